From an optimization exercise on the open Yosys and OpenROAD flow, aimed at small area; shortcuts taken in it are not production practice.
RTL that was checked went through simulation tests only; none was proved equivalent to the original.
Order is by start time. A run may have started before the one above it ended, and the first run may already hold edits.
Not every run is shown, and edits may drop behaviour that the tests do not exercise.
For runs 1, 3 to 8 and 12 to 16, only the layout was checked, not whether the RTL still works.
Power and IR drop assume default switching activity.

===== design.v =====
`timescale 1ns / 1ps
module wave(
	input clk,
	input rst,
	input [3:0]node,
	output reg wav
	);
	reg [31:0]cnt;
	reg [31:0]max;
	always@(*)
	begin
		case(node)
			0:max=-1;
			1:max=48;
			2:max=43;
			3:max=38;
			4:max=36;
			5:max=32;
			6:max=28;
			7:max=25;
			8:max=24;
			9:max=21;
			10:max=19;
			11:max=18;
			12:max=16;
			13:max=14;
			14:max=13;
			15:max=12;
		endcase
	end
	always@(posedge clk)
	begin
		if(rst)
		begin
			cnt<=0;
			wav<=0;
		end
		else if(cnt>=max)
		begin
			cnt<=0;
			wav<=~wav;
		end
		else
			cnt<=cnt+1;
	end
endmodule
module music(
	input clk,
	input rst,
	input rst_n,
	output beep
   );
	reg [207:0]music;
	reg [207:0]delay;
	reg [31:0]max;
	reg [31:0]cnt;
	reg t;
	reg t_q;
	reg [3:0]left;
	reg wt;
	reg [3:0]node;
	wire t_rise=t&~t_q;
	wave w(clk,rst,node,beep);
	always@(posedge clk)
	begin
		if(rst)begin
			cnt<=0;
			t<=0;
			t_q<=0;
		end else begin
			t_q<=t;
			if(~rst_n)
				cnt<=0;
			else if(cnt>=max)
			begin
				cnt<=0;
				t<=~t;
			end
			else
				cnt<=cnt+1;
		end
	end
	always@(posedge clk)
	begin
		if(rst)begin
			left<=0;
			wt<=0;
			node<=0;
			music<=0;
			delay<=0;
			max<=0;
		end else if(~rst_n)begin
			left<=1;
			wt<=0;
			node<=0;
			music<=208'h58898766699a98755aaba986556978_58887787659a98c5556978;
			delay<=208'h221111222211112222111122112224_2222422224222222112226;
		end else if(t_rise) begin
			left<=left-1;
			if(left==1)
			begin
				if(wt)
				begin
					music<={music[203:0],music[207:204]};
					delay<={delay[203:0],delay[207:204]};
					node<=music[207:204];
					left<=delay[207:204];
					max<=5172;
					wt<=0;
				end
				else
				begin
					node<=0;
					left<=1;
					max<=250;
					wt<=1;
				end
			end
		end
	end
endmodule
`timescale 1ns / 1ps
module button( 
	input in,
	input clk,
	input rst,
	output reg op
	);
	reg out;
	reg [31:0] cnt;
	always@(posedge clk)
	begin
		if(rst)
		begin
			out<=0;
			cnt<=0;
			op<=0;
		end
		else
		begin
			if(in!=out)
				cnt<=cnt+1;
			else
				cnt<=0;
			if(cnt>=500)
			begin
				out<=in;
				cnt<=0;
			end
			if(cnt>=500&&in)
			begin
				op<=1;
			end
			if(op)
				op<=0;
		end
	end
endmodule
module switch( 
	input in,
	input clk,
	input rst,
	output reg out
	);
	reg [31:0] cnt;
	always@(posedge clk)
	begin
		if(rst)
		begin
			out<=0;
			cnt<=0;
		end
		else
		begin
			if(in!=out)
				cnt<=cnt+1;
			else
				cnt<=0;
			if(cnt>=500)
			begin
				out<=in;
				cnt<=0;
			end
		end
	end
endmodule
module clock( 
	input clk,
	input rst,
	input [31:0]max,
	output reg c,
	output rise
	);
	reg [31:0]count1;
	reg c_q;
	assign rise=c&~c_q;
	always@(posedge clk)
	begin
		if(rst)
		begin
			count1<=0;
			c<=0;
			c_q<=0;
		end
		else
		begin
			c_q<=c;
			if(count1>=max)
			begin
				count1<=0;
				c<=~c;
			end
			else count1<=count1+1;
		end
	end
endmodule
module display( 
	input clk,
	input rst,
	input [19:0]num,
	output reg [3:0]an,
	output reg [6:0]seg
	);
	wire t0,t1;
	reg [1:0]c;
	reg [4:0]n;
	clock cl(clk,rst,25,t0,t1);
	always@(posedge clk)
	begin
		if(rst)
		begin
			an<=4'b1110;
			c<=0;
		end
		else if(t1)
		begin
			an<={an[2:0],an[3]};
			c<=c+1;
		end
	end
	always@(*)
	begin
		case(n)
			0:seg=7'b1000000; 
			1:seg=7'b1111001; 
			2:seg=7'b0100100; 
			3:seg=7'b0110000; 
			4:seg=7'b0011001; 
			5:seg=7'b0010010; 
			6:seg=7'b0000010; 
			7:seg=7'b1111000; 
			8:seg=7'b0000000; 
			9:seg=7'b0010000; 
			10:seg=7'b0001000; 
			11:seg=7'b0000011; 
			12:seg=7'b1000110; 
			13:seg=7'b0100001; 
			14:seg=7'b0000110; 
			15:seg=7'b0001110; 
			16:seg=7'b0001001; 
			17:seg=7'b1110001; 
			18:seg=7'b1000111; 
			19:seg=7'b0101011; 
			20:seg=7'b0001100; 
			21:seg=7'b0011000; 
			22:seg=7'b0101111; 
			23:seg=7'b0000111; 
			24:seg=7'b1000001; 
			25:seg=7'b0010001; 
			26:seg=7'b0111111; 
			27:seg=7'b1110111; 
			28:seg=7'b1111011; 
			29:seg=7'b0100011; 
			30:seg=7'b1100011; 
			31:seg=7'b1111111;
		endcase
	end
	always@(*)
	begin
		case(c)
			0:n=num[4:0];
			1:n=num[9:5];
			2:n=num[14:10];
			3:n=num[19:15];
		endcase
	end
endmodule
module edit( 
	input clk,
	input rst,
	input left,
	input right,
	input inc,
	input dec,
	output reg [1:0]curr,
	output reg [15:0]num
	);
	always@(posedge clk)
	begin
		if(rst)
			curr<=3;
		else if(left)
			curr<=curr+1;
		else if(right)
			curr<=curr-1;
	end
	always@(posedge clk)
	begin
		if(rst)begin
			num<=0;
		end
		else if(inc)
			case(curr)
				0:num[3:0]<=num[3:0]<9?num[3:0]+1:0;
				1:num[7:4]<=num[7:4]<9?num[7:4]+1:0;
				2:num[11:8]<=num[11:8]<9?num[11:8]+1:0;
				3:num[15:12]<=num[15:12]<9?num[15:12]+1:0;
			endcase
		else if(dec)
			case(curr)
				0:num[3:0]<=num[3:0]>0?num[3:0]-1:9;
				1:num[7:4]<=num[7:4]>0?num[7:4]-1:9;
				2:num[11:8]<=num[11:8]>0?num[11:8]-1:9;
				3:num[15:12]<=num[15:12]>0?num[15:12]-1:9;
			endcase
	end
endmodule
module showedit( 
	input clk,
	input rst,
	input [15:0]num,
	input [1:0]curr,
	output reg [19:0]data
	);
	wire t0,t;
	reg s;
	clock cl(clk,rst,5000,t0,t);
	always@(posedge clk)
	begin
		if(rst)
			s<=0;
		else if(t)
			s<=~s;
	end
	always@(*)
	begin
		if(s)
			data={1'b0,num[15:12],1'b0,num[11:8],1'b0,num[7:4],1'b0,num[3:0]};
		else
			case(curr)
				0:data={1'b0,num[15:12],1'b0,num[11:8],1'b0,num[7:4],5'd27};
				1:data={1'b0,num[15:12],1'b0,num[11:8],5'd27,1'b0,num[3:0]};
				2:data={1'b0,num[15:12],5'd27,1'b0,num[7:4],1'b0,num[3:0]};
				3:data={5'd27,1'b0,num[11:8],1'b0,num[7:4],1'b0,num[3:0]};
			endcase
	end
endmodule
module mem( 
	input clk,
	input rst,
	input [2:0]addr,
	input [15:0]idata,
	input we,
	output reg [15:0]odata
	);
	reg [15:0]data0;
	reg [15:0]data1;
	reg [15:0]data2;
	reg [15:0]data3;
	reg [15:0]data4;
	reg [15:0]data5;
	reg [15:0]data6;
	reg [15:0]data7;
	reg we_q;
	always@(*)
	begin
		case(addr)
			0:odata=data0;
			1:odata=data1;
			2:odata=data2;
			3:odata=data3;
			4:odata=data4;
			5:odata=data5;
			6:odata=data6;
			7:odata=data7;
		endcase
	end
	always@(posedge clk)
	begin
		if(rst)
		begin
			we_q<=0;
			data0<=0;
			data1<=0;
			data2<=0;
			data3<=0;
			data4<=0;
			data5<=0;
			data6<=0;
			data7<=0;
		end
		else
		begin
			we_q<=we;
			if(we&~we_q)
				case(addr)
					0:data0<=idata;
					1:data1<=idata;
					2:data2<=idata;
					3:data3<=idata;
					4:data4<=idata;
					5:data5<=idata;
					6:data6<=idata;
					7:data7<=idata;
				endcase
		end
	end
endmodule
module nosame( 
	input [15:0]num,
	output ok
	);
	wire [3:0]n0;
	wire [3:0]n1;
	wire [3:0]n2;
	wire [3:0]n3;
	assign n0=num[3:0];
	assign n1=num[7:4];
	assign n2=num[11:8];
	assign n3=num[15:12];
	assign ok=n0!=n1&&n0!=n2&&n0!=n3&&n1!=n2&&n1!=n3&&n2!=n3;
endmodule
module judge( 
	input [15:0]ans,
	input [15:0]num,
	output [2:0]a,
	output [2:0]b
	);
	wire [3:0]n0;
	wire [3:0]n1;
	wire [3:0]n2;
	wire [3:0]n3;
	wire [3:0]a0;
	wire [3:0]a1;
	wire [3:0]a2;
	wire [3:0]a3;
	assign n0=num[3:0];
	assign n1=num[7:4];
	assign n2=num[11:8];
	assign n3=num[15:12];
	assign a0=ans[3:0];
	assign a1=ans[7:4];
	assign a2=ans[11:8];
	assign a3=ans[15:12];
	assign a=(n0==a0)+(n1==a1)+(n2==a2)+(n3==a3);
	assign b=(n0==a1)+(n0==a2)+(n0==a3)
			  +(n1==a0)+(n1==a2)+(n1==a3)
			  +(n2==a0)+(n2==a1)+(n2==a3)
			  +(n3==a0)+(n3==a1)+(n3==a2);
endmodule
module showjudge( 
	input [15:0]ans,
	input [15:0]num,
	output [19:0]data
	);
	wire [2:0]a;
	wire [2:0]b;
	judge j(ans,num,a,b);
	assign data={2'd0,a,5'd10,2'd0,b,5'd11}; 
endmodule
module showrec( 
	input clk,
	input grst,
	input rst,
	input [2:0]currrec,
	input inc,
	input dec,
	input [15:0]memdata,
	input [15:0]ans,
	output reg [19:0]data,
	output [2:0]addr
	);
	wire c0,c;
	clock cl(clk,grst,12500,c0,c);
	reg [1:0]state;
	reg [2:0]showrec;
	wire [19:0]judgedata;
	showjudge sj(ans,memdata,judgedata);
	wire [3:0]showrecplus1;
	assign showrecplus1=showrec+1;
	assign addr=showrec;
	wire operate;
	assign operate=inc|dec|rst;
	always@(posedge clk)
	begin
		if(grst|operate)
			state<=0;
		else if(c)
		begin
			if(state==2)
				state<=0;
			else
				state<=state+1;
		end
	end
	always@(*)
	begin
		if(currrec==0)
			data={5'd19,5'd29,5'd19,5'd14};
		else
			case(state)
				0:data={1'd0,showrecplus1,5'd29,5'd15,2'd0,currrec};
				1:data={1'b0,memdata[15:12],1'b0,memdata[11:8],1'b0,memdata[7:4],1'b0,memdata[3:0]};
				2:data=judgedata;
				3:data=0;
			endcase
	end
	always@(posedge clk)
	begin
		if(grst)
			showrec<=0;
		else if(showrec>=currrec)
			showrec<=0;
		else if(inc)
		begin
			if(showrec<currrec-1)
				showrec<=showrec+1;
			else
				showrec<=0;
		end
		else if(dec)
		begin
			if(showrec>0)
				showrec<=showrec-1;
			else
				showrec<=currrec-1;
		end
	end
endmodule
module hello( 
	input clk,
	input rst,
	output [19:0]data
	);
	reg [44:0]txt;
	wire c0,c;
	clock cl(clk,rst,5000,c0,c);
	always@(posedge clk)
	begin
		if(rst)
			txt<={5'd31,5'd31,5'd31,5'd31,5'd16,5'd14,5'd18,5'd18,5'd0};
		else if(c)
			txt<={txt[39:0],txt[44:40]};
	end
	assign data=txt[44:25];
endmodule
module cong( 
	input clk,
	input grst,
	input rst,
	output [19:0]data
	);
	reg [94:0]txt;
	wire c0,c;
	clock cl(clk,grst,5000,c0,c);
	always@(posedge clk)
	begin
		if(grst)
			txt<=0;
		else if(rst)
			txt<={5'd31,5'd31,5'd31,5'd31,5'd12,5'd29,5'd19,5'd9,5'd22,5'd10,5'd23,5'd24,5'd18,5'd10,5'd23,5'd28,5'd29,5'd19,5'd5};
		else if(c)
			txt<={txt[89:0],txt[94:90]};
	end
	assign data=txt[94:75];
endmodule
module lose( 
	input clk,
	input grst,
	input rst,
	input [15:0]num,
	output [19:0]data
	);
	wire c0,c;
	clock cl(clk,grst,20000,c0,c);
	reg s;
	always@(posedge clk)
	begin
		if(grst|rst)
			s<=0;
		else if(c)
			s<=~s;
	end
	assign data=s?{1'b0,num[15:12],1'b0,num[11:8],1'b0,num[7:4],1'b0,num[3:0]}:{5'd18,5'd0,5'd5,5'd14};
endmodule
module gameover(
	input clk,
	input grst,
	input rst,
	input win,
	input [15:0]num,
	output [19:0]data
	);
	wire [19:0]data1,data2;
	cong cong1(clk,grst,rst,data1);
	lose lose1(clk,grst,rst,num,data2);
	assign data=win?data1:data2;
endmodule
module rndgen( 
	input clk,
	input rst,
	output reg [15:0]random
	);
	reg [15:0]rnd;
	wire ok;
	nosame n(rnd,ok);
	always@(posedge clk)
	begin
		if(rst)
			random<=16'd123;
		else if(ok)
			random<=rnd;
	end
	always@(posedge clk)
	begin
		if(rst)
			rnd<=0;
		else
		begin
			if(rnd[3:0]<9)
				rnd[3:0]<=rnd[3:0]+1;
			else
				rnd[3:0]<=0;
			if(rnd[3:0]==9)
				if(rnd[7:4]<9)
					rnd[7:4]<=rnd[7:4]+1;
				else
					rnd[7:4]<=0;
			if(rnd[7:4]==9&&rnd[3:0]==9)
				if(rnd[11:8]<9)
					rnd[11:8]<=rnd[11:8]+1;
				else
					rnd[11:8]<=0;
			if(rnd[11:8]==9&&rnd[7:4]==9&&rnd[3:0]==9)
				if(rnd[15:12]<9)
					rnd[15:12]<=rnd[15:12]+1;
				else
					rnd[15:12]<=0;
		end
	end
endmodule
module submit(
	input [15:0]ans,
	input [15:0]num,
	output [19:0]data
	);
	wire [19:0]sjdata;
	wire ok;
	showjudge sj(ans,num,sjdata);
	nosame n(num,ok);
	assign data=ok?sjdata:{5'd14,5'd22,5'd22,5'd31};
endmodule
module twinkle(
	input clk,
	input rst,
	input [2:0]n,
	output o
	);
	reg [7:0]br0;
	reg [6:0]cnt;
	wire c0,c;
	wire [7:0]br;
	wire [7:0]brc=(br0+(n<<5))%256;
	clock c1(clk,rst,250,c0,c);
	assign br=brc<128?brc:255-brc;
	always@(posedge clk)
	begin
		if(rst)
			br0<=0;
		else if(c)
			br0<=br0+1;
	end
	always@(posedge clk)
	begin
		if(rst)
			cnt<=0;
		else
			cnt<=cnt+1;
	end
	assign o=br>=cnt;
endmodule
module twinkle8(
	input clk,
	input rst,
	output [7:0]o
	);
	twinkle t0(clk,rst,0,o[0]);
	twinkle t1(clk,rst,1,o[1]);
	twinkle t2(clk,rst,2,o[2]);
	twinkle t3(clk,rst,3,o[3]);
	twinkle t4(clk,rst,4,o[4]);
	twinkle t5(clk,rst,5,o[5]);
	twinkle t6(clk,rst,6,o[6]);
	twinkle t7(clk,rst,7,o[7]);
endmodule
module sound(
	input clk,
	input rst,
	input press,
	input guesswrong,
	input win,
	output reg beep
	);
	wire music_out;
	reg press_en;
	reg [31:0]press_cnt;
	reg guesswrong_en;
	wire press_sound;
	wire press_rise;
	wire guesswrong_sound;
	reg [3:0]guesswrong_node;
	music music1(clk,rst,win,music_out);
	always@(posedge clk)
	begin
		if(rst)begin
			press_en<=0;
			press_cnt<=0;
		end else if(press)begin
			press_en<=1;
			press_cnt<=5000;
		end else if(press_cnt>0) begin
			press_cnt<=press_cnt-1;
		end else if(press_cnt==0) begin
			press_en<=0;
		end
	end
	clock c1(clk,rst,20,press_sound,press_rise);
	wave wv(clk,rst,guesswrong_node,guesswrong_sound);
	reg [31:0]guesswrong_cnt;
	always@(posedge clk)
	begin
		if(rst)begin
			guesswrong_en<=0;
			guesswrong_node<=0;
			guesswrong_cnt<=0;
		end else if(guesswrong)begin
			guesswrong_en<=1;
			guesswrong_node<=15;
			guesswrong_cnt<=2500;
		end else if(guesswrong_cnt>0)
			guesswrong_cnt<=guesswrong_cnt-1;
		else if(guesswrong_cnt==0)begin
			guesswrong_cnt<=2500;
			if(guesswrong_node>1)
				guesswrong_node<=guesswrong_node-1;
			else
				guesswrong_en<=0;
		end
	end
	always@(*)
	begin
		if(press_en)
			beep=press_sound;
		else if(guesswrong_en)
			beep=guesswrong_sound;
		else if(win)
			beep=music_out;
		else
			beep=1;
	end
endmodule
module top(
	input clk, 
	input rst, 
	input [7:0]sw, 
	input [3:0]btn, 
	output [3:0]an, 
	output [6:0]seg, 
	output dp, 
	output [7:0]led, 
	output beep 
	);
	wire [19:0]edit_disp;
	wire [19:0]hello_disp;
	wire [19:0]rec_disp;
	wire [19:0]submit_disp;
	wire [19:0]gameover_disp;
	reg [19:0]disp;
	wire key_l,key_r,key_i,key_d;
	reg edit_l,edit_r,edit_i,edit_d;
	reg rec_i,rec_d;
	wire [15:0]mem_odata;
	reg [2:0]mem_addr;
	wire [2:0]rec_addr;
	wire [15:0]mem_idata;
	reg mem_we;
	reg [3:0]curr_rec; 
	reg [15:0]ans; 
	wire [15:0]edit_num; 
	reg [1:0]gamestate; 
	wire [15:0]random;
	wire nosame_ok;
	wire sw0,sw1,sw2,sw3,sw4,sw5,sw6,sw7;
	wire sound_out;
	wire [2:0]judge_a,judge_b;
	reg win;
	reg gameover_rst;
	wire showrec_rst;
	reg edit_rst;
	wire [7:0]tw;
	reg guess_wrong;
	always@(posedge clk)
	begin
		if(rst)begin
			gamestate<=0;
			curr_rec<=0;
			win<=0;
			ans<=16'h1234;
			edit_rst<=0;
			mem_we<=0;
			gameover_rst<=0;
			guess_wrong<=0;
		end
		else if(sw7)begin
			gamestate<=0;
			curr_rec<=0;
			win<=0;
		end
		else begin
			guess_wrong<=0;
			case(gamestate)
				0:begin
					if(key_l|key_r|key_i|key_d)begin
						gamestate<=1;
						curr_rec<=0;
						ans<=random;
						edit_rst<=1;
					end
				end
				1:begin
					edit_rst<=0;
					if(sw1&&~sw0)begin 
						gamestate<=2;
						if(nosame_ok)begin
							curr_rec<=curr_rec+1;
							mem_we<=1;
							if(judge_a!=4)
								guess_wrong<=1;
						end
					end
				end
				2:begin
					if(nosame_ok)begin
						mem_we<=0;
						if(judge_a==4)begin
							win<=1;
							curr_rec<=curr_rec-1;
							gamestate<=3;
							gameover_rst<=1;
						end else if(curr_rec==8)begin
							win<=0;
							gamestate<=3;
							gameover_rst<=1;
						end
					end
					if(~sw1)
						gamestate<=1;
				end
				3:begin
					gameover_rst<=0;
					if(~sw1)begin
						gamestate<=0;
						curr_rec<=0;
						win<=0;
					end
				end
			endcase
		end
	end
	always@(*)
	begin
		if(sw6)begin 
			disp={1'b0,ans[15:12],1'b0,ans[11:8],1'b0,ans[7:4],1'b0,ans[3:0]};
			mem_addr=0;
			edit_i=0;
			edit_d=0;
			edit_l=0;
			edit_r=0;
			rec_i=0;
			rec_d=0;
		end else
		if(gamestate==0)begin 
			disp=hello_disp;
			mem_addr=0;
			edit_l=0;
			edit_r=0;
			edit_i=0;
			edit_d=0;
			rec_i=0;
			rec_d=0;
		end else if(gamestate==3)begin 
			disp=gameover_disp;
			mem_addr=0;
			edit_i=0;
			edit_d=0;
			edit_l=0;
			edit_r=0;
			rec_i=0;
			rec_d=0;
		end else if(sw0)begin 
			disp=rec_disp;
			mem_addr=rec_addr;
			edit_l=0;
			edit_r=0;
			edit_i=0;
			edit_d=0;
			rec_i=key_i;
			rec_d=key_d;
		end else begin
			if(gamestate==1)begin 
				disp=edit_disp;
				mem_addr=curr_rec[2:0];
				edit_i=key_i;
				edit_d=key_d;
				edit_l=key_l;
				edit_r=key_r;
				rec_i=0;
				rec_d=0;
			end else begin 
				disp=submit_disp;
				mem_addr=curr_rec[2:0];
				edit_i=0;
				edit_d=0;
				edit_l=0;
				edit_r=0;
				rec_i=0;
				rec_d=0;
			end
		end
	end
	button b1(btn[3],clk,rst,key_l);
	button b2(btn[2],clk,rst,key_r);
	button b3(btn[1],clk,rst,key_i);
	button b4(btn[0],clk,rst,key_d);
	switch s0(sw[0],clk,rst,sw0);
	switch s1(sw[1],clk,rst,sw1);
	switch s2(sw[2],clk,rst,sw2);
	switch s3(sw[3],clk,rst,sw3);
	switch s4(sw[4],clk,rst,sw4);
	switch s5(sw[5],clk,rst,sw5);
	switch s6(sw[6],clk,rst,sw6);
	switch s7(sw[7],clk,rst,sw7);
	rndgen rndgen1(clk,rst,random);
	mem mem1(clk,rst,mem_addr,mem_idata,mem_we,mem_odata);
	assign mem_idata=edit_num;
	display display1(clk,rst,disp,an,seg);
	hello hello1(clk,rst,hello_disp);
	sound sound1(clk,rst,key_l|key_r|key_i|key_d,guess_wrong,win,sound_out);
	assign beep=sw5?sound_out:1;
	wire [1:0]edit_currdigit;
	edit edit1(clk,rst|edit_rst,edit_l,edit_r,edit_i,edit_d,edit_currdigit,edit_num);
	showedit showedit1(clk,rst,edit_num,edit_currdigit,edit_disp);
	showrec showrec1(clk,rst,showrec_rst,curr_rec[2:0],rec_i,rec_d,mem_odata,ans,rec_disp,rec_addr);
	assign showrec_rst=~sw0;
	nosame nosame1(edit_num,nosame_ok);
	judge judge1(ans,edit_num,judge_a,judge_b);
	submit submit1(ans,edit_num,submit_disp);
	gameover gameover1(clk,rst,gameover_rst,win,ans,gameover_disp);
	twinkle8 twinkle81(clk,rst,tw);
	assign dp=1;
	assign led=(8'b11111111<<curr_rec)&tw;
endmodule

===== constraint.sdc =====
create_clock -name core_clock -period 12.0 [get_ports {clk}]
set_input_delay 2.4000 -clock core_clock [delete_from_list [all_inputs] [get_ports {clk}]]
set_output_delay 2.4000 -clock core_clock [all_outputs]
set_load 0.01 [all_outputs]

===== config.mk =====
export PLATFORM = sky130hd
export DESIGN_NAME = top
export DESIGN_NICKNAME = top
export VERILOG_FILES = /design/flow/design.v
export SDC_FILE = /design/flow/constraint.sdc
export NUM_CORES = 4
export LEC_CHECK = 0
export CAP_MARGIN = 20
export CORE_MARGIN = 2
export CORE_UTILIZATION = 40
export SLEW_MARGIN = 20

===== run.sh =====
#!/bin/bash
# synth_recipe.tcl (not shown) runs the flow's synth.tcl, then flattens the netlist and writes it again
# the make line also repeats each setting of config.mk as NAME=value (left out here)
make -C /OpenROAD-flow-scripts/flow DESIGN_CONFIG=/design/flow/config.mk WORK_HOME=/design/flow/orfs CLKGATE_MAP_FILE= SYNTH_SCRIPT=/design/flow/synth_recipe.tcl finish

==> impl_results.md, run 1 <==
- Clk slew on worst S/H paths: 0.06 ns
- Final Hold Vio Count: 0
- EDFF count, synth: 0
- Main combinational cell family by area after synthesis: simple AND/OR/NAND/NOR gates
- Core area: 0.181 mm^2
- First-pass GRT wire length: 253,000 um
- Max Clock Skew: 0.0204 ns
- CP Class: register to primary output
- CP peak stage delay: 0.57 ns
- Register area share after synthesis: 52.0%
- FMAX: 0.0860 GHz
- Nature of the critical path endpoint: primary output
- Fin crit period: 11.63 ns
- CP Data Required Time: 9.60 ns
- DR WL/cell: 13.7 um
- Crit path launch type: register
- Post-Place Cells: 10.7k
- Setup_tns: 0 ns
- IO Count: 35
- Max-slew violation count: 0
- Internal power: 10.8 mW
- Tightest Pin Transition: 1.06 ns
- P&R area growth vs syn: 15.6%
- Synth area leaders: dfxtp_1, nand2_1, ha_1
- RD Place Congestion: 0.928
- # DRC: 0
- Clock Tree Root: clkbuf_16
- Largest net degree at the start of global routing: 170
- Tcrit/Tclk final: 96.9%
- Unrepaired setup endpoints after global routing: no
- Post-synthesis xor/xnor area fraction: 7.98%
- Worst VDD drop: 0.000143 V
- Final Non-Filler Cells: 11.0k
- Placed instance area: 0.0775 mm^2
- Final setup vio count: 0
- Router iterations before antenna repair: 6
- Clock Path Buffers: 3
- Leakage: 32.1 nW
- Min-Delay Path Class: register to register
- Syn avg cell area: 9.06 um^2
- Hold-fix buffers at CTS: 0
- Design area: 0.0846 mm^2
- Max_cap viols: 0
- Synth Area in Simple Gates: 19.3%
- Crit path arrival time: 9.23 ns
- Yosys top cell by area: dfxtp_1
- # clock sinks: 1,901
- Yosys top cell area share: 52.0%
- Chip Height: 432 um
- Max H-tree Level: 4
- Row count: 156
- IO buf count: 30
- Via/cell ratio: 4.88
- Logic pwr share: 8.0%
- Synth Area in Compound Gates: 10.6%
- Critical path peak fanout: 28
- Register bit total from synthesis: 1,901
- Gate Count Post-Synth: 8,077
- Fin util: 46.6%
- Worst skew pair latency: 0.83 ns
- Critical path's slowest cell: a2111oi_0
- Rel. slew slack: 29.5%
- GR Overflow Total: 0
- Yosys warning count: 25
- Post-synthesis mux area share: 1.11%
- Post-DRT Antenna Nets: 0
- Unique masters post-synth: 102
- Pwr dens: 167 mW/mm^2
- Ratio of cells with drive above 1 in the final layout: 5.83%
- Reg power frac: 47.5%
- Status: timing/DRC/antenna clean
- Routed WL: 151,000 um
- Switching power: 3.32 mW
- Die ar.: 0.186 mm^2
- DP HPWL: 97,100 um
- Total GRT Usage: 16.1%
- Top FF cell, synth: dfxtp_1
- Vias: 53.9k
- Total Nets Final: 8,826
- TritonCTS buffer count: 193
- Minimum hold slack: 0.442 ns
- DIE WIDTH: 432 um
- Syn Std Cell Area: 0.0732 mm^2
- Most used cell, CP: inv_1
- Post-Synth Adder-Cell Area: 5.30%
- Clock power frac: 44.5%
- Sw Share: 23.5%
- Initial antenna violation count: 3
- Vias in the first global route: 51.0k
- Detailed router's first-iteration violation count: 3,532
- CTS tree: built
- Post-synthesis async set-or-reset flop share: 0%
- Starting Density: 40.4%
[final timing paths]
kind,start,endpoint,slack [ns],depth (start not counted)
hold reg to reg,hello1.txt[5]$_SDFFE_PP0P_,hello1.txt[10]$_SDFFE_PP0P_,0.44,2
setup / recovery,s0.out$_SDFFE_PP0P_,seg[3],0.37,30
setup reg to reg,ans[0]$_SDFFE_PP0P_,curr_rec[0]$_SDFFE_PP0P_,7.79,13
hold / removal,hello1.txt[5]$_SDFFE_PP0P_,hello1.txt[10]$_SDFFE_PP0P_,0.44,2
[power by group through the flow]
stage / logic [mW] / clock network [mW] / registers, mW
final: 1.13 / 6.28 / 6.71
after global routing: 1.28 / 6.74 / 6.73
after CTS: 1.13 / 6.47 / 6.71
after detailed placement: 1.12 / 0 / 6.84
after global placement: 1.10 / 0 / 6.83
after floorplan: 0.837 / 0 / 6.78
[synthesized netlist by cell type (61+ instances only)]
| library cell | count |
|---|---|
| o22ai_1 | 162 |
| nor4_1 | 179 |
| clkbuf_1 | 369 |
| o21ai_0 | 110 |
| nor3_1 | 77 |
| nor2_1 | 901 |
| xor2_1 | 301 |
| dfxtp_1 | 1901 |
| nand3_1 | 180 |
| nor2b_1 | 75 |
| ha_1 | 283 |
| nand2b_1 | 61 |
| a31oi_1 | 87 |
| and3_1 | 78 |
| a21oi_1 | 605 |
| nand2_1 | 1372 |
| nand4_1 | 107 |
| xnor2_1 | 363 |
| inv_1 | 235 |
[metal layers]
layer / global-route usage [%] / vias to the layer above / part of all wire, %
li1: - / 27500 / -
met1: 21.4 / 25200 / 46
met2: 26.7 / 1003 / 46
met3: 2.94 / 250 / 5.1
met4: 4.92 / 0 / 2.2
met5: 0 / - / 0
[kinds of logic (layout without fill, tap and decap cells)]
group / count (synthesis) / in the layout
other cells: 2 / 565
compound gates: 1269 / 1269
xor+xnor: 665 / 665
buf+inv: 681 / 715
fa+ha+maj: 300 / 300
flops: 1901 / 1901
simple gates: 3187 / 3187
mux: 72 / 72
[cell type report]
| cell class | count | area [um^2] |
|---|---|---|
| well taps | 2370 | 2970 |
| inverters | 238 | 895 |
| repair buffers | 121 | 1040 |
| diodes | 1 | 2.50 |
| clock buffers | 282 | 5680 |
| multi-input cells | 6057 | 34800 |
| clock inverters | 74 | 1160 |
| flip-flops and latches | 1901 | 38100 |
| fillers | 17100 | 96800 |
[registers in the layout, summed over array words and instances, names as in the netlist, 45 cells and up]
name                 cells
sound1.music1.delay    208
sound1.music1.music    208
gameover1.cong1.txt     95
hello1.txt              45
[per-stage QoR]
stage / setup WS, ns / power [mW]
2_1_floorplan: 2.79 / 7.62
3_3_place_gp: 0.960 / 7.93
3_5_place_dp: 1.04 / 7.97
4_1_cts: 0.0480 / 14.3
5_1_grt: 0.0187 / 14.7
6_report: 0.375 / 14.1
[cell usage in the layout, fill, tap and decap left out, drive strengths merged, types with 13 or more instances in the layout]
cell,n
nand2,1372
clkdlybuf4s50,28
nand3b,32
a211o,17
mux2i,61
nand3,180
inv,249
and3,78
nand4,108
nor2b,75
or3,25
nor3,81
o31ai,21
xor2,301
a211oi,21
o221ai,15
nor4,182
o22ai,162
fa,17
a221oi,16
buf,93
or4,24
o211ai,22
or2,13
clkinv,32
a21o,48
clkbuf,282
nor2,902
a21oi,608
ha,283
conb,564
dfxtp,1901
bufinv,23
and2,16
a31oi,88
o21ai,117
xnor2,363
nand2b,61
[critical path: cells and delay by family, from the launching register on]
kind            cells  cell delay [ns]
flops               1             0.51
xor+xnor            1             0.17
compound gates      9             2.27
fa+ha+maj           6             2.51
mux                 2             0.73
buf+inv             9             1.61
simple gates        3             0.54
[what timing repair did]
action | in CTS | in global routing
setup buffers | 0 | 9
gates resized for setup | 0 | 24
endpoints found under the hold margin | 0 | 0
endpoints found under the setup margin | 0 | 7
==> inputs of run 2 (changes only) <==
==> design.v (replaced) <==
`timescale 1ns / 1ps
module wave( 
	input clk,
	input rst,
	input [3:0]node,
	output reg wav
	);
	reg [25:0]hi;
	reg [5:0]lo;
	reg [5:0]max;
	always@(*)
	begin
		case(node)
			1:max=48;
			2:max=43;
			3:max=38;
			4:max=36;
			5:max=32;
			6:max=28;
			7:max=25;
			8:max=24;
			9:max=21;
			10:max=19;
			11:max=18;
			12:max=16;
			13:max=14;
			14:max=13;
			15:max=12;
			default:max=6'bxxxxxx;
		endcase
	end
	wire hit=(node==0)?((&hi)&&(&lo)):((|hi)||lo>=max);
	always@(posedge clk)
	begin
		if(rst)
		begin
			hi<=0;
			lo<=0;
			wav<=0;
		end
		else if(hit)
		begin
			hi<=0;
			lo<=0;
			wav<=~wav;
		end
		else
			{hi,lo}<={hi,lo}+1;
	end
endmodule
module music(
	input clk,
	input rst,
	input rst_n,
	output beep
	);
	reg [12:0]cnt;
	reg [1:0]msel; 
	reg t;
	reg t_q;
	reg [2:0]left;
	reg wt;
	reg [3:0]node;
	reg [5:0]idx;
	reg [3:0]mnote;
	reg [2:0]mdelay;
	wire t_rise=t&~t_q;
	wave w(clk,rst,node,beep);
	wire hit=(msel==0)||(msel==1&&cnt==250)||(msel==2&&cnt==5172);
	always@(posedge clk)
	begin
		if(rst)begin
			cnt<=0;
			t<=0;
			t_q<=0;
		end else begin
			t_q<=t;
			if(~rst_n)
				cnt<=0;
			else if(hit)
			begin
				cnt<=0;
				t<=~t;
			end
			else
				cnt<=cnt+1;
		end
	end
	always@(*)
	begin
		case(idx)
			0:mnote=4'h5; 1:mnote=4'h8; 2:mnote=4'h8; 3:mnote=4'h9;
			4:mnote=4'h8; 5:mnote=4'h7; 6:mnote=4'h6; 7:mnote=4'h6;
			8:mnote=4'h6; 9:mnote=4'h9; 10:mnote=4'h9; 11:mnote=4'ha;
			12:mnote=4'h9; 13:mnote=4'h8; 14:mnote=4'h7; 15:mnote=4'h5;
			16:mnote=4'h5; 17:mnote=4'ha; 18:mnote=4'ha; 19:mnote=4'hb;
			20:mnote=4'ha; 21:mnote=4'h9; 22:mnote=4'h8; 23:mnote=4'h6;
			24:mnote=4'h5; 25:mnote=4'h5; 26:mnote=4'h6; 27:mnote=4'h9;
			28:mnote=4'h7; 29:mnote=4'h8; 30:mnote=4'h5; 31:mnote=4'h8;
			32:mnote=4'h8; 33:mnote=4'h8; 34:mnote=4'h7; 35:mnote=4'h7;
			36:mnote=4'h8; 37:mnote=4'h7; 38:mnote=4'h6; 39:mnote=4'h5;
			40:mnote=4'h9; 41:mnote=4'ha; 42:mnote=4'h9; 43:mnote=4'h8;
			44:mnote=4'hc; 45:mnote=4'h5; 46:mnote=4'h5; 47:mnote=4'h5;
			48:mnote=4'h6; 49:mnote=4'h9; 50:mnote=4'h7; 51:mnote=4'h8;
			default:mnote=4'bxxxx;
		endcase
	end
	always@(*)
	begin
		case(idx)
			0:mdelay=2; 1:mdelay=2; 2:mdelay=1; 3:mdelay=1;
			4:mdelay=1; 5:mdelay=1; 6:mdelay=2; 7:mdelay=2;
			8:mdelay=2; 9:mdelay=2; 10:mdelay=1; 11:mdelay=1;
			12:mdelay=1; 13:mdelay=1; 14:mdelay=2; 15:mdelay=2;
			16:mdelay=2; 17:mdelay=2; 18:mdelay=1; 19:mdelay=1;
			20:mdelay=1; 21:mdelay=1; 22:mdelay=2; 23:mdelay=2;
			24:mdelay=1; 25:mdelay=1; 26:mdelay=2; 27:mdelay=2;
			28:mdelay=2; 29:mdelay=4; 30:mdelay=2; 31:mdelay=2;
			32:mdelay=2; 33:mdelay=2; 34:mdelay=4; 35:mdelay=2;
			36:mdelay=2; 37:mdelay=2; 38:mdelay=2; 39:mdelay=4;
			40:mdelay=2; 41:mdelay=2; 42:mdelay=2; 43:mdelay=2;
			44:mdelay=2; 45:mdelay=2; 46:mdelay=1; 47:mdelay=1;
			48:mdelay=2; 49:mdelay=2; 50:mdelay=2; 51:mdelay=6;
			default:mdelay=3'bxxx;
		endcase
	end
	always@(posedge clk)
	begin
		if(rst)
			msel<=0;
		else if(rst_n&&t_rise&&left==1)
			msel<=wt?2:1;
	end
	always@(posedge clk)
	begin
		if(rst|~rst_n)begin
			left<=1;
			wt<=0;
			node<=0;
			idx<=0;
		end else if(t_rise) begin
			left<=left-1;
			if(left==1)
			begin
				if(wt)
				begin
					idx<=(idx==51)?0:idx+1;
					node<=mnote;
					left<=mdelay;
					wt<=0;
				end
				else
				begin
					node<=0;
					left<=1;
					wt<=1;
				end
			end
		end
	end
endmodule
`timescale 1ns / 1ps
module button( 
	input in,
	input clk,
	input rst,
	output reg op
	);
	reg out;
	reg [8:0]cnt;
	wire hit=(&cnt[8:4])&cnt[2]; 
	always@(posedge clk)
	begin
		if(rst)
		begin
			out<=0;
			cnt<=0;
			op<=0;
		end
		else
		begin
			op<=hit&in;
			if(hit)
			begin
				out<=in;
				cnt<=0;
			end
			else if(in!=out)
				cnt<=cnt+1;
			else
				cnt<=0;
		end
	end
endmodule
module switch( 
	input in,
	input clk,
	input rst,
	output reg out
	);
	reg [8:0]cnt;
	wire hit=(&cnt[8:4])&cnt[2]; 
	always@(posedge clk)
	begin
		if(rst)
		begin
			out<=0;
			cnt<=0;
		end
		else
		begin
			if(hit)
			begin
				out<=in;
				cnt<=0;
			end
			else if(in!=out)
				cnt<=cnt+1;
			else
				cnt<=0;
		end
	end
endmodule
module timebase(
	input clk,
	input rst,
	output reg [6:0]t7, 
	output rise_a, 
	output rise_b, 
	output rise_c, 
	output rise_d, 
	output rise_e, 
	output sq_f 
	);
	reg [1:0]m3; 
	reg [3:0]qa; 
	reg [10:0]qb; 
	reg [12:0]qc; 
	reg [12:0]qd; 
	reg [2:0]qf; 
	reg [7:0]qe; 
	wire tick6=t7[0]&(m3==2); 
	wire p3=t7[0]&(m3==0); 
	wire pge3=p3|(~t7[0]&(m3==1))|(t7[0]&(m3==2)); 
	assign rise_a=(qa==6)&&(t7[1:0]==2); 
	assign rise_b=(qb==833)&&p3; 
	assign rise_c=(qc==2083)&&p3; 
	assign rise_d=(qd==3333)&&p3; 
	assign rise_e=(qe==125)&&t7[0]; 
	assign sq_f=(qf>=4)||(qf==3&&pge3); 
	always@(posedge clk)
	begin
		if(rst)
		begin
			t7<=0;
			m3<=0;
			qa<=0;
			qb<=0;
			qc<=0;
			qd<=0;
			qf<=0;
			qe<=0;
		end
		else
		begin
			t7<=t7+1;
			m3<=(m3==2)?0:m3+1;
			if(t7[1:0]==3)
				qa<=(qa==12)?0:qa+1;
			if(t7[0])
				qe<=(qe==250)?0:qe+1;
			if(tick6)
			begin
				qb<=(qb==1666)?0:qb+1;
				qc<=(qc==4166)?0:qc+1;
				qd<=(qd==6666)?0:qd+1;
				qf<=(qf==6)?0:qf+1;
			end
		end
	end
endmodule
module twinkle8( 
	input clk,
	input rst,
	input rise,
	input [6:0]cnt,
	output [7:0]o
	);
	reg [7:0]br0;
	always@(posedge clk)
	begin
		if(rst)
			br0<=0;
		else if(rise)
			br0<=br0+1;
	end
	genvar i;
	generate
		for(i=0;i<8;i=i+1)
		begin:tw
			wire [2:0]hb=br0[7:5]+i;
			wire [6:0]br=hb[2]?~{hb[1:0],br0[4:0]}:{hb[1:0],br0[4:0]};
			assign o[i]=br>=cnt;
		end
	endgenerate
endmodule
module sound(
	input clk,
	input rst,
	input press,
	input guesswrong,
	input win,
	input press_sound,
	output beep
	);
	wire music_out;
	reg press_en;
	reg [12:0]press_cnt;
	reg guesswrong_en;
	reg [3:0]guesswrong_node;
	reg [11:0]guesswrong_cnt;
	wire guesswrong_sound;
	music music1(clk,rst,win,music_out);
	wave wv(clk,rst,guesswrong_node,guesswrong_sound);
	always@(posedge clk)
	begin
		if(rst)begin
			press_en<=0;
			press_cnt<=0;
		end else if(press)begin
			press_en<=1;
			press_cnt<=5000;
		end else if(press_cnt!=0) begin
			press_cnt<=press_cnt-1;
		end else begin
			press_en<=0;
		end
	end
	always@(posedge clk)
	begin
		if(rst)begin
			guesswrong_en<=0;
			guesswrong_node<=0;
			guesswrong_cnt<=0;
		end else if(guesswrong)begin
			guesswrong_en<=1;
			guesswrong_node<=15;
			guesswrong_cnt<=2500;
		end else if(guesswrong_cnt!=0)
			guesswrong_cnt<=guesswrong_cnt-1;
		else begin
			guesswrong_cnt<=2500;
			if(guesswrong_node>1)
				guesswrong_node<=guesswrong_node-1;
			else
				guesswrong_en<=0;
		end
	end
	assign beep=press_en?press_sound:
		guesswrong_en?guesswrong_sound:
		win?music_out:1'b1;
endmodule
module top(
	input clk, 
	input rst, 
	input [7:0]sw, 
	input [3:0]btn, 
	output [3:0]an, 
	output reg [6:0]seg, 
	output dp, 
	output [7:0]led, 
	output beep 
	);
	wire key_l,key_r,key_i,key_d;
	wire sw0,sw1,sw5,sw6,sw7;
	button b1(btn[3],clk,rst,key_l);
	button b2(btn[2],clk,rst,key_r);
	button b3(btn[1],clk,rst,key_i);
	button b4(btn[0],clk,rst,key_d);
	switch s0(sw[0],clk,rst,sw0);
	switch s1(sw[1],clk,rst,sw1);
	switch s5(sw[5],clk,rst,sw5);
	switch s6(sw[6],clk,rst,sw6);
	switch s7(sw[7],clk,rst,sw7);
	wire [6:0]t7;
	wire rise_a,rise_b,rise_c,rise_d,rise_e,sq_f;
	timebase tb1(clk,rst,t7,rise_a,rise_b,rise_c,rise_d,rise_e,sq_f);
	reg [1:0]gamestate; 
	reg [3:0]curr_rec; 
	reg win;
	reg [15:0]ans;
	reg edit_rst;
	reg mem_we;
	reg gameover_rst;
	reg guess_wrong;
	reg [1:0]curr; 
	reg [15:0]num; 
	reg [15:0]rnd;
	reg [15:0]random;
	wire nosame_ok=num[3:0]!=num[7:4]&&num[3:0]!=num[11:8]&&num[3:0]!=num[15:12]&&
		num[7:4]!=num[11:8]&&num[7:4]!=num[15:12]&&num[11:8]!=num[15:12];
	wire rnd_ok=rnd[3:0]!=rnd[7:4]&&rnd[3:0]!=rnd[11:8]&&rnd[3:0]!=rnd[15:12]&&
		rnd[7:4]!=rnd[11:8]&&rnd[7:4]!=rnd[15:12]&&rnd[11:8]!=rnd[15:12];
	wire hit4=num==ans; 
	always@(posedge clk)
	begin
		if(rst)begin
			gamestate<=0;
			curr_rec<=0;
			win<=0;
			ans<=16'h1234;
			edit_rst<=0;
			mem_we<=0;
			gameover_rst<=0;
			guess_wrong<=0;
		end
		else if(sw7)begin
			gamestate<=0;
			curr_rec<=0;
			win<=0;
		end
		else begin
			guess_wrong<=0;
			case(gamestate)
				0:begin
					if(key_l|key_r|key_i|key_d)begin
						gamestate<=1;
						curr_rec<=0;
						ans<=random;
						edit_rst<=1;
					end
				end
				1:begin
					edit_rst<=0;
					if(sw1&&~sw0)begin 
						gamestate<=2;
						if(nosame_ok)begin
							curr_rec<=curr_rec+1;
							mem_we<=1;
							if(~hit4)
								guess_wrong<=1;
						end
					end
				end
				2:begin
					if(nosame_ok)begin
						mem_we<=0;
						if(hit4)begin
							win<=1;
							curr_rec<=curr_rec-1;
							gamestate<=3;
							gameover_rst<=1;
						end else if(curr_rec==8)begin
							win<=0;
							gamestate<=3;
							gameover_rst<=1;
						end
					end
					if(~sw1)
						gamestate<=1;
				end
				3:begin
					gameover_rst<=0;
					if(~sw1)begin
						gamestate<=0;
						curr_rec<=0;
						win<=0;
					end
				end
			endcase
		end
	end
	wire play=~sw6&&(gamestate==1||gamestate==2);
	wire edit_on=play&&~sw0&&gamestate==1;
	wire rec_on=play&&sw0;
	wire edit_l=edit_on&key_l;
	wire edit_r=edit_on&key_r;
	wire edit_i=edit_on&key_i;
	wire edit_d=edit_on&key_d;
	wire rec_i=rec_on&key_i;
	wire rec_d=rec_on&key_d;
	wire [3:0]cd=num[curr*4+:4];
	wire [3:0]cd_new=edit_i?(cd==9?4'd0:cd+4'd1):(cd==0?4'd9:cd-4'd1);
	always@(posedge clk)
	begin
		if(rst|edit_rst)
			curr<=3;
		else if(edit_l)
			curr<=curr+1;
		else if(edit_r)
			curr<=curr-1;
	end
	always@(posedge clk)
	begin
		if(rst|edit_rst)
			num<=0;
		else if(edit_i|edit_d)
			num[curr*4+:4]<=cd_new;
	end
	always@(posedge clk)
	begin
		if(rst)
			rnd<=0;
		else
		begin
			rnd[3:0]<=(rnd[3:0]==9)?4'd0:rnd[3:0]+4'd1;
			if(rnd[3:0]==9)
				rnd[7:4]<=(rnd[7:4]==9)?4'd0:rnd[7:4]+4'd1;
			if(rnd[7:0]==8'h99)
				rnd[11:8]<=(rnd[11:8]==9)?4'd0:rnd[11:8]+4'd1;
			if(rnd[11:0]==12'h999)
				rnd[15:12]<=(rnd[15:12]==9)?4'd0:rnd[15:12]+4'd1;
		end
	end
	always@(posedge clk)
	begin
		if(rst)
			random<=16'd123;
		else if(rnd_ok)
			random<=rnd;
	end
	reg we_q;
	reg [15:0]mem0,mem1,mem2,mem3,mem4,mem5,mem6,mem7;
	reg [2:0]showrec;
	wire [2:0]currrec=curr_rec[2:0];
	wire [2:0]mem_addr=(sw6||gamestate==0||gamestate==3)?3'd0:sw0?showrec:currrec;
	wire mem_wr=mem_we&~we_q;
	wire [15:0]wdata=num&{16{~rst}};
	always@(posedge clk)
	begin
		if(rst)
			we_q<=0;
		else
			we_q<=mem_we;
	end
	always@(posedge clk) if(rst||(mem_wr&&mem_addr==0)) mem0<=wdata;
	always@(posedge clk) if(rst||(mem_wr&&mem_addr==1)) mem1<=wdata;
	always@(posedge clk) if(rst||(mem_wr&&mem_addr==2)) mem2<=wdata;
	always@(posedge clk) if(rst||(mem_wr&&mem_addr==3)) mem3<=wdata;
	always@(posedge clk) if(rst||(mem_wr&&mem_addr==4)) mem4<=wdata;
	always@(posedge clk) if(rst||(mem_wr&&mem_addr==5)) mem5<=wdata;
	always@(posedge clk) if(rst||(mem_wr&&mem_addr==6)) mem6<=wdata;
	always@(posedge clk) if(rst||(mem_wr&&mem_addr==7)) mem7<=wdata;
	reg [15:0]memdata; 
	always@(*)
	begin
		case(showrec)
			0:memdata=mem0;
			1:memdata=mem1;
			2:memdata=mem2;
			3:memdata=mem3;
			4:memdata=mem4;
			5:memdata=mem5;
			6:memdata=mem6;
			7:memdata=mem7;
		endcase
	end
	reg [1:0]rstate;
	always@(posedge clk)
	begin
		if(rst|~sw0|rec_i|rec_d)
			rstate<=0;
		else if(rise_c)
			rstate<=(rstate==2)?2'd0:rstate+2'd1;
	end
	always@(posedge clk)
	begin
		if(rst)
			showrec<=0;
		else if(showrec>=currrec)
			showrec<=0;
		else if(rec_i)
			showrec<=(showrec+3'd1==currrec)?3'd0:showrec+3'd1;
		else if(rec_d)
			showrec<=(showrec!=0)?showrec-3'd1:currrec-3'd1;
	end
	reg blink;
	reg [3:0]hk; 
	reg [4:0]ck; 
	reg cl; 
	reg ls; 
	always@(posedge clk)
	begin
		if(rst)
		begin
			blink<=0;
			hk<=0;
		end
		else if(rise_b)
		begin
			blink<=~blink;
			hk<=(hk==8)?4'd0:hk+4'd1;
		end
	end
	always@(posedge clk)
	begin
		if(rst)
		begin
			cl<=0;
			ck<=0;
		end
		else if(gameover_rst)
		begin
			cl<=1;
			ck<=0;
		end
		else if(rise_b)
			ck<=(ck==18)?5'd0:ck+5'd1;
	end
	always@(posedge clk)
	begin
		if(rst|gameover_rst)
			ls<=0;
		else if(rise_d)
			ls<=~ls;
	end
	reg [1:0]c;
	always@(posedge clk)
	begin
		if(rst)
			c<=0;
		else if(rise_a)
			c<=c+2'd1;
	end
	assign an=~(4'b0001<<c);
	wire [15:0]jn=sw0?memdata:num;
	wire [3:0]xd=jn[c*4+:4];
	wire [3:0]ad=ans[c*4+:4];
	wire [2:0]ja=(jn[3:0]==ans[3:0])+(jn[7:4]==ans[7:4])+(jn[11:8]==ans[11:8])+(jn[15:12]==ans[15:12]);
	wire [2:0]jb=(jn[3:0]==ans[7:4])+(jn[3:0]==ans[11:8])+(jn[3:0]==ans[15:12])
			  +(jn[7:4]==ans[3:0])+(jn[7:4]==ans[11:8])+(jn[7:4]==ans[15:12])
			  +(jn[11:8]==ans[3:0])+(jn[11:8]==ans[7:4])+(jn[11:8]==ans[15:12])
			  +(jn[15:12]==ans[3:0])+(jn[15:12]==ans[7:4])+(jn[15:12]==ans[11:8]);
	reg [4:0]jch;
	always@(*)
	begin
		case(c)
			3:jch={2'd0,ja};
			2:jch=5'd10;
			1:jch={2'd0,jb};
			0:jch=5'd11;
		endcase
	end
	reg [4:0]hch;
	always@(*)
	begin
		case((hk+4'd3-c)%9)
			0,1,2,3:hch=5'd31;
			4:hch=5'd16;
			5:hch=5'd14;
			6,7:hch=5'd18;
			default:hch=5'd0;
		endcase
	end
	reg [4:0]cch;
	always@(*)
	begin
		case((ck+5'd3-c)%19)
			0,1,2,3:cch=5'd31;
			4:cch=5'd12;
			5:cch=5'd29;
			6:cch=5'd19;
			7:cch=5'd9;
			8:cch=5'd22;
			9:cch=5'd10;
			10:cch=5'd23;
			11:cch=5'd24;
			12:cch=5'd18;
			13:cch=5'd10;
			14:cch=5'd23;
			15:cch=5'd28;
			16:cch=5'd29;
			17:cch=5'd19;
			default:cch=5'd5;
		endcase
	end
	reg [4:0]n; 
	always@(*)
	begin
		if(sw6)
			n={1'b0,ad};
		else if(gamestate==0)
			n=hch;
		else if(gamestate==3)
		begin
			if(win)
				n=cl?cch:5'd0;
			else if(ls)
				n={1'b0,ad};
			else
				case(c)
					3:n=5'd18;
					2:n=5'd0;
					1:n=5'd5;
					0:n=5'd14;
				endcase
		end
		else if(sw0)
		begin
			if(currrec==0)
				case(c)
					3:n=5'd19;
					2:n=5'd29;
					1:n=5'd19;
					0:n=5'd14;
				endcase
			else
				case(rstate)
					0:case(c)
						3:n={1'b0,{1'b0,showrec}+4'd1};
						2:n=5'd29;
						1:n=5'd15;
						0:n={2'd0,currrec};
					endcase
					1:n={1'b0,xd};
					2:n=jch;
					3:n=5'd0;
				endcase
		end
		else if(gamestate==1)
			n=(~blink&&curr==c)?5'd27:{1'b0,xd};
		else if(nosame_ok)
			n=jch;
		else
			case(c)
				3:n=5'd14;
				2:n=5'd22;
				1:n=5'd22;
				0:n=5'd31;
			endcase
	end
	always@(*)
	begin
		case(n)
			0:seg=7'b1000000; 
			1:seg=7'b1111001; 
			2:seg=7'b0100100; 
			3:seg=7'b0110000; 
			4:seg=7'b0011001; 
			5:seg=7'b0010010; 
			6:seg=7'b0000010; 
			7:seg=7'b1111000; 
			8:seg=7'b0000000; 
			9:seg=7'b0010000; 
			10:seg=7'b0001000; 
			11:seg=7'b0000011; 
			12:seg=7'b1000110; 
			13:seg=7'b0100001; 
			14:seg=7'b0000110; 
			15:seg=7'b0001110; 
			16:seg=7'b0001001; 
			17:seg=7'b1110001; 
			18:seg=7'b1000111; 
			19:seg=7'b0101011; 
			20:seg=7'b0001100; 
			21:seg=7'b0011000; 
			22:seg=7'b0101111; 
			23:seg=7'b0000111; 
			24:seg=7'b1000001; 
			25:seg=7'b0010001; 
			26:seg=7'b0111111; 
			27:seg=7'b1110111; 
			28:seg=7'b1111011; 
			29:seg=7'b0100011; 
			30:seg=7'b1100011; 
			31:seg=7'b1111111;
		endcase
	end
	wire [7:0]tw;
	twinkle8 twinkle81(clk,rst,rise_e,t7,tw);
	wire sound_out;
	sound sound1(clk,rst,key_l|key_r|key_i|key_d,guess_wrong,win,sq_f,sound_out);
	assign beep=sw5?sound_out:1'b1;
	assign dp=1;
	assign led=(8'b11111111<<curr_rec)&tw;
endmodule
==> run 2 against run 1 <==
Area after synthesis down 57%. Cell count down 57%. Maximum frequency up 0.43%. Via count down 53%. Setup slack better by 0.050 ns. Largest power group unchanged.
==> impl_results.md, run 2 <==
- Status: timing/DRC/antenna clean
- Total Nets Final: 3,888
- Die ar.: 0.0818 mm^2
- Yosys top cell by area: dfxtp_1
- DIE WIDTH: 286 um
- Vias: 25.3k
- Via/cell ratio: 5.33
- Yosys top cell area share: 25.6%
- EDFF count, synth: 128
- Synth area leaders: dfxtp_1, edfxtp_1, ha_1
- Syn Std Cell Area: 0.0318 mm^2
- Total GRT Usage: 17.8%
- Clock power frac: 42.4%
- Biggest regs: sound1.music1.w.hi: 26 flops, sound1.wv.hi: 26 flops
- R2r startpoint: sound1.guesswrong_cnt[0]$_SDFF_PP0_
- Max Clock Skew: 0.0248 ns
- Flop2flop setup slack: 7.65 ns
- Max H-tree Level: 2
- Min-Delay Path Class: register to register
- Sw Share: 25.0%
- Hold path cells: 1
- Row count: 103
- Top FF cell, synth: dfxtp_1
- Internal power: 3.14 mW
- Switching power: 1.04 mW
- Critical path's slowest cell: clkdlybuf4s50_1
- Router iterations before antenna repair: 6
- Most frequent cells in the layout: nor2_1, dfxtp_1, nand2_1
- P&R area growth vs syn: 12.1%
- Clock Path Buffers: 3
- Core area: 0.0789 mm^2
- Post-Synth Adder-Cell Area: 9.03%
- CTS tree: built
- Clk slew on worst S/H paths: 0.06 ns
- Yosys warning count: 8
- FMAX: 0.0864 GHz
- Vias in the first global route: 24.2k
- Gate Count Post-Synth: 3,648
- Register area share after synthesis: 37.7%
- # clock sinks: 535
- Post-synthesis xor/xnor area fraction: 11.2%
- Logic pwr share: 10.9%
- Max_cap viols: 0
- Synth Area in Compound Gates: 14.1%
- Register bit total from synthesis: 535
- CP Data Required Time: 9.60 ns
- Post-DRT Antenna Nets: 0
- Final Hold Vio Count: 0
- IO buf count: 30
- IO Count: 35
- Largest net degree at the start of global routing: 123
- Clock Tree Root: clkbuf_16
- Commonest non-fill, non-tap cell in the layout: nor2_1
- RR Endpoint: sound1.wv.max[3]$_DFF_P_
- Worst skew pair latency: 0.63 ns
- Power Total: 4.18 mW
- Most used cell, CP: a2111oi_4
- Top cells by count, synth: nor2_1, dfxtp_1, nand2_1
- Pwr dens: 117 mW/mm^2
- GR Overflow Total: 0
- Unique masters post-synth: 110
- Nature of the critical path endpoint: primary output
- DR WL/cell: 15.5 um
- Rel. slew slack: 29.5%
- Final setup vio count: 0
- First-pass GRT wire length: 123,000 um
- Count leader, synth: nor2_1
- Initial antenna violation count: 0
- # DRC: 0
- Chip Height: 286 um
- CP Class: register to primary output
- Post-synthesis mux area share: 2.98%
- Routed WL: 73,600 um
- CP peak stage delay: 0.52 ns
- Tightest Pin Transition: 1.06 ns
- Worst-case reg-to-reg path depth: 15
- Crit path arrival time: 9.18 ns
- TritonCTS buffer count: 58
- Worst Hold Endpoint: sound1.guesswrong_cnt[0]$_SDFF_PP0_
- Ratio of cells with drive above 1 in the final layout: 8.11%
- DP HPWL: 51,400 um
- Crit path launch type: register
- Post-synthesis async set-or-reset flop share: 0%
- Syn avg cell area: 8.72 um^2
- Min-delay src: sound1.guesswrong_cnt[0]$_SDFF_PP0_
- RD Place Congestion: 0.900
- Minimum hold slack: 0.443 ns
- Max-slew violation count: 0
- Reg power frac: 46.7%
- Unrepaired setup endpoints after global routing: yes
- Worst VDD drop: 0.000124 V
- Synth Area in Simple Gates: 20.6%
- Tcrit/Tclk final: 96.5%
- Starting Density: 40.3%
- Detailed router's first-iteration violation count: 1,675
- Critical path peak fanout: 8
- Diode count: 0
- Leakage: 13.6 nW
- Main combinational cell family by area after synthesis: simple AND/OR/NAND/NOR gates
- Fin crit period: 11.58 ns
run 2: cell types whose count changed in the layout (fill, tap and decap cells not counted), sizes merged, moves of 85 or more:
cell	before	now
edfxtp	0	128
clkbuf	282	86
o22ai	162	8
nor4	182	49
nand2	1372	310
inv	249	164
dfxtp	1901	407
xnor2	363	207
a21oi	608	204
conb	564	3
xor2	301	200
nor2	902	496
run 2: per-stage QoR:
stage	std cells	setup WS [ns]	cell area (um^2)	setup TNS, ns	util [%]
after floorplan	3649	0.0178	31800	0	-
after global placement	4623	0.155	33300	0	42.3
after detailed placement	4623	0.152	33300	0	42.3
after CTS	4736	0.0189	35400	0	44.9
after global routing	4751	-0.183	35700	-0.216	45.2
final	4751	0.425	35700	0	45.2
run 2: cell families after synthesis:
group / count (synthesis)
other: 2
DFF: 535
and+or+nand+nor: 1385
muxes: 78
xor gates and xnor gates: 407
adders and majority gates: 223
buffers and inverters: 353
AOI/OAI and AO/OA: 665
run 2: critical path, delay by kind of cell (launching register included):
kind | cells | cell delay, ns
AOI/OAI and AO/OA | 15 | 3.42
adders and majority gates | 5 | 1.43
buffers and inverters | 7 | 1.22
muxes | 4 | 1.11
and+or+nand+nor | 3 | 0.78
DFF | 1 | 0.34
xor gates and xnor gates | 1 | 0.23
run 2: power by group through the flow:
stage                     clock, mW  combinational (mW)  sequential (mW)
after global routing           1.90               0.518             1.96
after CTS                      1.83               0.455             1.95
after detailed placement          0               0.452             1.99
after floorplan                   0               0.329             1.98
final                          1.77               0.456             1.95
after global placement            0               0.448             1.99
run 2: layout make-up:
cell class                      instances  area, um^2
Tap cell                             1050        1310
Sequential cell                       535       12000
Clock inverter                         23         224
Clock buffer                           86        1710
Multi-Input combinational cell       2761       18700
Timing Repair Buffer                  129        1090
Inverter                              167         629
Fill cell                            7627       43200
run 2: repair_timing:
item                       in CTS  in global routing
hold endpoints to repair        0                  0
hold buffers                    0                  0
setup endpoints to repair       7                  7
pin swaps                       3                  6
gates resized for setup        11                 36
cloned                          0                  0
setup buffers                   4                 13
run 2: worst max-delay path by stage:
| stage | from | slack (ns) | endpoint |
|---|---|---|---|
| CTS | showrec[0]$_SDFFE_PP0P_ | 0.02 | seg[3] |
| detailed placement | c[1]$_SDFFE_PP0P_ | 0.15 | seg[5] |
| global route | c[1]$_SDFFE_PP0P_ | -0.18 | seg[5] |
| finish | c[1]$_SDFFE_PP0P_ | 0.42 | seg[5] |
| floorplan | c[1]$_SDFFE_PP0P_ | 0.02 | seg[5] |
| global placement | c[1]$_SDFFE_PP0P_ | 0.15 | seg[5] |
run 2: per-layer routing:
metal / vias up / routed length (um) / global-route usage, % / part of all wire (%)
li1: 12800 / - / - / -
met1: 11900 / 35000 / 24.4 / 47
met2: 556 / 33400 / 29.1 / 45
met3: 118 / 3780 / 2.88 / 5.1
met4: 0 / 1430 / 4.69 / 1.9
met5: - / 0 / 0 / 0
==> inputs of run 3 (changes only) <==
--- a/design.v
+++ b/design.v
@@ -4,3 +4,4 @@
 	input rst,
-	input [3:0]node,
+	input z,
+	input [5:0]max,
 	output reg wav
@@ -9,28 +10,16 @@
 	reg [5:0]lo;
-	reg [5:0]max;
-	always@(*)
-	begin
-		case(node)
-			1:max=48;
-			2:max=43;
-			3:max=38;
-			4:max=36;
-			5:max=32;
-			6:max=28;
-			7:max=25;
-			8:max=24;
-			9:max=21;
-			10:max=19;
-			11:max=18;
-			12:max=16;
-			13:max=14;
-			14:max=13;
-			15:max=12;
-			default:max=6'bxxxxxx;
-		endcase
-	end
-	wire hit=(node==0)?((&hi)&&(&lo)):((|hi)||lo>=max);
+	function ge6(input [5:0]a,input [5:0]b);
+		integer k;
+		reg r;
+		begin
+			r=1;
+			for(k=0;k<6;k=k+1)
+				r=(a[k]&~b[k])|(~(a[k]^b[k])&r);
+			ge6=r;
+		end
+	endfunction
+	wire hit=z?((&hi)&(&lo)):((|hi)|ge6(lo,max));
 	always@(posedge clk)
 	begin
-		if(rst)
+		if(rst|hit)
 		begin
@@ -38,12 +27,9 @@
 			lo<=0;
-			wav<=0;
 		end
+		else
+			{hi,lo}<={hi,lo}+32'd1;
+		if(rst)
+			wav<=0;
 		else if(hit)
-		begin
-			hi<=0;
-			lo<=0;
 			wav<=~wav;
-		end
-		else
-			{hi,lo}<={hi,lo}+1;
 	end
@@ -56,3 +42,3 @@
 	);
-	reg [12:0]cnt;
+	reg [12:0]cnt; 
 	reg [1:0]msel; 
@@ -60,29 +46,39 @@
 	reg t_q;
-	reg [2:0]left;
+	reg [2:0]left; 
 	reg wt;
 	reg [3:0]node;
-	reg [5:0]idx;
+	reg [5:0]idx; 
 	reg [3:0]mnote;
 	reg [2:0]mdelay;
+	reg [5:0]mmax;
 	wire t_rise=t&~t_q;
-	wave w(clk,rst,node,beep);
-	wire hit=(msel==0)||(msel==1&&cnt==250)||(msel==2&&cnt==5172);
+	always@(*)
+	begin
+		case(node)
+			5:mmax=32;
+			6:mmax=28;
+			7:mmax=25;
+			8:mmax=24;
+			9:mmax=21;
+			10:mmax=19;
+			11:mmax=18;
+			default:mmax=16;
+		endcase
+	end
+	wave w(clk,rst,node==0,mmax,beep);
+	wire hit=(msel==0)|(msel==1&(~cnt[1]&cnt[2]&~cnt[3]&~cnt[7]&cnt[8]))|(msel==2&(cnt[0]&~cnt[1]&~cnt[2]&~cnt[3]&cnt[5]&~cnt[6]&~cnt[9]&cnt[10]&cnt[11]&cnt[12]));
 	always@(posedge clk)
 	begin
-		if(rst)begin
+		if(rst|~rst_n|hit)
 			cnt<=0;
+		else
+			cnt<={cnt[11:0],~(cnt[7]^cnt[12])};
+		if(rst)
 			t<=0;
+		else if(rst_n&hit)
+			t<=~t;
+		if(rst)
 			t_q<=0;
-		end else begin
+		else
 			t_q<=t;
-			if(~rst_n)
-				cnt<=0;
-			else if(hit)
-			begin
-				cnt<=0;
-				t<=~t;
-			end
-			else
-				cnt<=cnt+1;
-		end
 	end
@@ -91,37 +87,58 @@
 		case(idx)
-			0:mnote=4'h5; 1:mnote=4'h8; 2:mnote=4'h8; 3:mnote=4'h9;
-			4:mnote=4'h8; 5:mnote=4'h7; 6:mnote=4'h6; 7:mnote=4'h6;
-			8:mnote=4'h6; 9:mnote=4'h9; 10:mnote=4'h9; 11:mnote=4'ha;
-			12:mnote=4'h9; 13:mnote=4'h8; 14:mnote=4'h7; 15:mnote=4'h5;
-			16:mnote=4'h5; 17:mnote=4'ha; 18:mnote=4'ha; 19:mnote=4'hb;
-			20:mnote=4'ha; 21:mnote=4'h9; 22:mnote=4'h8; 23:mnote=4'h6;
-			24:mnote=4'h5; 25:mnote=4'h5; 26:mnote=4'h6; 27:mnote=4'h9;
-			28:mnote=4'h7; 29:mnote=4'h8; 30:mnote=4'h5; 31:mnote=4'h8;
-			32:mnote=4'h8; 33:mnote=4'h8; 34:mnote=4'h7; 35:mnote=4'h7;
-			36:mnote=4'h8; 37:mnote=4'h7; 38:mnote=4'h6; 39:mnote=4'h5;
-			40:mnote=4'h9; 41:mnote=4'ha; 42:mnote=4'h9; 43:mnote=4'h8;
-			44:mnote=4'hc; 45:mnote=4'h5; 46:mnote=4'h5; 47:mnote=4'h5;
-			48:mnote=4'h6; 49:mnote=4'h9; 50:mnote=4'h7; 51:mnote=4'h8;
-			default:mnote=4'bxxxx;
-		endcase
-	end
-	always@(*)
-	begin
-		case(idx)
-			0:mdelay=2; 1:mdelay=2; 2:mdelay=1; 3:mdelay=1;
-			4:mdelay=1; 5:mdelay=1; 6:mdelay=2; 7:mdelay=2;
-			8:mdelay=2; 9:mdelay=2; 10:mdelay=1; 11:mdelay=1;
-			12:mdelay=1; 13:mdelay=1; 14:mdelay=2; 15:mdelay=2;
-			16:mdelay=2; 17:mdelay=2; 18:mdelay=1; 19:mdelay=1;
-			20:mdelay=1; 21:mdelay=1; 22:mdelay=2; 23:mdelay=2;
-			24:mdelay=1; 25:mdelay=1; 26:mdelay=2; 27:mdelay=2;
-			28:mdelay=2; 29:mdelay=4; 30:mdelay=2; 31:mdelay=2;
-			32:mdelay=2; 33:mdelay=2; 34:mdelay=4; 35:mdelay=2;
-			36:mdelay=2; 37:mdelay=2; 38:mdelay=2; 39:mdelay=4;
-			40:mdelay=2; 41:mdelay=2; 42:mdelay=2; 43:mdelay=2;
-			44:mdelay=2; 45:mdelay=2; 46:mdelay=1; 47:mdelay=1;
-			48:mdelay=2; 49:mdelay=2; 50:mdelay=2; 51:mdelay=6;
-			default:mdelay=3'bxxx;
+			6'd0:begin mnote=4'h5; mdelay=3'd4; end
+			6'd1:begin mnote=4'h8; mdelay=3'd4; end
+			6'd2:begin mnote=4'h8; mdelay=3'd0; end
+			6'd5:begin mnote=4'h9; mdelay=3'd0; end
+			6'd10:begin mnote=4'h8; mdelay=3'd0; end
+			6'd21:begin mnote=4'h7; mdelay=3'd0; end
+			6'd42:begin mnote=4'h6; mdelay=3'd4; end
+			6'd20:begin mnote=4'h6; mdelay=3'd4; end
+			6'd41:begin mnote=4'h6; mdelay=3'd4; end
+			6'd19:begin mnote=4'h9; mdelay=3'd4; end
+			6'd38:begin mnote=4'h9; mdelay=3'd0; end
+			6'd12:begin mnote=4'ha; mdelay=3'd0; end
+			6'd25:begin mnote=4'h9; mdelay=3'd0; end
+			6'd50:begin mnote=4'h8; mdelay=3'd0; end
+			6'd36:begin mnote=4'h7; mdelay=3'd4; end
+			6'd8:begin mnote=4'h5; mdelay=3'd4; end
+			6'd17:begin mnote=4'h5; mdelay=3'd4; end
+			6'd34:begin mnote=4'ha; mdelay=3'd4; end
+			6'd4:begin mnote=4'ha; mdelay=3'd0; end
+			6'd9:begin mnote=4'hb; mdelay=3'd0; end
+			6'd18:begin mnote=4'ha; mdelay=3'd0; end
+			6'd37:begin mnote=4'h9; mdelay=3'd0; end
+			6'd11:begin mnote=4'h8; mdelay=3'd4; end
+			6'd22:begin mnote=4'h6; mdelay=3'd4; end
+			6'd45:begin mnote=4'h5; mdelay=3'd0; end
+			6'd27:begin mnote=4'h5; mdelay=3'd0; end
+			6'd54:begin mnote=4'h6; mdelay=3'd4; end
+			6'd44:begin mnote=4'h9; mdelay=3'd4; end
+			6'd24:begin mnote=4'h7; mdelay=3'd4; end
+			6'd49:begin mnote=4'h8; mdelay=3'd3; end
+			6'd35:begin mnote=4'h5; mdelay=3'd4; end
+			6'd7:begin mnote=4'h8; mdelay=3'd4; end
+			6'd14:begin mnote=4'h8; mdelay=3'd4; end
+			6'd29:begin mnote=4'h8; mdelay=3'd4; end
+			6'd58:begin mnote=4'h7; mdelay=3'd3; end
+			6'd52:begin mnote=4'h7; mdelay=3'd4; end
+			6'd40:begin mnote=4'h8; mdelay=3'd4; end
+			6'd16:begin mnote=4'h7; mdelay=3'd4; end
+			6'd33:begin mnote=4'h6; mdelay=3'd4; end
+			6'd3:begin mnote=4'h5; mdelay=3'd3; end
+			6'd6:begin mnote=4'h9; mdelay=3'd4; end
+			6'd13:begin mnote=4'ha; mdelay=3'd4; end
+			6'd26:begin mnote=4'h9; mdelay=3'd4; end
+			6'd53:begin mnote=4'h8; mdelay=3'd4; end
+			6'd43:begin mnote=4'hc; mdelay=3'd4; end
+			6'd23:begin mnote=4'h5; mdelay=3'd4; end
+			6'd46:begin mnote=4'h5; mdelay=3'd0; end
+			6'd28:begin mnote=4'h5; mdelay=3'd0; end
+			6'd57:begin mnote=4'h6; mdelay=3'd4; end
+			6'd51:begin mnote=4'h9; mdelay=3'd4; end
+			6'd39:begin mnote=4'h7; mdelay=3'd4; end
+			6'd15:begin mnote=4'h8; mdelay=3'd2; end
+			default:begin mnote=4'bxxxx; mdelay=3'bxxx; end
 		endcase
 	end
+	wire left1=left==3'd0;
 	always@(posedge clk)
@@ -130,4 +147,4 @@
 			msel<=0;
-		else if(rst_n&&t_rise&&left==1)
-			msel<=wt?2:1;
+		else if(rst_n&t_rise&left1)
+			msel<=wt?2'd2:2'd1;
 	end
@@ -136,3 +153,3 @@
 		if(rst|~rst_n)begin
-			left<=1;
+			left<=3'd0;
 			wt<=0;
@@ -141,4 +158,3 @@
 		end else if(t_rise) begin
-			left<=left-1;
-			if(left==1)
+			if(left1)
 			begin
@@ -146,3 +162,3 @@
 				begin
-					idx<=(idx==51)?0:idx+1;
+					idx<=(idx[0]&idx[1]&idx[2]&idx[3])?6'd0:{idx[4:0],~(idx[0]^idx[5])};
 					node<=mnote;
@@ -154,3 +170,3 @@
 					node<=0;
-					left<=1;
+					left<=3'd0;
 					wt<=1;
@@ -158,2 +174,4 @@
 			end
+			else
+				left<={left[1:0],~(left[0]^left[2])};
 		end
@@ -169,4 +187,4 @@
 	reg out;
-	reg [8:0]cnt;
-	wire hit=(&cnt[8:4])&cnt[2]; 
+	reg [8:0]cnt; 
+	wire hit=(cnt[0]&cnt[1]&cnt[2]&~cnt[3]&~cnt[4]&~cnt[5]&~cnt[6]&cnt[7]&~cnt[8]);
 	always@(posedge clk)
@@ -176,3 +194,2 @@
 			out<=0;
-			cnt<=0;
 			op<=0;
@@ -183,11 +200,8 @@
 			if(hit)
-			begin
 				out<=in;
-				cnt<=0;
-			end
-			else if(in!=out)
-				cnt<=cnt+1;
-			else
-				cnt<=0;
 		end
+		if(rst|hit|(in==out))
+			cnt<=0;
+		else
+			cnt<={cnt[7:0],~(cnt[3]^cnt[8])};
 	end
@@ -201,3 +215,3 @@
 	reg [8:0]cnt;
-	wire hit=(&cnt[8:4])&cnt[2]; 
+	wire hit=(cnt[0]&cnt[1]&cnt[2]&~cnt[3]&~cnt[4]&~cnt[5]&~cnt[6]&cnt[7]&~cnt[8]);
 	always@(posedge clk)
@@ -205,18 +219,9 @@
 		if(rst)
-		begin
 			out<=0;
+		else if(hit)
+			out<=in;
+		if(rst|hit|(in==out))
 			cnt<=0;
-		end
 		else
-		begin
-			if(hit)
-			begin
-				out<=in;
-				cnt<=0;
-			end
-			else if(in!=out)
-				cnt<=cnt+1;
-			else
-				cnt<=0;
-		end
+			cnt<={cnt[7:0],~(cnt[3]^cnt[8])};
 	end
@@ -232,20 +237,16 @@
 	output rise_e, 
-	output sq_f 
+	output reg sq_f 
 	);
-	reg [1:0]m3; 
-	reg [3:0]qa; 
-	reg [10:0]qb; 
-	reg [12:0]qc; 
-	reg [12:0]qd; 
-	reg [2:0]qf; 
-	reg [7:0]qe; 
-	wire tick6=t7[0]&(m3==2); 
-	wire p3=t7[0]&(m3==0); 
-	wire pge3=p3|(~t7[0]&(m3==1))|(t7[0]&(m3==2)); 
-	assign rise_a=(qa==6)&&(t7[1:0]==2); 
-	assign rise_b=(qb==833)&&p3; 
-	assign rise_c=(qc==2083)&&p3; 
-	assign rise_d=(qd==3333)&&p3; 
-	assign rise_e=(qe==125)&&t7[0]; 
-	assign sq_f=(qf>=4)||(qf==3&&pge3); 
+	reg [5:0]qa;
+	reg [13:0]qb;
+	reg [14:0]qc;
+	reg [15:0]qd;
+	reg [8:0]qe;
+	reg [4:0]qf;
+	assign rise_a=(qa[0]&qa[1]&qa[2]&qa[3]);
+	assign rise_b=(qb[1]&qb[2]&qb[4]&~qb[6]&qb[7]&~qb[8]&~qb[9]&~qb[10]&~qb[11]&qb[12]&qb[13]);
+	assign rise_c=(qc[0]&~qc[1]&qc[2]&~qc[3]&qc[4]&~qc[5]&~qc[6]&qc[8]&~qc[9]&~qc[10]&~qc[11]&~qc[12]&~qc[13]);
+	assign rise_d=(qd[0]&~qd[1]&~qd[2]&~qd[3]&qd[4]&~qd[5]&~qd[6]&~qd[7]&~qd[8]&qd[11]&qd[12]&qd[13]&~qd[14]&~qd[15]);
+	assign rise_e=(qe[0]&qe[1]&qe[2]&qe[3]&~qe[4]&~qe[5]&~qe[6]&~qe[7]&qe[8]);
+	wire end_f=(~qf[0]&~qf[1]&~qf[3]&qf[4]);
 	always@(posedge clk)
@@ -255,9 +256,9 @@
 			t7<=0;
-			m3<=0;
-			qa<=0;
-			qb<=0;
-			qc<=0;
-			qd<=0;
+			qa<=6'd27;
+			qb<=14'd4899;
+			qc<=15'd1034;
+			qd<=16'd62712;
+			qe<=9'd319;
 			qf<=0;
-			qe<=0;
+			sq_f<=0;
 		end
@@ -265,15 +266,11 @@
 		begin
-			t7<=t7+1;
-			m3<=(m3==2)?0:m3+1;
-			if(t7[1:0]==3)
-				qa<=(qa==12)?0:qa+1;
-			if(t7[0])
-				qe<=(qe==250)?0:qe+1;
-			if(tick6)
-			begin
-				qb<=(qb==1666)?0:qb+1;
-				qc<=(qc==4166)?0:qc+1;
-				qd<=(qd==6666)?0:qd+1;
-				qf<=(qf==6)?0:qf+1;
-			end
+			t7<=t7+7'd1;
+			qa<=rise_a?6'd0:{qa[4:0],~(qa[0]^qa[5])};
+			qb<=rise_b?14'd0:{qb[12:0],~(qb[12]^qb[13])};
+			qc<=rise_c?15'd0:{qc[13:0],~(qc[0]^qc[14])};
+			qd<=rise_d?16'd0:{qd[14:0],~(qd[2]^qd[15])};
+			qe<=rise_e?9'd0:{qe[7:0],~(qe[3]^qe[8])};
+			qf<=end_f?5'd0:{qf[3:0],~(qf[0]^qf[4])};
+			if(end_f)
+				sq_f<=~sq_f;
 		end
@@ -294,4 +291,16 @@
 		else if(rise)
-			br0<=br0+1;
+			br0<=br0+8'd1;
 	end
+	function ge5(input [4:0]a,input [4:0]b);
+		integer k;
+		reg r;
+		begin
+			r=1;
+			for(k=0;k<5;k=k+1)
+				r=(a[k]&~b[k])|(~(a[k]^b[k])&r);
+			ge5=r;
+		end
+	endfunction
+	wire p=ge5(br0[4:0],cnt[4:0]);
+	wire q=ge5(~cnt[4:0],br0[4:0]);
 	genvar i;
@@ -301,4 +310,5 @@
 			wire [2:0]hb=br0[7:5]+i;
-			wire [6:0]br=hb[2]?~{hb[1:0],br0[4:0]}:{hb[1:0],br0[4:0]};
-			assign o[i]=br>=cnt;
+			wire [1:0]h=hb[2]?~hb[1:0]:hb[1:0];
+			wire e=hb[2]?q:p;
+			assign o[i]=(h>cnt[6:5])|((h==cnt[6:5])&e);
 		end
@@ -317,39 +327,64 @@
 	reg press_en;
-	reg [12:0]press_cnt;
+	reg [12:0]press_cnt; 
 	reg guesswrong_en;
-	reg [3:0]guesswrong_node;
-	reg [11:0]guesswrong_cnt;
+	reg [3:0]guesswrong_node; 
+	reg [11:0]guesswrong_cnt; 
+	reg [5:0]guesswrong_max;
 	wire guesswrong_sound;
 	music music1(clk,rst,win,music_out);
-	wave wv(clk,rst,guesswrong_node,guesswrong_sound);
+	always@(*)
+	begin
+		case(guesswrong_node)
+			4'd8:guesswrong_max=6'd48;
+			4'd12:guesswrong_max=6'd43;
+			4'd14:guesswrong_max=6'd38;
+			4'd7:guesswrong_max=6'd36;
+			4'd11:guesswrong_max=6'd32;
+			4'd13:guesswrong_max=6'd28;
+			4'd6:guesswrong_max=6'd25;
+			4'd3:guesswrong_max=6'd24;
+			4'd9:guesswrong_max=6'd21;
+			4'd4:guesswrong_max=6'd19;
+			4'd10:guesswrong_max=6'd18;
+			4'd5:guesswrong_max=6'd16;
+			4'd2:guesswrong_max=6'd14;
+			4'd1:guesswrong_max=6'd13;
+			4'd0:guesswrong_max=6'd12;
+			default:guesswrong_max=6'bxxxxxx;
+		endcase
+	end
+	wave wv(clk,rst,guesswrong_node==4'b1111,guesswrong_max,guesswrong_sound);
+	wire press_end=(~press_cnt[0]&~press_cnt[1]&~press_cnt[2]&~press_cnt[3]&press_cnt[4]&~press_cnt[7]&~press_cnt[9]&press_cnt[10]&press_cnt[11]&~press_cnt[12]);
 	always@(posedge clk)
 	begin
-		if(rst)begin
-			press_en<=0;
+		if(rst|press)
 			press_cnt<=0;
-		end else if(press)begin
+		else
+			press_cnt<={press_cnt[11:0],~(press_cnt[5]^press_cnt[12])};
+		if(rst)
+			press_en<=0;
+		else if(press)
 			press_en<=1;
-			press_cnt<=5000;
-		end else if(press_cnt!=0) begin
-			press_cnt<=press_cnt-1;
-		end else begin
+		else if(press_end)
 			press_en<=0;
-		end
 	end
+	wire gw_end=(~guesswrong_cnt[1]&guesswrong_cnt[2]&~guesswrong_cnt[3]&guesswrong_cnt[4]&guesswrong_cnt[5]&~guesswrong_cnt[6]&guesswrong_cnt[7]&~guesswrong_cnt[8]&~guesswrong_cnt[9]&~guesswrong_cnt[11]);
+	wire gw_last=guesswrong_node==4'd8||guesswrong_node==4'b1111;
 	always@(posedge clk)
 	begin
+		if(rst)
+			guesswrong_cnt<=12'd1204;
+		else if(guesswrong|gw_end)
+			guesswrong_cnt<=0;
+		else
+			guesswrong_cnt<={guesswrong_cnt[10:0],~(guesswrong_cnt[0]^guesswrong_cnt[11])};
 		if(rst)begin
 			guesswrong_en<=0;
-			guesswrong_node<=0;
-			guesswrong_cnt<=0;
+			guesswrong_node<=4'b1111;
 		end else if(guesswrong)begin
 			guesswrong_en<=1;
-			guesswrong_node<=15;
-			guesswrong_cnt<=2500;
-		end else if(guesswrong_cnt!=0)
-			guesswrong_cnt<=guesswrong_cnt-1;
-		else begin
-			guesswrong_cnt<=2500;
-			if(guesswrong_node>1)
-				guesswrong_node<=guesswrong_node-1;
+			guesswrong_node<=4'd0;
+		end else if(gw_end)begin
+			if(~gw_last)
+				guesswrong_node<={guesswrong_node[2:0],~(guesswrong_node[0]^guesswrong_node[3])};
 			else
@@ -437,3 +472,3 @@
 						if(nosame_ok)begin
-							curr_rec<=curr_rec+1;
+							curr_rec<=curr_rec+4'd1;
 							mem_we<=1;
@@ -449,3 +484,3 @@
 							win<=1;
-							curr_rec<=curr_rec-1;
+							curr_rec<=curr_rec-4'd1;
 							gamestate<=3;
@@ -481,4 +516,25 @@
 	wire rec_d=rec_on&key_d;
-	wire [3:0]cd=num[curr*4+:4];
-	wire [3:0]cd_new=edit_i?(cd==9?4'd0:cd+4'd1):(cd==0?4'd9:cd-4'd1);
+	function [3:0]inc10(input [3:0]d);
+		case(d)
+			0:inc10=1; 1:inc10=2; 2:inc10=3; 3:inc10=4; 4:inc10=5;
+			5:inc10=6; 6:inc10=7; 7:inc10=8; 8:inc10=9; default:inc10=0;
+		endcase
+	endfunction
+	function [3:0]dec10(input [3:0]d);
+		case(d)
+			1:dec10=0; 2:dec10=1; 3:dec10=2; 4:dec10=3; 5:dec10=4;
+			6:dec10=5; 7:dec10=6; 8:dec10=7; 9:dec10=8; default:dec10=9;
+		endcase
+	endfunction
+	reg [3:0]cd;
+	always@(*)
+	begin
+		case(curr)
+			0:cd=num[3:0];
+			1:cd=num[7:4];
+			2:cd=num[11:8];
+			3:cd=num[15:12];
+		endcase
+	end
+	wire [3:0]cd_new=edit_i?inc10(cd):dec10(cd);
 	always@(posedge clk)
@@ -488,5 +544,5 @@
 		else if(edit_l)
-			curr<=curr+1;
+			curr<={curr[1]^curr[0],~curr[0]};
 		else if(edit_r)
-			curr<=curr-1;
+			curr<={curr[1]^~curr[0],~curr[0]};
 	end
@@ -497,3 +553,8 @@
 		else if(edit_i|edit_d)
-			num[curr*4+:4]<=cd_new;
+			case(curr)
+				0:num[3:0]<=cd_new;
+				1:num[7:4]<=cd_new;
+				2:num[11:8]<=cd_new;
+				3:num[15:12]<=cd_new;
+			endcase
 	end
@@ -505,9 +566,9 @@
 		begin
-			rnd[3:0]<=(rnd[3:0]==9)?4'd0:rnd[3:0]+4'd1;
+			rnd[3:0]<=inc10(rnd[3:0]);
 			if(rnd[3:0]==9)
-				rnd[7:4]<=(rnd[7:4]==9)?4'd0:rnd[7:4]+4'd1;
+				rnd[7:4]<=inc10(rnd[7:4]);
 			if(rnd[7:0]==8'h99)
-				rnd[11:8]<=(rnd[11:8]==9)?4'd0:rnd[11:8]+4'd1;
+				rnd[11:8]<=inc10(rnd[11:8]);
 			if(rnd[11:0]==12'h999)
-				rnd[15:12]<=(rnd[15:12]==9)?4'd0:rnd[15:12]+4'd1;
+				rnd[15:12]<=inc10(rnd[15:12]);
 		end
@@ -563,3 +624,3 @@
 		else if(rise_c)
-			rstate<=(rstate==2)?2'd0:rstate+2'd1;
+			rstate<={rstate[0],~rstate[1]&~rstate[0]};
 	end
@@ -591,3 +652,3 @@
 			blink<=~blink;
-			hk<=(hk==8)?4'd0:hk+4'd1;
+			hk<=(hk[1]&hk[2])?4'd0:{hk[2:0],~(hk[0]^hk[3])};
 		end
@@ -607,3 +668,3 @@
 		else if(rise_b)
-			ck<=(ck==18)?5'd0:ck+5'd1;
+			ck<=(~ck[0]&~ck[1]&ck[4])?5'd0:{ck[3:0],~(ck[0]^ck[4])};
 	end
@@ -622,14 +683,7 @@
 		else if(rise_a)
-			c<=c+2'd1;
+			c<={c[1]^c[0],~c[0]};
 	end
-	assign an=~(4'b0001<<c);
+	assign an={~(c[1]&c[0]),~(c[1]&~c[0]),~(~c[1]&c[0]),~(~c[1]&~c[0])};
 	wire [15:0]jn=sw0?memdata:num;
-	wire [3:0]xd=jn[c*4+:4];
-	wire [3:0]ad=ans[c*4+:4];
-	wire [2:0]ja=(jn[3:0]==ans[3:0])+(jn[7:4]==ans[7:4])+(jn[11:8]==ans[11:8])+(jn[15:12]==ans[15:12]);
-	wire [2:0]jb=(jn[3:0]==ans[7:4])+(jn[3:0]==ans[11:8])+(jn[3:0]==ans[15:12])
-			  +(jn[7:4]==ans[3:0])+(jn[7:4]==ans[11:8])+(jn[7:4]==ans[15:12])
-			  +(jn[11:8]==ans[3:0])+(jn[11:8]==ans[7:4])+(jn[11:8]==ans[15:12])
-			  +(jn[15:12]==ans[3:0])+(jn[15:12]==ans[7:4])+(jn[15:12]==ans[11:8]);
-	reg [4:0]jch;
+	reg [3:0]xd,ad;
 	always@(*)
@@ -637,8 +691,26 @@
 		case(c)
-			3:jch={2'd0,ja};
-			2:jch=5'd10;
-			1:jch={2'd0,jb};
-			0:jch=5'd11;
+			0:begin xd=jn[3:0]; ad=ans[3:0]; end
+			1:begin xd=jn[7:4]; ad=ans[7:4]; end
+			2:begin xd=jn[11:8]; ad=ans[11:8]; end
+			3:begin xd=jn[15:12]; ad=ans[15:12]; end
+		endcase
+	end
+	wire [3:0]e0={jn[3:0]==ans[15:12],jn[3:0]==ans[11:8],jn[3:0]==ans[7:4],jn[3:0]==ans[3:0]};
+	wire [3:0]e1={jn[7:4]==ans[15:12],jn[7:4]==ans[11:8],jn[7:4]==ans[7:4],jn[7:4]==ans[3:0]};
+	wire [3:0]e2={jn[11:8]==ans[15:12],jn[11:8]==ans[11:8],jn[11:8]==ans[7:4],jn[11:8]==ans[3:0]};
+	wire [3:0]e3={jn[15:12]==ans[15:12],jn[15:12]==ans[11:8],jn[15:12]==ans[7:4],jn[15:12]==ans[3:0]};
+	wire [3:0]m=c[1]?{e3[3],e2[2],e1[1],e0[0]}:
+		{e3[2]|e3[1]|e3[0],e2[3]|e2[1]|e2[0],e1[3]|e1[2]|e1[0],e0[3]|e0[2]|e0[1]};
+	reg [2:0]jcnt;
+	always@(*)
+	begin
+		case(m)
+			4'b0000:jcnt=0;
+			4'b0001,4'b0010,4'b0100,4'b1000:jcnt=1;
+			4'b0011,4'b0101,4'b0110,4'b1001,4'b1010,4'b1100:jcnt=2;
+			4'b1111:jcnt=4;
+			default:jcnt=3;
 		endcase
 	end
+	wire [4:0]jch=c[0]?{2'd0,jcnt}:{4'b0101,~c[1]};
 	reg [4:0]hch;
@@ -646,8 +718,40 @@
 	begin
-		case((hk+4'd3-c)%9)
-			0,1,2,3:hch=5'd31;
-			4:hch=5'd16;
-			5:hch=5'd14;
-			6,7:hch=5'd18;
-			default:hch=5'd0;
+		case({hk,c})
+			{4'd0,2'd0}:hch=5'd31;
+			{4'd0,2'd1}:hch=5'd31;
+			{4'd0,2'd2}:hch=5'd31;
+			{4'd0,2'd3}:hch=5'd31;
+			{4'd1,2'd0}:hch=5'd16;
+			{4'd1,2'd1}:hch=5'd31;
+			{4'd1,2'd2}:hch=5'd31;
+			{4'd1,2'd3}:hch=5'd31;
+			{4'd2,2'd0}:hch=5'd14;
+			{4'd2,2'd1}:hch=5'd16;
+			{4'd2,2'd2}:hch=5'd31;
+			{4'd2,2'd3}:hch=5'd31;
+			{4'd5,2'd0}:hch=5'd18;
+			{4'd5,2'd1}:hch=5'd14;
+			{4'd5,2'd2}:hch=5'd16;
+			{4'd5,2'd3}:hch=5'd31;
+			{4'd10,2'd0}:hch=5'd18;
+			{4'd10,2'd1}:hch=5'd18;
+			{4'd10,2'd2}:hch=5'd14;
+			{4'd10,2'd3}:hch=5'd16;
+			{4'd4,2'd0}:hch=5'd0;
+			{4'd4,2'd1}:hch=5'd18;
+			{4'd4,2'd2}:hch=5'd18;
+			{4'd4,2'd3}:hch=5'd14;
+			{4'd9,2'd0}:hch=5'd31;
+			{4'd9,2'd1}:hch=5'd0;
+			{4'd9,2'd2}:hch=5'd18;
+			{4'd9,2'd3}:hch=5'd18;
+			{4'd3,2'd0}:hch=5'd31;
+			{4'd3,2'd1}:hch=5'd31;
+			{4'd3,2'd2}:hch=5'd0;
+			{4'd3,2'd3}:hch=5'd18;
+			{4'd6,2'd0}:hch=5'd31;
+			{4'd6,2'd1}:hch=5'd31;
+			{4'd6,2'd2}:hch=5'd31;
+			{4'd6,2'd3}:hch=5'd0;
+			default:hch=5'bxxxxx;
 		endcase
@@ -657,19 +761,80 @@
 	begin
-		case((ck+5'd3-c)%19)
-			0,1,2,3:cch=5'd31;
-			4:cch=5'd12;
-			5:cch=5'd29;
-			6:cch=5'd19;
-			7:cch=5'd9;
-			8:cch=5'd22;
-			9:cch=5'd10;
-			10:cch=5'd23;
-			11:cch=5'd24;
-			12:cch=5'd18;
-			13:cch=5'd10;
-			14:cch=5'd23;
-			15:cch=5'd28;
-			16:cch=5'd29;
-			17:cch=5'd19;
-			default:cch=5'd5;
+		case({ck,c})
+			{5'd0,2'd0}:cch=5'd31;
+			{5'd0,2'd1}:cch=5'd31;
+			{5'd0,2'd2}:cch=5'd31;
+			{5'd0,2'd3}:cch=5'd31;
+			{5'd1,2'd0}:cch=5'd12;
+			{5'd1,2'd1}:cch=5'd31;
+			{5'd1,2'd2}:cch=5'd31;
+			{5'd1,2'd3}:cch=5'd31;
+			{5'd2,2'd0}:cch=5'd29;
+			{5'd2,2'd1}:cch=5'd12;
+			{5'd2,2'd2}:cch=5'd31;
+			{5'd2,2'd3}:cch=5'd31;
+			{5'd5,2'd0}:cch=5'd19;
+			{5'd5,2'd1}:cch=5'd29;
+			{5'd5,2'd2}:cch=5'd12;
+			{5'd5,2'd3}:cch=5'd31;
+			{5'd10,2'd0}:cch=5'd9;
+			{5'd10,2'd1}:cch=5'd19;
+			{5'd10,2'd2}:cch=5'd29;
+			{5'd10,2'd3}:cch=5'd12;
+			{5'd21,2'd0}:cch=5'd22;
+			{5'd21,2'd1}:cch=5'd9;
+			{5'd21,2'd2}:cch=5'd19;
+			{5'd21,2'd3}:cch=5'd29;
+			{5'd11,2'd0}:cch=5'd10;
+			{5'd11,2'd1}:cch=5'd22;
+			{5'd11,2'd2}:cch=5'd9;
+			{5'd11,2'd3}:cch=5'd19;
+			{5'd22,2'd0}:cch=5'd23;
+			{5'd22,2'd1}:cch=5'd10;
+			{5'd22,2'd2}:cch=5'd22;
+			{5'd22,2'd3}:cch=5'd9;
+			{5'd12,2'd0}:cch=5'd24;
+			{5'd12,2'd1}:cch=5'd23;
+			{5'd12,2'd2}:cch=5'd10;
+			{5'd12,2'd3}:cch=5'd22;
+			{5'd25,2'd0}:cch=5'd18;
+			{5'd25,2'd1}:cch=5'd24;
+			{5'd25,2'd2}:cch=5'd23;
+			{5'd25,2'd3}:cch=5'd10;
+			{5'd19,2'd0}:cch=5'd10;
+			{5'd19,2'd1}:cch=5'd18;
+			{5'd19,2'd2}:cch=5'd24;
+			{5'd19,2'd3}:cch=5'd23;
+			{5'd7,2'd0}:cch=5'd23;
+			{5'd7,2'd1}:cch=5'd10;
+			{5'd7,2'd2}:cch=5'd18;
+			{5'd7,2'd3}:cch=5'd24;
+			{5'd14,2'd0}:cch=5'd28;
+			{5'd14,2'd1}:cch=5'd23;
+			{5'd14,2'd2}:cch=5'd10;
+			{5'd14,2'd3}:cch=5'd18;
+			{5'd29,2'd0}:cch=5'd29;
+			{5'd29,2'd1}:cch=5'd28;
+			{5'd29,2'd2}:cch=5'd23;
+			{5'd29,2'd3}:cch=5'd10;
+			{5'd27,2'd0}:cch=5'd19;
+			{5'd27,2'd1}:cch=5'd29;
+			{5'd27,2'd2}:cch=5'd28;
+			{5'd27,2'd3}:cch=5'd23;
+			{5'd23,2'd0}:cch=5'd5;
+			{5'd23,2'd1}:cch=5'd19;
+			{5'd23,2'd2}:cch=5'd29;
+			{5'd23,2'd3}:cch=5'd28;
+			{5'd15,2'd0}:cch=5'd31;
+			{5'd15,2'd1}:cch=5'd5;
+			{5'd15,2'd2}:cch=5'd19;
+			{5'd15,2'd3}:cch=5'd29;
+			{5'd30,2'd0}:cch=5'd31;
+			{5'd30,2'd1}:cch=5'd31;
+			{5'd30,2'd2}:cch=5'd5;
+			{5'd30,2'd3}:cch=5'd19;
+			{5'd28,2'd0}:cch=5'd31;
+			{5'd28,2'd1}:cch=5'd31;
+			{5'd28,2'd2}:cch=5'd31;
+			{5'd28,2'd3}:cch=5'd5;
+			default:cch=5'bxxxxx;
 		endcase
@@ -715,4 +880,3 @@
 					1:n={1'b0,xd};
-					2:n=jch;
-					3:n=5'd0;
+					default:n=jch;
 				endcase
@@ -774,3 +938,3 @@
 	assign dp=1;
-	assign led=(8'b11111111<<curr_rec)&tw;
+	assign led={curr_rec<=7,curr_rec<=6,curr_rec<=5,curr_rec<=4,curr_rec<=3,curr_rec<=2,curr_rec<=1,curr_rec==0}&tw;
 endmodule
==> flow/run.sh (new file) <==
#!/bin/bash
# standard layout, output kept in standard.log
bash standard.sh > standard.log 2>&1
==> standard.sh (new file) <==
#!/bin/bash
# synth_recipe.tcl (not shown) runs the flow's synth.tcl, then flattens the netlist and writes it again
# the make line also repeats each setting of config.mk as NAME=value (left out here)
make -C /OpenROAD-flow-scripts/flow DESIGN_CONFIG=/design/flow/config.mk WORK_HOME=/design/flow/orfs CLKGATE_MAP_FILE= SYNTH_SCRIPT=/design/flow/synth_recipe.tcl "${@:-finish}"
removed: run.sh
==> run 3 against run 2 <==
Maximum frequency is 19% higher. Sequential share of layout area rose by 7.0 points. Non-clock buffer count is 67 lower. Synthesized cell count is 21% lower. Design area decreased by 16%. Register-to-register slack better by 0.59 ns. Cell count shrank 22%. Worst hold slack worse by 0.022 ns.
==> impl_results.md, run 3 <==
- Post-synthesis async set-or-reset flop share: 0%
- Synth area leaders: dfxtp_1, edfxtp_1, ha_1
- Rel. slew slack: 31.8%
- Core area: 0.0670 mm^2
- DIE WIDTH: 264 um
- Vias: 20.8k
- CP Data Required Time: 9.60 ns
- Routed WL: 65,300 um
- Final setup vio count: 0
- Clock Tree Root: clkbuf_16
- Max H-tree Level: 2
- Most frequent cells in the layout: dfxtp_1, nor2_1, nand2_1
- Syn avg cell area: 9.38 um^2
- Crit path max-delay family: compound AO/OA/AOI/OAI gates
- Initial antenna violation count: 1
- Total GRT Usage: 18.3%
- Design area: 0.0298 mm^2
- Crit path launch type: register
- IO Count: 35
- Crit path cell chain: inv_1, ha_1, buf_4, nor4_4, and3_1, o32a_1, xor2_1, o41ai_1, o21a_1, inv_1, ha_1, nand2_1, o22ai_1, a31o_2, o21ai_0, a31oi_4, o21ai_2, inv_1, ha_1, xnor2_1, a211oi_1, a21oi_1, clkdlybuf4s50_1
- Chip Height: 264 um
- Fin crit period: 9.69 ns
- Critical path's slowest cell: nor4_4
- Switching power: 992 uW
- IO buf count: 30
- Crit path arrival time: 7.29 ns
- Detailed router's first-iteration violation count: 1,464
- Max Clock Skew: 0.0377 ns
- RD Place Congestion: 0.919
- Worst VDD drop: 0.000112 V
- Unrepaired setup endpoints after global routing: no
- Router iterations before antenna repair: 7
- EDFF count, synth: 128
- Max_cap viols: 0
- CP peak stage delay: 0.86 ns
- Tightest Pin Transition: 1.02 ns
- Syn Std Cell Area: 0.0271 mm^2
- Sw Share: 24.4%
- Unique masters post-synth: 91
- Placed instance area: 0.0279 mm^2
- Minimum hold slack: 0.421 ns
- Via/cell ratio: 5.58
- GR Overflow Total: 0
- Register area share after synthesis: 44.8%
- Buf+Inv Stages, Crit Path: 5
- DP HPWL: 43,700 um
- Status: timing/DRC/antenna clean
- Final worst slack: 2.31 ns
- First-pass GRT wire length: 105,000 um
- Clk slew on worst S/H paths: 0.07 ns
- Reg power frac: 47.8%
- Power Total: 4.07 mW
- Yosys warning count: 8
- Setup_tns: 0 ns
- Fin util: 44.5%
- Vias in the first global route: 20.0k
- Clock Path Buffers: 3
- Post-DRT Antenna Nets: 0
- DR WL/cell: 17.5 um
- Top cells by count, synth: dfxtp_1, nor2_1, nand2_1
- Flop2flop setup slack: 8.24 ns
- Die ar.: 0.0698 mm^2
- Logic pwr share: 9.0%
- Row count: 95
- Nature of the critical path endpoint: primary output
- Yosys top cell area share: 30.6%
- Tcrit/Tclk final: 80.8%
- Final Hold Vio Count: 0
- Setup WS pre-CTS: 3.02 ns
- Internal power: 3.08 mW
- Ratio of cells with drive above 1 in the final layout: 6.79%
- Count leader, synth: dfxtp_1
- Register bit total from synthesis: 541
- CP Class: register to primary output
- Post-CTS Setup Bufs: 0
- Gate Count Post-Synth: 2,886
- Starting Density: 40.4%
- Top FF cell, synth: dfxtp_1
- FMAX: 0.103 GHz
- Max-slew violation count: 0
- Diode count: 0
- Resize count post-CTS: 0
- Total Nets Final: 2,942
- Biggest regs: sound1.music1.w.hi: 26 flops, sound1.wv.hi: 26 flops
- Hold-fix buffers at CTS: 0
- P&R area growth vs syn: 10.2%
- Clock power frac: 43.2%
- Commonest non-fill, non-tap cell in the layout: dfxtp_1
- Worst skew pair latency: 0.63 ns
- Final Non-Filler Cells: 3,729
- # DRC: 0
- Leakage: 11.2 nW
- Critical path peak fanout: 33
- Largest net degree at the start of global routing: 80
- TritonCTS buffer count: 56
- Pwr dens: 136 mW/mm^2
- Min-Delay Path Class: register to register
- # clock sinks: 541
- Yosys top cell by area: dfxtp_1
- Post-Place Cells: 3,626
- CTS tree: built
## run 3: layer usage
| metal | up-vias | GRT usage (%) | wire length (um) | part of all wire [%] |
|---|---|---|---|---|
| met2 | 618 | 29.4 | 29500 | 45 |
| met3 | 98 | 3.02 | 4020 | 6.2 |
| met1 | 10000 | 25.1 | 30300 | 46 |
| li1 | 10100 | - | - | - |
| met4 | 0 | 5.44 | 1450 | 2.2 |
| met5 | - | 0 | 0 | 0 |
## run 3: kinds of logic after synthesis
| group | count (synthesis) | share of synthesized area [%] |
|---|---|---|
| buffers and inverters | 291 | 4.38 |
| AND/OR/NAND/NOR | 1070 | 20.2 |
| AO/OA/AOI/OAI | 535 | 14.2 |
| XOR/XNOR | 256 | 8.28 |
| other | 1 | 0.0139 |
| adder cells (fa/ha/maj) | 116 | 5.36 |
| flip-flops | 541 | 44.8 |
| multiplexers | 76 | 2.85 |
## run 3: cell type report
class | instances | area [um^2]
clock inverter | 25 | 323
inverter | 97 | 364
tap | 873 | 1090
timing repair buffer | 62 | 542
clock buffer | 77 | 1570
sequential | 541 | 12100
multi-input combinational | 2054 | 13800
fill | 6419 | 37200
## run 3: worst min-delay path, delay by kind of cell (launching register included)
| kind | cells | cell delay (ns) |
|---|---|---|
| flops | 1 | 0.31 |
| simple gates | 2 | 0.09 |
## run 3: final timing paths
kind,start,end,cells after the start
min reg2reg,tb1.qd[9]$_SDFF_PP0_,tb1.qd[10]$_SDFF_PP1_,2
max,showrec[0]$_SDFFE_PP0P_,seg[6],23
min,tb1.qd[9]$_SDFF_PP0_,tb1.qd[10]$_SDFF_PP1_,2
max reg2reg,win$_SDFFE_PP0P_,sound1.music1.mnote[3]$_DFF_P_,10
## run 3: power groups by stage
stage          logic [mW]  clock network, mW  registers [mW]
5_1_grt             0.398               1.88            1.95
3_3_place_gp        0.350                  0            1.98
2_1_floorplan       0.252                  0            1.97
6_report            0.365               1.76            1.95
3_5_place_dp        0.357                  0            1.99
4_1_cts             0.359               1.81            1.95
==> inputs of run 4 (changes only) <==
==> flow/run.sh (replaced) <==
#!/bin/bash
# Own flow: the standard synthesis, then its combinational logic re-mapped
# for area by ABC (flip-flop instances untouched), then the standard layout.
# Each tool writes its full output to a log file in this folder.
set -euo pipefail
R=$PWD/orfs/results/$FLOW_PLATFORM/top/base
LIB=$FLOW_HOME/platforms/$FLOW_PLATFORM/lib/sky130_fd_sc_hd__tt_025C_1v80.lib
YOSYS=$FLOW_HOME/../tools/install/yosys/bin/yosys
command -v "$YOSYS" >/dev/null 2>&1 || YOSYS=yosys

bash standard.sh synth > synth_std.log 2>&1
cp $R/1_2_yosys.v netlist_std.v

FFS=$(grep -o "sky130_fd_sc_hd__[a-z]*df[a-z0-9_]*" netlist_std.v | sort -u | tr '\n' ' ')
sed -e "s#@LIB@#$LIB#g" -e "s#@FFS@#$FFS#g" -e "s#@ABC@#$PWD/flow/area.abc#g" \
    -e "s#@IN@#$PWD/netlist_std.v#g" -e "s#@OUT@#$PWD/netlist_resyn.v#g" flow/resyn.ys > resyn.ys
"$YOSYS" -l resyn.log -s resyn.ys > /dev/null 2>&1

cp netlist_resyn.v $R/1_2_yosys.v
rm -f $R/1_synth.odb $R/1_synth.sdc
bash standard.sh synth > synth_odb.log 2>&1
bash standard.sh > layout.log 2>&1
==> flow/area.abc (new file) <==
strash
balance -l
resub -K 6 -l
rewrite -l
resub -K 6 -N 2 -l
refactor -l
resub -K 8 -l
balance -l
resub -K 8 -N 2 -l
rewrite -l
resub -K 10 -l
rewrite -z -l
resub -K 10 -N 2 -l
balance -l
resub -K 12 -l
refactor -z -l
resub -K 12 -N 2 -l
rewrite -z -l
balance -l
&get -n
&deepsyn -T 60
&put
dch -f
amap
==> flow/resyn.ys (new file) <==
# re-map the combinational logic of the standard synthesis netlist
read_liberty -ignore_miss_func @LIB@
read_verilog @IN@
hierarchy -top top
setattr -mod -set keep_hierarchy 1 @FFS@
flatten top
select -module top
opt_clean
abc -liberty @LIB@ -script @ABC@ -dont_use sky130_fd_sc_hd__probe_p_8 -dont_use sky130_fd_sc_hd__probec_p_8 -dont_use *lpflow*
opt_clean -purge
hilomap -singleton -hicell sky130_fd_sc_hd__conb_1 HI -locell sky130_fd_sc_hd__conb_1 LO
splitnets
opt_clean -purge
select -clear
tee -o resyn_stat.txt stat -liberty @LIB@ top
select top
write_verilog -noattr -nohex -nodec -selected @OUT@
==> run 4 against run 3 <==
Total power shrank 3.4%. Non-clock buffer count grew 5. Sequential cell count is the same. Setup slack lost 0.72 ns. Core utilization grew 2.1 points. Global-route usage grew 3.0 points.
==> impl_results.md, run 4 <==
- Status: timing/DRC/antenna clean
- Resize count post-CTS: 0
- Crit path arrival time: 8.02 ns
- Chip Height: 240 um
- IO buf count: 30
- P&R area growth vs syn: 15.1%
- Largest net degree at the start of global routing: 68
- Hold path cells: 2
- Die ar.: 0.0578 mm^2
- Crit path max-delay family: compound AO/OA/AOI/OAI gates
- Buf+Inv Stages, Crit Path: 5
- Vias: 19.7k
- Detailed router's first-iteration violation count: 1,748
- DR WL/cell: 18.3 um
- Ratio of cells with drive above 1 in the final layout: 4.86%
- Gate Count Post-Synth: 2,486
- Unrepaired setup endpoints after global routing: no
- DP HPWL: 42,000 um
- CP Data Required Time: 9.60 ns
- Leakage: 8.94 nW
- Post-DRT Antenna Nets: 0
- RD Place Congestion: 0.919
- Footprint of the multi-input gates: 0.00905 mm^2
- Max-slew violation count: 0
- Row count: 86
- CP peak stage delay: 1.06 ns
- CTS tree: built
- Clk slew on worst S/H paths: 0.06 ns
- Routed WL: 62,300 um
- Fin crit period: 10.42 ns
- # clock sinks: 541
- Yosys warning count: 8
- Critical path's slowest cell: a222oi_1
- Nature of the critical path endpoint: primary output
- Max H-tree Level: 2
- Most used cell, CP: clkinv_1
- IO Count: 35
- DIE WIDTH: 240 um
- Clock Path Buffers: 3
- Total Nets Final: 2,625
- Final setup vio count: 0
- Worst-case reg-to-reg path depth: 26
- FMAX: 0.0960 GHz
- Syn Std Cell Area: 0.0224 mm^2
- Setup_tns: 0 ns
- GR Overflow Total: 0
- Router iterations before antenna repair: 6
- Crit path cell chain: clkinv_1, nor2_4, a222oi_1, a222oi_1, clkinv_1, o22ai_1, or4_1, nand3_1, a22o_1, nand2_1, o21ai_0, o21ai_0, nor2_1, nor2_1, nor4_1, o32ai_1, clkinv_1, nor4_1, or2_0, nor2_1, o21ai_0, clkinv_1, o22ai_1, clkdlybuf4s50_1
- CP Class: register to primary output
- Worst skew pair latency: 0.60 ns
- Register Area: 0.0121 mm^2
- Syn avg cell area: 8.99 um^2
- Commonest non-fill, non-tap cell in the layout: dfxtp_1
- # DRC: 0
- Fillers: 5,224
- CP Depth: 24
- Min-Delay Path Class: register to register
- Worst VDD drop: 0.000141 V
- Tightest Pin Transition: 1.19 ns
- Biggest regs: sound1.music1.w.hi: 26 flops, sound1.wv.hi: 26 flops
- First-pass GRT wire length: 98,600 um
- Rel. slew slack: 20.5%
- Via/cell ratio: 5.78
- Critical path peak fanout: 23
- Minimum hold slack: 0.417 ns
- Max Clock Skew: 0.00865 ns
- Diode count: 0
- Tcrit/Tclk final: 86.8%
- Core area: 0.0552 mm^2
- Most frequent cells in the layout: dfxtp_1, nor2_1, clkinv_1
- Max_cap viols: 0
- Post-CTS Setup Bufs: 0
- Pwr dens: 153 mW/mm^2
- Crit path launch type: register
- Starting Density: 40.5%
- Total GRT Usage: 21.2%
- Vias in the first global route: 18.4k
- TritonCTS buffer count: 56
- Initial antenna violation count: 0
- Hold-fix buffers at CTS: 0
- Final Hold Vio Count: 0
- Clock Tree Root: clkbuf_16
-- run 4: changes by cell type in the layout (fill, tap and decap cells not counted), sizes merged, moves of 56 or more --
cell	previous run	this run
nand2	246	135
o21ai	79	135
nor3	37	114
mux2i	68	0
nor2	251	406
clkinv	21	332
xnor2	113	0
inv	96	5
ha	116	0
o22ai	6	163
xor2	143	0
and2	105	4
-- run 4: cell type report --
type | count | share of cell area, %
flip-flops and latches | 541 | 47.1
multi-input cells | 1624 | 35.2
clock buffers | 81 | 6.41
inverters | 321 | 4.69
well taps | 748 | 3.64
repair buffers | 67 | 2.22
clock inverters | 20 | 0.764
-- run 4: metrics by stage --
stage | setup slack [ns] | instances | cell area [um^2] | util [%] | power (mW)
2_1_floorplan | 3.75 | 2486 | 22400 | - | 2.14
3_3_place_gp | 2.19 | 3299 | 23900 | 43.2 | 2.24
3_5_place_dp | 2.18 | 3299 | 23900 | 43.2 | 2.24
4_1_cts | 1.49 | 3400 | 25700 | 46.6 | 3.97
5_1_grt | 1.07 | 3402 | 25700 | 46.6 | 4.08
6_report | 1.58 | 3402 | 25700 | 46.6 | 3.93
-- run 4: metal layers --
metal	GRT usage [%]	vias up	share of wire [%]	wire length [um]
met5	0	-	0	0
met4	7.17	0	2.6	1590
met3	3.04	128	7.0	4340
met2	35.0	769	46	28400
met1	28.5	9284	45	28000
li1	-	9488	-	-
-- run 4: path summary, 6_finish.rpt --
check	startpoint	endpoint	slack, ns
setup / recovery	showrec[0]$_SDFFE_PP0P_	seg[4]	1.58
hold / removal	sound1.music1.cnt[6]$_SDFF_PP0_	sound1.music1.cnt[7]$_SDFF_PP0_	0.42
setup reg to reg	sound1.wv.lo[1]$_SDFF_PP0_	sound1.wv.hi[22]$_SDFF_PP0_	6.68
hold reg to reg	sound1.music1.cnt[6]$_SDFF_PP0_	sound1.music1.cnt[7]$_SDFF_PP0_	0.42
-- run 4: worst register-to-register path: stages, from the launching register on --
cell      delay, ns
dfxtp_1        0.31
clkinv_1       0.10
nor2_1         0.16
clkinv_1       0.09
nor2_1         0.16
nand2_1        0.11
nor2_1         0.16
nand2_1        0.12
nor2_1         0.21
and2_0         0.22
and3_1         0.22
and3_1         0.21
and3_1         0.21
and3_1         0.20
and3_1         0.21
and3_1         0.22
and3_1         0.21
and3_1         0.20
and3_1         0.20
and3_1         0.22
and3_1         0.20
nand2_1        0.10
o211ai_1       0.19
o21a_1         0.21
nor2_1         0.06
clkinv_1       0.51
nor3_1         0.14
-- run 4: power by group --
part           switching (mW)  internal [mW]  total [mW]
registers              0.0362           1.93        1.96
logic                   0.163         0.0818       0.245
clock network           0.706           1.02        1.72
total                   0.905           3.02        3.93
==> inputs of run 5 (changes only) <==
--- a/config.mk
+++ b/config.mk
@@ -9,3 +9,4 @@
 export CORE_MARGIN = 2
-export CORE_UTILIZATION = 40
+export CORE_UTILIZATION = 60
+export CTS_BUF_LIST = sky130_fd_sc_hd__clkbuf_4
 export SLEW_MARGIN = 20
==> run 5 against run 4 <==
Sequential cell count stayed put. Via count is 4.3% higher. Area after synthesis is 0.72% higher. Global-route usage is 9.8 points higher. Design area is 1.5% lower. Wire length is 3.8% lower. Clock skew is 0.049 ns higher.
==> impl_results.md, run 5 <==
- FMAX: 0.0985 GHz
- Syn avg cell area: 8.86 um^2
- CTS tree: built
- Final setup vio count: 0
- Sw Share: 25.7%
- Ratio of cells with drive above 1 in the final layout: 8.96%
- Fillers: 2,926
- Design area: 0.0253 mm^2
- Largest net degree at the start of global routing: 54
- Logic pwr share: 8.7%
- Reg power frac: 52.3%
- Most frequent cells in the layout: nor2_1, dfxtp_1, clkinv_1
- Commonest non-fill, non-tap cell in the layout: nor2_1
- Fin crit period: 10.15 ns
- Die ar.: 0.0391 mm^2
- Clk slew on worst S/H paths: 0.06 ns
- Chip Height: 198 um
- Register Area: 0.0121 mm^2
- Yosys warning count: 8
- P&R area growth vs syn: 12.5%
- DIE WIDTH: 198 um
- Critical path peak fanout: 19
- First-pass GRT wire length: 97,800 um
- Final worst slack: 1.85 ns
- Worst VDD drop: 0.000124 V
- Router iterations before antenna repair: 9
- Routed WL: 60,000 um
- Final Hold Vio Count: 0
- Row count: 70
- Total GRT Usage: 31.0%
- Setup_tns: 0 ns
- Core area: 0.0368 mm^2
- DR WL/cell: 18.2 um
- CP Data Required Time: 9.60 ns
- Max-slew violation count: 0
- Fin util: 68.8%
- Nature of the critical path endpoint: primary output
- Tightest Pin Transition: 1.22 ns
- # clock sinks: 541
- Minimum hold slack: 0.389 ns
- Clock Path Buffers: 3
- Crit path arrival time: 7.75 ns
- Placed instance area: 0.0237 mm^2
- Via/cell ratio: 6.21
- Max_cap viols: 0
- TritonCTS buffer count: 138
- Vias in the first global route: 19.9k
- Crit path launch type: register
- Starting Density: 61.2%
- DP HPWL: 40,400 um
- Post-DRT Antenna Nets: 0
- Syn Std Cell Area: 0.0225 mm^2
- IO buf count: 30
- Post-CTS Setup Bufs: 0
- Detailed router's first-iteration violation count: 1,907
- Vias: 20.5k
- Max H-tree Level: 4
- Post-Place Cells: 3,072
- Final Non-Filler Cells: 3,305
- CP Class: register to primary output
- Tcrit/Tclk final: 84.6%
- Gate Count Post-Synth: 2,540
- Unrepaired setup endpoints after global routing: no
- Buf+Inv Stages, Crit Path: 5
- Biggest regs: sound1.music1.w.hi: 26 flops, sound1.wv.hi: 26 flops
- Crit path max-delay family: compound AO/OA/AOI/OAI gates
- Internal power: 2.81 mW
- GR Overflow Total: 0
- Min-Delay Path Class: register to register
- Critical path's slowest cell: a221oi_1
- CP peak stage delay: 0.91 ns
- Initial antenna violation count: 1
- IO Count: 35
- Pwr dens: 150 mW/mm^2
- Leakage: 8.98 nW
- Setup WS pre-CTS: 2.95 ns
- Worst skew pair latency: 0.83 ns
- RD Place Congestion: 1.02
- Hold-fix buffers at CTS: 0
- Status: timing/DRC/antenna clean
- # DRC: 0
- Total Nets Final: 2,759
- Clock Tree Root: clkbuf_4
- Footprint of the multi-input gates: 0.00916 mm^2
- Max Clock Skew: 0.0573 ns
- Switching power: 972 uW
- Clock power frac: 39.0%
- Rel. slew slack: 18.4%
- Resize count post-CTS: 0
- Power Total: 3.79 mW
==> run 5: worst register-to-register path: cells and delay by family (launching register included) <==
kind	cells	cell delay (ns)
and+or+nand+nor	20	4.15
buffers and inverters	2	0.46
AOI/OAI and AO/OA	2	0.34
DFF	1	0.31
==> run 5: worst paths after layout <==
check                                        to  slack, ns  depth (start not counted)                             from
max                                      seg[6]       1.85                         26          showrec[0]$_SDFFE_PP0P_
min          sound1.music1.left[1]$_SDFFE_PP0P_       0.39                          2  sound1.music1.mdelay[1]$_DFF_P_
max reg2reg         sound1.wv.hi[10]$_SDFF_PP0_       6.63                         24       sound1.wv.lo[1]$_SDFF_PP0_
min reg2reg  sound1.music1.left[1]$_SDFFE_PP0P_       0.39                          2  sound1.music1.mdelay[1]$_DFF_P_
==> run 5: cell type report <==
cell class,count,share of cell area [%]
flip-flops and latches,541,47.8
multi-input cells,1662,36.2
clock buffers,202,5.99
inverters,337,4.99
well taps,468,2.31
repair buffers,65,2.24
clock inverters,29,0.474
diodes,1,0.00988
==> run 5: layer usage <==
layer | track usage (%) | routed length [um]
met5 | 0 | 0
met4 | 14.5 | 2040
met3 | 7.24 | 5430
met2 | 49.4 | 27400
met1 | 40.1 | 25200
==> run 5: power groups by stage <==
stage,clock [mW],sequential (mW),combinational [mW]
floorplan,0,2.01,0.209
global placement,0,2.02,0.314
detailed placement,0,2.02,0.318
CTS,1.51,1.98,0.319
global route,1.62,1.98,0.359
finish,1.48,1.98,0.329
==> inputs of run 6 (changes only) <==
--- a/config.mk
+++ b/config.mk
@@ -9,4 +9,6 @@
 export CORE_MARGIN = 2
-export CORE_UTILIZATION = 60
-export CTS_BUF_LIST = sky130_fd_sc_hd__clkbuf_4
+export CORE_UTILIZATION = 50
+export CTS_BUF_LIST = sky130_fd_sc_hd__clkbuf_8
+export CTS_CLUSTER_DIAMETER = 40
+export CTS_CLUSTER_SIZE = 20
 export SLEW_MARGIN = 20
==> run 6 against run 5 <==
Still clean on timing, DRC and antenna. Clock power up 7%. Design area up 0.71%. Clock skew shrank 0.031 ns. Synthesized cell count did not move. Worst hold slack gained 0.026 ns. Sequential share of layout area decreased by 0.34 points. Total power rose by 3.1%. Largest cell class unchanged. Largest power group unchanged. Highest routed layer is now met5.
==> impl_results.md, run 6 <==
- CP peak stage delay: 0.91 ns
- Fillers: 4,051
- Fin crit period: 9.79 ns
- Syn avg cell area: 8.86 um^2
- Clock Path Buffers: 3
- Hold path cells: 2
- CP Class: register to primary output
- Worst-case reg-to-reg path depth: 28
- Critical path peak fanout: 17
- Final Hold Vio Count: 0
- Die ar.: 0.0467 mm^2
- Tcrit/Tclk final: 81.5%
- Min-delay src: sound1.press_cnt[10]$_SDFF_PP0_
- Routed WL: 61,200 um
- Tightest Pin Transition: 1.19 ns
- Final worst slack: 2.21 ns
- Total Nets Final: 2,691
- CP Data Required Time: 9.60 ns
- Placed instance area: 0.0238 mm^2
- Min-Delay Path Class: register to register
- Max_cap viols: 0
- Clk slew on worst S/H paths: 0.08 ns
- Ratio of cells with drive above 1 in the final layout: 6.11%
- Initial antenna violation count: 2
- Biggest regs: sound1.music1.w.hi: 26 flops, sound1.wv.hi: 26 flops
- Nature of the critical path endpoint: primary output
- DIE WIDTH: 216 um
- Fin util: 57.6%
- First-pass GRT wire length: 98,900 um
- Core area: 0.0443 mm^2
- Largest net degree at the start of global routing: 60
- P&R area growth vs syn: 13.3%
- Total GRT Usage: 26.1%
- Internal power: 2.86 mW
- Gate Count Post-Synth: 2,540
- Chip Height: 216 um
- DR WL/cell: 18.4 um
- Detailed router's first-iteration violation count: 1,835
- Max-slew violation count: 0
- Clock Tree Root: clkbuf_8
- Post-DRT Antenna Nets: 0
- FMAX: 0.102 GHz
- DP HPWL: 41,100 um
- Syn Std Cell Area: 0.0225 mm^2
- Worst skew pair latency: 0.68 ns
- Design area: 0.0255 mm^2
- Unrepaired setup endpoints after global routing: no
- Hold-fix buffers at CTS: 0
- Worst Hold Endpoint: sound1.press_cnt[11]$_SDFF_PP0_
- Crit path launch type: register
- Footprint of the multi-input gates: 0.00915 mm^2
- Commonest non-fill, non-tap cell in the layout: nor2_1
- Post-CTS Setup Bufs: 0
- Resize count post-CTS: 0
- # clock sinks: 541
- Setup WS pre-CTS: 3.15 ns
- IO buf count: 30
- Crit path cell chain: clkinv_1, nor2_2, buf_4, a222oi_1, and3_1, a221oi_1, clkinv_1, o22ai_1, or4_1, nand3_1, a32o_1, nand2_1, o21ai_0, o21ai_0, a21oi_1, nor2_1, o41ai_1, o21ai_0, nor2_1, nor2_1, nor2_1, or3_1, o31ai_1, clkdlybuf4s50_1
- Crit path arrival time: 7.39 ns
- Max H-tree Level: 3
- CTS tree: built
- Most used cell, CP: nor2_1
- Most frequent cells in the layout: nor2_1, dfxtp_1, clkinv_1
- Flop2flop setup slack: 6.50 ns
- Leakage: 8.81 nW
- TritonCTS buffer count: 72
- Yosys warning count: 8
- R2r startpoint: sound1.music1.w.lo[1]$_SDFF_PP0_
- RD Place Congestion: 0.994
- Rel. slew slack: 20.9%
- RR Endpoint: sound1.music1.w.hi[7]$_SDFF_PP0_
- Register Area: 0.0121 mm^2
- Router iterations before antenna repair: 6
- Setup_tns: 0 ns
- Row count: 77
- Worst VDD drop: 0.000107 V
- Max Clock Skew: 0.0267 ns
- Sw Share: 26.7%
- Pwr dens: 153 mW/mm^2
- Via/cell ratio: 5.96
- Clock power frac: 40.9%
- Switching power: 1.04 mW
- Status: timing/DRC/antenna clean
- Reg power frac: 50.7%
- Logic pwr share: 8.5%
- Critical path's slowest cell: a221oi_1
- # DRC: 0
- Vias: 19.8k
- Power Total: 3.90 mW
- Starting Density: 50.8%
- Final setup vio count: 0
- Vias in the first global route: 18.8k
- IO Count: 35
- GR Overflow Total: 0
## run 6: cell count changes in the layout (fill, tap and decap cells not counted), moves of 4 or more
cell and change:
clkinv_4 +5, bufinv_16 +9, clkinvlp_4 +10, inv_1 +4, inv_2 -5, clkbuf_4 -202
inv_6 +8, inv_8 +6, clkinv_8 +4, clkinv_1 -19, clkbuf_8 +74
## run 6: through the flow
step | instances | hold WS (ns)
4_1_cts | 3326 | 0.417
5_1_grt | 3327 | 0.431
3_5_place_dp | 3195 | 0.410
6_report | 3327 | 0.414
3_3_place_gp | 3195 | 0.406
2_1_floorplan | 2540 | 0.397
## run 6: area by class of cell
cell class                 instances  area share (%)
timing repair buffer              63            2.14
clock buffer                      74            3.99
multi-input combinational       1662            35.9
tap                              592            2.90
sequential                       541            47.5
antenna                            1         0.00981
inverter                         337            4.96
clock inverter                    57            2.63
## run 6: worst max path at each step
stage                     slack (ns)                     from  cells past startpoint      to
after floorplan                 4.12  showrec[1]$_SDFFE_PP0P_                     24  seg[6]
after global routing            1.76  showrec[0]$_SDFFE_PP0P_                     25  seg[6]
final                           2.21  showrec[0]$_SDFFE_PP0P_                     24  seg[6]
after global placement          3.11  showrec[0]$_SDFFE_PP0P_                     25  seg[6]
after CTS                       2.37  showrec[2]$_SDFFE_PP0P_                     26  seg[1]
after detailed placement        3.15  showrec[0]$_SDFFE_PP0P_                     25  seg[6]
## run 6: layer usage
layer / routed length [um] / part of all wire, % / track usage, %
met5: 13 / 0.021 / 0
met4: 1910 / 3.1 / 10.3
met3: 3880 / 6.3 / 4.88
met2: 26900 / 44 / 40.6
met1: 28400 / 47 / 36.1
## run 6: critical path: cells and delay by family, from the launching register on
family | cells | cell delay, ns
flops | 1 | 0.45
buf+inv | 4 | 1.63
simple gates | 10 | 1.97
compound gates | 10 | 2.64
## run 6: power by group through the flow
stage          clock network [mW]  registers (mW)  logic (mW)
2_1_floorplan                   0            2.01       0.209
3_3_place_gp                    0            2.02       0.319
3_5_place_dp                    0            2.02       0.323
4_1_cts                      1.64            1.98       0.325
5_1_grt                      1.71            1.98       0.362
6_report                     1.59            1.98       0.331
==> inputs of run 7 (changes only) <==
--- a/design.v
+++ b/design.v
@@ -582,4 +582,20 @@
 	end
+	function [6:0]enc2(input [3:0]a,input [3:0]b);
+		case({a[3],b[3]})
+			2'b00:enc2={1'b0,a[2:0],b[2:0]};
+			2'b10:enc2={3'b100,a[0],b[2:0]};
+			2'b01:enc2={3'b101,b[0],a[2:0]};
+			2'b11:enc2={5'b11000,a[0],b[0]};
+		endcase
+	endfunction
+	function [7:0]dec2(input [6:0]x);
+		casez(x[6:4])
+			3'b0??:dec2={1'b0,x[5:3],1'b0,x[2:0]};
+			3'b100:dec2={3'b100,x[3],1'b0,x[2:0]};
+			3'b101:dec2={1'b0,x[2:0],3'b100,x[3]};
+			default:dec2={3'b100,x[1],3'b100,x[0]};
+		endcase
+	endfunction
 	reg we_q;
-	reg [15:0]mem0,mem1,mem2,mem3,mem4,mem5,mem6,mem7;
+	reg [13:0]mem0,mem1,mem2,mem3,mem4,mem5,mem6,mem7;
 	reg [2:0]showrec;
@@ -588,3 +604,3 @@
 	wire mem_wr=mem_we&~we_q;
-	wire [15:0]wdata=num&{16{~rst}};
+	wire [13:0]wdata={enc2(num[15:12],num[11:8]),enc2(num[7:4],num[3:0])}&{14{~rst}};
 	always@(posedge clk)
@@ -604,3 +620,3 @@
 	always@(posedge clk) if(rst||(mem_wr&&mem_addr==7)) mem7<=wdata;
-	reg [15:0]memdata; 
+	reg [13:0]memraw; 
 	always@(*)
@@ -608,12 +624,13 @@
 		case(showrec)
-			0:memdata=mem0;
-			1:memdata=mem1;
-			2:memdata=mem2;
-			3:memdata=mem3;
-			4:memdata=mem4;
-			5:memdata=mem5;
-			6:memdata=mem6;
-			7:memdata=mem7;
+			0:memraw=mem0;
+			1:memraw=mem1;
+			2:memraw=mem2;
+			3:memraw=mem3;
+			4:memraw=mem4;
+			5:memraw=mem5;
+			6:memraw=mem6;
+			7:memraw=mem7;
 		endcase
 	end
+	wire [15:0]memdata={dec2(memraw[13:7]),dec2(memraw[6:0])};
 	reg [1:0]rstate;
--- a/flow/run.sh
+++ b/flow/run.sh
@@ -21,2 +21,4 @@
 bash standard.sh synth > synth_odb.log 2>&1
+# clock tree: large buffers on clusters of flip-flops, no dummy loads
+export CTS_ARGS="-sink_clustering_enable -repair_clock_nets -sink_clustering_size 16 -sink_clustering_max_diameter 50 -buf_list {sky130_fd_sc_hd__clkbuf_8 sky130_fd_sc_hd__clkbuf_16} -dont_use_dummy_load"
 bash standard.sh > layout.log 2>&1
==> config.mk (replaced) <==
export PLATFORM = sky130hd
export DESIGN_NAME = top
export DESIGN_NICKNAME = top
export VERILOG_FILES = /design/flow/design.v
export SDC_FILE = /design/flow/constraint.sdc
export NUM_CORES = 4
export LEC_CHECK = 0
export CAP_MARGIN = 0
export CORE_MARGIN = 2
export CORE_UTILIZATION = 50
export SLEW_MARGIN = 0
==> run 7 against run 6 <==
Cell count is 0.81% lower. Area after synthesis is 0.28% lower. Clock skew is 0.027 ns higher. Sequential share of layout area is 0.59 points lower. Critical path depth is 6 higher. Sequential power hardly changed. Wire length is 2.5% higher. Combinational power is 6.6% higher. Core utilization is 1.5 points lower. Via count is 1.4% higher. Critical path type unchanged. Highest routed layer is now met4.
==> impl_results.md, run 7 <==
- First-pass GRT wire length: 101,000 um
- Post-DRT Antenna Nets: 0
- Crit path launch type: register
- Detailed router's first-iteration violation count: 2,008
- Core area: 0.0442 mm^2
- Most frequent cells in the layout: nor2_1, dfxtp_1, clkinv_1
- Critical path's slowest cell: o21ai_0
- Total GRT Usage: 26.8%
- RR Endpoint: sound1.music1.w.hi[5]$_SDFF_PP0_
- Fillers: 4,090
- # clock sinks: 525
- Minimum hold slack: 0.416 ns
- Tightest Pin Transition: 1.24 ns
- Router iterations before antenna repair: 6
- Starting Density: 50.8%
- Fin util: 56.1%
- Worst-case reg-to-reg path depth: 35
- Flop2flop setup slack: 6.33 ns
- Unrepaired setup endpoints after global routing: no
- Leakage: 8.44 nW
- Min-Delay Path Class: register to register
- Via/cell ratio: 6.10
- DP HPWL: 43,600 um
- TritonCTS buffer count: 45
- IO buf count: 30
- Max_cap viols: 0
- Fin crit period: 11.04 ns
- # DRC: 0
- R2r startpoint: sound1.music1.w.lo[0]$_SDFF_PP0_
- Largest net degree at the start of global routing: 48
- Yosys warning count: 8
- Vias: 20.1k
- Setup crit start: showrec[0]$_SDFFE_PP0P_
- Rel. slew slack: 16.2%
- Footprint of the multi-input gates: 0.00956 mm^2
- Critical path peak fanout: 18
- Initial antenna violation count: 0
- Pwr dens: 143 mW/mm^2
- Clock Path Buffers: 3
- Hold path cells: 2
- Nature of the critical path endpoint: primary output
- Min-delay src: b4.cnt[6]$_SDFF_PP0_
- Ratio of cells with drive above 1 in the final layout: 2.73%
- FMAX: 0.0906 GHz
- P&R area growth vs syn: 10.5%
- DR WL/cell: 19.0 um
- Crit path arrival time: 8.64 ns
- Syn Std Cell Area: 0.0224 mm^2
- RD Place Congestion: 0.960
- Worst Hold Endpoint: b4.cnt[7]$_SDFF_PP0_
- Final Hold Vio Count: 0
- Max-slew violation count: 0
- CP Class: register to primary output
- Power Total: 3.55 mW
- Setup_tns: 0 ns
- Diode count: 0
- Vias in the first global route: 18.8k
- Worst VDD drop: 0.000122 V
- Clock Tree Root: clkbuf_16
- Die ar.: 0.0466 mm^2
- DIE WIDTH: 216 um
- IO Count: 35
- CP peak stage delay: 0.78 ns
- Total Nets Final: 2,724
- Final setup vio count: 0
- CP Data Required Time: 9.60 ns
- Routed WL: 62,700 um
- CTS tree: built
- Post-CTS Setup Bufs: 0
- Tcrit/Tclk final: 92.0%
- Post-Place Cells: 3,255
- Max H-tree Level: 2
- Most used cell, CP: nor2_1
- Chip Height: 216 um
- Clk slew on worst S/H paths: 0.06 ns
- Worst skew pair latency: 0.57 ns
- Final Non-Filler Cells: 3,300
- Row count: 77
- Register Area: 0.0116 mm^2
- Max Clock Skew: 0.0538 ns
- Syn avg cell area: 8.59 um^2
- Status: timing/DRC/antenna clean
- Gate Count Post-Synth: 2,612
- Hold-fix buffers at CTS: 0
- Commonest non-fill, non-tap cell in the layout: nor2_1
- Biggest regs: sound1.music1.w.hi: 26 flops, sound1.wv.hi: 26 flops
- GR Overflow Total: 0
[run 7: final cells by class]
| cell class | instances | area share [%] |
|---|---|---|
| clock buffers | 45 | 4.54 |
| inverters | 344 | 5.21 |
| multi-input cells | 1743 | 38.5 |
| flip-flops and latches | 525 | 46.9 |
| well taps | 592 | 2.99 |
| repair buffers | 51 | 1.84 |
[run 7: power breakdown]
group / total [mW] / internal [mW] / switching, mW / leakage (nW)
Combinational: 0.353 / 0.111 / 0.242 / 3.38
Clock: 1.24 / 0.658 / 0.580 / 0.555
Sequential: 1.96 / 1.90 / 0.0543 / 4.50
[run 7: worst max path at each step]
stage	end	slack, ns	depth (start not counted)
3_3_place_gp	seg[1]	1.70	27
3_5_place_dp	seg[2]	1.46	32
4_1_cts	seg[2]	0.79	32
5_1_grt	seg[3]	0.22	32
2_1_floorplan	seg[2]	3.08	35
6_report	seg[3]	0.96	30
[run 7: stage by stage]
step                      setup WS [ns]  area (um^2)
final                             0.958        24800
after global routing              0.221        24800
after CTS                         0.794        24800
after detailed placement           1.46        23700
after global placement             1.70        23700
after floorplan                    3.08        22400
[run 7: worst max-delay path, delay by kind of cell, from the launching register on]
kind            cells  cell delay [ns]
simple gates       13             2.06
buf+inv             7             2.19
flops               1             0.38
compound gates     10             3.40
[run 7: layer usage]
layer	up-vias	GRT usage (%)	share of wire, %
met4	0	8.11	2.6
met3	149	4.83	7.8
met5	-	0	0
met1	9430	36.9	45
li1	9742	-	-
met2	793	43.1	45
[run 7: repair_timing]
| action | in CTS | in global routing |
|---|---|---|
| endpoints found under the setup margin | 0 | 4 |
| hold endpoints to repair | 0 | 0 |
| resized for setup | 0 | 2 |
==> inputs of run 8 (changes only) <==
--- a/flow/run.sh
+++ b/flow/run.sh
@@ -22,3 +22,3 @@
 # clock tree: large buffers on clusters of flip-flops, no dummy loads
-export CTS_ARGS="-sink_clustering_enable -repair_clock_nets -sink_clustering_size 16 -sink_clustering_max_diameter 50 -buf_list {sky130_fd_sc_hd__clkbuf_8 sky130_fd_sc_hd__clkbuf_16} -dont_use_dummy_load"
+export CTS_ARGS="-sink_clustering_enable -repair_clock_nets -sink_clustering_size 30 -sink_clustering_max_diameter 60 -buf_list sky130_fd_sc_hd__clkbuf_16 -dont_use_dummy_load"
 bash standard.sh > layout.log 2>&1
==> run 8 against run 7 <==
Design area shrank 0.71%. Cell count shrank 0.21%. Still clean on timing, DRC and antenna. Wire length shrank 0.17%. First-iteration DRC count shrank 6.7%. Die area is the same. Critical path depth grew 4. Critical path type unchanged. Register-to-register slack lost 0.02 ns. Maximum frequency shrank 1.3%. Worst hold slack lost 0.023 ns.
==> impl_results.md, run 8 <==
- First-pass GRT wire length: 101,000 um
- DIE WIDTH: 216 um
- Worst Hold Endpoint: sound1.music1.left[1]$_SDFFE_PP0P_
- Biggest regs: sound1.music1.w.hi: 26 flops, sound1.wv.hi: 26 flops
- Minimum hold slack: 0.393 ns
- Fin util: 55.7%
- Sw Share: 25.2%
- Initial antenna violation count: 0
- Row count: 77
- Total Nets Final: 2,717
- Via/cell ratio: 6.08
- CP Class: register to primary output
- Starting Density: 50.8%
- Diode count: 0
- Post-Place Cells: 3,255
- Gate Count Post-Synth: 2,612
- Yosys warning count: 8
- Worst-case reg-to-reg path depth: 35
- GR Overflow Total: 0
- IO Count: 35
- Min-Delay Path Class: register to register
- Pwr dens: 139 mW/mm^2
- Final worst slack: 0.811 ns
- Reg power frac: 56.9%
- R2r startpoint: sound1.music1.w.lo[0]$_SDFF_PP0_
- Logic pwr share: 10.3%
- Most frequent cells in the layout: nor2_1, dfxtp_1, clkinv_1
- Tcrit/Tclk final: 93.2%
- Clock Path Buffers: 3
- Chip Height: 216 um
- Final Non-Filler Cells: 3,293
- RD Place Congestion: 0.960
- Detailed router's first-iteration violation count: 1,874
- Commonest non-fill, non-tap cell in the layout: nor2_1
- Worst VDD drop: 0.0000924 V
- Switching power: 864 uW
- Critical path's slowest cell: o21ai_0
- Max-slew violation count: 0
- Final setup vio count: 0
- Status: timing/DRC/antenna clean
- Placed instance area: 0.0237 mm^2
- Hold-fix buffers at CTS: 0
- Rel. slew slack: 19.8%
- Crit path launch type: register
- DR WL/cell: 19.0 um
- Clk slew on worst S/H paths: 0.09 ns
- # DRC: 0
- Critical path peak fanout: 18
- CTS tree: built
- Nature of the critical path endpoint: primary output
- Most used cell, CP: nor2_1
- DP HPWL: 43,600 um
- Router iterations before antenna repair: 6
- Final Hold Vio Count: 0
- Syn Std Cell Area: 0.0224 mm^2
- Min-delay src: sound1.music1.mdelay[1]$_DFF_P_
- Leakage: 8.35 nW
- CP peak stage delay: 0.65 ns
- IO buf count: 30
- Hold path cells: 2
- Core area: 0.0442 mm^2
- Setup WS pre-CTS: 1.46 ns
- Setup crit start: showrec[0]$_SDFFE_PP0P_
- RR Endpoint: sound1.music1.w.lo[5]$_SDFF_PP0_
- FMAX: 0.0894 GHz
- CP Data Required Time: 9.60 ns
- P&R area growth vs syn: 9.70%
- Clock power frac: 32.9%
- Unrepaired setup endpoints after global routing: no
- Total GRT Usage: 26.8%
- Worst skew pair latency: 0.59 ns
- Power Total: 3.43 mW
- Design area: 0.0246 mm^2
- Clock Tree Root: clkbuf_16
- Crit path arrival time: 8.79 ns
- Largest net degree at the start of global routing: 48
- Post-DRT Antenna Nets: 0
- Syn avg cell area: 8.59 um^2
- Routed WL: 62,600 um
- Ratio of cells with drive above 1 in the final layout: 2.48%
- # clock sinks: 525
- Setup_tns: 0 ns
- Fin crit period: 11.19 ns
- Vias in the first global route: 18.8k
- Max H-tree Level: 2
- Die ar.: 0.0466 mm^2
- Max_cap viols: 0
- Vias: 20.0k
- Max Clock Skew: 0.0462 ns
- Internal power: 2.57 mW
- TritonCTS buffer count: 38
- Tightest Pin Transition: 1.19 ns
- Flop2flop setup slack: 6.31 ns
==> run 8: changes by cell type in the layout (fill, tap and decap cells not counted), sizes merged <==
cell    delta
clkbuf     -7
==> run 8: what timing repair did <==
action / 4_1_cts / 5_1_grt
setup buffers: 0 / 0
endpoints found under the setup margin: 0 / 2
hold endpoints to repair: 0 / 0
resized for setup: 0 / 1
==> run 8: worst max path at each step <==
| stage | end | slack [ns] | depth (start not counted) |
|---|---|---|---|
| floorplan | seg[2] | 3.08 | 35 |
| detailed placement | seg[2] | 1.46 | 32 |
| global placement | seg[1] | 1.70 | 27 |
| CTS | seg[2] | 0.83 | 32 |
| finish | seg[2] | 0.81 | 34 |
| global route | seg[2] | 0.03 | 36 |
==> run 8: power groups by stage <==
stage / Combinational, mW / Clock [mW] / Sequential (mW)
6_report: 0.352 / 1.13 / 1.95
5_1_grt: 0.387 / 1.22 / 1.96
4_1_cts: 0.344 / 1.16 / 1.95
3_5_place_dp: 0.343 / 0 / 1.99
3_3_place_gp: 0.339 / 0 / 1.99
2_1_floorplan: 0.237 / 0 / 1.97
==> run 8: cell type report <==
cell class                 count  area (um^2)
fill                        4100        19600
sequential                   525        11600
multi-input combinational   1743         9560
inverter                     344         1290
clock buffer                  38          951
tap                          592          741
timing repair buffer          51          455
==> run 8: per-layer routing <==
metal	vias to the layer above	track usage (%)	share of wire, %
met4	0	9.38	2.8
met2	761	42.8	45
li1	9741	-	-
met1	9400	36.8	45
met3	130	4.36	7.4
met5	-	0	0
==> run 8: worst max-delay path, delay by kind of cell, from the launching register on <==
| family | cells | cell delay, ns |
|---|---|---|
| simple gates | 11 | 1.97 |
| compound gates | 15 | 3.61 |
| buf+inv | 8 | 2.30 |
| flops | 1 | 0.37 |
==> inputs of run 9 (changes only) <==
--- a/design.v
+++ b/design.v
@@ -669,3 +669,3 @@
 			blink<=~blink;
-			hk<=(hk[1]&hk[2])?4'd0:{hk[2:0],~(hk[0]^hk[3])};
+			hk<=(hk==8)?4'd0:hk+4'd1;
 		end
@@ -685,3 +685,3 @@
 		else if(rise_b)
-			ck<=(~ck[0]&~ck[1]&ck[4])?5'd0:{ck[3:0],~(ck[0]^ck[4])};
+			ck<=(ck==18)?5'd0:ck+5'd1;
 	end
@@ -732,2 +732,6 @@
 	wire [4:0]jch=c[0]?{2'd0,jcnt}:{4'b0101,~c[1]};
+	wire [4:0]hj0={1'b0,hk}+{3'd0,~c};
+	wire [3:0]hj=(hj0>=9)?hj0-5'd9:hj0;
+	wire [5:0]cj0={1'b0,ck}+{4'd0,~c};
+	wire [4:0]cj=(cj0>=19)?cj0-6'd19:cj0;
 	reg [4:0]hch;
@@ -735,39 +739,8 @@
 	begin
-		case({hk,c})
-			{4'd0,2'd0}:hch=5'd31;
-			{4'd0,2'd1}:hch=5'd31;
-			{4'd0,2'd2}:hch=5'd31;
-			{4'd0,2'd3}:hch=5'd31;
-			{4'd1,2'd0}:hch=5'd16;
-			{4'd1,2'd1}:hch=5'd31;
-			{4'd1,2'd2}:hch=5'd31;
-			{4'd1,2'd3}:hch=5'd31;
-			{4'd2,2'd0}:hch=5'd14;
-			{4'd2,2'd1}:hch=5'd16;
-			{4'd2,2'd2}:hch=5'd31;
-			{4'd2,2'd3}:hch=5'd31;
-			{4'd5,2'd0}:hch=5'd18;
-			{4'd5,2'd1}:hch=5'd14;
-			{4'd5,2'd2}:hch=5'd16;
-			{4'd5,2'd3}:hch=5'd31;
-			{4'd10,2'd0}:hch=5'd18;
-			{4'd10,2'd1}:hch=5'd18;
-			{4'd10,2'd2}:hch=5'd14;
-			{4'd10,2'd3}:hch=5'd16;
-			{4'd4,2'd0}:hch=5'd0;
-			{4'd4,2'd1}:hch=5'd18;
-			{4'd4,2'd2}:hch=5'd18;
-			{4'd4,2'd3}:hch=5'd14;
-			{4'd9,2'd0}:hch=5'd31;
-			{4'd9,2'd1}:hch=5'd0;
-			{4'd9,2'd2}:hch=5'd18;
-			{4'd9,2'd3}:hch=5'd18;
-			{4'd3,2'd0}:hch=5'd31;
-			{4'd3,2'd1}:hch=5'd31;
-			{4'd3,2'd2}:hch=5'd0;
-			{4'd3,2'd3}:hch=5'd18;
-			{4'd6,2'd0}:hch=5'd31;
-			{4'd6,2'd1}:hch=5'd31;
-			{4'd6,2'd2}:hch=5'd31;
-			{4'd6,2'd3}:hch=5'd0;
+		case(hj)
+			0,1,2,3:hch=5'd31;
+			4:hch=5'd16;
+			5:hch=5'd14;
+			6,7:hch=5'd18;
+			8:hch=5'd0;
 			default:hch=5'bxxxxx;
@@ -778,79 +751,19 @@
 	begin
-		case({ck,c})
-			{5'd0,2'd0}:cch=5'd31;
-			{5'd0,2'd1}:cch=5'd31;
-			{5'd0,2'd2}:cch=5'd31;
-			{5'd0,2'd3}:cch=5'd31;
-			{5'd1,2'd0}:cch=5'd12;
-			{5'd1,2'd1}:cch=5'd31;
-			{5'd1,2'd2}:cch=5'd31;
-			{5'd1,2'd3}:cch=5'd31;
-			{5'd2,2'd0}:cch=5'd29;
-			{5'd2,2'd1}:cch=5'd12;
-			{5'd2,2'd2}:cch=5'd31;
-			{5'd2,2'd3}:cch=5'd31;
-			{5'd5,2'd0}:cch=5'd19;
-			{5'd5,2'd1}:cch=5'd29;
-			{5'd5,2'd2}:cch=5'd12;
-			{5'd5,2'd3}:cch=5'd31;
-			{5'd10,2'd0}:cch=5'd9;
-			{5'd10,2'd1}:cch=5'd19;
-			{5'd10,2'd2}:cch=5'd29;
-			{5'd10,2'd3}:cch=5'd12;
-			{5'd21,2'd0}:cch=5'd22;
-			{5'd21,2'd1}:cch=5'd9;
-			{5'd21,2'd2}:cch=5'd19;
-			{5'd21,2'd3}:cch=5'd29;
-			{5'd11,2'd0}:cch=5'd10;
-			{5'd11,2'd1}:cch=5'd22;
-			{5'd11,2'd2}:cch=5'd9;
-			{5'd11,2'd3}:cch=5'd19;
-			{5'd22,2'd0}:cch=5'd23;
-			{5'd22,2'd1}:cch=5'd10;
-			{5'd22,2'd2}:cch=5'd22;
-			{5'd22,2'd3}:cch=5'd9;
-			{5'd12,2'd0}:cch=5'd24;
-			{5'd12,2'd1}:cch=5'd23;
-			{5'd12,2'd2}:cch=5'd10;
-			{5'd12,2'd3}:cch=5'd22;
-			{5'd25,2'd0}:cch=5'd18;
-			{5'd25,2'd1}:cch=5'd24;
-			{5'd25,2'd2}:cch=5'd23;
-			{5'd25,2'd3}:cch=5'd10;
-			{5'd19,2'd0}:cch=5'd10;
-			{5'd19,2'd1}:cch=5'd18;
-			{5'd19,2'd2}:cch=5'd24;
-			{5'd19,2'd3}:cch=5'd23;
-			{5'd7,2'd0}:cch=5'd23;
-			{5'd7,2'd1}:cch=5'd10;
-			{5'd7,2'd2}:cch=5'd18;
-			{5'd7,2'd3}:cch=5'd24;
-			{5'd14,2'd0}:cch=5'd28;
-			{5'd14,2'd1}:cch=5'd23;
-			{5'd14,2'd2}:cch=5'd10;
-			{5'd14,2'd3}:cch=5'd18;
-			{5'd29,2'd0}:cch=5'd29;
-			{5'd29,2'd1}:cch=5'd28;
-			{5'd29,2'd2}:cch=5'd23;
-			{5'd29,2'd3}:cch=5'd10;
-			{5'd27,2'd0}:cch=5'd19;
-			{5'd27,2'd1}:cch=5'd29;
-			{5'd27,2'd2}:cch=5'd28;
-			{5'd27,2'd3}:cch=5'd23;
-			{5'd23,2'd0}:cch=5'd5;
-			{5'd23,2'd1}:cch=5'd19;
-			{5'd23,2'd2}:cch=5'd29;
-			{5'd23,2'd3}:cch=5'd28;
-			{5'd15,2'd0}:cch=5'd31;
-			{5'd15,2'd1}:cch=5'd5;
-			{5'd15,2'd2}:cch=5'd19;
-			{5'd15,2'd3}:cch=5'd29;
-			{5'd30,2'd0}:cch=5'd31;
-			{5'd30,2'd1}:cch=5'd31;
-			{5'd30,2'd2}:cch=5'd5;
-			{5'd30,2'd3}:cch=5'd19;
-			{5'd28,2'd0}:cch=5'd31;
-			{5'd28,2'd1}:cch=5'd31;
-			{5'd28,2'd2}:cch=5'd31;
-			{5'd28,2'd3}:cch=5'd5;
+		case(cj)
+			0,1,2,3:cch=5'd31;
+			4:cch=5'd12;
+			5:cch=5'd29;
+			6:cch=5'd19;
+			7:cch=5'd9;
+			8:cch=5'd22;
+			9:cch=5'd10;
+			10:cch=5'd23;
+			11:cch=5'd24;
+			12:cch=5'd18;
+			13:cch=5'd10;
+			14:cch=5'd23;
+			15:cch=5'd28;
+			16:cch=5'd29;
+			17:cch=5'd19;
+			18:cch=5'd5;
 			default:cch=5'bxxxxx;
@@ -928,3 +841,2 @@
 			12:seg=7'b1000110; 
-			13:seg=7'b0100001; 
 			14:seg=7'b0000110; 
@@ -932,7 +844,4 @@
 			16:seg=7'b0001001; 
-			17:seg=7'b1110001; 
 			18:seg=7'b1000111; 
 			19:seg=7'b0101011; 
-			20:seg=7'b0001100; 
-			21:seg=7'b0011000; 
 			22:seg=7'b0101111; 
@@ -940,4 +849,2 @@
 			24:seg=7'b1000001; 
-			25:seg=7'b0010001; 
-			26:seg=7'b0111111; 
 			27:seg=7'b1110111; 
@@ -945,4 +852,4 @@
 			29:seg=7'b0100011; 
-			30:seg=7'b1100011; 
 			31:seg=7'b1111111;
+			default:seg=7'bxxxxxxx; 
 		endcase
==> run 9 against run 8 <==
Design area decreased by 1.2%. Sequential power decreased by 5%. Area after synthesis decreased by 1.3%. Critical path type unchanged.
==> impl_results.md, run 9 <==
- Worst skew pair latency: 0.57 ns
- Starting Density: 50.4%
- Detailed router's first-iteration violation count: 1,839
- Max_cap viols: 0
- Min-Delay Path Class: register to register
- DR WL/cell: 18.6 um
- Min-delay src: sound1.music1.mnote[2]$_DFF_P_
- Clock Tree Root: clkbuf_16
- Core area: 0.0439 mm^2
- FMAX: 0.0959 GHz
- DP HPWL: 42,000 um
- Unrepaired setup endpoints after global routing: no
- Post-DRT Antenna Nets: 0
- GR Overflow Total: 0
- Routed WL: 59,900 um
- DIE WIDTH: 214 um
- RD Place Congestion: 0.991
- Total Nets Final: 2,637
- Nature of the critical path endpoint: primary output
- Tightest Pin Transition: 1.31 ns
- Syn Std Cell Area: 0.0222 mm^2
- Crit path launch type: register
- Syn avg cell area: 8.76 um^2
- CP Data Required Time: 9.60 ns
- Leakage: 8.36 nW
- Placed instance area: 0.0234 mm^2
- Pwr dens: 129 mW/mm^2
- Ratio of cells with drive above 1 in the final layout: 2.40%
- Diode count: 0
- Router iterations before antenna repair: 6
- Critical path peak fanout: 15
- Initial antenna violation count: 0
- Crit path arrival time: 8.03 ns
- Final Hold Vio Count: 0
- # clock sinks: 525
- Most frequent cells in the layout: nor2_1, dfxtp_1, clkinv_1
- Vias in the first global route: 18.4k
- TritonCTS buffer count: 38
- Max-slew violation count: 0
- R2r startpoint: sound1.wv.lo[1]$_SDFF_PP0_
- IO Count: 35
- Crit path max-delay family: compound AO/OA/AOI/OAI gates
- Setup_tns: 0 ns
- Total GRT Usage: 25.7%
- Critical path's slowest cell: a222oi_1
- Post-CTS Setup Bufs: 0
- Buf+Inv Stages, Crit Path: 8
- Fin util: 55.4%
- Status: timing/DRC/antenna clean
- Power Total: 3.14 mW
- IO buf count: 30
- # DRC: 0
- CP Class: register to primary output
- Clock Path Buffers: 3
- P&R area growth vs syn: 9.77%
- Row count: 77
- Chip Height: 214 um
- CTS tree: built
- Via/cell ratio: 6.08
- Tcrit/Tclk final: 86.9%
- Setup crit start: showrec[0]$_SDFFE_PP0P_
- Max H-tree Level: 2
- Clk slew on worst S/H paths: 0.09 ns
- Gate Count Post-Synth: 2,530
- Minimum hold slack: 0.403 ns
- Fin crit period: 10.43 ns
- Final setup vio count: 0
- Most used cell, CP: clkinv_1
- Rel. slew slack: 12.4%
- Design area: 0.0243 mm^2
- First-pass GRT wire length: 96,700 um
- Die ar.: 0.0460 mm^2
- Vias: 19.5k
- Biggest regs: sound1.music1.w.hi: 26 flops, sound1.wv.hi: 26 flops
- Hold-fix buffers at CTS: 0
- CP peak stage delay: 0.98 ns
- Commonest non-fill, non-tap cell in the layout: nor2_1
- Largest net degree at the start of global routing: 58
- Max Clock Skew: 0.0492 ns
- Resize count post-CTS: 0
- Flop2flop setup slack: 6.69 ns
- Worst VDD drop: 0.000113 V
- Yosys warning count: 8
run 9: metrics by stage:
step / std cells / setup slack, ns
2_1_floorplan: 2530 / 4.04
3_3_place_gp: 3175 / 2.42
3_5_place_dp: 3175 / 2.36
4_1_cts: 3213 / 1.71
5_1_grt: 3213 / 0.892
6_report: 3213 / 1.57
run 9: path summary, 6_finish.rpt:
kind / endpoint / depth (start not counted)
setup / recovery: seg[3] / 30
hold / removal: sound1.music1.node[2]$_SDFFE_PP0P_ / 1
setup reg to reg: sound1.wv.hi[2]$_SDFF_PP0_ / 26
hold reg to reg: sound1.music1.node[2]$_SDFFE_PP0P_ / 1
run 9: cell type report:
type / instances / area, um^2
Fill cell: 4047 / 19600
Sequential cell: 525 / 11600
Multi-Input combinational cell: 1681 / 9310
Inverter: 324 / 1220
Clock buffer: 38 / 951
Tap cell: 592 / 741
Timing Repair Buffer: 53 / 470
run 9: power by group:
part / internal, mW / switching (mW) / leakage [nW]
combinational: 0.0493 / 0.101 / 3.38
clock: 0.561 / 0.565 / 0.468
sequential: 1.84 / 0.0215 / 4.51
total: 2.45 / 0.688 / 8.36
run 9: worst register-to-register path: stages (launching register included):
cell and delay [ns]:
dfxtp_1 0.32, clkinv_1 0.10, nor2_1 0.17, clkinv_1 0.09, nor2_1 0.16, nand2_1 0.11
nor2_1 0.17, nand2_1 0.11, nor2_1 0.20, and2_0 0.22, and3_1 0.21, and3_1 0.20
and3_1 0.21, and3_1 0.20, and3_1 0.21, and3_1 0.21, and3_1 0.21, and3_1 0.21
and3_1 0.21, and3_1 0.22, and3_1 0.21, nand2_1 0.09, nor2_1 0.09, o22a_1 0.29
nor2_1 0.08, clkinv_1 0.53, nor3_1 0.14
run 9: metal layers:
layer | wire [um] | global-route usage (%) | part of all wire (%) | vias up
li1 | - | - | - | 9497
met1 | 27400 | 35.7 | 46 | 9183
met2 | 26100 | 40.5 | 44 | 730
met3 | 4110 | 3.48 | 6.9 | 124
met4 | 2300 | 10.8 | 3.8 | 0
met5 | 0 | 0 | 0 | -
==> inputs of run 10 (changes only) <==
--- a/flow/run.sh
+++ b/flow/run.sh
@@ -22,3 +22,5 @@
 # clock tree: large buffers on clusters of flip-flops, no dummy loads
-export CTS_ARGS="-sink_clustering_enable -repair_clock_nets -sink_clustering_size 30 -sink_clustering_max_diameter 60 -buf_list sky130_fd_sc_hd__clkbuf_16 -dont_use_dummy_load"
+export CTS_ARGS="-sink_clustering_enable -repair_clock_nets -sink_clustering_size 35 -sink_clustering_max_diameter 80 -buf_list sky130_fd_sc_hd__clkbuf_16 -dont_use_dummy_load"
+# small port buffers
+export BUFFER_PORTS_ARGS="-buffer_cell sky130_fd_sc_hd__buf_1"
 bash standard.sh > layout.log 2>&1
==> run 10 against run 9 <==
Cell count decreased by 0.28%. Largest cell class unchanged. Area after synthesis unchanged. Combinational power decreased by 3%. Still clean. Clock power decreased by 18%. First-iteration DRC count increased by 8.3%. Highest routed layer unchanged.
==> impl_results.md, run 10 <==
- Status: timing/DRC/antenna clean
- GR Overflow Total: 0
- Clock Path Buffers: 3
- Via/cell ratio: 6.07
- Router iterations before antenna repair: 7
- DP HPWL: 42,200 um
- Vias: 19.5k
- Vias in the first global route: 18.4k
- Final Hold Vio Count: 0
- Gate Count Post-Synth: 2,530
- Clk slew on worst S/H paths: 0.12 ns
- Final setup vio count: 0
- Syn Std Cell Area: 0.0222 mm^2
- # clock sinks: 525
- Setup WS pre-CTS: 2.67 ns
- Tcrit/Tclk final: 84.5%
- Worst VDD drop: 0.0000987 V
- Power Total: 2.94 mW
- First-pass GRT wire length: 96,600 um
- Pwr dens: 123 mW/mm^2
- Crit path arrival time: 7.74 ns
- Clock Tree Root: clkbuf_16
- Final worst slack: 1.86 ns
- Minimum hold slack: 0.418 ns
- Max_cap viols: 0
- Setup_tns: 0 ns
- TritonCTS buffer count: 27
- Post-CTS Setup Bufs: 0
- Tightest Pin Transition: 1.31 ns
- Nature of the critical path endpoint: primary output
- CTS tree: built
- Flop2flop setup slack: 6.66 ns
- DIE WIDTH: 214 um
- Worst skew pair latency: 0.61 ns
- Design area: 0.0239 mm^2
- Largest net degree at the start of global routing: 58
- P&R area growth vs syn: 7.77%
- Routed WL: 59,800 um
- Crit path launch type: register
- Unrepaired setup endpoints after global routing: no
- Core area: 0.0439 mm^2
- Rel. slew slack: 11.2%
- IO buf count: 30
- Min-Delay Path Class: register to register
- Critical path peak fanout: 18
- Yosys warning count: 8
- Most used cell, CP: clkinv_1
- CP Class: register to primary output
- CP peak stage delay: 0.86 ns
- FMAX: 0.0986 GHz
- Resize count post-CTS: 0
- Most frequent cells in the layout: nor2_1, dfxtp_1, clkinv_1
- RD Place Congestion: 1.00
- Detailed router's first-iteration violation count: 1,992
- # DRC: 0
- IO Count: 35
- Total Nets Final: 2,628
- Ratio of cells with drive above 1 in the final layout: 2.07%
- Starting Density: 50.4%
- Row count: 77
- Chip Height: 214 um
- Critical path's slowest cell: a222oi_1
- Max H-tree Level: 1
- Syn avg cell area: 8.76 um^2
- CP Data Required Time: 9.60 ns
- Post-DRT Antenna Nets: 0
- Die ar.: 0.0460 mm^2
- DR WL/cell: 18.7 um
- Commonest non-fill, non-tap cell in the layout: nor2_1
- Max Clock Skew: 0.0663 ns
- Fin crit period: 10.14 ns
- Initial antenna violation count: 0
- Leakage: 8.15 nW
- Hold-fix buffers at CTS: 0
- Biggest regs: sound1.music1.w.hi: 26 flops, sound1.wv.hi: 26 flops
- Diode count: 0
- Placed instance area: 0.0232 mm^2
- Total GRT Usage: 25.6%
- Max-slew violation count: 0
-- run 10: path summary, 6_finish.rpt --
path	to	depth (start not counted)	start
min reg2reg	b1.cnt[1]$_SDFF_PP0_	1	b1.cnt[0]$_SDFF_PP0_
min	b1.cnt[1]$_SDFF_PP0_	1	b1.cnt[0]$_SDFF_PP0_
max	seg[6]	31	showrec[0]$_SDFFE_PP0P_
max reg2reg	sound1.wv.hi[12]$_SDFF_PP0_	26	sound1.wv.lo[1]$_SDFF_PP0_
-- run 10: power breakdown --
group / leakage [nW] / internal (mW) / switching (mW)
Sequential: 4.51 / 1.84 / 0.0213
Clock: 0.333 / 0.400 / 0.531
Combinational: 3.31 / 0.0446 / 0.101
Total: 8.15 / 2.28 / 0.654
-- run 10: cell type report --
class | instances | area (um^2)
Fill cell | 4169 | 20100
Sequential cell | 525 | 11600
Multi-Input combinational cell | 1681 | 9310
Inverter | 324 | 1220
Tap cell | 592 | 741
Clock buffer | 27 | 676
Timing Repair Buffer | 55 | 304
-- run 10: critical path: cells and delay by family, from the launching register on --
kind / cells / cell delay, ns
flops: 1 / 0.44
simple gates: 8 / 0.90
buf+inv: 10 / 1.95
compound gates: 13 / 3.84
-- run 10: layer usage --
layer	up-vias	global-route usage (%)	wire, um	share of wire [%]
met1	9137	36.1	27300	46
li1	9474	-	-	-
met2	712	40.8	26400	44
met4	0	9.40	2190	3.7
met3	128	2.74	3850	6.4
met5	-	0	0	0
-- run 10: through the flow --
step,utilization [%],cells
after floorplan,-,2530
after global placement,52.8,3177
after detailed placement,52.8,3177
after CTS,54.3,3204
after global routing,54.3,3204
final,54.3,3204
==> inputs of run 11 (changes only) <==
--- a/flow/run.sh
+++ b/flow/run.sh
@@ -22,3 +22,3 @@
 # clock tree: large buffers on clusters of flip-flops, no dummy loads
-export CTS_ARGS="-sink_clustering_enable -repair_clock_nets -sink_clustering_size 35 -sink_clustering_max_diameter 80 -buf_list sky130_fd_sc_hd__clkbuf_16 -dont_use_dummy_load"
+export CTS_ARGS="-sink_clustering_enable -repair_clock_nets -sink_clustering_size 30 -sink_clustering_max_diameter 60 -buf_list sky130_fd_sc_hd__clkbuf_16 -dont_use_dummy_load"
 # small port buffers
--- a/config.mk
+++ b/config.mk
@@ -10,2 +10,4 @@
 export CORE_UTILIZATION = 50
+export GPL_TIMING_DRIVEN = 0
+export PLACE_DENSITY = 0.75
 export SLEW_MARGIN = 0
==> run 11 against run 10 <==
Still clean. Clock skew fell by 0.0049 ns. First-iteration DRC count rose by 0.50%. Area after synthesis did not move. Count of clock-buffer cells in the layout rose by 7. Sequential cell count did not move. Total power rose by 4.0%. Critical path depth fell by 1. Clock power rose by 13%. Register-to-register slack improved by 0.03 ns. Largest cell class unchanged. Highest routed layer unchanged.
==> impl_results.md, run 11 <==
- Power Total: 3.05 mW
- CP Class: register to primary output
- Yosys warning count: 8
- Internal power: 2.39 mW
- Critical path peak fanout: 18
- DR WL/cell: 18.4 um
- DP HPWL: 40,900 um
- CP Data Required Time: 9.60 ns
- Tcrit/Tclk final: 92.4%
- Syn Std Cell Area: 0.0222 mm^2
- Switching power: 666 uW
- Ratio of cells with drive above 1 in the final layout: 1.96%
- GRT met1 Usage: 34.1%
- Max_cap viols: 0
- Flop2flop setup slack: 6.69 ns
- Worst skew pair latency: 0.58 ns
- # clock sinks: 525
- Met2 Use GR: 39.8%
- Post-CTS Setup Bufs: 0
- Leakage: 8.16 nW
- TritonCTS buffer count: 34
- Pwr dens: 127 mW/mm^2
- DIE WIDTH: 214 um
- Crit path launch type: register
- First-pass GRT wire length: 94,900 um
- Vias in the first global route: 18.4k
- IO buf count: 30
- CP peak stage delay: 1.06 ns
- Reg power frac: 60.9%
- Min-delay src: b1.cnt[5]$_SDFF_PP0_
- Crit path arrival time: 8.68 ns
- Max H-tree Level: 2
- Unrepaired setup endpoints after global routing: no
- P&R area growth vs syn: 8.18%
- Detailed router's first-iteration violation count: 2,002
- Clk slew on worst S/H paths: 0.10 ns
- Vias: 19.7k
- Fin crit period: 11.08 ns
- Initial antenna violation count: 0
- Critical path's slowest cell: o32ai_1
- Row count: 77
- Post-Place Cells: 3,156
- Logic pwr share: 4.7%
- Grt peak-use layer: met2
- Max-slew violation count: 0
- # DRC: 0
- Hold-fix buffers at CTS: 0
- Post-DRT Antenna Nets: 0
- CTS tree: built
- Rel. slew slack: 8.07%
- Total Nets Final: 2,614
- Diode count: 0
- R2r startpoint: sound1.wv.lo[1]$_SDFF_PP0_
- Starting Density: 50.4%
- Gate Count Post-Synth: 2,530
- Routed WL: 58,700 um
- Router iterations before antenna repair: 6
- Total GRT Usage: 25.1%
- Die ar.: 0.0460 mm^2
- RR Endpoint: sound1.wv.hi[6]$_SDFF_PP0_
- Syn avg cell area: 8.76 um^2
- Met3 Use GR: 4.79%
- Commonest non-fill, non-tap cell in the layout: nor2_1
- Nature of the critical path endpoint: primary output
- Clock power frac: 34.4%
- Hold path cells: 2
- Worst-case reg-to-reg path depth: 26
- Final setup vio count: 0
- Most frequent cells in the layout: nor2_1, dfxtp_1, clkinv_1
- Largest net degree at the start of global routing: 97
- Resize count post-CTS: 0
- Sw Share: 21.8%
- Via/cell ratio: 6.16
- Clock Path Buffers: 3
- Final Hold Vio Count: 0
- Biggest regs: sound1.music1.w.hi: 26 flops, sound1.wv.hi: 26 flops
- Final Non-Filler Cells: 3,190
- Max Clock Skew: 0.0614 ns
- FMAX: 0.0902 GHz
- Worst VDD drop: 0.000117 V
- Status: timing/DRC/antenna clean
- IO Count: 35
- Min-Delay Path Class: register to register
- Core area: 0.0439 mm^2
- Clock Tree Root: clkbuf_16
- Tightest Pin Transition: 1.37 ns
- Chip Height: 214 um
- RD Place Congestion: 0.992
- Worst Hold Endpoint: b1.cnt[6]$_SDFF_PP0_
- GR Overflow Total: 0
run 11: cell count changes in the layout (fill, tap and decap cells not counted), moves of 2 or more:
cell	delta
clkbuf_16	+7
o21ai_1	-7
buf_4	-24
buf_12	+2
nor2_2	+3
nor2_1	-3
o21ai_2	+7
run 11: critical path, delay by kind of cell (launching register included):
kind / cells / cell delay (ns)
DFF: 1 / 0.58
buffers and inverters: 6 / 2.04
AOI/OAI and AO/OA: 14 / 3.73
and+or+nand+nor: 10 / 1.73
run 11: layout make-up:
class | count | area, um^2
timing repair buffer | 34 | 176
multi-input combinational | 1681 | 9350
sequential | 525 | 11600
tap | 592 | 741
fill | 3978 | 20000
clock buffer | 34 | 851
inverter | 324 | 1220
run 11: worst max path at each step:
stage | from | end
detailed placement | showrec[0]$_SDFFE_PP0P_ | seg[6]
CTS | showrec[0]$_SDFFE_PP0P_ | seg[6]
global placement | rst | sound1.music1.mnote[3]$_DFF_P_
finish | showrec[0]$_SDFFE_PP0P_ | seg[6]
global route | showrec[0]$_SDFFE_PP0P_ | seg[3]
floorplan | showrec[2]$_SDFFE_PP0P_ | seg[3]
run 11: power by group through the flow:
stage / combinational, mW / clock [mW] / sequential [mW]
3_3_place_gp: 0.136 / 0 / 1.90
5_1_grt: 0.161 / 1.14 / 1.86
6_report: 0.144 / 1.05 / 1.86
3_5_place_dp: 0.141 / 0 / 1.90
2_1_floorplan: 0.0978 / 0 / 1.89
4_1_cts: 0.142 / 1.08 / 1.86
run 11: routing by layer:
layer / vias to the layer above / part of all wire, %
met2: 860 / 44
met3: 149 / 8.2
met4: 0 / 3.5
li1: 9414 / -
met1: 9234 / 44
met5: - / 0
run 11: metrics by stage:
stage | setup TNS [ns] | hold slack (ns) | area (um^2) | utilization (%) | setup slack [ns]
6_report | 0 | 0.407 | 24000 | 54.6 | 0.915
5_1_grt | 0 | 0.432 | 24000 | 54.6 | 0.148
4_1_cts | 0 | 0.416 | 24000 | 54.5 | 0.614
3_5_place_dp | 0 | 0.406 | 23100 | 52.6 | 1.31
3_3_place_gp | -92.43 | 0.407 | 23000 | 52.4 | -1.08
2_1_floorplan | 0 | 0.397 | 22200 | - | 4.04
==> inputs of run 12 (changes only) <==
--- a/design.v
+++ b/design.v
@@ -438,3 +438,13 @@
 		rnd[7:4]!=rnd[11:8]&&rnd[7:4]!=rnd[15:12]&&rnd[11:8]!=rnd[15:12];
-	wire hit4=num==ans; 
+	wire hit4_now;
+	wire jmem;
+	reg hit4_q;
+	always@(posedge clk)
+	begin
+		if(rst)
+			hit4_q<=0;
+		else if(~jmem)
+			hit4_q<=hit4_now;
+	end
+	wire hit4=jmem?hit4_q:hit4_now;
 	always@(posedge clk)
@@ -474,3 +484,3 @@
 							mem_we<=1;
-							if(~hit4)
+							if(~hit4_now)
 								guess_wrong<=1;
@@ -703,3 +713,4 @@
 	assign an={~(c[1]&c[0]),~(c[1]&~c[0]),~(~c[1]&c[0]),~(~c[1]&~c[0])};
-	wire [15:0]jn=sw0?memdata:num;
+	assign jmem=sw0&(rstate!=0);
+	wire [15:0]jn=jmem?memdata:num;
 	reg [3:0]xd,ad;
@@ -718,2 +729,3 @@
 	wire [3:0]e3={jn[15:12]==ans[15:12],jn[15:12]==ans[11:8],jn[15:12]==ans[7:4],jn[15:12]==ans[3:0]};
+	assign hit4_now=e3[3]&e2[2]&e1[1]&e0[0];
 	wire [3:0]m=c[1]?{e3[3],e2[2],e1[1],e0[0]}:
--- a/flow/run.sh
+++ b/flow/run.sh
@@ -22,3 +22,3 @@
 # clock tree: large buffers on clusters of flip-flops, no dummy loads
-export CTS_ARGS="-sink_clustering_enable -repair_clock_nets -sink_clustering_size 30 -sink_clustering_max_diameter 60 -buf_list sky130_fd_sc_hd__clkbuf_16 -dont_use_dummy_load"
+export CTS_ARGS="-sink_clustering_enable -repair_clock_nets -sink_clustering_size 35 -sink_clustering_max_diameter 70 -buf_list sky130_fd_sc_hd__clkbuf_16 -dont_use_dummy_load"
 # small port buffers
--- a/flow/area.abc
+++ b/flow/area.abc
@@ -23,2 +23,2 @@
 dch -f
-amap
+amap -m
==> run 12 against run 11 <==
Worst hold slack got worse by 0.027 ns. Critical path depth fell by 5. Still clean. Cell count fell by 0.56%. Highest routed layer unchanged. Via count fell by 2.3%.
==> impl_results.md, run 12 <==
- Status: timing/DRC/antenna clean
- Rel. slew slack: 29.2%
- Setup_tns: 0 ns
- Most frequent cells in the layout: nor2_1, dfxtp_1, clkinv_1
- Switching power: 680 uW
- Vias in the first global route: 18.2k
- Initial antenna violation count: 0
- Tcrit/Tclk final: 94.4%
- Nature of the critical path endpoint: primary output
- Via/cell ratio: 6.06
- Fin crit period: 11.33 ns
- Pwr dens: 126 mW/mm^2
- RD Place Congestion: 0.985
- Clk slew on worst S/H paths: 0.09 ns
- Router iterations before antenna repair: 6
- P&R area growth vs syn: 8.56%
- DR WL/cell: 17.7 um
- Chip Height: 214 um
- Logic pwr share: 5.6%
- Final Hold Vio Count: 0
- Leakage: 8.25 nW
- Final setup vio count: 0
- Worst VDD drop: 0.000102 V
- Fin util: 55.2%
- Min-Delay Path Class: register to register
- Clock Tree Root: clkbuf_16
- DP HPWL: 40,200 um
- Diode count: 0
- Design area: 0.0240 mm^2
- Critical path peak fanout: 28
- Tightest Pin Transition: 1.05 ns
- IO buf count: 30
- Crit path launch type: register
- Clock Path Buffers: 3
- Row count: 76
- Post-DRT Antenna Nets: 0
- Placed instance area: 0.0231 mm^2
- DIE WIDTH: 214 um
- Power Total: 3.03 mW
- Reg power frac: 61.5%
- Internal power: 2.35 mW
- Core area: 0.0434 mm^2
- TritonCTS buffer count: 31
- Post-CTS Setup Bufs: 0
- IO Count: 35
- Fillers: 3,946
- Detailed router's first-iteration violation count: 1,822
- Max_cap viols: 0
- Sw Share: 22.5%
- Total GRT Usage: 24.0%
- Resize count post-CTS: 0
- Vias: 19.2k
- CP Class: register to primary output
- Die ar.: 0.0458 mm^2
- Biggest regs: sound1.music1.w.hi: 26 flops, sound1.wv.hi: 26 flops
- Minimum hold slack: 0.380 ns
- Total Nets Final: 2,603
- Max H-tree Level: 1
- First-pass GRT wire length: 92,600 um
- Hold-fix buffers at CTS: 0
- Gate Count Post-Synth: 2,514
- Commonest non-fill, non-tap cell in the layout: nor2_1
- Routed WL: 56,100 um
- Largest net degree at the start of global routing: 61
- Max-slew violation count: 0
- Syn avg cell area: 8.78 um^2
- Worst skew pair latency: 0.63 ns
- Clock power frac: 32.9%
- Unrepaired setup endpoints after global routing: no
- Ratio of cells with drive above 1 in the final layout: 2.32%
- CTS tree: built
- Syn Std Cell Area: 0.0221 mm^2
- CP Data Required Time: 9.60 ns
- Max Clock Skew: 0.0843 ns
- Starting Density: 50.9%
- # clock sinks: 526
- GR Overflow Total: 0
- Crit path arrival time: 8.93 ns
- Yosys warning count: 8
- FMAX: 0.0883 GHz
- # DRC: 0
[run 12: metrics by stage]
stage / std cells / setup WS [ns]
2_1_floorplan: 2514 / 4.05
3_3_place_gp: 3129 / -1.81
3_5_place_dp: 3140 / 0.834
4_1_cts: 3171 / 0.226
5_1_grt: 3172 / 0.125
6_report: 3172 / 0.672
[run 12: path summary, 6_finish.rpt]
kind | to | slack (ns) | startpoint | depth (start not counted)
max | seg[3] | 0.67 | showrec[2]$_SDFFE_PP0P_ | 25
min reg2reg | s6.cnt[6]$_SDFF_PP0_ | 0.38 | s6.cnt[5]$_SDFF_PP0_ | 2
min | s6.cnt[6]$_SDFF_PP0_ | 0.38 | s6.cnt[5]$_SDFF_PP0_ | 2
max reg2reg | curr_rec[3]$_SDFFE_PP0P_ | 4.45 | showrec[2]$_SDFFE_PP0P_ | 20
[run 12: power by group through the flow]
stage          sequential (mW)  combinational [mW]  clock, mW
2_1_floorplan             1.89               0.107          0
5_1_grt                   1.86               0.185       1.07
3_3_place_gp              1.90               0.156          0
4_1_cts                   1.86               0.166       1.01
3_5_place_dp              1.90               0.166          0
6_report                  1.86               0.169      0.997
[run 12: critical path: stages (launching register included)]
cell and delay (ns):
dfxtp_1 1.01, clkinv_1 1.09, nor2_1 0.62, a222oi_1 0.21, o41ai_1 0.15, o21ai_0 0.27, nor2_1 0.22, clkinv_1 0.15
o32a_1 0.37, o22ai_1 0.58, clkinv_1 0.34, o22ai_1 0.23, nor4b_1 0.08, a311oi_1 0.42, o22ai_1 0.15, nand2_1 0.14
nor4_1 0.07, a2111oi_0 0.44, nor2_1 0.08, nor2_1 0.40, clkinv_1 0.28, nor2_1 0.20, clkinv_1 0.13, and3_1 0.19
a2111o_1 0.34, buf_1 0.13
[run 12: final cells by class]
type	count	area [um^2]	area share, %
Clock buffer	31	776	3.24
Inverter	323	1210	5.07
Multi-Input combinational cell	1665	9260	38.7
Sequential cell	526	11700	48.6
Tap cell	585	732	3.06
Timing Repair Buffer	42	322	1.34
[run 12: routing by layer]
metal / GRT usage (%) / vias to the layer above / part of all wire (%)
met2: 40.5 / 770 / 46
met3: 3.12 / 104 / 7.1
li1: - / 9327 / -
met5: 0 / - / 0
met4: 5.74 / 0 / 2.2
met1: 32.9 / 9008 / 44
==> inputs of run 13 (changes only) <==
--- a/flow/run.sh
+++ b/flow/run.sh
@@ -22,3 +22,3 @@
 # clock tree: large buffers on clusters of flip-flops, no dummy loads
-export CTS_ARGS="-sink_clustering_enable -repair_clock_nets -sink_clustering_size 35 -sink_clustering_max_diameter 70 -buf_list sky130_fd_sc_hd__clkbuf_16 -dont_use_dummy_load"
+export CTS_ARGS="-sink_clustering_enable -repair_clock_nets -sink_clustering_size 40 -sink_clustering_max_diameter 70 -buf_list sky130_fd_sc_hd__clkbuf_16 -dont_use_dummy_load"
 # small port buffers
==> run 13 against run 12 <==
Die area is 0.28% lower. Core utilization fell by 0.064 points. Clock power decreased by 4.2%. Largest cell class unchanged. Combinational power increased by 110%. Sequential cell count unchanged.
==> impl_results.md, run 13 <==
- Status: timing/DRC/antenna clean
- Router iterations before antenna repair: 8
- R2r startpoint: showrec[2]$_SDFFE_PP0P_
- Via/cell ratio: 6.08
- CTS tree: built
- GR Overflow Total: 0
- Vias in the first global route: 17.9k
- Vias: 19.3k
- Largest net degree at the start of global routing: 103
- Post-DRT Antenna Nets: 0
- Max H-tree Level: 1
- IO Count: 35
- Chip Height: 214 um
- Starting Density: 50.8%
- Fin crit period: 11.26 ns
- Ratio of cells with drive above 1 in the final layout: 2.36%
- Crit path max-delay family: compound AO/OA/AOI/OAI gates
- Max-slew violation count: 0
- Yosys warning count: 8
- Tightest Pin Transition: 1.22 ns
- Min-delay src: s1.cnt[4]$_SDFF_PP0_
- Buf+Inv Stages, Crit Path: 3
- Crit path arrival time: 8.86 ns
- CP peak stage delay: 1.11 ns
- RD Place Congestion: 0.978
- Hold path cells: 2
- Biggest regs: sound1.music1.w.hi: 26 flops, sound1.wv.hi: 26 flops
- DIE WIDTH: 214 um
- Pwr dens: 137 mW/mm^2
- Total Nets Final: 2,600
- Most frequent cells in the layout: nor2_1, dfxtp_1, clkinv_1
- P&R area growth vs syn: 8.51%
- Die ar.: 0.0457 mm^2
- Most used cell, CP: nor2_1
- Critical path's slowest cell: dfxtp_1
- Initial antenna violation count: 0
- Routed WL: 56,900 um
- Row count: 76
- Rel. slew slack: 16.6%
- Worst-case reg-to-reg path depth: 22
- # clock sinks: 526
- Core area: 0.0433 mm^2
- Final Hold Vio Count: 0
- RR Endpoint: curr_rec[3]$_SDFFE_PP0P_
- Minimum hold slack: 0.395 ns
- Fillers: 3,893
- Max_cap viols: 0
- CP Data Required Time: 9.60 ns
- Setup WS pre-CTS: 1.33 ns
- DR WL/cell: 18.0 um
- Detailed router's first-iteration violation count: 1,882
- Crit path launch type: register
- Final worst slack: 0.738 ns
- Gate Count Post-Synth: 2,510
- Tcrit/Tclk final: 93.8%
- Critical path peak fanout: 25
- TritonCTS buffer count: 29
- Fin util: 55.2%
- Nature of the critical path endpoint: primary output
- Crit path cell chain: clkinvlp_4, nand2_1, nor2_1, o32a_1, a2111oi_0, nor2_1, o32ai_1, clkinv_1, o22ai_1, nor3_1, a311oi_1, o22ai_1, and2_0, nor2_1, nand2_1, a31o_1, a31oi_1, nor2_1, or3_1, o21ai_0, nand2_1, o211ai_1, buf_1
- Diode count: 0
- Final setup vio count: 0
- Clk slew on worst S/H paths: 0.12 ns
- First-pass GRT wire length: 91,100 um
- Clock Path Buffers: 3
- Total GRT Usage: 24.6%
- IO buf count: 30
- Placed instance area: 0.0231 mm^2
- Flop2flop setup slack: 4.72 ns
- Design area: 0.0239 mm^2
- Final Non-Filler Cells: 3,169
- Worst Hold Endpoint: s1.cnt[5]$_SDFF_PP0_
- Syn avg cell area: 8.76 um^2
- # DRC: 0
- Worst skew pair latency: 0.61 ns
- Worst VDD drop: 0.000129 V
- Commonest non-fill, non-tap cell in the layout: nor2_1
- Leakage: 8.24 nW
- Post-Place Cells: 3,140
- Max Clock Skew: 0.0846 ns
- FMAX: 0.0888 GHz
- Unrepaired setup endpoints after global routing: no
- Syn Std Cell Area: 0.0220 mm^2
- Clock Tree Root: clkbuf_16
- Min-Delay Path Class: register to register
- Post-CTS Setup Bufs: 0
- DP HPWL: 40,900 um
- CP Class: register to primary output
==> run 13: per-layer routing <==
metal	routed length (um)	GRT usage, %	vias up
li1	-	-	9318
met1	24700	32.2	9073
met2	26900	42.5	740
met3	3560	2.84	146
met4	1760	8.05	0
met5	0	0	-
==> run 13: worst max-delay path by stage <==
stage / start / endpoint / slack [ns] / depth (start not counted)
after CTS: showrec[2]$_SDFFE_PP0P_ / seg[3] / 0.64 / 24
after detailed placement: showrec[2]$_SDFFE_PP0P_ / seg[3] / 1.33 / 24
final: showrec[2]$_SDFFE_PP0P_ / seg[3] / 0.74 / 23
after global routing: showrec[2]$_SDFFE_PP0P_ / seg[3] / 0.12 / 24
after floorplan: showrec[1]$_SDFFE_PP0P_ / seg[3] / 3.48 / 31
after global placement: rst / mem3[1]$_DFFE_PP_ / -0.39 / 3
==> run 13: final cells by class <==
| class | instances | area (um^2) | area share [%] |
|---|---|---|---|
| repair buffers | 45 | 354 | 1.48 |
| flip-flops and latches | 526 | 11700 | 48.8 |
| multi-input cells | 1651 | 9150 | 38.3 |
| well taps | 585 | 732 | 3.07 |
| clock buffers | 29 | 726 | 3.04 |
| inverters | 333 | 1260 | 5.27 |
==> run 13: metrics by stage <==
stage                     TNS (ns)  power [mW]
after global placement      -36.07        2.33
after global routing             0        3.40
after floorplan                  0        2.22
after detailed placement         0        2.34
after CTS                        0        3.28
final                            0        3.27
==> run 13: report_power, final <==
| group | internal (mW) | total [mW] | switching [mW] |
|---|---|---|---|
| Sequential | 1.90 | 1.96 | 0.0535 |
| Clock | 0.427 | 0.955 | 0.527 |
| Combinational | 0.113 | 0.356 | 0.242 |
==> run 13: worst register-to-register path: stages, from the launching register on <==
cell and delay, ns:
dfxtp_1 1.11, clkinvlp_4 0.81, nand2_1 0.27, o22ai_1 0.10, o31ai_1 0.35, o21ai_0 0.22, nor2_1 0.18, clkinv_1 0.12
o21ai_0 0.18, a211oi_1 0.07, a211oi_1 0.65, clkinv_1 0.38, a2111oi_0 0.52, o221ai_1 0.25, nor4_1 0.77, o22ai_1 0.20
nor2_1 0.18, clkinv_1 0.11, nand2_1 0.16, o221ai_1 0.19, nor2_1 0.18, nor2_1 0.05, a211oi_1 0.16
==> run 13: repair_timing <==
item	in CTS	in global routing
endpoints found under the hold margin	0	0
resized for setup	0	1
endpoints found under the setup margin	0	2
hold buffers	0	0
==> inputs of run 14 (changes only) <==
--- a/design.v
+++ b/design.v
@@ -425,3 +425,4 @@
 	reg win;
-	reg [15:0]ans;
+	reg [15:0]ans_n; 
+	wire [15:0]ans=~ans_n;
 	reg edit_rst;
@@ -432,4 +433,6 @@
 	reg [15:0]num; 
-	reg [15:0]rnd;
-	reg [15:0]random;
+	reg [15:0]rnd_n; 
+	reg [15:0]random_n; 
+	wire [15:0]rnd=~rnd_n;
+	wire [15:0]random=~random_n;
 	wire nosame_ok=num[3:0]!=num[7:4]&&num[3:0]!=num[11:8]&&num[3:0]!=num[15:12]&&
@@ -455,3 +458,3 @@
 			win<=0;
-			ans<=16'h1234;
+			ans_n<=~16'h1234;
 			edit_rst<=0;
@@ -473,3 +476,3 @@
 						curr_rec<=0;
-						ans<=random;
+						ans_n<=random_n;
 						edit_rst<=1;
@@ -573,12 +576,12 @@
 		if(rst)
-			rnd<=0;
+			rnd_n<=16'hffff;
 		else
 		begin
-			rnd[3:0]<=inc10(rnd[3:0]);
+			rnd_n[3:0]<=~inc10(rnd[3:0]);
 			if(rnd[3:0]==9)
-				rnd[7:4]<=inc10(rnd[7:4]);
+				rnd_n[7:4]<=~inc10(rnd[7:4]);
 			if(rnd[7:0]==8'h99)
-				rnd[11:8]<=inc10(rnd[11:8]);
+				rnd_n[11:8]<=~inc10(rnd[11:8]);
 			if(rnd[11:0]==12'h999)
-				rnd[15:12]<=inc10(rnd[15:12]);
+				rnd_n[15:12]<=~inc10(rnd[15:12]);
 		end
@@ -588,5 +591,5 @@
 		if(rst)
-			random<=16'd123;
+			random_n<=~16'd123;
 		else if(rnd_ok)
-			random<=rnd;
+			random_n<=rnd_n;
 	end
--- a/flow/run.sh
+++ b/flow/run.sh
@@ -22,3 +22,3 @@
 # clock tree: large buffers on clusters of flip-flops, no dummy loads
-export CTS_ARGS="-sink_clustering_enable -repair_clock_nets -sink_clustering_size 40 -sink_clustering_max_diameter 70 -buf_list sky130_fd_sc_hd__clkbuf_16 -dont_use_dummy_load"
+export CTS_ARGS="-sink_clustering_enable -repair_clock_nets -sink_clustering_size 35 -sink_clustering_max_diameter 70 -buf_list sky130_fd_sc_hd__clkbuf_16 -dont_use_dummy_load"
 # small port buffers
==> run 14 against run 13 <==
Core utilization decreased by 0.061 points. Design area fell by 0.11%. Via count is essentially flat. Clock power rose by 2%. Global-route usage decreased by 0.095 points. Critical path depth is 2 higher. Worst hold slack improved by 0.012 ns. Total power is 1.2% lower. Highest routed layer unchanged. Die area is 0.13% lower.
==> impl_results.md, run 14 <==
- Leakage: 8.17 nW
- Pwr dens: 135 mW/mm^2
- Clock Tree Root: clkbuf_16
- DIE WIDTH: 214 um
- Routed WL: 56,600 um
- Crit path launch type: register
- Initial antenna violation count: 0
- CP peak stage delay: 1.05 ns
- Internal power: 2.43 mW
- Total GRT Usage: 24.5%
- Biggest regs: sound1.music1.w.hi: 26 flops, sound1.wv.hi: 26 flops
- Status: timing/DRC/antenna clean
- GR Overflow Total: 0
- DR WL/cell: 17.9 um
- Flop2flop setup slack: 4.71 ns
- Nature of the critical path endpoint: primary output
- Core area: 0.0433 mm^2
- Chip Height: 214 um
- Total Nets Final: 2,593
- Largest net degree at the start of global routing: 51
- CP Class: register to primary output
- Die ar.: 0.0456 mm^2
- # DRC: 0
- Minimum hold slack: 0.407 ns
- Max Clock Skew: 0.0728 ns
- Post-DRT Antenna Nets: 0
- Worst skew pair latency: 0.62 ns
- FMAX: 0.0863 GHz
- Hold-fix buffers at CTS: 0
- Router iterations before antenna repair: 8
- Unrepaired setup endpoints after global routing: no
- Worst Hold Endpoint: s6.cnt[7]$_SDFF_PP0_
- TritonCTS buffer count: 30
- Starting Density: 50.8%
- Most used cell, CP: nor2_1
- Worst VDD drop: 0.000115 V
- RD Place Congestion: 0.994
- Min-Delay Path Class: register to register
- Fin util: 55.1%
- Fin crit period: 11.59 ns
- Critical path's slowest cell: a2111oi_0
- Final Hold Vio Count: 0
- Worst-case reg-to-reg path depth: 17
- Clk slew on worst S/H paths: 0.10 ns
- Ratio of cells with drive above 1 in the final layout: 2.33%
- Max H-tree Level: 1
- Vias in the first global route: 18.0k
- Rel. slew slack: 15.5%
- Clock Path Buffers: 3
- Vias: 19.3k
- Most frequent cells in the layout: nor2_1, dfxtp_1, clkinv_1
- Max_cap viols: 0
- CP Data Required Time: 9.60 ns
- Tightest Pin Transition: 1.24 ns
- Critical path peak fanout: 19
- Logic pwr share: 9.9%
- DP HPWL: 41,400 um
- Final setup vio count: 0
- CTS tree: built
- Buf+Inv Stages, Crit Path: 4
- Crit path arrival time: 9.19 ns
- Via/cell ratio: 6.09
- IO Count: 35
- First-pass GRT wire length: 90,900 um
- Sw Share: 24.6%
- RR Endpoint: curr_rec[1]$_SDFFE_PP0P_
- Min-delay src: s6.cnt[6]$_SDFF_PP0_
- Row count: 76
- IO buf count: 30
- Commonest non-fill, non-tap cell in the layout: nor2_1
- Crit path max-delay family: compound AO/OA/AOI/OAI gates
- R2r startpoint: s0.out$_SDFFE_PP0P_
- Reg power frac: 60.0%
- Yosys warning count: 8
- P&R area growth vs syn: 8.53%
- Switching power: 795 uW
- # clock sinks: 526
- Gate Count Post-Synth: 2,503
- Tcrit/Tclk final: 96.6%
- Max-slew violation count: 0
- Detailed router's first-iteration violation count: 1,964
- Hold path cells: 2
- Clock power frac: 30.1%
- Syn avg cell area: 8.78 um^2
- Syn Std Cell Area: 0.0220 mm^2
- Diode count: 0
- Post-CTS Setup Bufs: 0
run 14: cell types whose count changed in the layout (fill, tap and decap cells not counted), moves of 7 or more:
cell,change
o22ai_1,-16
nor2b_1,-8
nor2_1,+7
o22a_1,+15
o21ai_0,-14
o221ai_1,-7
nor4_1,-12
a21oi_1,+29
clkinv_1,-20
a22oi_1,+8
nor3_1,+9
nand2_1,+10
a2111oi_0,+11
a222oi_1,-17
run 14: worst register-to-register path, cell delays in order (launching register included):
cell and delay, ns:
dfxtp_1 0.68, clkinv_1 0.50, nor2_1 1.02, clkinv_1 0.76, nor2_1 0.37, nand2_1 0.15, a32oi_1 0.65, clkinv_1 0.31
a222oi_1 0.29, or4b_1 0.52, nor4_1 0.69, a22oi_1 0.25, o21ai_0 0.28, o21ai_0 0.17, clkinv_1 0.12, o221ai_1 0.15
a21oi_1 0.20, a211oi_1 0.06
run 14: layout make-up:
cell class	instances	area, um^2
Timing Repair inverter	1	5.00
Clock buffer	30	751
Multi-Input combinational cell	1664	9200
Tap cell	585	732
Sequential cell	526	11700
Timing Repair Buffer	43	329
Fill cell	3888	19400
Inverter	313	1180
run 14: power by group through the flow:
stage / Combinational, mW / Clock, mW / Sequential, mW
after floorplan: 0.208 / 0 / 1.96
after global placement: 0.292 / 0 / 1.98
after detailed placement: 0.306 / 0 / 1.98
after CTS: 0.307 / 0.995 / 1.94
after global routing: 0.347 / 1.05 / 1.95
final: 0.318 / 0.972 / 1.94
run 14: per-layer routing:
layer | global-route usage (%) | part of all wire [%] | wire, um
met1 | 33.0 | 44 | 24900
met3 | 3.06 | 7.0 | 3960
met2 | 41.5 | 46 | 26100
met5 | 0 | 0 | 0
met4 | 6.87 | 2.9 | 1610
run 14: worst max-delay path by stage:
stage / depth (start not counted) / slack [ns] / from / end
floorplan: 22 / 3.54 / showrec[2]$_SDFFE_PP0P_ / seg[5]
global placement: 17 / -0.75 / rst / sound1.music1.mnote[2]$_DFF_P_
detailed placement: 25 / 0.70 / showrec[0]$_SDFFE_PP0P_ / seg[0]
CTS: 25 / 0.08 / showrec[0]$_SDFFE_PP0P_ / seg[0]
global route: 25 / 0.03 / showrec[0]$_SDFFE_PP0P_ / seg[5]
finish: 25 / 0.41 / showrec[2]$_SDFFE_PP0P_ / seg[5]
run 14: timing repair:
action / 4_1_cts / 5_1_grt
setup endpoints to repair: 0 / 7
resized for setup: 0 / 4
endpoints found under the hold margin: 0 / 0
run 14: through the flow:
stage          instance area, um^2  instances  worst slack (ns)  TNS [ns]  power, mW
3_5_place_dp                 23100       3130             0.703         0       2.28
5_1_grt                      23800       3162            0.0256         0       3.34
3_3_place_gp                 22800       3118            -0.747    -27.46       2.27
6_report                     23800       3162             0.412         0       3.23
2_1_floorplan                22000       2503              3.54         0       2.17
4_1_cts                      23800       3160            0.0752         0       3.24
==> inputs of run 15 (changes only) <==
--- a/flow/run.sh
+++ b/flow/run.sh
@@ -22,3 +22,3 @@
 # clock tree: large buffers on clusters of flip-flops, no dummy loads
-export CTS_ARGS="-sink_clustering_enable -repair_clock_nets -sink_clustering_size 35 -sink_clustering_max_diameter 70 -buf_list sky130_fd_sc_hd__clkbuf_16 -dont_use_dummy_load"
+export CTS_ARGS="-sink_clustering_enable -repair_clock_nets -sink_clustering_size 18 -sink_clustering_max_diameter 55 -buf_list sky130_fd_sc_hd__clkbuf_8 -dont_use_dummy_load"
 # small port buffers
--- a/config.mk
+++ b/config.mk
@@ -7,3 +7,3 @@
 export LEC_CHECK = 0
-export CAP_MARGIN = 0
+export CAP_MARGIN = 10
 export CORE_MARGIN = 2
@@ -12,2 +12,2 @@
 export PLACE_DENSITY = 0.75
-export SLEW_MARGIN = 0
+export SLEW_MARGIN = 10
==> run 15 against run 14 <==
Sequential share of layout area is 0.53 points higher. Global-route usage is 0.52 points lower. Critical path depth is 1 higher. Design area is 1.1% lower. Via count is 1.2% lower. Die area is 0.30% lower. Synthesized cell count is 0.48% lower. Maximum frequency is 2.3% higher. Count of clock-buffer cells in the layout is 11 higher.
==> impl_results.md, run 15 <==
- Status: timing/DRC/antenna clean
- Footprint of the multi-input gates: 0.00906 mm^2
- Initial antenna violation count: 0
- Vias: 19.0k
- First-pass GRT wire length: 88,600 um
- Pwr dens: 121 mW/mm^2
- Setup WS pre-CTS: 1.16 ns
- CP peak stage delay: 0.96 ns
- Max Clock Skew: 0.0697 ns
- DR WL/cell: 17.2 um
- Routed WL: 54,400 um
- Worst skew pair latency: 0.63 ns
- Commonest non-fill, non-tap cell in the layout: nor2_1
- P&R area growth vs syn: 7.69%
- Post-DRT Antenna Nets: 0
- Internal power: 2.20 mW
- RD Place Congestion: 1.04
- Largest net degree at the start of global routing: 92
- Worst VDD drop: 0.000103 V
- Crit path launch type: register
- Nature of the critical path endpoint: primary output
- Most used cell, CP: nor2_1
- Leakage: 8.10 nW
- Total Nets Final: 2,591
- Gate Count Post-Synth: 2,491
- Fin crit period: 11.33 ns
- Post-CTS Setup Bufs: 0
- Die ar.: 0.0455 mm^2
- Max-slew violation count: 0
- CP Class: register to primary output
- IO Count: 35
- Unrepaired setup endpoints after global routing: no
- Sw Share: 22.8%
- Yosys warning count: 8
- Detailed router's first-iteration violation count: 1,771
- Register Area: 0.0117 mm^2
- CP Data Required Time: 9.60 ns
- Min-delay src: tb1.qb[1]$_SDFF_PP1_
- Max H-tree Level: 2
- Chip Height: 213 um
- Biggest regs: sound1.music1.w.hi: 26 flops, sound1.wv.hi: 26 flops
- Minimum hold slack: 0.387 ns
- Total GRT Usage: 24.0%
- Starting Density: 50.7%
- Resize count post-CTS: 0
- TritonCTS buffer count: 41
- Min-Delay Path Class: register to register
- R2r startpoint: showrec[0]$_SDFFE_PP0P_
- Setup crit start: showrec[0]$_SDFFE_PP0P_
- Syn avg cell area: 8.79 um^2
- Switching power: 652 uW
- DIE WIDTH: 213 um
- Syn Std Cell Area: 0.0219 mm^2
- FMAX: 0.0883 GHz
- Final setup vio count: 0
- Clock Path Buffers: 3
- # clock sinks: 526
- Crit path arrival time: 8.93 ns
- Logic pwr share: 5.3%
- Power Total: 2.85 mW
- Core area: 0.0432 mm^2
- Max_cap viols: 0
- Fillers: 3,908
- Clk slew on worst S/H paths: 0.10 ns
- Vias in the first global route: 17.9k
- Final Hold Vio Count: 0
- Most frequent cells in the layout: nor2_1, dfxtp_1, clkinv_1
- Clock power frac: 29.1%
- Critical path peak fanout: 16
- IO buf count: 30
- # DRC: 0
- Ratio of cells with drive above 1 in the final layout: 2.72%
- GR Overflow Total: 0
- Reg power frac: 65.6%
- Router iterations before antenna repair: 8
- Final worst slack: 0.675 ns
- DP HPWL: 38,900 um
- CTS tree: built
- Hold-fix buffers at CTS: 0
- Tcrit/Tclk final: 94.4%
- Critical path's slowest cell: nor2_1
- Tightest Pin Transition: 1.26 ns
- Clock Tree Root: clkbuf_8
- Row count: 76
- Via/cell ratio: 6.02
- Setup_tns: 0 ns
- Rel. slew slack: 15.8%
==> run 15: path summary, 6_finish.rpt <==
kind,end,slack [ns],cells after the start
worst min register to register,tb1.qb[2]$_SDFF_PP0_,0.39,2
worst max-delay path,seg[6],0.67,26
worst max register to register,curr_rec[3]$_SDFFE_PP0P_,4.45,18
worst min-delay path,tb1.qb[2]$_SDFF_PP0_,0.39,2
==> run 15: stage by stage <==
step           cells  utilization (%)  instance area [um^2]
6_report        3161             54.6                 23600
2_1_floorplan   2491                -                 21900
3_3_place_gp    3106             52.7                 22700
5_1_grt         3160             54.6                 23600
4_1_cts         3160             54.6                 23600
3_5_place_dp    3119             53.3                 23000
==> run 15: per-layer routing <==
| metal | track usage (%) | routed length [um] |
|---|---|---|
| met5 | 0 | 0 |
| met4 | 10.1 | 1770 |
| met3 | 3.78 | 3990 |
| met2 | 39.1 | 25100 |
| met1 | 31.8 | 23500 |
==> run 15: layout make-up <==
class | count | share of cell area, %
Inverter | 329 | 5.27
Sequential cell | 526 | 49.4
Tap cell | 585 | 3.10
Timing Repair Buffer | 43 | 1.41
Clock buffer | 41 | 2.39
Multi-Input combinational cell | 1636 | 38.4
Antenna cell | 1 | 0.0106
==> run 15: critical path, delay by kind of cell, from the launching register on <==
family | cells | cell delay [ns]
buffers and inverters | 5 | 1.84
AOI/OAI and AO/OA | 13 | 4.31
DFF | 1 | 0.39
and+or+nand+nor | 8 | 1.74
==> run 15: power groups by stage <==
stage	clock, mW	combinational, mW	sequential, mW
5_1_grt	0.914	0.173	1.88
2_1_floorplan	0	0.103	1.90
6_report	0.831	0.153	1.87
4_1_cts	0.860	0.152	1.87
3_5_place_dp	0	0.152	1.91
3_3_place_gp	0	0.140	1.91
==> inputs of run 16 (changes only) <==
--- a/flow/run.sh
+++ b/flow/run.sh
@@ -22,3 +22,3 @@
 # clock tree: large buffers on clusters of flip-flops, no dummy loads
-export CTS_ARGS="-sink_clustering_enable -repair_clock_nets -sink_clustering_size 18 -sink_clustering_max_diameter 55 -buf_list sky130_fd_sc_hd__clkbuf_8 -dont_use_dummy_load"
+export CTS_ARGS="-sink_clustering_enable -repair_clock_nets -sink_clustering_size 20 -sink_clustering_max_diameter 60 -buf_list sky130_fd_sc_hd__clkbuf_8 -dont_use_dummy_load"
 # small port buffers
==> run 16 against run 15 <==
Area after synthesis is the same. Still clean. Via count grew 0.22%. Worst hold slack better by 0.021 ns. Count of clock-buffer cells in the layout fell by 3. Die area unchanged. Clock power is 2.9% lower. Total power down 0.78%.
==> impl_results.md, run 16 <==
- Status: timing/DRC/antenna clean
- Starting Density: 50.7%
- Ratio of cells with drive above 1 in the final layout: 2.60%
- Syn avg cell area: 8.79 um^2
- Yosys warning count: 8
- Via/cell ratio: 6.04
- Most frequent cells in the layout: nor2_1, dfxtp_1, clkinv_1
- Clock Tree Root: clkbuf_8
- CTS tree: built
- Core area: 0.0432 mm^2
- Die ar.: 0.0455 mm^2
- Row count: 76
- Crit path arrival time: 8.98 ns
- Vias in the first global route: 17.7k
- DP HPWL: 38,900 um
- Worst skew pair latency: 0.65 ns
- Tcrit/Tclk final: 94.8%
- Met2 Use GR: 38.9%
- Post-CTS Setup Bufs: 0
- Total Nets Final: 2,588
- Grt peak-use layer: met2
- Tightest Pin Transition: 1.28 ns
- Nature of the critical path endpoint: primary output
- Post-Place Cells: 3,119
- Minimum hold slack: 0.408 ns
- Max H-tree Level: 2
- Critical path peak fanout: 16
- CP Class: register to primary output
- Max Clock Skew: 0.0979 ns
- Router iterations before antenna repair: 8
- Worst VDD drop: 0.0000969 V
- Rel. slew slack: 14.4%
- First-pass GRT wire length: 88,500 um
- Met3 Use GR: 4.50%
- Largest net degree at the start of global routing: 92
- Syn Std Cell Area: 0.0219 mm^2
- Leakage: 8.07 nW
- # DRC: 0
- CP Data Required Time: 9.60 ns
- GRT met1 Usage: 32.0%
- Fin crit period: 11.38 ns
- GR Overflow Total: 0
- DR WL/cell: 17.2 um
- Final setup vio count: 0
- Chip Height: 213 um
- # clock sinks: 526
- Commonest non-fill, non-tap cell in the layout: nor2_1
- Max_cap viols: 0
- IO Count: 35
- Fin util: 54.5%
- Unrepaired setup endpoints after global routing: no
- Total GRT Usage: 23.9%
- DIE WIDTH: 213 um
- Min-Delay Path Class: register to register
- Power Total: 2.83 mW
- Final Hold Vio Count: 0
- Gate Count Post-Synth: 2,491
- Routed WL: 54,400 um
- Initial antenna violation count: 1
- Detailed router's first-iteration violation count: 1,851
- TritonCTS buffer count: 38
- Pwr dens: 120 mW/mm^2
- FMAX: 0.0879 GHz
- Crit path launch type: register
- Max-slew violation count: 0
- Final Non-Filler Cells: 3,158
- Clk slew on worst S/H paths: 0.10 ns
- Vias: 19.1k
- Clock Path Buffers: 3
- RD Place Congestion: 1.04
- Biggest regs: sound1.music1.w.hi: 26 flops, sound1.wv.hi: 26 flops
- IO buf count: 30
- P&R area growth vs syn: 7.51%
- Post-DRT Antenna Nets: 0
==> run 16: cell types whose count changed in the layout (fill, tap and decap cells not counted) <==
| cell | before | now |
|---|---|---|
| clkbuf_8 | 41 | 38 |
==> run 16: cell type report <==
type,count,area (um^2)
diodes,1,2.50
clock buffers,38,523
fillers,3921,19600
inverters,329,1240
multi-input cells,1636,9060
flip-flops and latches,526,11700
well taps,585,732
repair buffers,43,332
==> run 16: what timing repair did <==
item / 4_1_cts / 5_1_grt
resized for setup: 0 / 2
setup endpoints to repair: 0 / 5
hold buffers: 0 / 0
==> run 16: stage by stage <==
step | cell area (um^2) | TNS [ns] | setup slack [ns]
after floorplan | 21900 | 0 | 3.69
after global placement | 22700 | -24.26 | -0.273
after detailed placement | 23000 | 0 | 1.16
after CTS | 23500 | 0 | 0.491
after global routing | 23500 | 0 | 0.0990
final | 23500 | 0 | 0.624
==> run 16: final timing paths <==
kind,from,end,slack [ns],cells after the start
hold / removal,sound1.music1.cnt[6]$_SDFF_PP0_,sound1.music1.cnt[7]$_SDFF_PP0_,0.41,2
hold reg to reg,sound1.music1.cnt[6]$_SDFF_PP0_,sound1.music1.cnt[7]$_SDFF_PP0_,0.41,2
setup / recovery,showrec[0]$_SDFFE_PP0P_,seg[6],0.62,26
setup reg to reg,showrec[0]$_SDFFE_PP0P_,curr_rec[3]$_SDFFE_PP0P_,4.52,18
==> run 16: per-layer routing <==
metal	wire length, um	vias up	part of all wire, %
li1	-	9232	-
met3	4280	140	7.9
met1	23500	8934	43
met4	1730	0	3.2
met2	24900	779	46
met5	0	-	0
==> run 16: critical path: stages, from the launching register on <==
cell,delay [ns]
dfxtp_1,0.38
nor2_1,0.98
clkinvlp_4,0.77
o22a_1,0.38
o221ai_1,0.08
a32oi_1,0.18
clkinv_1,0.16
nor2_1,0.06
o32ai_1,0.75
clkinv_1,0.42
a222oi_1,0.34
o221ai_1,0.18
a2111oi_0,0.41
nor3_1,0.14
o22ai_1,0.23
nand2_1,0.11
o21ai_0,0.14
nor2_1,0.09
a211oi_1,0.27
a311oi_1,0.17
o32ai_1,0.89
clkinv_1,0.33
nand2_1,0.15
nor2_1,0.08
a222oi_1,0.33
nand3_1,0.16
buf_1,0.16
==> run 16: where the power goes <==
part,internal (mW),leakage [nW],switching (mW)
Sequential,1.84,4.52,0.0271
Clock,0.286,0.273,0.522
Combinational,0.0510,3.28,0.102
==> inputs of run 17 (changes only) <==
--- a/design.v
+++ b/design.v
@@ -72,3 +72,3 @@
 		if(rst|~rst_n|hit)
-			cnt<=0;
+			cnt<=13'd0;
 		else
@@ -156,3 +156,3 @@
 			node<=0;
-			idx<=0;
+			idx<=6'd0;
 		end else if(t_rise) begin
@@ -203,3 +203,3 @@
 		if(rst|hit|(in==out))
-			cnt<=0;
+			cnt<=9'd0;
 		else
@@ -223,3 +223,3 @@
 		if(rst|hit|(in==out))
-			cnt<=0;
+			cnt<=9'd0;
 		else
@@ -261,3 +261,3 @@
 			qe<=9'd319;
-			qf<=0;
+			qf<=5'd0;
 			sq_f<=0;
@@ -360,3 +360,3 @@
 		if(rst|press)
-			press_cnt<=0;
+			press_cnt<=13'd0;
 		else
@@ -377,3 +377,3 @@
 		else if(guesswrong|gw_end)
-			guesswrong_cnt<=0;
+			guesswrong_cnt<=12'd0;
 		else
==> flow/run.sh (replaced) <==
#!/bin/bash
# Own flow: the standard synthesis, then its combinational logic re-mapped
# for area by ABC (flip-flop instances untouched; three ABC runs with
# different seeds, the smallest result is kept), then the standard layout
# with a clock tree of mid-size buffers on clusters of flip-flops and
# small port buffers. Each tool writes its full output to a log file in
# this folder.
set -euo pipefail
R=$PWD/orfs/results/$FLOW_PLATFORM/top/base
LIB=$FLOW_HOME/platforms/$FLOW_PLATFORM/lib/sky130_fd_sc_hd__tt_025C_1v80.lib
YOSYS=$FLOW_HOME/../tools/install/yosys/bin/yosys
command -v "$YOSYS" >/dev/null 2>&1 || YOSYS=yosys

bash standard.sh synth > synth_std.log 2>&1
cp $R/1_2_yosys.v netlist_std.v

FFS=$(grep -o "sky130_fd_sc_hd__[a-z]*df[a-z0-9_]*" netlist_std.v | sort -u | tr '\n' ' ')
for S in 0 7 13; do
  sed -e "s#@T@#150#" -e "s#@S@#$S#" flow/area.abc > area_$S.abc
  sed -e "s#@LIB@#$LIB#g" -e "s#@FFS@#$FFS#g" -e "s#@ABC@#$PWD/area_$S.abc#g" \
      -e "s#@IN@#$PWD/netlist_std.v#g" -e "s#@OUT@#$PWD/netlist_resyn_$S.v#g" \
      -e "s#@STAT@#$PWD/resyn_stat_$S.txt#g" flow/resyn.ys > resyn_$S.ys
  "$YOSYS" -l resyn_$S.log -s resyn_$S.ys > /dev/null 2>&1 &
done
wait
best=""; besta=""
for S in 0 7 13; do
  [[ -s netlist_resyn_$S.v && -f resyn_stat_$S.txt ]] || continue
  a=$(grep "Chip area for module" resyn_stat_$S.txt | awk '{print $NF}' || true)
  [[ -n "$a" ]] || continue
  if [[ -z "$besta" ]] || awk "BEGIN{exit !($a < $besta)}"; then best=$S; besta=$a; fi
done
[[ -n "$best" ]]
echo "seed $best area $besta" > resyn_choice.txt
cp netlist_resyn_$best.v $R/1_2_yosys.v
rm -f $R/1_synth.odb $R/1_synth.sdc
bash standard.sh synth > synth_odb.log 2>&1
# clock tree: mid-size buffers on clusters of flip-flops, no dummy loads
export CTS_ARGS="-sink_clustering_enable -repair_clock_nets -sink_clustering_size 18 -sink_clustering_max_diameter 55 -buf_list sky130_fd_sc_hd__clkbuf_8 -dont_use_dummy_load"
# small port buffers
export BUFFER_PORTS_ARGS="-buffer_cell sky130_fd_sc_hd__buf_1"
bash standard.sh > layout.log 2>&1
--- a/flow/area.abc
+++ b/flow/area.abc
@@ -20,3 +20,3 @@
 &get -n
-&deepsyn -T 60
+&deepsyn -T @T@ -S @S@
 &put
--- a/flow/resyn.ys
+++ b/flow/resyn.ys
@@ -14,3 +14,3 @@
 select -clear
-tee -o resyn_stat.txt stat -liberty @LIB@ top
+tee -o @STAT@ stat -liberty @LIB@ top
 select top
==> run 17 against run 16 <==
Design area is 0.35% lower. First-iteration DRC count is 0.11% higher. Maximum frequency is 3.4% higher. Setup slack better by 0.38 ns. Still clean. Clock power is 7.7% higher.
==> impl_results.md, run 17 <==
- # clock sinks: 526
- Tcrit/Tclk final: 91.6%
- Most frequent cells in the layout: nor2_1, dfxtp_1, clkinv_1
- Nature of the critical path endpoint: primary output
- Routed WL: 55,100 um
- Final setup vio count: 0
- Clk slew on worst S/H paths: 0.10 ns
- Vias in the first global route: 17.8k
- CTS tree: built
- Max H-tree Level: 2
- Biggest regs: sound1.music1.w.hi: 26 flops, sound1.wv.hi: 26 flops
- Design area: 0.0235 mm^2
- Critical path peak fanout: 19
- Status: timing/DRC/antenna clean
- Commonest non-fill, non-tap cell in the layout: nor2_1
- First-pass GRT wire length: 88,700 um
- Syn Std Cell Area: 0.0218 mm^2
- Core area: 0.0431 mm^2
- Vias: 19.0k
- GR Overflow Total: 0
- Buf+Inv Stages, Crit Path: 5
- Crit path arrival time: 8.60 ns
- Max_cap viols: 0
- Minimum hold slack: 0.385 ns
- Placed instance area: 0.0229 mm^2
- Resize count post-CTS: 0
- Clock Path Buffers: 3
- Syn avg cell area: 8.81 um^2
- Total Nets Final: 2,573
- Clock Tree Root: clkbuf_8
- Clock power frac: 30.5%
- Ratio of cells with drive above 1 in the final layout: 2.74%
- # DRC: 0
- DP HPWL: 38,900 um
- Critical path's slowest cell: nor2_1
- DIE WIDTH: 213 um
- IO Count: 35
- FMAX: 0.0909 GHz
- Initial antenna violation count: 1
- Total GRT Usage: 24.3%
- CP Depth: 26
- Final worst slack: 1.00 ns
- Rel. slew slack: 22.0%
- Via/cell ratio: 6.04
- Fin crit period: 11.00 ns
- RD Place Congestion: 0.978
- Worst VDD drop: 0.0000862 V
- Largest net degree at the start of global routing: 102
- Yosys warning count: 8
- Internal power: 2.21 mW
- Chip Height: 213 um
- Crit path launch type: register
- Setup WS pre-CTS: 1.85 ns
- Crit path max-delay family: compound AO/OA/AOI/OAI gates
- CP Class: register to primary output
- Max Clock Skew: 0.0909 ns
- Leakage: 8.06 nW
- Router iterations before antenna repair: 6
- Row count: 76
- CP Data Required Time: 9.60 ns
- Gate Count Post-Synth: 2,471
- Reg power frac: 65.3%
- Pwr dens: 121 mW/mm^2
- Worst skew pair latency: 0.66 ns
- Worst-case reg-to-reg path depth: 21
- Hold-fix buffers at CTS: 0
- Min-Delay Path Class: register to register
- Starting Density: 50.6%
- Final Hold Vio Count: 0
- Post-DRT Antenna Nets: 0
- Switching power: 641 uW
- IO buf count: 30
- Logic pwr share: 4.2%
- Die ar.: 0.0452 mm^2
- Max-slew violation count: 0
- Post-CTS Setup Bufs: 0
- P&R area growth vs syn: 7.75%
- Detailed router's first-iteration violation count: 1,853
- Unrepaired setup endpoints after global routing: no
- TritonCTS buffer count: 44
- CP peak stage delay: 1.02 ns
- DR WL/cell: 17.5 um
- Hold path cells: 2
- Tightest Pin Transition: 1.17 ns
- Sw Share: 22.5%
## run 17: worst paths after layout
check	startpoint	to	slack, ns
setup / recovery	s0.out$_SDFFE_PP0P_	seg[6]	1.00
hold / removal	sound1.music1.cnt[1]$_SDFF_PP0_	sound1.music1.cnt[2]$_SDFF_PP0_	0.39
setup reg to reg	showrec[1]$_SDFFE_PP0P_	curr_rec[3]$_SDFFE_PP0P_	4.64
hold reg to reg	sound1.music1.cnt[1]$_SDFF_PP0_	sound1.music1.cnt[2]$_SDFF_PP0_	0.39
## run 17: worst min-delay path, stage by stage, from the launching register on
cell,delay [ns]
dfxtp_1,0.30
clkinv_1,0.05
nor2_1,0.04
## run 17: power by group through the flow
| stage | Sequential (mW) | Combinational [mW] | Clock [mW] |
|---|---|---|---|
| after floorplan | 1.89 | 0.0775 | 0 |
| after global placement | 1.90 | 0.109 | 0 |
| after detailed placement | 1.90 | 0.118 | 0 |
| after CTS | 1.86 | 0.119 | 0.894 |
| after global routing | 1.86 | 0.133 | 0.955 |
| final | 1.86 | 0.120 | 0.869 |
## run 17: metal layers
| layer | vias to the layer above | global-route usage, % | part of all wire, % |
|---|---|---|---|
| met5 | - | 0 | 0 |
| met4 | 0 | 9.93 | 3.8 |
| met3 | 155 | 4.22 | 7.6 |
| met2 | 792 | 39.5 | 45 |
| met1 | 8882 | 32.1 | 43 |
| li1 | 9151 | - | - |
## run 17: final cells by class
| cell class | instances | area, um^2 |
|---|---|---|
| tap | 585 | 732 |
| fill | 3885 | 19600 |
| clock buffer | 44 | 606 |
| multi-input combinational | 1625 | 8970 |
| sequential | 526 | 11700 |
| inverter | 320 | 1210 |
| antenna | 1 | 2.50 |
| timing repair buffer | 42 | 300 |
## run 17: per-stage QoR
stage	util [%]	setup TNS, ns	instances	power, mW
floorplan	-	0	2471	1.97
detailed placement	53.1	0	3098	2.02
CTS	54.5	0	3142	2.87
global route	54.5	0	3143	2.95
global placement	52.5	-14.00	3086	2.01
finish	54.5	0	3143	2.85
==> inputs of run 18 (changes only) <==
==> flow/run.sh (replaced) <==
#!/bin/bash
# Own flow: the standard synthesis, then its combinational logic re-mapped
# for area by ABC (flip-flop instances untouched; four ABC runs with
# different seeds and mappings, the smallest result is kept), then the standard layout
# with a clock tree of mid-size buffers on clusters of flip-flops and
# small port buffers. Each tool writes its full output to a log file in
# this folder.
set -euo pipefail
R=$PWD/orfs/results/$FLOW_PLATFORM/top/base
LIB=$FLOW_HOME/platforms/$FLOW_PLATFORM/lib/sky130_fd_sc_hd__tt_025C_1v80.lib
YOSYS=$FLOW_HOME/../tools/install/yosys/bin/yosys
command -v "$YOSYS" >/dev/null 2>&1 || YOSYS=yosys

bash standard.sh synth > synth_std.log 2>&1
cp $R/1_2_yosys.v netlist_std.v

FFS=$(grep -o "sky130_fd_sc_hd__[a-z]*df[a-z0-9_]*" netlist_std.v | sort -u | tr '\n' ' ')
# ABC runs: two deepsyn seeds, each mapped with and without a dc2 pass
RUNS="0a 0b 13a 13b"
for K in $RUNS; do
  S=${K%?}; M=${K: -1}
  if [[ $M == b ]]; then PRE="dc2"; else PRE=""; fi
  sed -e "s#@T@#150#" -e "s#@S@#$S#" -e "s#@PRE@#$PRE#" flow/area.abc > area_$K.abc
  sed -e "s#@LIB@#$LIB#g" -e "s#@FFS@#$FFS#g" -e "s#@ABC@#$PWD/area_$K.abc#g" \
      -e "s#@IN@#$PWD/netlist_std.v#g" -e "s#@OUT@#$PWD/netlist_resyn_$K.v#g" \
      -e "s#@STAT@#$PWD/resyn_stat_$K.txt#g" flow/resyn.ys > resyn_$K.ys
  "$YOSYS" -l resyn_$K.log -s resyn_$K.ys > /dev/null 2>&1 &
done
wait
best=""; besta=""
for K in $RUNS; do
  [[ -s netlist_resyn_$K.v && -f resyn_stat_$K.txt ]] || continue
  a=$(grep "Chip area for module" resyn_stat_$K.txt | awk '{print $NF}' || true)
  [[ -n "$a" ]] || continue
  if [[ -z "$besta" ]] || awk "BEGIN{exit !($a < $besta)}"; then best=$K; besta=$a; fi
done
[[ -n "$best" ]]
echo "run $best area $besta" > resyn_choice.txt
cp netlist_resyn_$best.v $R/1_2_yosys.v
rm -f $R/1_synth.odb $R/1_synth.sdc
bash standard.sh synth > synth_odb.log 2>&1
# clock tree: mid-size buffers on clusters of flip-flops, no dummy loads
export CTS_ARGS="-sink_clustering_enable -repair_clock_nets -sink_clustering_size 18 -sink_clustering_max_diameter 55 -buf_list sky130_fd_sc_hd__clkbuf_8 -dont_use_dummy_load"
# small port buffers
export BUFFER_PORTS_ARGS="-buffer_cell sky130_fd_sc_hd__buf_1"
bash standard.sh > layout.log 2>&1
--- a/flow/area.abc
+++ b/flow/area.abc
@@ -22,2 +22,3 @@
 &put
+@PRE@
 dch -f
==> run 18 against run 17 <==
Still clean. Largest cell class unchanged. Total power decreased by 0.32%. Area after synthesis down 0.31%. Largest power group unchanged. Clock power is 2% lower. Via count shrank 0.75%.
==> impl_results.md, run 18 <==
- DP HPWL: 38,100 um
- Clock Path Buffers: 3
- CP Data Required Time: 9.60 ns
- Total Nets Final: 2,519
- Max H-tree Level: 2
- P&R area growth vs syn: 7.95%
- Detailed router's first-iteration violation count: 2,117
- Tightest Pin Transition: 1.18 ns
- RD Place Congestion: 1.00
- Buf+Inv Stages, Crit Path: 6
- Final Non-Filler Cells: 3,088
- Chip Height: 212 um
- Max-slew violation count: 0
- Max Clock Skew: 0.0577 ns
- Crit path arrival time: 8.16 ns
- Rel. slew slack: 20.0%
- Leakage: 8.11 nW
- Vias in the first global route: 17.9k
- Diode count: 0
- Via/cell ratio: 6.10
- Clock Tree Root: clkbuf_8
- Crit path cell chain: clkinv_1, a32oi_1, clkinv_1, a21oi_1, clkinv_1, o21ai_0, clkinv_1, o221ai_1, nor3_1, or4_1, o21ai_0, nor2_1, a21oi_1, a21oi_1, a2111oi_0, o22ai_1, o21ai_0, clkinv_1, nor2_1, nor2_1, or2_0, o2111ai_1, o2111ai_1, buf_1
- Syn avg cell area: 8.99 um^2
- Final Hold Vio Count: 0
- Most used cell, CP: clkinv_1
- Hold-fix buffers at CTS: 0
- CTS tree: built
- # clock sinks: 526
- Nature of the critical path endpoint: primary output
- Crit path max-delay family: compound AO/OA/AOI/OAI gates
- Post-CTS Setup Bufs: 0
- Pwr dens: 121 mW/mm^2
- Gate Count Post-Synth: 2,416
- Ratio of cells with drive above 1 in the final layout: 2.88%
- Critical path peak fanout: 25
- Setup WS pre-CTS: 2.33 ns
- Status: timing/DRC/antenna clean
- Max_cap viols: 0
- # DRC: 0
- Fillers: 3,914
- Largest net degree at the start of global routing: 96
- Fin crit period: 10.56 ns
- FMAX: 0.0947 GHz
- Worst VDD drop: 0.000135 V
- DR WL/cell: 17.6 um
- Crit path launch type: register
- Min-Delay Path Class: register to register
- CP Class: register to primary output
- Unrepaired setup endpoints after global routing: no
- Final setup vio count: 0
- Total GRT Usage: 24.1%
- IO buf count: 30
- Die ar.: 0.0451 mm^2
- Starting Density: 50.5%
- Resize count post-CTS: 0
- Initial antenna violation count: 0
- Post-Place Cells: 3,046
- Routed WL: 54,400 um
- GR Overflow Total: 0
- First-pass GRT wire length: 88,600 um
- Clk slew on worst S/H paths: 0.10 ns
- IO Count: 35
- Critical path's slowest cell: dfxtp_1
- Most frequent cells in the layout: dfxtp_1, nor2_1, clkinv_1
- TritonCTS buffer count: 42
- Row count: 76
- Tcrit/Tclk final: 88.0%
- DIE WIDTH: 212 um
- Minimum hold slack: 0.395 ns
- Vias: 18.8k
- Core area: 0.0430 mm^2
- Yosys warning count: 8
- CP peak stage delay: 1.01 ns
- Syn Std Cell Area: 0.0217 mm^2
- Post-DRT Antenna Nets: 0
- Final worst slack: 1.44 ns
- Commonest non-fill, non-tap cell in the layout: dfxtp_1
- Biggest regs: sound1.music1.w.hi: 26 flops, sound1.wv.hi: 26 flops
- Worst skew pair latency: 0.63 ns
- Router iterations before antenna repair: 6
-- run 18: final timing paths --
check                                              from                  endpoint  slack [ns]  cells past startpoint
worst max-delay path            showrec[2]$_SDFFE_PP0P_                    seg[6]        1.44                     24
worst min-delay path               s6.cnt[5]$_SDFF_PP0_      s6.cnt[6]$_SDFF_PP0_        0.40                      2
worst max register to register      s0.out$_SDFFE_PP0P_  curr_rec[3]$_SDFFE_PP0P_        5.16                     21
worst min register to register     s6.cnt[5]$_SDFF_PP0_      s6.cnt[6]$_SDFF_PP0_        0.40                      2
-- run 18: cell type report --
cell class | instances | area, um^2 | share of cell area (%)
clock buffers | 42 | 578 | 2.47
inverters | 295 | 1110 | 4.75
flip-flops and latches | 526 | 11700 | 49.7
well taps | 585 | 732 | 3.12
multi-input cells | 1595 | 9000 | 38.4
repair buffers | 45 | 367 | 1.56
-- run 18: routing by layer --
| layer | wire (um) | track usage [%] | up-vias |
|---|---|---|---|
| li1 | - | - | 9078 |
| met1 | 23200 | 31.3 | 8776 |
| met2 | 25100 | 39.7 | 815 |
| met3 | 3940 | 3.66 | 169 |
| met4 | 2170 | 11.1 | 0 |
| met5 | 0 | 0 | - |
-- run 18: worst register-to-register path, delay by kind of cell, from the launching register on --
family,cells,cell delay [ns]
buffers and inverters,6,1.67
flip-flops,1,0.70
AND/OR/NAND/NOR,5,1.98
AO/OA/AOI/OAI,10,2.39
-- run 18: where the power goes --
part           internal (mW)  switching, mW  leakage, nW
Combinational         0.0415         0.0839         3.29
Clock                  0.314          0.538        0.302
Sequential              1.84         0.0204         4.52
Total                   2.19          0.642         8.11
-- run 18: through the flow --
step | TNS, ns | power (mW) | utilization (%) | instance area, um^2
4_1_cts | 0 | 2.87 | 54.5 | 23400
5_1_grt | 0 | 2.94 | 54.5 | 23400
2_1_floorplan | 0 | 1.97 | - | 21700
3_3_place_gp | -51.73 | 2.01 | 52.5 | 22600
3_5_place_dp | 0 | 2.02 | 53.2 | 22900
6_report | 0 | 2.84 | 54.5 | 23400
==> inputs of run 19 (changes only) <==
--- a/flow/run.sh
+++ b/flow/run.sh
@@ -18,3 +18,3 @@
 # ABC runs: two deepsyn seeds, each mapped with and without a dc2 pass
-RUNS="0a 0b 13a 13b"
+RUNS="0b"
 for K in $RUNS; do
--- a/config.mk
+++ b/config.mk
@@ -9,5 +9,5 @@
 export CORE_MARGIN = 2
-export CORE_UTILIZATION = 50
+export CORE_UTILIZATION = 60
 export GPL_TIMING_DRIVEN = 0
-export PLACE_DENSITY = 0.75
+export PLACE_DENSITY = 0.85
 export SLEW_MARGIN = 10
==> run 19 against run 18 <==
Count of clock-buffer cells in the layout decreased by 1. Setup slack got worse by 0.45 ns. Total power decreased by 0.55%. Via count about the same. Register-to-register slack improved by 0.23 ns. Sequential power about the same. Core utilization increased by 11 points. Critical endpoint unchanged. Combinational power about the same. Maximum frequency decreased by 4.1%.
==> impl_results.md, run 19 <==
- FMAX: 0.0908 GHz
- Routed WL: 54,600 um
- Crit path arrival time: 8.61 ns
- Max H-tree Level: 2
- DIE WIDTH: 194 um
- Footprint of the multi-input gates: 0.00900 mm^2
- Final Non-Filler Cells: 2,960
- Setup_tns: 0 ns
- Resize count post-CTS: 0
- Setup WS pre-CTS: 1.56 ns
- Most frequent cells in the layout: dfxtp_1, nor2_1, clkinv_1
- Chip Height: 194 um
- Max Clock Skew: 0.0872 ns
- Leakage: 8.09 nW
- Crit path launch type: register
- Nature of the critical path endpoint: primary output
- Ratio of cells with drive above 1 in the final layout: 2.72%
- Commonest non-fill, non-tap cell in the layout: dfxtp_1
- Worst VDD drop: 0.000125 V
- Fillers: 2,878
- Status: timing/DRC/antenna clean
- Tightest Pin Transition: 1.11 ns
- Initial antenna violation count: 0
- CTS tree: built
- Core area: 0.0356 mm^2
- Die ar.: 0.0377 mm^2
- Starting Density: 61.0%
- Tcrit/Tclk final: 91.8%
- Row count: 69
- Largest net degree at the start of global routing: 96
- Fin util: 65.2%
- Syn avg cell area: 8.99 um^2
- GR Overflow Total: 0
- Min-Delay Path Class: register to register
- Max-slew violation count: 0
- Final setup vio count: 0
- # DRC: 0
- IO Count: 35
- Detailed router's first-iteration violation count: 1,754
- Hold-fix buffers at CTS: 0
- Clock Tree Root: clkbuf_8
- Vias in the first global route: 17.9k
- CP Class: register to primary output
- Register Area: 0.0117 mm^2
- Pwr dens: 122 mW/mm^2
- RD Place Congestion: 0.941
- Placed instance area: 0.0226 mm^2
- Max_cap viols: 0
- Final worst slack: 0.990 ns
- Vias: 18.9k
- IO buf count: 30
- Critical path peak fanout: 19
- DP HPWL: 38,800 um
- Post-Place Cells: 2,919
- Total GRT Usage: 28.4%
- Total Nets Final: 2,515
- Post-CTS Setup Bufs: 0
- TritonCTS buffer count: 41
- Syn Std Cell Area: 0.0217 mm^2
- Rel. slew slack: 25.0%
- Via/cell ratio: 6.37
- Router iterations before antenna repair: 7
- Clock Path Buffers: 3
- Biggest regs: sound1.music1.w.hi: 26 flops, sound1.wv.hi: 26 flops
- DR WL/cell: 18.4 um
- Design area: 0.0232 mm^2
- Yosys warning count: 8
- Worst skew pair latency: 0.64 ns
- First-pass GRT wire length: 88,900 um
- P&R area growth vs syn: 6.89%
- Final Hold Vio Count: 0
- Gate Count Post-Synth: 2,416
- Diode count: 0
- CP Data Required Time: 9.60 ns
- Unrepaired setup endpoints after global routing: no
- Post-DRT Antenna Nets: 0
- Clk slew on worst S/H paths: 0.10 ns
- Fin crit period: 11.01 ns
- # clock sinks: 526
[run 19: cell count changes in the layout (fill, tap and decap cells not counted)]
cell / change
o311ai_0: -1
buf_8: -4
buf_6: +3
clkbuf_8: -1
o311ai_1: +1
buf_16: -1
buf_4: -1
[run 19: path summary, 6_finish.rpt]
check / slack, ns / startpoint / endpoint / depth (start not counted)
min: 0.38 / b3.cnt[6]$_SDFF_PP0_ / b3.cnt[7]$_SDFF_PP0_ / 2
max: 0.99 / showrec[0]$_SDFFE_PP0P_ / seg[6] / 27
max reg2reg: 5.39 / s0.out$_SDFFE_PP0P_ / curr_rec[3]$_SDFFE_PP0P_ / 21
min reg2reg: 0.38 / b3.cnt[6]$_SDFF_PP0_ / b3.cnt[7]$_SDFF_PP0_ / 2
[run 19: power by group]
| group | internal, mW | total, mW | switching [mW] |
|---|---|---|---|
| logic | 0.0406 | 0.125 | 0.0844 |
| registers | 1.84 | 1.86 | 0.0205 |
| clock network | 0.307 | 0.836 | 0.529 |
[run 19: final cells by class]
type,count,share of cell area (%)
inverter,295,4.79
tap,461,2.49
sequential,526,50.2
timing repair buffer,42,1.32
multi-input combinational,1595,38.8
clock buffer,41,2.43
[run 19: critical path, cell delays in order (launching register included)]
cell and delay, ns:
dfxtp_1 0.46, clkinv_1 0.24, nor2_2 0.77, clkinv_1 0.64, o22ai_1 0.35, o32a_1 0.36
nor2_1 0.12, nand2_1 0.14, o22ai_1 0.11, a21oi_1 0.71, clkinv_1 0.40, a22oi_1 0.27
nor4_1 0.11, or4_1 0.52, o21ai_0 0.15, nor2_1 0.13, a21oi_1 0.19, a21oi_1 0.11
a2111oi_0 0.45, o22ai_1 0.12, o21ai_0 0.32, clkinv_1 0.32, nor2_1 0.27, nor2_1 0.10
or2_0 0.20, o2111ai_1 0.11, o2111ai_1 0.14, buf_1 0.15
[run 19: routing by layer]
layer,vias to the layer above,GRT usage [%],part of all wire [%]
met3,155,4.26,7.2
li1,9064,-,-
met5,-,0,0
met1,8851,37.4,43
met2,782,46.3,46
met4,0,13.2,4.0
[run 19: through the flow]
step                hold slack [ns]  power, mW
detailed placement            0.414       2.02
floorplan                     0.397       1.97
global route                  0.410       2.92
CTS                           0.379       2.84
global placement              0.407       2.01
finish                        0.378       2.82
==> inputs of run 20 (changes only) <==
--- a/flow/run.sh
+++ b/flow/run.sh
@@ -18,3 +18,3 @@
 # ABC runs: two deepsyn seeds, each mapped with and without a dc2 pass
-RUNS="0b"
+RUNS="0a 0b 13a 13b"
 for K in $RUNS; do
==> run 20 against run 19 <==
Still clean. First-iteration DRC count did not move. Maximum frequency did not move. Die area did not move. Sequential share of layout area did not move. Critical path type unchanged. Highest routed layer unchanged.
==> impl_results.md, run 20 <==
- Status: timing/DRC/antenna clean
- CP Data Required Time: 9.60 ns
- Leakage: 8.09 nW
- Hold-fix buffers at CTS: 0
- TritonCTS buffer count: 41
- Critical path peak fanout: 19
- Syn Std Cell Area: 0.0217 mm^2
- Final Hold Vio Count: 0
- Max Clock Skew: 0.0872 ns
- CP peak stage delay: 0.77 ns
- DR WL/cell: 18.4 um
- Max-slew violation count: 0
- FMAX: 0.0908 GHz
- Resize count post-CTS: 0
- DIE WIDTH: 194 um
- Final worst slack: 0.990 ns
- Largest net degree at the start of global routing: 96
- Routed WL: 54,600 um
- Row count: 69
- Total GRT Usage: 28.4%
- Final setup vio count: 0
- Min-delay src: b3.cnt[6]$_SDFF_PP0_
- Post-DRT Antenna Nets: 0
- Ratio of cells with drive above 1 in the final layout: 2.72%
- Worst VDD drop: 0.000125 V
- Via/cell ratio: 6.37
- Crit path arrival time: 8.61 ns
- Min-Delay Path Class: register to register
- Biggest regs: sound1.music1.w.hi: 26 flops, sound1.wv.hi: 26 flops
- # DRC: 0
- Nature of the critical path endpoint: primary output
- Clock Path Buffers: 3
- DP HPWL: 38,800 um
- RD Place Congestion: 0.941
- Rel. slew slack: 25.0%
- Setup_tns: 0 ns
- IO Count: 35
- GR Overflow Total: 0
- Unrepaired setup endpoints after global routing: no
- Detailed router's first-iteration violation count: 1,754
- Setup WS pre-CTS: 1.56 ns
- R2r startpoint: s0.out$_SDFFE_PP0P_
- Vias in the first global route: 17.9k
- Crit path launch type: register
- # clock sinks: 526
- Clk slew on worst S/H paths: 0.10 ns
- Die ar.: 0.0377 mm^2
- Tcrit/Tclk final: 91.8%
- Post-CTS Setup Bufs: 0
- Router iterations before antenna repair: 7
- Starting Density: 61.0%
- Vias: 18.9k
- Clock Tree Root: clkbuf_8
- Commonest non-fill, non-tap cell in the layout: dfxtp_1
- CTS tree: built
- First-pass GRT wire length: 88,900 um
- Initial antenna violation count: 0
- Critical path's slowest cell: nor2_2
- CP Class: register to primary output
- Chip Height: 194 um
- Max_cap viols: 0
- Minimum hold slack: 0.378 ns
- IO buf count: 30
- Yosys warning count: 8
- Most frequent cells in the layout: dfxtp_1, nor2_1, clkinv_1
- Gate Count Post-Synth: 2,416
- Core area: 0.0356 mm^2
- Fin crit period: 11.01 ns
- P&R area growth vs syn: 6.89%
- Pwr dens: 122 mW/mm^2
- Worst skew pair latency: 0.64 ns
- Tightest Pin Transition: 1.11 ns
- Syn avg cell area: 8.99 um^2
- Total Nets Final: 2,515
- Setup crit start: showrec[0]$_SDFFE_PP0P_
- Diode count: 0
- Max H-tree Level: 2
run 20: final timing paths:
check	endpoint	slack [ns]	cells past startpoint
setup / recovery	seg[6]	0.99	27
hold / removal	b3.cnt[7]$_SDFF_PP0_	0.38	2
setup reg to reg	curr_rec[3]$_SDFFE_PP0P_	5.39	21
hold reg to reg	b3.cnt[7]$_SDFF_PP0_	0.38	2
run 20: final cells by class:
cell class | instances | area [um^2]
Clock buffer | 41 | 564
Fill cell | 2878 | 12400
Inverter | 295 | 1110
Multi-Input combinational cell | 1595 | 9000
Sequential cell | 526 | 11700
Tap cell | 461 | 577
Timing Repair Buffer | 42 | 305
run 20: power by group:
group          total (mW)  switching [mW]  leakage, nW  internal [mW]
Combinational       0.125          0.0844         3.27         0.0406
Sequential           1.86          0.0205         4.52           1.84
Clock               0.836           0.529        0.295          0.307
Total                2.82           0.634         8.09           2.19
run 20: per-stage QoR:
stage / power (mW) / util, % / instance area (um^2) / std cells
global route: 2.92 / 65.2 / 23200 / 2960
global placement: 2.01 / 63.0 / 22400 / 2907
floorplan: 1.97 / - / 21700 / 2416
detailed placement: 2.02 / 63.6 / 22600 / 2919
finish: 2.82 / 65.2 / 23200 / 2960
CTS: 2.84 / 65.2 / 23200 / 2960
run 20: worst max-delay path, delay by kind of cell, from the launching register on:
kind / cells / cell delay (ns)
AOI/OAI and AO/OA: 13 / 3.39
and+or+nand+nor: 9 / 2.36
buffers and inverters: 5 / 1.75
DFF: 1 / 0.46
run 20: layer usage:
| metal | GRT usage [%] | vias up | routed length [um] |
|---|---|---|---|
| li1 | - | 9064 | - |
| met1 | 37.4 | 8851 | 23200 |
| met2 | 46.3 | 782 | 25200 |
| met3 | 4.26 | 155 | 3960 |
| met4 | 13.2 | 0 | 2170 |
| met5 | 0 | - | 0 |

-- what the ideal ports hide --
In the flow no input, the clock included, has a driving cell. The finished layouts below were timed again as built, in two steps.
Step 1 sets driving cells, clkbuf_16 on the clock port and buf_2 on the other inputs (assumed; they add their load-dependent delay and slew).
Step 2, shift: input delay + t, output delay - t, t = (earliest + latest rising clock arrival at the registers) / 2. This alone moves slack from input paths to output paths.
Three values: ideal, step 1, step 2; two values: the first two.
| run | shift t [ns] | setup WS [ns] | pins driven straight from the clock port |
|---|---|---|---|
| run 1 | 0.902 | 0.375 / 0.291 / 1.193 | 1 |
| run 2 | 0.677 | 0.425 / 0.362 / 1.039 | 1 |
| run 3 | 0.675 | 2.308 / 2.250 / 2.925 | 1 |
| run 4 | 0.650 | 1.584 / 1.527 / 2.177 | 1 |
| run 5 | 0.849 | 1.849 / 1.802 / 2.651 | 1 |
| run 6 | 0.717 | 2.215 / 2.158 / 2.875 | 1 |
| run 7 | 0.606 | 0.958 / 0.901 / 1.507 | 1 |
| run 8 | 0.613 | 0.811 / 0.753 / 1.366 | 1 |
| run 9 | 0.605 | 1.573 / 1.515 / 2.120 | 1 |
| run 10 | 0.638 | 1.860 / 1.803 / 2.441 | 1 |
| run 11 | 0.609 | 0.915 / 0.855 / 1.465 | 1 |
| run 12 | 0.645 | 0.672 / 0.616 / 1.261 | 1 |
| run 13 | 0.621 | 0.738 / 0.689 / 1.310 | 1 |
| run 14 | 0.645 | 0.412 / 0.352 / 0.997 | 1 |
| run 15 | 0.647 | 0.675 / 0.627 / 1.274 | 1 |
| run 16 | 0.655 | 0.624 / 0.575 / 1.230 | 1 |
| run 17 | 0.672 | 1.004 / 0.950 / 1.622 | 1 |
| run 18 | 0.665 | 1.439 / 1.384 / 2.049 | 1 |
| run 19 | 0.650 | 0.990 / 0.938 / 1.589 | 1 |
| run 20 | 0.650 | 0.990 / 0.938 / 1.589 | 1 |
After both steps every run listed still meets setup and hold.
